Source: an optimization exercise on an open RTL-to-GDS flow (aim: a short achievable clock period and few clock cycles). Production flows keep margins and buffers that such runs may drop. Function was checked by simulation only, so behaviour that the tests miss may differ from the original. The runs stand in the order in which they began. Some may have run side by side, so a run need not build on the results above it, and the first need not be the original design. The series may have gaps, and a smaller design here may also do less where the tests do not look. Power and IR drop assume default switching activity.

--- design.v ---
module regfile(input         clk, 
               input         we, 
               input  [4:0]  ra1, ra2, wa, 
               input  [31:0] wd, 
               output [31:0] rd1, rd2);
  reg [31:0] rf[31:0];
  always @(posedge clk)
    if (we) rf[wa] <= wd;	
  assign rd1 = (ra1 != 0) ? rf[ra1] : 0;
  assign rd2 = (ra2 != 0) ? rf[ra2] : 0;
endmodule
module alu(input      [31:0] a, b, 
           input      [3:0]  alucont, 
           output reg [31:0] result,
           output            zero);
  wire [31:0] a2, b2, sum, slt;
  assign a2 = alucont[3] ? ~a:a;
  assign b2 = alucont[2] ? ~b:b; 
  assign sum = a2 + b2 + alucont[3] + alucont[2];
  assign slt = sum[31];
  always@(*)
    case(alucont[1:0])
      2'b00: result <= a2 & b2;
      2'b01: result <= a2 | b2;
      2'b10: result <= sum;
      2'b11: result <= slt;
    endcase
  assign zero = (result == 32'b0);
endmodule
module adder(input [31:0] a, b,
             output [31:0] y);
  assign y = a + b;
endmodule
module sl2(input  [31:0] a,
           output [31:0] y);
  assign y = {a[29:0], 2'b00};
endmodule
module sign_zero_ext(input      [15:0] a,
                     input             signext,
                     output reg [31:0] y);
   always @(*)
	begin
	   if (signext)  y <= {{16{a[15]}}, a[15:0]};
	   else          y <= {16'b0, a[15:0]};
	end
endmodule
module byte_addr(	input			[31:0] 	addr_in,
						input			 			loadbyte,
						output reg 	[31:0]	addr_out);
	always @(*)
	begin		
		if(loadbyte)
			addr_out <= {addr_in[31:2], 2'b00};
		else
			addr_out <= addr_in;
	end
endmodule
module word_to_byte(input		 [31:0] a,
						  input		 [1:0]  whichbyte,
						  input				  loadbyte,
						  output reg [31:0] y);
	always @(*)
	begin
		if(loadbyte)	
			case(whichbyte[1:0])
				2'b00: y <= {24'b0, a[7:0]};
				2'b01: y <= {24'b0, a[15:8]};
				2'b10: y <= {24'b0, a[23:16]};
				2'b11: y <= {24'b0, a[31:24]};
			endcase
		else				
			y <= a[31:0];
	end
endmodule
module shift_left_16(input      [31:0] a,
		               input         		shiftl16,
                     output reg [31:0] y);
   always @(*)
	begin
	   if (shiftl16) y = {a[15:0],16'b0};
	   else          y = a[31:0];
	end
endmodule
module flopr #(parameter WIDTH = 8)
              (input                  clk, reset,
               input      [WIDTH-1:0] d, 
               output reg [WIDTH-1:0] q);
  always @(posedge clk, posedge reset)
    if (reset) q <= 0;
    else       q <= d;
endmodule
module flopenr #(parameter WIDTH = 8)
                (input                  clk, reset,
                 input                  en,
                 input      [WIDTH-1:0] d, 
                 output reg [WIDTH-1:0] q);
  always @(posedge clk, posedge reset)
    if      (reset) q <= 0;
    else if (en)    q <= d;
endmodule
module mux2 #(parameter WIDTH = 8)
             (input  [WIDTH-1:0] d0, d1, 
              input              s, 
              output [WIDTH-1:0] y);
  assign y = s ? d1 : d0; 
endmodule
module mips(input         clk, reset,
            output [31:0] pc,
            input  [31:0] instr,
            output        memwrite,
            output [31:0] memaddr,
            output [31:0] memwritedata,
            input  [31:0] memreaddata);
  wire        signext, shiftl16, memtoreg, branch;
  wire        pcsrc, zero;
  wire        alusrc, regdst, regwrite, jump;
  wire 		  loadbyte; 
  wire [3:0]  alucontrol;
  wire [31:0] aluout;
  controller c(.op         (instr[31:26]), 
			      .funct      (instr[5:0]), 
					.zero       (zero),
               .signext    (signext), 
               .shiftl16   (shiftl16), 
               .memtoreg   (memtoreg), 
					.memwrite   (memwrite), 
					.pcsrc      (pcsrc),
               .alusrc     (alusrc), 
					.regdst     (regdst), 
					.regwrite   (regwrite),
					.loadbyte   (loadbyte),
					.jump       (jump),
               .alucontrol (alucontrol));
  datapath dp( .clk        (clk), 
			      .reset      (reset), 
					.signext    (signext), 
					.shiftl16   (shiftl16), 
					.memtoreg   (memtoreg), 
					.pcsrc      (pcsrc),
               .alusrc     (alusrc), 
					.regdst     (regdst), 
					.regwrite   (regwrite),
					.loadbyte   (loadbyte),
					.jump       (jump),
               .alucontrol (alucontrol),
               .zero       (zero), 
					.pc         (pc), 
					.instr      (instr),
               .aluout     (aluout), 
					.writedata  (memwritedata), 
					.readdata   (memreaddata));
	byte_addr ba(.addr_in(aluout),
					 .loadbyte(loadbyte),
					 .addr_out(memaddr));
endmodule
module controller(input  [5:0] op, funct,
                  input        zero,
                  output       signext,
                  output       shiftl16,
                  output       memtoreg, memwrite,
                  output       pcsrc, alusrc,
                  output       regdst, regwrite,
						output		 loadbyte,
                  output       jump,
                  output [3:0] alucontrol);
  wire [2:0] aluop;
  wire       branch;
  maindec md( .op    (op), 
			     .signext   (signext), 
			     .shiftl16  (shiftl16), 
			     .memtoreg  (memtoreg), 
				  .memwrite  (memwrite), 
				  .branch    (branch),
              .alusrc    (alusrc), 
				  .regdst    (regdst), 
				  .regwrite  (regwrite),
				  .loadbyte  (loadbyte), 
				  .jump      (jump),
              .aluop     (aluop));
  aludec  ad( .funct      (funct), 
			     .aluop      (aluop), 
				  .alucontrol (alucontrol));
  assign pcsrc = branch & zero;
endmodule
module maindec(input  [5:0] op,
               output       signext,
               output       shiftl16,
               output       memtoreg, memwrite,
               output       branch, alusrc,
               output       regdst, regwrite,
					output		 loadbyte,
               output       jump,
               output [2:0] aluop);
  reg [13:0] controls;
  assign {signext, shiftl16, regwrite, regdst, 
			 alusrc, branch, memwrite,
          memtoreg, loadbyte, jump, aluop} = controls;
  always @(*)
    case(op)
      6'b000000: controls <= 13'b0011000000100;  
      6'b100011: controls <= 13'b1010100100000;  
		6'b100100: controls <= 13'b1010100110000;  
      6'b101011: controls <= 13'b1000101000000;  
      6'b000100: controls <= 13'b1000010000001;  
      6'b001000, 
      6'b001001: controls <= 13'b1010100000000;  
      6'b001101: controls <= 13'b0010100000010;  
		6'b001100: controls <= 13'b0010100000011;  
      6'b001111: controls <= 13'b0110100000000;  
      6'b000010: controls <= 13'b0000000001000;  
      default:   controls <= 13'bxxxxxxxxxxxxx;  
    endcase
endmodule
module aludec(input      [5:0] funct,
              input      [2:0] aluop,
              output reg [3:0] alucontrol);
  always @(*)
    case(aluop)
      3'b000: alucontrol <= 4'b0010;   
      3'b001: alucontrol <= 4'b0110;   
      3'b010: alucontrol <= 4'b0001;   
		3'b011: alucontrol <= 4'b0000;   
      3'b100:  
				case(funct)             
					6'b100000,
					6'b100001: alucontrol <= 4'b0010;  
					6'b100010, 
					6'b100011: alucontrol <= 4'b0110;  
					6'b100100: alucontrol <= 4'b0000;  
					6'b100101: alucontrol <= 4'b0001;  
					6'b101010: alucontrol <= 4'b0111;  
					6'b100111: alucontrol <= 4'b1100;  
					default:   alucontrol <= 4'bxxxx;  
				endcase
		default: alucontrol <= 4'bxxxx;  
    endcase
endmodule
module datapath(input         clk, reset,
                input         signext,
                input         shiftl16,
                input         memtoreg, pcsrc,
                input         alusrc, regdst,
                input         regwrite, jump,
					 input			loadbyte,
                input  [3:0]  alucontrol,
                output        zero,
                output [31:0] pc,
                input  [31:0] instr,
                output [31:0] aluout, writedata,
                input  [31:0] readdata);
  wire [4:0]  writereg;
  wire [31:0] pcnext, pcnextbr, pcplus4, pcbranch;
  wire [31:0] signimm, signimmsh, shiftedimm;
  wire [31:0] srca, srcb;
  wire [31:0] result;
  wire [31:0] memdata;
  wire        shift;
  flopr #(32) pcreg (.clk   (clk), 
			            .reset (reset), 
						   .d     (pcnext), 
						   .q     (pc));
  adder       pcadd1 (.a (pc), 
			             .b (32'b100), 
						 	 .y (pcplus4));
  sl2         immsh (.a (signimm), 
			            .y (signimmsh));
  adder       pcadd2 (.a (pcplus4), 
			             .b (signimmsh), 
							 .y (pcbranch));
  mux2 #(32)  pcbrmux(.d0  (pcplus4), 
			             .d1  (pcbranch), 
							 .s   (pcsrc), 
							 .y   (pcnextbr));
  mux2 #(32)  pcmux (.d0   (pcnextbr), 
			            .d1   ({pcplus4[31:28], instr[25:0], 2'b00}), 
                     .s    (jump), 
							.y    (pcnext));
  regfile     rf(.clk     (clk), 
			        .we      (regwrite), 
					  .ra1     (instr[25:21]),
					  .ra2     (instr[20:16]), 
					  .wa      (writereg),
                 .wd      (result), 
					  .rd1     (srca), 
					  .rd2     (writedata));
  mux2 #(5)   wrmux(.d0  (instr[20:16]), 
			           .d1  (instr[15:11]), 
						  .s   (regdst), 
						  .y   (writereg));
  mux2 #(32)  resmux(.d0 (aluout), 
			            .d1 (memdata), 
							.s  (memtoreg), 
							.y  (result));
  sign_zero_ext  sze(.a       (instr[15:0]), 
			            .signext (signext),
			            .y       (signimm[31:0]));
  word_to_byte	  wtb(.a			  (readdata),
							.loadbyte  (loadbyte),
							.whichbyte (aluout[1:0]),
							.y			  (memdata));	
  shift_left_16 sl16(.a         (signimm[31:0]), 
			            .shiftl16  (shiftl16),
			            .y         (shiftedimm[31:0]));
  mux2 #(32)  srcbmux(.d0 (writedata), 
			             .d1 (shiftedimm[31:0]), 
							 .s  (alusrc), 
							 .y  (srcb));
  alu         alu( .a       (srca), 
			          .b       (srcb), 
						 .alucont (alucontrol),
						 .result  (aluout), 
						 .zero    (zero));
endmodule
--- run.sh ---
#!/bin/bash
# synth_recipe.tcl (not shown) runs the flow's synth.tcl, then flattens the netlist and writes it again
# the make line also repeats each setting of config.mk as NAME=value (left out here)
make -C /OpenROAD-flow-scripts/flow DESIGN_CONFIG=/design/flow/config.mk WORK_HOME=/design/flow/orfs CLKGATE_MAP_FILE= SYNTH_SCRIPT=/design/flow/synth_recipe.tcl finish
--- config.mk ---
export PLATFORM = sky130hd
export DESIGN_NAME = mips
export DESIGN_NICKNAME = mips
export VERILOG_FILES = /design/flow/design.v
export SDC_FILE = /design/flow/constraint.sdc
export NUM_CORES = 4
export LEC_CHECK = 0
export CAP_MARGIN = 20
export CORE_MARGIN = 2
export CORE_UTILIZATION = 40
export SETUP_SLACK_MARGIN = 0.2
export SLEW_MARGIN = 20
--- constraint.sdc ---
create_clock -name core_clock -period 9.0 [get_ports {clk}]
set_input_delay 1.8000 -clock core_clock [delete_from_list [all_inputs] [get_ports {clk}]]
set_output_delay 1.8000 -clock core_clock [all_outputs]
set_load 0.01 [all_outputs]
==> insert_results.sql, run 1 <==
INSERT INTO impl_metrics (metric_group, metric, value, unit) VALUES
('run_status', 'run_status', 'timing/DRC/antenna clean', ''),
('cells_and_area', 'final_core_utilization', '0.494', ''),
('clock_network', 'cts-root-to-sink-buffers', '3', ''),
('setup_path', 'slowest_cell_on_crit_path', 'sky130_fd_sc_hd__clkdlybuf4s50_1', ''),
('routing', 'wl', '186000', 'um'),
('setup_path', 'cell_count_along_the_critical_path', '20', ''),
('cells_and_area', 'layout.nets', '4098', ''),
('setup_path', 'timing.critical_path.max_delay_family', 'buffers and inverters', ''),
('timing', 'slew-limit-headroom', '0.216', ''),
('setup_path', 'startpoint_of_the_most_critical_register_to_register_path', 'dp.rf.rf[7][7]', ''),
('synthesis', 'synth.distinct_cells', '81', ''),
('timing', 'final_min_period_over_clock_period', '0.969', ''),
('clock_network', 'cts_num_sinks', '1054', ''),
('pwr', 'vdd.ir_drop.worst', '0.179', 'mV'),
('setup_path', 'setup.worst_path.end_class', 'output port', ''),
('setup_path', 'rr_worst_depth', '25', ''),
('routing', 'first_pass_iters', '6', ''),
('clock_network', 'cts_inserted_buffers', '107', ''),
('pwr', 'clock_power_share', '0.266', ''),
('setup_path', 'path_class', 'input port to output port', ''),
('setup_path', 'crit_path_start', 'instr[27]', ''),
('setup_path', 'timing.critical_path.arrival', '6.92', 'ns'),
('clock_network', 'cts_root_buffer', 'sky130_fd_sc_hd__clkbuf_16', ''),
('timing', 'setup_repair_after_global_routing_missed_its_margin', 'yes', ''),
('timing', 'worst-slew-pin-transition', '1.17', 'ns'),
('floorplan', 'floorplan.core_area', '0.138', 'mm2'),
('pwr', 'power_switching_share', '0.315', ''),
('setup_path', 'critPathMaxFanout', '23', ''),
('timing', 'fmax', '115', 'MHz'),
('clock_network', 'clkLatencyLatePin', '0.76', 'ns'),
('routing', 'drt-wirelength-per-cell', '32.2', 'um'),
('clock_network', 'clk_pin_slew', '0.06', 'ns'),
('global_routing', 'antenna_found_initial', '4', ''),
('routing', 'route.vias.total', '36048', ''),
('cells_and_area', 'syn_to_final_growth', '22.2', '%'),
('setup_path', 'required', '7.20', 'ns'),
('pwr', 'power.density', '244', 'mW/mm2'),
('cells_and_area', 'layout-drive-gt1-share', '0.378', ''),
('synthesis', 'synth_area_per_inst', '16.8', 'um2'),
('pwr', 'switching_power', '5230', 'uW'),
('timing', 'setup_slack', '0.279', 'ns'),
('synthesis', 'synth_sequential_area_ratio', '0.565', ''),
('pwr', 'leakagePower', '0.0236', 'uW'),
('cells_and_area', 'final_cell_mix', '1024 x sky130_fd_sc_hd__edfxtp_1, 634 x sky130_fd_sc_hd__mux4_2, 473 x sky130_fd_sc_hd__buf_4, 178 x sky130_fd_sc_hd__nand2_1, 153 x sky130_fd_sc_hd__nor2_1', ''),
('global_routing', 'grt_pass1_vias', '35796', ''),
('floorplan', 'die_height', '377', 'um'),
('timing', 'timing.clock.skew', '0.0669', 'ns'),
('clock_network', 'h-tree-depth', '3', ''),
('synthesis', 'synthCells', '3322', ''),
('timing', 'totalNegativeSetupSlack', '0', 'ns'),
('global_routing', 'grt_use_total', '0.261', ''),
('global_routing', 'grt_start_max_net_pins', '52', ''),
('routing', 'drc_errors', '0', ''),
('timing', 'report.final.hold_viol_count', '0', ''),
('synthesis', 'syn-cell-area', '0.0557', 'mm2'),
('pwr', 'comb_power_share', '0.319', ''),
('floorplan', 'num_rows', '136', ''),
('synthesis', 'synth.top_cell.area_share', '0.552', ''),
('placement', 'routabilityCongestion', '0.939', ''),
('synthesis', 'postSynth.topFlopCell', 'sky130_fd_sc_hd__edfxtp_1', ''),
('floorplan', 'die_area', '0.142', 'mm2'),
('synthesis', 'synth_top_area_cell', 'sky130_fd_sc_hd__edfxtp_1', ''),
('clock_network', 'cts_tree', 'yes', ''),
('clock_network', 'cts_hold_buffers', '0', ''),
('timing', 'fin_crit', '8.72', 'ns'),
('timing', 'slew_viol_final', '0', ''),
('pwr', 'internal_power', '11400', 'uW'),
('routing', 'drt_iter0_drc', '4568', ''),
('setup_path', 'max_stage_delay', '0.56', 'ns'),
('flow_run', 'cap_violations', '0', ''),
('cells_and_area', 'antenna_cell_count', '0', '');
[metrics by stage]
stage / instance area (um2) / total power (uW) / std cells
final: 68100 / 16600 / 5787
after global routing: 68100 / 17200 / 5787
after CTS: 67400 / 16500 / 5768
after detailed placement: 63600 / 12100 / 5549
after global placement: 63600 / 12000 / 5548
after floorplan: 55800 / 9560 / 3323
[repair_timing]
item	in CTS	in global routing
setup endpoints to repair	16	32
buffers inserted	22	18
resized for setup	37	101
gates cloned	2	1
pin swaps	6	20
[flip-flops by register name, indices dropped and copies added (netlist names)]
| name | count |
|---|---|
| dp.rf.rf | 1024 |
| dp.pcreg.q | 30 |
[power by group through the flow]
stage	Sequential (uW)	Combinational (uW)	Clock [uW]
3_5_place_dp	7000	5080	0
3_3_place_gp	6990	5050	0
6_report	6890	5300	4430
2_1_floorplan	7010	2540	0
4_1_cts	6900	5130	4480
5_1_grt	6920	5640	4670
[worst min-delay path, cell delays in order, from the launching register on]
cell and delay, ns:
sky130_fd_sc_hd__dfrtp_1 0.36, sky130_fd_sc_hd__xor2_1 0.08, sky130_fd_sc_hd__xnor2_1 0.12
[routing by layer]
metal,global-route usage,up-vias,part of all wire
li1,-,14840,-
met1,0.358,18993,0.40
met2,0.426,1895,0.48
met3,0.0399,318,0.091
met4,0.0869,2,0.033
met5,0,-,0.000070
[layout make-up]
cell class | instances | area, um2
clock buffer | 128 | 2760
clock inverter | 67 | 688
fill | 11457 | 69800
inverter | 97 | 369
multi-input combinational | 1935 | 23700
sequential | 1054 | 31500
tap | 1794 | 2240
timing repair buffer | 712 | 6780
[Yosys cell counts, types with 45 or more instances]
cell	count
sky130_fd_sc_hd__nand2_1	182
sky130_fd_sc_hd__xor2_1	60
sky130_fd_sc_hd__o21ai_0	61
sky130_fd_sc_hd__mux4_2	634
sky130_fd_sc_hd__mux2i_1	45
sky130_fd_sc_hd__a21oi_1	148
sky130_fd_sc_hd__clkbuf_1	142
sky130_fd_sc_hd__buf_1	73
sky130_fd_sc_hd__inv_1	96
sky130_fd_sc_hd__nor2_1	185
sky130_fd_sc_hd__nor3_1	47
sky130_fd_sc_hd__ha_1	123
sky130_fd_sc_hd__edfxtp_1	1024
sky130_fd_sc_hd__xnor2_1	84
[final timing paths]
kind                                   to  slack [ns]
max                           memaddr[11]        0.28
max reg2reg                 dp.pcreg.q[6]        2.40
min                        dp.pcreg.q[31]        0.60
min reg2reg                dp.pcreg.q[31]        0.60
max in group asynchronous   dp.pcreg.q[2]        6.86
min in group asynchronous  dp.pcreg.q[27]        1.43
[logic make-up after synthesis]
| kind of cell | share of synthesized area |
|---|---|
| flops | 0.565 |
| mux | 0.267 |
| simple gates | 0.0477 |
| compound gates | 0.0453 |
| buf+inv | 0.0235 |
| xor+xnor | 0.0226 |
| fa+ha+maj | 0.0285 |
| other cells | 0.0000673 |
Testbench counts, summed over its fixed seeds: cycles 59,620.
==> run 2, diff against run 1 <==
==> design.v (replaced) <==
module regfile(input         clk,
               input         we,
               input  [4:0]  ra1, ra2, wa,
               input  [31:0] wd,
               output [31:0] rd1, rd2);
  reg [31:0] rf[31:1];
  always @(posedge clk)
    if (we && wa != 5'd0) rf[wa] <= wd;
  assign rd1 = (ra1 != 5'd0) ? rf[ra1] : 32'b0;
  assign rd2 = (ra2 != 5'd0) ? rf[ra2] : 32'b0;
endmodule
module loadsel(input      [31:0] a,
               input             lbu,
               input      [1:0]  off,
               output reg [31:0] y);
  always @(*)
    if (lbu)
      case (off)
        2'b00: y = {24'b0, a[7:0]};
        2'b01: y = {24'b0, a[15:8]};
        2'b10: y = {24'b0, a[23:16]};
        2'b11: y = {24'b0, a[31:24]};
      endcase
    else
      y = a;
endmodule
module mips(input         clk, reset,
            output [31:0] pc,
            input  [31:0] instr,
            output        memwrite,
            output [31:0] memaddr,
            output [31:0] memwritedata,
            input  [31:0] memreaddata);
  reg  [31:0] pc_r;
  wire [31:0] pcplus4 = pc_r + 32'd4;
  wire        if_j    = (instr[31:26] == 6'b000010);
  reg         d_v;
  reg  [31:0] d_ir;
  reg  [31:0] d_pc4;
  reg         e_v;           
  reg         e_we;          
  reg         e_ld;          
  reg         e_lbu;
  reg         e_sw;
  reg         e_beq;
  reg         e_sub;
  reg         e_sel_sum, e_sel_and, e_sel_or, e_sel_nor, e_sel_slt;
  reg  [4:0]  e_wr;
  reg  [31:0] e_a, e_b, e_sd;
  reg         e_fa, e_fb, e_fsd;
  reg  [31:0] e_bt;
  reg         m_we, m_ld, m_lbu, m_sw;
  reg  [4:0]  m_wr;
  reg  [31:0] m_res;
  reg  [1:0]  m_alo;
  reg  [31:0] m_sd;
  reg         w_we;
  reg  [4:0]  w_wr;
  reg  [31:0] w_res;
  wire [5:0] op    = d_ir[31:26];
  wire [5:0] funct = d_ir[5:0];
  wire [4:0] rs    = d_ir[25:21];
  wire [4:0] rt    = d_ir[20:16];
  wire [4:0] rd    = d_ir[15:11];
  wire isR    = (op == 6'b000000);
  wire isLW   = (op == 6'b100011);
  wire isLBU  = (op == 6'b100100);
  wire isSW   = (op == 6'b101011);
  wire isBEQ  = (op == 6'b000100);
  wire isADDI = (op == 6'b001000) | (op == 6'b001001);
  wire isORI  = (op == 6'b001101);
  wire isANDI = (op == 6'b001100);
  wire isLUI  = (op == 6'b001111);
  wire fAND = (funct == 6'b100100);
  wire fOR  = (funct == 6'b100101);
  wire fNOR = (funct == 6'b100111);
  wire fSLT = (funct == 6'b101010);
  wire fSUB = (funct == 6'b100010) | (funct == 6'b100011);
  wire       d_regw = isR | isLW | isLBU | isADDI | isORI | isANDI | isLUI;
  wire [4:0] d_wr   = isR ? rd : rt;
  wire       d_we   = d_v & d_regw & (d_wr != 5'd0);
  wire       d_ld   = isLW | isLBU;
  wire       use_rt = isR | isSW | isBEQ;
  wire       alusrc = ~(isR | isBEQ);
  wire [31:0] simm = {{16{d_ir[15]}}, d_ir[15:0]};
  wire [31:0] imm  = isLUI ? {d_ir[15:0], 16'b0} :
                     (isORI | isANDI) ? {16'b0, d_ir[15:0]} : simm;
  wire [31:0] rf_a, rf_b;
  regfile rf(.clk(clk), .we(w_we), .ra1(rs), .ra2(rt), .wa(w_wr),
             .wd(w_res), .rd1(rf_a), .rd2(rf_b));
  wire [31:0] m_lddata;
  loadsel ls(.a(memreaddata), .lbu(m_lbu), .off(m_res[1:0]), .y(m_lddata));
  wire [31:0] m_val = m_ld ? m_lddata : m_res;
  wire a_m = m_we & (m_wr == rs);
  wire a_w = w_we & (w_wr == rs);
  wire b_m = m_we & (m_wr == rt);
  wire b_w = w_we & (w_wr == rt);
  wire [31:0] va = a_m ? m_val : a_w ? w_res : rf_a;
  wire [31:0] vb = b_m ? m_val : b_w ? w_res : rf_b;
  wire a_e = e_we & (e_wr == rs);
  wire b_e = e_we & (e_wr == rt);
  wire taken = e_beq & (ex_a == ex_b);
  wire stall = d_v & e_ld & (a_e | (b_e & use_rt));
  wire [31:0] ex_a  = e_fa  ? m_res : e_a;
  wire [31:0] ex_b  = e_fb  ? m_res : e_b;
  wire [31:0] ex_sd = e_fsd ? m_res : e_sd;
  wire [31:0] sum = ex_a + (e_sub ? ~ex_b : ex_b) + {31'b0, e_sub};
  wire [31:0] aor = ex_a | ex_b;
  wire [31:0] res = ({32{e_sel_sum}} & sum) |
                    ({32{e_sel_and}} & (ex_a & ex_b)) |
                    ({32{e_sel_or}}  & aor) |
                    ({32{e_sel_nor}} & ~aor) |
                    {31'b0, e_sel_slt & sum[31]};
  always @(posedge clk, posedge reset)
    if (reset) begin
      pc_r <= 32'b0;
      d_v  <= 1'b0;
      e_v <= 1'b0; e_we <= 1'b0; e_ld <= 1'b0; e_sw <= 1'b0; e_beq <= 1'b0;
      e_fa <= 1'b0; e_fb <= 1'b0; e_fsd <= 1'b0;
      m_we <= 1'b0; m_ld <= 1'b0; m_sw <= 1'b0;
      w_we <= 1'b0;
    end else begin
      if (taken)       pc_r <= e_bt;
      else if (!stall) pc_r <= if_j ? {pcplus4[31:28], instr[25:0], 2'b00} : pcplus4;
      if (taken)       d_v <= 1'b0;
      else if (!stall) d_v <= 1'b1;
      if (taken | stall) begin
        e_v <= 1'b0; e_we <= 1'b0; e_ld <= 1'b0; e_sw <= 1'b0; e_beq <= 1'b0;
        e_fa <= 1'b0; e_fb <= 1'b0; e_fsd <= 1'b0;
      end else begin
        e_v   <= d_v;
        e_we  <= d_we;
        e_ld  <= d_v & d_ld;
        e_sw  <= d_v & isSW;
        e_beq <= d_v & isBEQ;
        e_fa  <= d_v & a_e;
        e_fb  <= d_v & b_e & ~alusrc;
        e_fsd <= d_v & b_e;
      end
      m_we <= e_we;
      m_ld <= e_ld;
      m_sw <= e_sw;
      w_we <= m_we;
    end
  always @(posedge clk) begin
    if (!taken & !stall) begin
      d_ir  <= instr;
      d_pc4 <= pcplus4;
    end
    e_lbu     <= isLBU;
    e_sub     <= isR & (fSUB | fSLT);
    e_sel_sum <= isR ? ~(fAND | fOR | fNOR | fSLT) : ~(isORI | isANDI);
    e_sel_and <= (isR & fAND) | isANDI;
    e_sel_or  <= (isR & fOR) | isORI;
    e_sel_nor <= isR & fNOR;
    e_sel_slt <= isR & fSLT;
    e_wr      <= d_wr;
    e_a       <= va;
    e_b       <= alusrc ? imm : vb;
    e_sd      <= vb;
    e_bt      <= d_pc4 + {simm[29:0], 2'b00};
    m_lbu <= e_lbu;
    m_wr  <= e_wr;
    m_res <= res;
    m_alo <= res[1:0] & {2{~e_lbu}};
    m_sd  <= ex_sd;
    w_wr  <= m_wr;
    w_res <= m_val;
  end
  assign pc           = pc_r;
  assign memwrite     = m_sw;
  assign memaddr      = {m_res[31:2], m_alo};
  assign memwritedata = m_sd;
endmodule
==> insert_results.sql, run 2 <==
INSERT INTO impl_metrics (metric_group, metric, value, unit) VALUES
('run_status', 'run_status', 'timing/DRC/antenna clean', ''),
('setup_path', 'startpoint_of_the_most_critical_register_to_register_path', 'e_fb', ''),
('timing', 'worst-slew-pin-transition', '1.18', 'ns'),
('timing', 'slew_viol_final', '0', ''),
('floorplan', 'floorplan.core_area', '0.162', 'mm2'),
('timing', 'final_min_period_over_clock_period', '0.496', ''),
('clock_network', 'cts_inserted_buffers', '146', ''),
('setup_path', 'critical_path.startpoint_type', 'flip-flop', ''),
('routing', 'drc_errors', '0', ''),
('synthesis', 'synthCells', '4142', ''),
('synthesis', 'synth_warn', '3', ''),
('setup_path', 'critPathMaxFanout', '51', ''),
('timing', 'setup_repair_after_global_routing_missed_its_margin', 'no', ''),
('global_routing', 'first_pass_grt_wire_length', '285000', 'um'),
('timing', 'report.final.hold_viol_count', '0', ''),
('synthesis', 'number_of_synthesized_register_bits', '1359', ''),
('synthesis', 'most_frequent_cell_after_synthesis', 'sky130_fd_sc_hd__edfxtp_1', ''),
('global_routing', 'total_grt_overflow', '0', ''),
('hold_path', 'hold_path.class', 'flip-flop to flip-flop', ''),
('synthesis', 'synth_sequential_area_ratio', '0.582', ''),
('synthesis', 'post_synth_most_frequent_cells', '1056 x sky130_fd_sc_hd__edfxtp_1, 551 x sky130_fd_sc_hd__mux4_2, 259 x sky130_fd_sc_hd__dfxtp_1', ''),
('cells_and_area', 'syn_to_final_growth', '13.8', '%'),
('clock_network', 'clkLatencyLatePin', '0.80', 'ns'),
('clock_network', 'cts-resized-gates', '0', ''),
('global_routing', 'antenna_found_initial', '2', ''),
('pwr', 'vdd.ir_drop.worst', '0.214', 'mV'),
('synthesis', 'synth-edff-count', '1056', ''),
('routing', 'route.vias.total', '39514', ''),
('cells_and_area', 'largest_register_ff_count', '992', ''),
('cells_and_area', 'final_cell_mix', '1056 x sky130_fd_sc_hd__edfxtp_1, 551 x sky130_fd_sc_hd__mux4_2, 231 x sky130_fd_sc_hd__a21oi_1, 228 x sky130_fd_sc_hd__dfxtp_1, 197 x sky130_fd_sc_hd__nor2_1', ''),
('synthesis', 'synth_top_area_cell', 'sky130_fd_sc_hd__edfxtp_1', ''),
('synthesis', 'postSynth.topFlopCell', 'sky130_fd_sc_hd__edfxtp_1', ''),
('timing', 'fin_crit', '4.46', 'ns'),
('global_routing', 'grt_use_total', '0.235', ''),
('clock_network', 'cts-root-to-sink-buffers', '3', ''),
('clock_network', 'cts_tree', 'yes', ''),
('synthesis', 'synth_area_per_inst', '15.8', 'um2'),
('clock_network', 'h-tree-depth', '4', ''),
('placement', 'post-place-ws', '4.57', 'ns'),
('cells_and_area', 'layout-drive-gt1-share', '0.239', ''),
('global_routing', 'grt_pass1_vias', '39980', ''),
('cells_and_area', 'final_common_cell', 'sky130_fd_sc_hd__edfxtp_1', ''),
('placement', 'routabilityCongestion', '0.899', ''),
('placement', 'detailed_place_hpwl', '120000', 'um'),
('pwr', 'leakagePower', '0.0252', 'uW'),
('cells_and_area', 'layout.nets', '4434', ''),
('synthesis', 'syn-cell-area', '0.0653', 'mm2'),
('synthesis', 'synth.top_cell.area_share', '0.486', ''),
('placement', 'portBuffers', '162', ''),
('pwr', 'p_seq_frac', '0.504', ''),
('pwr', 'total_power', '17500', 'uW'),
('setup_path', 'rr_worst_depth', '14', ''),
('floorplan', 'starting_density_of_the_core', '0.402', ''),
('synthesis', 'synth.area.top_cells', 'sky130_fd_sc_hd__edfxtp_1 49%, sky130_fd_sc_hd__mux4_2 19%, sky130_fd_sc_hd__dfxtp_1 7.9%', ''),
('setup_path', 'ff2ff_setup_slack', '4.54', 'ns'),
('floorplan', 'floorplan.io_pins', '163', ''),
('placement', 'place_area', '0.0695', 'mm2'),
('setup_path', 'timing.critical_path.arrival', '5.08', 'ns'),
('hold_path', 'timing.hold.worst_path_depth', '0', ''),
('timing', 'setup_slack', '4.54', 'ns'),
('clock_network', 'cts_root_buffer', 'sky130_fd_sc_hd__clkbuf_16', ''),
('pwr', 'power_switching_share', '0.284', ''),
('clock_network', 'post-cts-setup-buffer-count', '0', ''),
('cells_and_area', 'final_core_utilization', '0.457', ''),
('pwr', 'power.density', '236', 'mW/mm2'),
('floorplan', 'die_area', '0.166', 'mm2'),
('floorplan', 'die_height', '408', 'um'),
('global_routing', 'grt_start_max_net_pins', '119', ''),
('cells_and_area', 'finish.instance_area', '0.0743', 'mm2'),
('timing', 'slew-limit-headroom', '0.213', ''),
('timing', 'totalNegativeSetupSlack', '0', 'ns'),
('setup_path', 'setup.worst_path.end_class', 'flip-flop', ''),
('routing', 'drt-wirelength-per-cell', '30.2', 'um'),
('floorplan', 'num_rows', '148', ''),
('setup_path', 'regToRegEndpoint', 'm_res[28]', ''),
('timing', 'finalSetupViolCount', '0', ''),
('timing', 'timing.clock.skew', '0.0354', 'ns'),
('routing', 'drt_iter0_drc', '4270', ''),
('clock_network', 'clk_pin_slew', '0.06', 'ns'),
('routing', 'wl', '197000', 'um'),
('routing', 'first_pass_iters', '6', ''),
('flow_run', 'cap_violations', '0', ''),
('cells_and_area', 'fillCellCount', '13994', ''),
('clock_network', 'cts_num_sinks', '1359', ''),
('setup_path', 'required', '9.62', 'ns'),
('setup_path', 'crit_path_start', 'e_fb', ''),
('setup_path', 'worst_setup_path_endpoint', 'm_res[28]', ''),
('pwr', 'clock_power_share', '0.343', ''),
('pwr', 'switching_power', '4980', 'uW'),
('routing', 'ant_nets', '0', ''),
('pwr', 'comb_power_share', '0.153', ''),
('floorplan', 'die_w', '408', 'um'),
('cells_and_area', 'most_flop_heavy_register', 'rf.rf', ''),
('synthesis', 'synth.distinct_cells', '84', ''),
('pwr', 'internal_power', '12500', 'uW'),
('timing', 'fmax', '224', 'MHz'),
('synthesis', 'postSynth.asyncResetShare', '0.0324', ''),
('routing', 'vias_per_cell', '6.04', ''),
('clock_network', 'cts_hold_buffers', '0', ''),
('setup_path', 'path_class', 'flip-flop to flip-flop', '');
[run 2: cell types whose count changed in the layout (fill, tap and decap cells not counted), moves of 83 or more]
cell	previous run	this run
sky130_fd_sc_hd__a21oi_1	128	231
sky130_fd_sc_hd__buf_4	473	68
sky130_fd_sc_hd__dfxtp_1	0	228
sky130_fd_sc_hd__mux2_2	8	107
sky130_fd_sc_hd__mux2i_1	45	177
sky130_fd_sc_hd__mux4_2	634	551
sky130_fd_sc_hd__nand2_1	178	78
[run 2: how the worst min path moves through the flow]
stage	end	slack, ns	startpoint
2_1_floorplan	e_bt[0]	0.32	d_pc4[0]
3_3_place_gp	e_bt[0]	0.33	d_pc4[0]
3_5_place_dp	e_bt[0]	0.33	d_pc4[0]
4_1_cts	e_bt[0]	0.35	d_pc4[0]
5_1_grt	e_bt[0]	0.35	d_pc4[0]
6_report	e_bt[0]	0.34	d_pc4[0]
[run 2: kinds of logic after synthesis]
| kind of cell | Yosys count | synth area share |
|---|---|---|
| mux | 838 | 0.236 |
| xor+xnor | 168 | 0.0225 |
| fa+ha+maj | 126 | 0.0244 |
| simple gates | 522 | 0.0382 |
| buf+inv | 445 | 0.0265 |
| compound gates | 684 | 0.0698 |
| flops | 1359 | 0.582 |
[run 2: layout make-up]
type	count	area [um2]	area share
flip-flops and latches	1359	38100	0.513
multi-input cells	2338	25800	0.348
clock buffers	194	3990	0.0537
well taps	2175	2720	0.0367
repair buffers	239	2310	0.0311
clock inverters	74	732	0.00986
inverters	158	593	0.00799
diodes	1	2.50	0.0000337
[run 2: per-stage QoR]
stage / cells / hold slack [ns]
after global routing: 6538 / 0.354
after CTS: 6537 / 0.345
after floorplan: 4142 / 0.323
after detailed placement: 6269 / 0.333
final: 6538 / 0.342
after global placement: 6269 / 0.325
[run 2: per-layer routing]
layer	share of wire	vias up	track usage	wire length (um)
met4	0.037	2	0.0895	7230
met2	0.47	1732	0.375	93500
met5	0.000056	-	0	11
met1	0.41	20634	0.321	81700
met3	0.075	356	0.0414	14900
li1	-	16790	-	-
[run 2: power groups by stage]
stage / combinational, uW / sequential (uW) / clock (uW)
2_1_floorplan: 1710 / 8480 / 0
5_1_grt: 2890 / 8920 / 6330
6_report: 2670 / 8820 / 6000
4_1_cts: 2660 / 8810 / 6100
3_5_place_dp: 2640 / 8930 / 0
3_3_place_gp: 2630 / 8920 / 0
[run 2: worst max-delay path, stage by stage (launching register included)]
cell and delay, ns:
sky130_fd_sc_hd__dfrtp_2 0.34, sky130_fd_sc_hd__buf_4 0.64, sky130_fd_sc_hd__mux2i_1 0.39, sky130_fd_sc_hd__xnor2_1 0.11
sky130_fd_sc_hd__ha_1 0.35, sky130_fd_sc_hd__nor2b_1 0.16, sky130_fd_sc_hd__o31a_1 0.27, sky130_fd_sc_hd__or3_1 0.34
sky130_fd_sc_hd__a31o_1 0.25, sky130_fd_sc_hd__a31oi_1 0.45, sky130_fd_sc_hd__o21ai_2 0.21, sky130_fd_sc_hd__a21boi_1 0.37
sky130_fd_sc_hd__o31ai_1 0.15, sky130_fd_sc_hd__xnor2_1 0.17, sky130_fd_sc_hd__o21ai_1 0.08
Testbench counts for the RTL of run 2, summed over its fixed seeds: cycles 65,056.
==> run 3, diff against run 2 <==
--- a/design.v
+++ b/design.v
@@ -51,2 +51,4 @@
   reg  [31:0] e_bt;
+  reg         e_off0;        
+  reg         e_off1;        
   reg         m_we, m_ld, m_lbu, m_sw;
@@ -101,3 +103,6 @@
   wire b_e = e_we & (e_wr == rt);
-  wire taken = e_beq & (ex_a == ex_b);
+  wire eq     = e_beq & (ex_a == ex_b);
+  wire d_isj  = (op == 6'b000010);
+  wire taken  = eq & ~e_off0 & ~(e_off1 & ~d_isj);
+  wire squash = eq & ~e_off0;
   wire stall = d_v & e_ld & (a_e | (b_e & use_rt));
@@ -126,3 +131,3 @@
       else if (!stall) d_v <= 1'b1;
-      if (taken | stall) begin
+      if (squash | stall) begin
         e_v <= 1'b0; e_we <= 1'b0; e_ld <= 1'b0; e_sw <= 1'b0; e_beq <= 1'b0;
@@ -161,2 +166,4 @@
     e_bt      <= d_pc4 + {simm[29:0], 2'b00};
+    e_off0    <= (d_ir[15:0] == 16'd0);
+    e_off1    <= (d_ir[15:0] == 16'd1);
     m_lbu <= e_lbu;
--- a/config.mk
+++ b/config.mk
@@ -7,6 +7,7 @@
 export LEC_CHECK = 0
+export ABC_CLOCK_PERIOD_IN_PS = 2500
 export CAP_MARGIN = 20
 export CORE_MARGIN = 2
-export CORE_UTILIZATION = 40
-export SETUP_SLACK_MARGIN = 0.2
+export CORE_UTILIZATION = 55
+export SETUP_SLACK_MARGIN = 5
 export SLEW_MARGIN = 20
==> insert_results.sql, run 3 <==
INSERT INTO impl_metrics (metric_group, metric, value, unit) VALUES
('routing', 'drt-wirelength-per-cell', '33.9', 'um'),
('global_routing', 'grt_use_total', '0.334', ''),
('pwr', 'leakagePower', '0.0256', 'uW'),
('synthesis', 'number_of_synthesized_register_bits', '1361', ''),
('routing', 'ant_nets', '0', ''),
('synthesis', 'synth_sequential_area_ratio', '0.584', ''),
('synthesis', 'synth.area.top_cells', 'sky130_fd_sc_hd__edfxtp_1 49%, sky130_fd_sc_hd__mux4_2 19%, sky130_fd_sc_hd__dfxtp_1 8.0%', ''),
('synthesis', 'post_synth_most_frequent_cells', '1056 x sky130_fd_sc_hd__edfxtp_1, 552 x sky130_fd_sc_hd__mux4_2, 261 x sky130_fd_sc_hd__dfxtp_1', ''),
('hold_path', 'hold_start', 'd_pc4[0]', ''),
('floorplan', 'die_height', '348', 'um'),
('cells_and_area', 'area_of_the_multi_input_gates', '0.0259', 'mm2'),
('hold_path', 'hold_path.class', 'flip-flop to flip-flop', ''),
('synthesis', 'synth.top_cell.area_share', '0.487', ''),
('hold_path', 'timing.hold.worst_path_depth', '0', ''),
('routing', 'route.vias.total', '39965', ''),
('timing', 'timing.clock.skew', '0.0279', 'ns'),
('pwr', 'power.density', '231', 'mW/mm2'),
('synthesis', 'synth_top_area_cell', 'sky130_fd_sc_hd__edfxtp_1', ''),
('routing', 'first_pass_iters', '6', ''),
('setup_path', 'max_stage_delay', '0.70', 'ns'),
('floorplan', 'floorplan.io_pins', '163', ''),
('synthesis', 'synthCells', '4153', ''),
('clock_network', 'clkLatencyLatePin', '0.77', 'ns'),
('global_routing', 'antenna_found_initial', '4', ''),
('synthesis', 'postSynth.topFlopCell', 'sky130_fd_sc_hd__edfxtp_1', ''),
('pwr', 'total_power', '17000', 'uW'),
('timing', 'fmax', '258', 'MHz'),
('clock_network', 'cts_root_buffer', 'sky130_fd_sc_hd__clkbuf_16', ''),
('cells_and_area', 'sequential_cell_area_in_the_final_layout', '0.0381', 'mm2'),
('timing', 'finalSetupViolCount', '0', ''),
('setup_path', 'critical_path_buf_inv_count', '1', ''),
('setup_path', 'critical_path.startpoint_type', 'flip-flop', ''),
('timing', 'totalNegativeSetupSlack', '0', 'ns'),
('routing', 'wl', '202000', 'um'),
('cells_and_area', 'final_cell_mix', '1056 x sky130_fd_sc_hd__edfxtp_1, 552 x sky130_fd_sc_hd__mux4_2, 251 x sky130_fd_sc_hd__a21oi_1, 229 x sky130_fd_sc_hd__dfxtp_1, 209 x sky130_fd_sc_hd__mux2i_1', ''),
('pwr', 'switching_power', '4780', 'uW'),
('timing', 'fin_crit', '3.88', 'ns'),
('setup_path', 'required', '9.62', 'ns'),
('synthesis', 'synth_warn', '3', ''),
('synthesis', 'synth.distinct_cells', '79', ''),
('floorplan', 'starting_density_of_the_core', '0.553', ''),
('timing', 'slew_viol_final', '0', ''),
('cells_and_area', 'largest_register_ff_count', '992', ''),
('synthesis', 'synth_area_per_inst', '15.7', 'um2'),
('run_status', 'run_status', 'timing/DRC/antenna clean', ''),
('synthesis', 'synth-edff-count', '1056', ''),
('setup_path', 'ff2ff_setup_slack', '5.12', 'ns'),
('setup_path', 'timing.critical_path.mode_cell', 'sky130_fd_sc_hd__mux4_2', ''),
('clock_network', 'h-tree-depth', '4', ''),
('pwr', 'power_switching_share', '0.281', ''),
('routing', 'drt_iter0_drc', '4895', ''),
('placement', 'post-place-ws', '4.41', 'ns'),
('placement', 'portBuffers', '162', ''),
('floorplan', 'die_w', '348', 'um'),
('pwr', 'vdd.ir_drop.worst', '0.214', 'mV'),
('global_routing', 'grt_pass1_vias', '39365', ''),
('placement', 'routabilityCongestion', '0.918', ''),
('clock_network', 'cts-root-to-sink-buffers', '3', ''),
('routing', 'drc_errors', '0', ''),
('cells_and_area', 'fillCellCount', '8649', ''),
('setup_path', 'timing.critical_path.max_delay_family', 'multiplexers', ''),
('setup_path', 'rr_worst_depth', '9', ''),
('floorplan', 'die_area', '0.121', 'mm2'),
('synthesis', 'syn-cell-area', '0.0651', 'mm2'),
('synthesis', 'most_frequent_cell_after_synthesis', 'sky130_fd_sc_hd__edfxtp_1', ''),
('timing', 'final_min_period_over_clock_period', '0.431', ''),
('floorplan', 'floorplan.core_area', '0.118', 'mm2'),
('cells_and_area', 'layout-drive-gt1-share', '0.245', ''),
('global_routing', 'first_pass_grt_wire_length', '287000', 'um'),
('pwr', 'clock_power_share', '0.347', ''),
('clock_network', 'cts_num_sinks', '1361', ''),
('cells_and_area', 'final_common_cell', 'sky130_fd_sc_hd__edfxtp_1', ''),
('pwr', 'internal_power', '12200', 'uW'),
('timing', 'setup_repair_after_global_routing_missed_its_margin', 'yes', ''),
('setup_path', 'path_class', 'flip-flop to flip-flop', ''),
('global_routing', 'grt_start_max_net_pins', '124', ''),
('pwr', 'p_seq_frac', '0.511', ''),
('hold_path', 'whs_endpoint', 'e_bt[0]', ''),
('clock_network', 'cts_tree', 'yes', ''),
('global_routing', 'total_grt_overflow', '0', ''),
('setup_path', 'timing.critical_path.arrival', '4.50', 'ns'),
('floorplan', 'num_rows', '126', ''),
('setup_path', 'slowest_cell_on_crit_path', 'sky130_fd_sc_hd__dfxtp_4', ''),
('synthesis', 'postSynth.asyncResetShare', '0.0323', ''),
('pwr', 'comb_power_share', '0.142', ''),
('timing', 'setup_slack', '5.12', 'ns'),
('timing', 'slew-limit-headroom', '0.193', ''),
('setup_path', 'setup.worst_path.end_class', 'flip-flop', ''),
('cells_and_area', 'layout.nets', '4479', ''),
('setup_path', 'worstPathCellList', 'buf_12, mux4_2, mux4_2, mux2i_1, nor2_1, a211oi_2, a21oi_1, nand2_1, o21ai_0', ''),
('placement', 'detailed_place_hpwl', '120000', 'um'),
('setup_path', 'critPathMaxFanout', '109', ''),
('setup_path', 'regToRegEndpoint', 'e_b[26]', ''),
('clock_network', 'clk_pin_slew', '0.06', 'ns'),
('timing', 'worst-slew-pin-transition', '1.20', 'ns'),
('timing', 'hold_ws', '0.348', 'ns'),
('cells_and_area', 'layoutNonFillerInstCount', '5944', ''),
('flow_run', 'cap_violations', '0', ''),
('placement', 'numPlacedInstances', '5655', ''),
('cells_and_area', 'most_flop_heavy_register', 'rf.rf', ''),
('routing', 'vias_per_cell', '6.72', ''),
('clock_network', 'cts_inserted_buffers', '147', ''),
('cells_and_area', 'syn_to_final_growth', '13.3', '%'),
('timing', 'report.final.hold_viol_count', '0', '');
-- run 3: cell count changes after synthesis, sizes merged, moves of 21 or more --
cell and delta:
a211oi +24, a21o -26, inv -26, mux2 -30, mux2i +39, nand2 +69, nor2 -21, o21a -21
o21ai +32
-- run 3: stage by stage --
| stage | area (um2) | utilization |
|---|---|---|
| after global routing | 73800 | 0.627 |
| after detailed placement | 68600 | 0.583 |
| after floorplan | 65100 | - |
| after CTS | 73600 | 0.625 |
| final | 73800 | 0.627 |
| after global placement | 68600 | 0.583 |
-- run 3: final cells by class --
type | count | share of cell area
sequential | 1361 | 0.516
clock inverter | 71 | 0.00788
timing repair buffer | 268 | 0.0364
multi-input combinational | 2378 | 0.351
clock buffer | 198 | 0.0557
tap | 1536 | 0.0260
inverter | 131 | 0.00666
antenna | 1 | 0.0000339
-- run 3: power by group through the flow --
stage                     clock network, uW  registers (uW)  logic (uW)
final                                  5910            8690        2420
after CTS                              5980            8670        2390
after floorplan                           0            8400        1450
after global routing                   6230            8770        2600
after global placement                    0            8780        2350
after detailed placement                  0            8790        2350
-- run 3: cells by family (layout without fill, tap and decap cells) --
logic type      after synthesis  in the layout  share of synthesized area
buf+inv                     414            668                     0.0250
xor+xnor                    174            174                     0.0235
compound gates              642            642                     0.0625
simple gates                588            588                     0.0424
other cells                   0              1                          0
flops                      1361           1361                      0.584
fa+ha+maj                   126            126                     0.0244
mux                         848            848                      0.238
-- run 3: what timing repair did --
item,CTS,global route
gates cloned,0,1
setup buffers,7,11
hold buffers,0,0
pin swaps,1,3
endpoints found under the setup margin,161,100
endpoints found under the hold margin,0,0
gates resized for setup,29,23
-- run 3: worst max-delay path by stage --
stage | startpoint | slack (ns) | end | depth (start not counted)
global route | e_fb | 4.94 | m_res[30] | 15
CTS | d_ir[20] | 4.94 | e_b[29] | 12
floorplan | e_sub | 5.00 | m_res[0] | 17
detailed placement | e_fb | 4.41 | m_res[24] | 15
global placement | e_fb | 4.50 | m_res[30] | 16
finish | flip-flop | 5.12 | e_b[26] | 9
-- run 3: layer usage --
layer | global-route usage | part of all wire
met1 | 0.476 | 0.40
met2 | 0.524 | 0.47
met3 | 0.0589 | 0.089
met4 | 0.115 | 0.035
met5 | 0 | 0.00013
Testbench counts for the RTL of run 3, summed over its fixed seeds: cycles 63,626.
==> run 4, diff against run 3 <==
--- a/design.v
+++ b/design.v
@@ -33,5 +33,6 @@
             input  [31:0] memreaddata);
-  reg  [31:0] pc_r;
-  wire [31:0] pcplus4 = pc_r + 32'd4;
-  wire        if_j    = (instr[31:26] == 6'b000010);
+  reg  [31:0] pc_r;          
+  wire [31:0] pc4  = pc_r + 32'd4;
+  wire        if_j = (instr[31:26] == 6'b000010);
+  wire [31:0] jt   = {pc4[31:28], instr[25:0], 2'b00};
   reg         d_v;
@@ -39,3 +40,2 @@
   reg  [31:0] d_pc4;
-  reg         e_v;           
   reg         e_we;          
@@ -45,7 +45,5 @@
   reg         e_beq;
-  reg         e_sub;
-  reg         e_sel_sum, e_sel_and, e_sel_or, e_sel_nor, e_sel_slt;
+  reg         e_sel_add, e_sel_sub, e_sel_and, e_sel_or, e_sel_nor, e_sel_slt;
   reg  [4:0]  e_wr;
   reg  [31:0] e_a, e_b, e_sd;
-  reg         e_fa, e_fb, e_fsd;
   reg  [31:0] e_bt;
@@ -56,3 +54,3 @@
   reg  [31:0] m_res;
-  reg  [1:0]  m_alo;
+  reg  [31:0] m_addr;
   reg  [31:0] m_sd;
@@ -71,2 +69,3 @@
   wire isBEQ  = (op == 6'b000100);
+  wire isJ    = (op == 6'b000010);
   wire isADDI = (op == 6'b001000) | (op == 6'b001001);
@@ -87,2 +86,4 @@
   wire [31:0] simm = {{16{d_ir[15]}}, d_ir[15:0]};
+  wire        d_bz = isBEQ & (rs == rt);               
+  wire [31:0] d_bt = d_pc4 + {simm[29:0], 2'b00};
   wire [31:0] imm  = isLUI ? {d_ir[15:0], 16'b0} :
@@ -103,23 +104,23 @@
   wire b_e = e_we & (e_wr == rt);
-  wire eq     = e_beq & (ex_a == ex_b);
-  wire d_isj  = (op == 6'b000010);
-  wire taken  = eq & ~e_off0 & ~(e_off1 & ~d_isj);
+  wire [31:0] sum  = e_a + e_b;
+  wire [31:0] diff = e_a - e_b;
+  wire [31:0] aor  = e_a | e_b;
+  wire [31:0] res  = ({32{e_sel_add}} & sum) |
+                     ({32{e_sel_sub}} & diff) |
+                     ({32{e_sel_and}} & (e_a & e_b)) |
+                     ({32{e_sel_or}}  & aor) |
+                     ({32{e_sel_nor}} & ~aor) |
+                     {31'b0, e_sel_slt & diff[31]};
+  wire eq     = e_beq & (e_a == e_b);
+  wire taken  = eq & ~e_off0 & ~(e_off1 & ~isJ);
   wire squash = eq & ~e_off0;
-  wire stall = d_v & e_ld & (a_e | (b_e & use_rt));
-  wire [31:0] ex_a  = e_fa  ? m_res : e_a;
-  wire [31:0] ex_b  = e_fb  ? m_res : e_b;
-  wire [31:0] ex_sd = e_fsd ? m_res : e_sd;
-  wire [31:0] sum = ex_a + (e_sub ? ~ex_b : ex_b) + {31'b0, e_sub};
-  wire [31:0] aor = ex_a | ex_b;
-  wire [31:0] res = ({32{e_sel_sum}} & sum) |
-                    ({32{e_sel_and}} & (ex_a & ex_b)) |
-                    ({32{e_sel_or}}  & aor) |
-                    ({32{e_sel_nor}} & ~aor) |
-                    {31'b0, e_sel_slt & sum[31]};
+  wire stall  = d_v & e_ld & ~d_bz & (a_e | (b_e & use_rt));
+  wire idtake = d_v & d_bz & (d_ir[15:0] != 16'd0) & ~squash;
+  wire        jsel    = if_j & ~taken & ~idtake & ~stall;
+  wire [31:0] pc_seq  = taken ? e_bt : idtake ? d_bt : stall ? pc_r : pc4;
   always @(posedge clk, posedge reset)
     if (reset) begin
-      pc_r <= 32'b0;
-      d_v  <= 1'b0;
-      e_v <= 1'b0; e_we <= 1'b0; e_ld <= 1'b0; e_sw <= 1'b0; e_beq <= 1'b0;
-      e_fa <= 1'b0; e_fb <= 1'b0; e_fsd <= 1'b0;
+      pc_r  <= 32'b0;
+      d_v   <= 1'b0;
+      e_we <= 1'b0; e_ld <= 1'b0; e_sw <= 1'b0; e_beq <= 1'b0;
       m_we <= 1'b0; m_ld <= 1'b0; m_sw <= 1'b0;
@@ -127,11 +128,8 @@
     end else begin
-      if (taken)       pc_r <= e_bt;
-      else if (!stall) pc_r <= if_j ? {pcplus4[31:28], instr[25:0], 2'b00} : pcplus4;
-      if (taken)       d_v <= 1'b0;
-      else if (!stall) d_v <= 1'b1;
+      pc_r  <= jsel ? jt  : pc_seq;
+      if (taken | idtake) d_v <= 1'b0;
+      else if (!stall)    d_v <= 1'b1;
       if (squash | stall) begin
-        e_v <= 1'b0; e_we <= 1'b0; e_ld <= 1'b0; e_sw <= 1'b0; e_beq <= 1'b0;
-        e_fa <= 1'b0; e_fb <= 1'b0; e_fsd <= 1'b0;
+        e_we <= 1'b0; e_ld <= 1'b0; e_sw <= 1'b0; e_beq <= 1'b0;
       end else begin
-        e_v   <= d_v;
         e_we  <= d_we;
@@ -139,6 +137,3 @@
         e_sw  <= d_v & isSW;
-        e_beq <= d_v & isBEQ;
-        e_fa  <= d_v & a_e;
-        e_fb  <= d_v & b_e & ~alusrc;
-        e_fsd <= d_v & b_e;
+        e_beq <= d_v & isBEQ & ~d_bz;
       end
@@ -150,9 +145,9 @@
   always @(posedge clk) begin
-    if (!taken & !stall) begin
+    if (!stall) begin
       d_ir  <= instr;
-      d_pc4 <= pcplus4;
+      d_pc4 <= pc4;
     end
     e_lbu     <= isLBU;
-    e_sub     <= isR & (fSUB | fSLT);
-    e_sel_sum <= isR ? ~(fAND | fOR | fNOR | fSLT) : ~(isORI | isANDI);
+    e_sel_add <= isR ? (funct[5:1] == 5'b10000) : ~(isORI | isANDI);
+    e_sel_sub <= isR & fSUB;
     e_sel_and <= (isR & fAND) | isANDI;
@@ -162,13 +157,13 @@
     e_wr      <= d_wr;
-    e_a       <= va;
-    e_b       <= alusrc ? imm : vb;
-    e_sd      <= vb;
-    e_bt      <= d_pc4 + {simm[29:0], 2'b00};
+    e_a       <= a_e ? res : va;
+    e_b       <= (b_e & ~alusrc) ? res : alusrc ? imm : vb;
+    e_sd      <= b_e ? res : vb;
+    e_bt      <= d_bt;
     e_off0    <= (d_ir[15:0] == 16'd0);
     e_off1    <= (d_ir[15:0] == 16'd1);
-    m_lbu <= e_lbu;
-    m_wr  <= e_wr;
-    m_res <= res;
-    m_alo <= res[1:0] & {2{~e_lbu}};
-    m_sd  <= ex_sd;
+    m_lbu  <= e_lbu;
+    m_wr   <= e_wr;
+    m_res  <= res;
+    m_addr <= {sum[31:2], sum[1:0] & {2{~e_lbu}}};
+    m_sd   <= e_sd;
     w_wr  <= m_wr;
@@ -178,3 +173,3 @@
   assign memwrite     = m_sw;
-  assign memaddr      = {m_res[31:2], m_alo};
+  assign memaddr      = m_addr;
   assign memwritedata = m_sd;
==> flow/run.sh (new file) <==
#!/bin/bash
set -euo pipefail
bash standard.sh \
  SETUP_SLACK_MARGIN=6.5 \
  "BUFFER_PORTS_ARGS=-buffer_cell sky130_fd_sc_hd__buf_4" \
  MATCH_CELL_FOOTPRINT=0 \
  finish > make_finish.log 2>&1
==> standard.sh (new file) <==
#!/bin/bash
# synth_recipe.tcl (not shown) runs the flow's synth.tcl, then flattens the netlist and writes it again
# the make line also repeats each setting of config.mk as NAME=value (left out here)
make -C /OpenROAD-flow-scripts/flow DESIGN_CONFIG=/design/flow/config.mk WORK_HOME=/design/flow/orfs CLKGATE_MAP_FILE= SYNTH_SCRIPT=/design/flow/synth_recipe.tcl "${@:-finish}"
removed: run.sh
==> insert_results.sql, run 4 <==
INSERT INTO impl_metrics (metric_group, metric, value, unit) VALUES
('cells_and_area', 'layout.nets', '5266', ''),
('synthesis', 'synth_top_area_cell', 'sky130_fd_sc_hd__edfxtp_1', ''),
('setup_path', 'startpoint_of_the_most_critical_register_to_register_path', 'd_pc4[2]', ''),
('synthesis', 'syn-cell-area', '0.0668', 'mm2'),
('routing', 'ant_nets', '0', ''),
('synthesis', 'synth.area.top_cells', 'sky130_fd_sc_hd__edfxtp_1 47%, sky130_fd_sc_hd__mux4_2 18%, sky130_fd_sc_hd__dfxtp_1 8.7%', ''),
('clock_network', 'cts-root-to-sink-buffers', '3', ''),
('timing', 'setup_repair_after_global_routing_missed_its_margin', 'yes', ''),
('cells_and_area', 'antenna_cell_count', '0', ''),
('routing', 'route.vias.total', '47264', ''),
('synthesis', 'synth_area_per_inst', '14.9', 'um2'),
('timing', 'fmax', '294', 'MHz'),
('pwr', 'switching_power', '5640', 'uW'),
('synthesis', 'postSynth.topFlopCell', 'sky130_fd_sc_hd__edfxtp_1', ''),
('floorplan', 'num_rows', '127', ''),
('clock_network', 'cts_root_buffer', 'sky130_fd_sc_hd__clkbuf_16', ''),
('global_routing', 'met1_usage', '0.517', ''),
('clock_network', 'cts_num_sinks', '1388', ''),
('synthesis', 'postSynth.asyncResetShare', '0.0295', ''),
('placement', 'place_area', '0.0703', 'mm2'),
('clock_network', 'clk_pin_slew', '0.06', 'ns'),
('pwr', 'power.density', '226', 'mW/mm2'),
('global_routing', 'grt_start_max_net_pins', '54', ''),
('floorplan', 'floorplan.core_area', '0.120', 'mm2'),
('run_status', 'run_status', 'timing/DRC/antenna clean', ''),
('setup_path', 'critPathMaxFanout', '3', ''),
('global_routing', 'use_met2', '0.578', ''),
('timing', 'slew_viol_final', '0', ''),
('cells_and_area', 'syn_to_final_growth', '27.4', '%'),
('placement', 'numPlacedInstances', '6026', ''),
('pwr', 'internal_power', '13600', 'uW'),
('cells_and_area', 'final_common_cell', 'sky130_fd_sc_hd__edfxtp_1', ''),
('clock_network', 'h-tree-depth', '4', ''),
('cells_and_area', 'layoutNonFillerInstCount', '6799', ''),
('synthesis', 'synth-edff-count', '1056', ''),
('clock_network', 'clkLatencyLatePin', '0.81', 'ns'),
('routing', 'drc_errors', '0', ''),
('floorplan', 'die_area', '0.124', 'mm2'),
('cells_and_area', 'most_flop_heavy_register', 'rf.rf', ''),
('timing', 'finalSetupViolCount', '0', ''),
('setup_path', 'timing.critical_path.arrival', '4.10', 'ns'),
('hold_path', 'hold_path.class', 'flip-flop to flip-flop', ''),
('timing', 'report.final.hold_viol_count', '0', ''),
('routing', 'drt-wirelength-per-cell', '35.3', 'um'),
('global_routing', 'grt_use_total', '0.380', ''),
('pwr', 'total_power', '19200', 'uW'),
('floorplan', 'die_w', '353', 'um'),
('placement', 'detailed_place_hpwl', '123000', 'um'),
('pwr', 'vdd.ir_drop.worst', '0.214', 'mV'),
('routing', 'vias_per_cell', '6.95', ''),
('floorplan', 'floorplan.io_pins', '163', ''),
('setup_path', 'crit_path_start', 'd_pc4[2]', ''),
('global_routing', 'antenna_found_initial', '5', ''),
('clock_network', 'cts_inserted_buffers', '147', ''),
('synthesis', 'most_frequent_cell_after_synthesis', 'sky130_fd_sc_hd__edfxtp_1', ''),
('synthesis', 'synth.top_cell.area_share', '0.475', ''),
('setup_path', 'path_class', 'flip-flop to flip-flop', ''),
('pwr', 'comb_power_share', '0.228', ''),
('cells_and_area', 'finish.instance_area', '0.0851', 'mm2'),
('cells_and_area', 'largest_register_ff_count', '992', ''),
('setup_path', 'critical_path.startpoint_type', 'flip-flop', ''),
('global_routing', 'total_grt_overflow', '0', ''),
('clock_network', 'cts_tree', 'yes', ''),
('routing', 'first_pass_iters', '6', ''),
('timing', 'slew-limit-headroom', '0.242', ''),
('cells_and_area', 'final_cell_mix', '1056 x sky130_fd_sc_hd__edfxtp_1, 541 x sky130_fd_sc_hd__mux4_2, 358 x sky130_fd_sc_hd__buf_4, 226 x sky130_fd_sc_hd__buf_6, 212 x sky130_fd_sc_hd__nor2_1', ''),
('synthesis', 'synth.distinct_cells', '92', ''),
('timing', 'timing.clock.skew', '0.0161', 'ns'),
('routing', 'wl', '240000', 'um'),
('global_routing', 'first_pass_grt_wire_length', '335000', 'um'),
('cells_and_area', 'fillCellCount', '7843', ''),
('global_routing', 'met3_usage', '0.0847', ''),
('global_routing', 'grt_pass1_vias', '46184', ''),
('pwr', 'p_seq_frac', '0.448', ''),
('timing', 'totalNegativeSetupSlack', '0', 'ns'),
('floorplan', 'starting_density_of_the_core', '0.556', ''),
('setup_path', 'required', '9.69', 'ns'),
('synthesis', 'synthCells', '4492', ''),
('synthesis', 'number_of_synthesized_register_bits', '1388', ''),
('floorplan', 'die_height', '353', 'um'),
('clock_network', 'cts_hold_buffers', '0', ''),
('placement', 'portBuffers', '162', ''),
('cells_and_area', 'final_core_utilization', '0.708', ''),
('pwr', 'leakagePower', '0.0304', 'uW'),
('pwr', 'power_switching_share', '0.294', ''),
('cells_and_area', 'layout-drive-gt1-share', '0.427', ''),
('timing', 'worst-slew-pin-transition', '1.14', 'ns'),
('hold_path', 'hold_start', 'e_sd[31]', ''),
('pwr', 'clock_power_share', '0.324', ''),
('synthesis', 'post_synth_most_frequent_cells', '1056 x sky130_fd_sc_hd__edfxtp_1, 541 x sky130_fd_sc_hd__mux4_2, 291 x sky130_fd_sc_hd__dfxtp_1', ''),
('flow_run', 'cap_violations', '0', ''),
('placement', 'routabilityCongestion', '0.955', ''),
('synthesis', 'synth_sequential_area_ratio', '0.577', ''),
('global_routing', 'global_route.peak_usage_layer', 'met2', ''),
('synthesis', 'synth_warn', '3', ''),
('routing', 'drt_iter0_drc', '6751', ''),
('timing', 'fin_crit', '3.41', 'ns'),
('setup_path', 'setup.worst_path.end_class', 'flip-flop', ''),
('timing', 'final_min_period_over_clock_period', '0.378', '');
run 4: changes by cell type after synthesis, moves of 26 or more:
| cell | previous run | this run |
|---|---|---|
| sky130_fd_sc_hd__mux2i_1 | 216 | 134 |
| sky130_fd_sc_hd__nor2_1 | 210 | 266 |
| sky130_fd_sc_hd__dfxtp_1 | 261 | 291 |
| sky130_fd_sc_hd__buf_2 | 45 | 83 |
| sky130_fd_sc_hd__mux2_2 | 78 | 34 |
| sky130_fd_sc_hd__o21ai_1 | 2 | 61 |
| sky130_fd_sc_hd__a211oi_1 | 106 | 132 |
| sky130_fd_sc_hd__a221o_1 | 5 | 35 |
| sky130_fd_sc_hd__nand2_1 | 147 | 191 |
| sky130_fd_sc_hd__a21o_1 | 37 | 69 |
run 4: worst max-delay path, cell delays in order (launching register included):
cell	delay, ns
sky130_fd_sc_hd__edfxtp_1	0.43
sky130_fd_sc_hd__ha_4	0.20
sky130_fd_sc_hd__fa_2	0.36
sky130_fd_sc_hd__a21oi_2	0.15
sky130_fd_sc_hd__nor2b_2	0.06
sky130_fd_sc_hd__a311o_1	0.30
sky130_fd_sc_hd__a221o_1	0.36
sky130_fd_sc_hd__a21oi_4	0.23
sky130_fd_sc_hd__o22ai_4	0.12
sky130_fd_sc_hd__a311o_1	0.41
sky130_fd_sc_hd__a221o_1	0.33
sky130_fd_sc_hd__xor2_1	0.17
sky130_fd_sc_hd__o21a_1	0.17
run 4: area by class of cell:
| type | instances | area (um2) | area share |
|---|---|---|---|
| inverter | 149 | 611 | 0.00717 |
| timing repair buffer | 745 | 8610 | 0.101 |
| clock inverter | 76 | 821 | 0.00964 |
| tap | 1612 | 2020 | 0.0237 |
| multi-input combinational | 2636 | 30200 | 0.355 |
| sequential | 1388 | 38800 | 0.455 |
| timing repair inverter | 4 | 50.0 | 0.000588 |
| clock buffer | 189 | 4050 | 0.0476 |
run 4: path summary, 6_finish.rpt:
check	slack (ns)	endpoint	cells after the start
min in group asynchronous	1.18	pc_r[28]	3
max in group asynchronous	7.30	pc_r[8]	3
worst max register to register	5.59	pc_r[30]	12
worst min register to register	0.32	m_sd[31]	0
worst max-delay path	5.59	pc_r[30]	12
worst min-delay path	0.32	m_sd[31]	0
run 4: through the flow:
step / hold WS (ns) / setup WS, ns
2_1_floorplan: 0.310 / 5.74
3_3_place_gp: 0.314 / 4.51
3_5_place_dp: 0.312 / 4.47
4_1_cts: 0.324 / 5.65
5_1_grt: 0.327 / 5.51
6_report: 0.322 / 5.59
run 4: power groups by stage:
stage	combinational, uW	clock (uW)	sequential (uW)
2_1_floorplan	1880	0	8510
3_3_place_gp	2920	0	8700
3_5_place_dp	2930	0	8720
4_1_cts	3930	6260	8570
5_1_grt	4570	6510	8660
6_report	4380	6230	8600
run 4: layer usage:
| layer | wire length (um) | up-vias |
|---|---|---|
| met1 | 88200 | 24335 |
| li1 | - | 19095 |
| met5 | 163 | - |
| met2 | 110000 | 3141 |
| met3 | 26800 | 687 |
| met4 | 14700 | 6 |
run 4: cell families after synthesis:
| family | count (synthesis) | share of synthesized area |
|---|---|---|
| compound gates | 907 | 0.0905 |
| xor+xnor | 137 | 0.0180 |
| fa+ha+maj | 129 | 0.0245 |
| buf+inv | 477 | 0.0294 |
| flops | 1388 | 0.577 |
| mux | 710 | 0.208 |
| simple gates | 744 | 0.0524 |
run 4: timing repair:
item	in CTS	in global routing
pin swaps	209	140
setup buffers	344	93
gates resized for setup	820	281
cloned	64	7
setup endpoints to repair	730	1039
Testbench counts for the RTL of run 4, summed over its fixed seeds: cycles 62,901.
==> run 5, diff against run 4 <==
--- a/design.v
+++ b/design.v
@@ -34,3 +34,8 @@
   reg  [31:0] pc_r;          
-  wire [31:0] pc4  = pc_r + 32'd4;
+  reg  [31:0] pcb_r;         
+  reg         pcb_j;
+  wire [31:0] pcb4 = pcb_r + 32'd4;
+  wire [31:0] pcb8 = pcb_r + 32'd8;
+  wire [31:0] pc4  = pcb_j ? pcb4 : pcb_r;      
+  wire [31:0] pc8  = pcb_j ? pcb8 : pcb4;       
   wire        if_j = (instr[31:26] == 6'b000010);
@@ -40,2 +45,3 @@
   reg  [31:0] d_pc4;
+  reg  [13:0] d_hip, d_him;  
   reg         e_we;          
@@ -87,3 +93,6 @@
   wire        d_bz = isBEQ & (rs == rt);               
-  wire [31:0] d_bt = d_pc4 + {simm[29:0], 2'b00};
+  wire [18:0] btlo = {1'b0, d_pc4[17:0]} + {1'b0, d_ir[15:0], 2'b00};
+  wire        bneg = d_ir[15];
+  wire [13:0] bthi = (btlo[18] == bneg) ? d_pc4[31:18] : bneg ? d_him : d_hip;
+  wire [31:0] d_bt = {bthi, btlo[17:0]};
   wire [31:0] imm  = isLUI ? {d_ir[15:0], 16'b0} :
@@ -96,2 +105,4 @@
   wire [31:0] m_val = m_ld ? m_lddata : m_res;
+  wire a_e = e_we & (e_wr == rs);
+  wire b_e = e_we & (e_wr == rt);
   wire a_m = m_we & (m_wr == rs);
@@ -100,6 +111,6 @@
   wire b_w = w_we & (w_wr == rt);
-  wire [31:0] va = a_m ? m_val : a_w ? w_res : rf_a;
-  wire [31:0] vb = b_m ? m_val : b_w ? w_res : rf_b;
-  wire a_e = e_we & (e_wr == rs);
-  wire b_e = e_we & (e_wr == rt);
+  wire [31:0] va_old = a_m ? m_res : a_w ? w_res : rf_a;    
+  wire [31:0] vb_old = b_m ? m_res : b_w ? w_res : rf_b;
+  wire        a_ld   = a_m & m_ld;
+  wire        b_ld   = b_m & m_ld;
   wire [31:0] sum  = e_a + e_b;
@@ -107,5 +118,3 @@
   wire [31:0] aor  = e_a | e_b;
-  wire [31:0] res  = ({32{e_sel_add}} & sum) |
-                     ({32{e_sel_sub}} & diff) |
-                     ({32{e_sel_and}} & (e_a & e_b)) |
+  wire [31:0] lres = ({32{e_sel_and}} & (e_a & e_b)) |
                      ({32{e_sel_or}}  & aor) |
@@ -113,2 +122,19 @@
                      {31'b0, e_sel_slt & diff[31]};
+  wire [31:0] res  = ({32{e_sel_add}} & sum) | ({32{e_sel_sub}} & diff) | lres;
+  wire        sa_add = a_e & e_sel_add, sa_sub = a_e & e_sel_sub;
+  wire        sa_ld  = ~a_e & a_ld, sa_old = ~a_e & ~a_ld;
+  wire        bx_e   = b_e & ~alusrc;
+  wire        sb_add = bx_e & e_sel_add, sb_sub = bx_e & e_sel_sub;
+  wire        sb_ld  = ~alusrc & ~b_e & b_ld, sb_old = ~alusrc & ~b_e & ~b_ld;
+  wire        sd_add = b_e & e_sel_add, sd_sub = b_e & e_sel_sub;
+  wire        sd_ld  = ~b_e & b_ld, sd_old = ~b_e & ~b_ld;
+  wire [31:0] nx_a  = ({32{sa_add}} & sum) | ({32{sa_sub}} & diff) |
+                      ({32{a_e}} & lres) | ({32{sa_ld}} & m_lddata) |
+                      ({32{sa_old}} & va_old);
+  wire [31:0] nx_b  = ({32{sb_add}} & sum) | ({32{sb_sub}} & diff) |
+                      ({32{bx_e}} & lres) | ({32{sb_ld}} & m_lddata) |
+                      ({32{sb_old}} & vb_old) | ({32{alusrc}} & imm);
+  wire [31:0] nx_sd = ({32{sd_add}} & sum) | ({32{sd_sub}} & diff) |
+                      ({32{b_e}} & lres) | ({32{sd_ld}} & m_lddata) |
+                      ({32{sd_old}} & vb_old);
   wire eq     = e_beq & (e_a == e_b);
@@ -119,3 +145,4 @@
   wire        jsel    = if_j & ~taken & ~idtake & ~stall;
-  wire [31:0] pc_seq  = taken ? e_bt : idtake ? d_bt : stall ? pc_r : pc4;
+  wire        redir   = taken | idtake;
+  wire [31:0] rtgt    = taken ? e_bt : d_bt;
   always @(posedge clk, posedge reset)
@@ -123,2 +150,4 @@
       pc_r  <= 32'b0;
+      pcb_r <= 32'b0;
+      pcb_j <= 1'b1;
       d_v   <= 1'b0;
@@ -128,3 +157,5 @@
     end else begin
-      pc_r  <= jsel ? jt  : pc_seq;
+      pc_r  <= jsel ? jt : redir ? rtgt : stall ? pc_r  : pc4;
+      pcb_r <= jsel ? jt : redir ? rtgt : stall ? pcb_r : pc8;
+      pcb_j <= jsel | redir | (stall & pcb_j);
       if (taken | idtake) d_v <= 1'b0;
@@ -148,2 +179,4 @@
       d_pc4 <= pc4;
+      d_hip <= pc4[31:18] + 14'd1;
+      d_him <= pc4[31:18] - 14'd1;
     end
@@ -157,5 +190,5 @@
     e_wr      <= d_wr;
-    e_a       <= a_e ? res : va;
-    e_b       <= (b_e & ~alusrc) ? res : alusrc ? imm : vb;
-    e_sd      <= b_e ? res : vb;
+    e_a       <= nx_a;
+    e_b       <= nx_b;
+    e_sd      <= nx_sd;
     e_bt      <= d_bt;
==> insert_results.sql, run 5 <==
INSERT INTO impl_metrics (metric_group, metric, value, unit) VALUES
('pwr', 'total_power', '20900', 'uW'),
('timing', 'slew-limit-headroom', '0.182', ''),
('floorplan', 'die_w', '363', 'um'),
('clock_network', 'clkLatencyLatePin', '0.81', 'ns'),
('clock_network', 'cts_root_buffer', 'sky130_fd_sc_hd__clkbuf_16', ''),
('timing', 'setup_slack', '5.69', 'ns'),
('run_status', 'run_status', 'timing/DRC/antenna clean', ''),
('timing', 'fmax', '302', 'MHz'),
('synthesis', 'synth_area_per_inst', '14.3', 'um2'),
('timing', 'timing.clock.skew', '0.0412', 'ns'),
('pwr', 'switching_power', '6270', 'uW'),
('synthesis', 'most_frequent_cell_after_synthesis', 'sky130_fd_sc_hd__edfxtp_1', ''),
('floorplan', 'die_height', '363', 'um'),
('pwr', 'clock_power_share', '0.317', ''),
('synthesis', 'synth-edff-count', '1083', ''),
('pwr', 'power.density', '227', 'mW/mm2'),
('synthesis', 'synth_sequential_area_ratio', '0.569', ''),
('synthesis', 'post_synth_most_frequent_cells', '1083 x sky130_fd_sc_hd__edfxtp_1, 532 x sky130_fd_sc_hd__mux4_2, 291 x sky130_fd_sc_hd__dfxtp_1', ''),
('setup_path', 'critical_path.startpoint_type', 'flip-flop', ''),
('routing', 'drt-wirelength-per-cell', '34.8', 'um'),
('floorplan', 'starting_density_of_the_core', '0.555', ''),
('timing', 'setup_repair_after_global_routing_missed_its_margin', 'yes', ''),
('cells_and_area', 'most_flop_heavy_register', 'rf.rf', ''),
('timing', 'final_min_period_over_clock_period', '0.367', ''),
('setup_path', 'required', '9.68', 'ns'),
('setup_path', 'critPathMaxFanout', '8', ''),
('global_routing', 'grt_use_total', '0.390', ''),
('global_routing', 'total_grt_overflow', '0', ''),
('clock_network', 'cts-root-to-sink-buffers', '3', ''),
('pwr', 'leakagePower', '0.0329', 'uW'),
('timing', 'totalNegativeSetupSlack', '0', 'ns'),
('global_routing', 'antenna_found_initial', '7', ''),
('synthesis', 'synth.distinct_cells', '93', ''),
('global_routing', 'grt_start_max_net_pins', '75', ''),
('clock_network', 'clk_pin_slew', '0.06', 'ns'),
('routing', 'wl', '260000', 'um'),
('timing', 'fin_crit', '3.31', 'ns'),
('routing', 'route.vias.total', '52495', ''),
('placement', 'detailed_place_hpwl', '140000', 'um'),
('global_routing', 'first_pass_grt_wire_length', '363000', 'um'),
('global_routing', 'grt_pass1_vias', '50566', ''),
('cells_and_area', 'syn_to_final_growth', '30.5', '%'),
('routing', 'first_pass_iters', '8', ''),
('synthesis', 'synth_top_area_cell', 'sky130_fd_sc_hd__edfxtp_1', ''),
('pwr', 'internal_power', '14600', 'uW'),
('placement', 'routabilityCongestion', '0.973', ''),
('setup_path', 'path_class', 'flip-flop to flip-flop', ''),
('synthesis', 'postSynth.topFlopCell', 'sky130_fd_sc_hd__edfxtp_1', ''),
('clock_network', 'cts_inserted_buffers', '154', ''),
('placement', 'post-place-ws', '4.58', 'ns'),
('setup_path', 'timing.critical_path.arrival', '3.98', 'ns'),
('clock_network', 'cts_num_sinks', '1448', ''),
('cells_and_area', 'finish.instance_area', '0.0923', 'mm2'),
('synthesis', 'postSynth.asyncResetShare', '0.0511', ''),
('cells_and_area', 'layout.nets', '5885', ''),
('clock_network', 'cts_hold_buffers', '0', ''),
('clock_network', 'cts_tree', 'yes', ''),
('timing', 'slew_viol_final', '0', ''),
('floorplan', 'floorplan.core_area', '0.128', 'mm2'),
('routing', 'ant_nets', '0', ''),
('synthesis', 'synth_warn', '3', ''),
('setup_path', 'setup.worst_path.end_class', 'flip-flop', ''),
('cells_and_area', 'layout-drive-gt1-share', '0.448', ''),
('routing', 'drt_iter0_drc', '7492', ''),
('cells_and_area', 'final_common_cell', 'sky130_fd_sc_hd__edfxtp_1', ''),
('hold_path', 'hold_path.class', 'flip-flop to flip-flop', ''),
('synthesis', 'number_of_synthesized_register_bits', '1448', ''),
('floorplan', 'num_rows', '131', ''),
('floorplan', 'die_area', '0.131', 'mm2'),
('clock_network', 'h-tree-depth', '4', ''),
('pwr', 'comb_power_share', '0.250', ''),
('cells_and_area', 'largest_register_ff_count', '992', ''),
('flow_run', 'cap_violations', '0', ''),
('placement', 'portBuffers', '162', ''),
('pwr', 'power_switching_share', '0.300', ''),
('cells_and_area', 'final_cell_mix', '1083 x sky130_fd_sc_hd__edfxtp_1, 532 x sky130_fd_sc_hd__mux4_2, 489 x sky130_fd_sc_hd__buf_4, 314 x sky130_fd_sc_hd__buf_6, 200 x sky130_fd_sc_hd__clkbuf_16', ''),
('pwr', 'p_seq_frac', '0.434', ''),
('routing', 'drc_errors', '0', ''),
('synthesis', 'synthCells', '4940', ''),
('timing', 'worst-slew-pin-transition', '1.21', 'ns'),
('synthesis', 'synth.area.top_cells', 'sky130_fd_sc_hd__edfxtp_1 46%, sky130_fd_sc_hd__mux4_2 17%, sky130_fd_sc_hd__dfxtp_1 8.2%', ''),
('synthesis', 'synth.top_cell.area_share', '0.460', ''),
('routing', 'vias_per_cell', '7.01', ''),
('pwr', 'vdd.ir_drop.worst', '0.219', 'mV'),
('timing', 'report.final.hold_viol_count', '0', ''),
('placement', 'place_area', '0.0749', 'mm2'),
('timing', 'finalSetupViolCount', '0', ''),
('floorplan', 'floorplan.io_pins', '163', ''),
('synthesis', 'syn-cell-area', '0.0707', 'mm2');
-- run 5: cell types whose count changed after synthesis, moves of 26 or more --
cell                       delta
sky130_fd_sc_hd__edfxtp_1    +27
sky130_fd_sc_hd__clkbuf_1    +31
sky130_fd_sc_hd__buf_1       +27
sky130_fd_sc_hd__o211ai_1    +27
sky130_fd_sc_hd__mux2i_1     +29
sky130_fd_sc_hd__o21ai_0     +66
sky130_fd_sc_hd__dfrtp_1     +32
sky130_fd_sc_hd__o21ai_1     -53
sky130_fd_sc_hd__a22oi_1     +26
sky130_fd_sc_hd__a21oi_1     +28
sky130_fd_sc_hd__a21o_1      -27
sky130_fd_sc_hd__nor3_1      +31
sky130_fd_sc_hd__nand2_1     +43
-- run 5: routing by layer --
| metal | vias up | global-route usage | wire length (um) |
|---|---|---|---|
| met3 | 747 | 0.0767 | 28200 |
| met1 | 27016 | 0.537 | 97000 |
| met4 | 8 | 0.208 | 16700 |
| met5 | - | 0.00407 | 110 |
| met2 | 3508 | 0.592 | 118000 |
| li1 | 21216 | - | - |
-- run 5: worst max-delay path: stages (launching register included) --
cell and delay, ns:
sky130_fd_sc_hd__dfxtp_4 0.40, sky130_fd_sc_hd__inv_4 0.04, sky130_fd_sc_hd__ha_4 0.26, sky130_fd_sc_hd__buf_12 0.14, sky130_fd_sc_hd__nor4_4 0.27, sky130_fd_sc_hd__nand2_1 0.09, sky130_fd_sc_hd__or4_4 0.65, sky130_fd_sc_hd__o21ai_4 0.29
sky130_fd_sc_hd__buf_12 0.24, sky130_fd_sc_hd__nor2_4 0.06, sky130_fd_sc_hd__buf_12 0.15, sky130_fd_sc_hd__a22oi_2 0.12, sky130_fd_sc_hd__o31ai_1 0.10, sky130_fd_sc_hd__or3_1 0.32
-- run 5: logic make-up (layout without fill, tap and decap cells) --
family / Yosys count / after routing / synth area share
flip-flops: 1448 / 1448 / 0.569
AND/OR/NAND/NOR: 897 / 902 / 0.0611
buffers and inverters: 525 / 1406 / 0.0297
other: 0 / 1 / 0
adder cells (fa/ha/maj): 119 / 119 / 0.0214
XOR/XNOR: 154 / 154 / 0.0191
AO/OA/AOI/OAI: 1078 / 1081 / 0.104
multiplexers: 719 / 719 / 0.196
-- run 5: area by class of cell --
| class | instances | area (um2) |
|---|---|---|
| Multi-Input combinational cell | 2975 | 33400 |
| Timing Repair Buffer | 953 | 10400 |
| Clock inverter | 82 | 990 |
| Tap cell | 1662 | 2080 |
| Fill cell | 8089 | 35200 |
| Clock buffer | 203 | 4250 |
| Sequential cell | 1448 | 40400 |
| Inverter | 161 | 698 |
| Timing Repair inverter | 7 | 98.8 |
| Antenna cell | 1 | 2.50 |
-- run 5: power groups by stage --
stage                     combinational, uW  sequential (uW)  clock (uW)
final                                  5220             9070        6620
after detailed placement               3420             9150           0
after global placement                 3410             9130           0
after CTS                              4610             9040        6660
after floorplan                        2260             8910           0
after global routing                   5450             9140        6930
-- run 5: final timing paths --
check	startpoint	endpoint	slack, ns	cells past startpoint
max	e_a[7]	pcb_r[24]	5.69	13
min	e_sd[11]	m_sd[11]	0.32	0
max reg2reg	e_a[7]	pcb_r[24]	5.69	13
min reg2reg	e_sd[11]	m_sd[11]	0.32	0
max in group asynchronous	reset	pcb_r[11]	7.13	3
min in group asynchronous	reset	pcb_r[0]	1.24	3
-- run 5: metrics by stage --
step / utilization / cells / hold WS (ns)
CTS: 0.700 / 7293 / 0.323
finish: 0.724 / 7492 / 0.320
global route: 0.724 / 7491 / 0.329
detailed placement: 0.587 / 6503 / 0.312
floorplan: - / 4940 / 0.310
global placement: 0.587 / 6501 / 0.312
-- run 5: what timing repair did --
| item | in CTS | in global routing |
|---|---|---|
| hold endpoints to repair | 0 | 0 |
| resized for setup | 995 | 375 |
| pin swaps | 308 | 224 |
| cloned | 70 | 2 |
| endpoints found under the setup margin | 770 | 747 |
| buffers inserted | 435 | 195 |
Testbench counts for the RTL of run 5, summed over its fixed seeds: cycles 62,901.
==> run 6, diff against run 5 <==
--- a/design.v
+++ b/design.v
@@ -45,3 +45,3 @@
   reg  [31:0] d_pc4;
-  reg  [13:0] d_hip, d_him;  
+  reg  [23:0] d_pch1;        
   reg         e_we;          
@@ -54,2 +54,3 @@
   reg  [31:0] e_a, e_b, e_sd;
+  reg         e_fsd;         
   reg  [31:0] e_bt;
@@ -89,10 +90,8 @@
   wire       d_ld   = isLW | isLBU;
-  wire       use_rt = isR | isSW | isBEQ;
+  wire       use_rt = isR | isBEQ;      
   wire       alusrc = ~(isR | isBEQ);
   wire [31:0] simm = {{16{d_ir[15]}}, d_ir[15:0]};
-  wire        d_bz = isBEQ & (rs == rt);               
-  wire [18:0] btlo = {1'b0, d_pc4[17:0]} + {1'b0, d_ir[15:0], 2'b00};
-  wire        bneg = d_ir[15];
-  wire [13:0] bthi = (btlo[18] == bneg) ? d_pc4[31:18] : bneg ? d_him : d_hip;
-  wire [31:0] d_bt = {bthi, btlo[17:0]};
+  wire        d_bz = isBEQ & (rs == rt) & (d_ir[15:6] == 10'd0) & (d_ir[5:0] != 6'd0);
+  wire [8:0]  sblo = {1'b0, d_pc4[7:0]} + {1'b0, d_ir[5:0], 2'b00};
+  wire [31:0] d_sbt = {sblo[8] ? d_pch1 : d_pc4[31:8], sblo[7:0]};
   wire [31:0] imm  = isLUI ? {d_ir[15:0], 16'b0} :
@@ -128,4 +127,3 @@
   wire        sb_ld  = ~alusrc & ~b_e & b_ld, sb_old = ~alusrc & ~b_e & ~b_ld;
-  wire        sd_add = b_e & e_sel_add, sd_sub = b_e & e_sel_sub;
-  wire        sd_ld  = ~b_e & b_ld, sd_old = ~b_e & ~b_ld;
+  wire        sd_ld  = b_ld;
   wire [31:0] nx_a  = ({32{sa_add}} & sum) | ({32{sa_sub}} & diff) |
@@ -136,5 +134,3 @@
                       ({32{sb_old}} & vb_old) | ({32{alusrc}} & imm);
-  wire [31:0] nx_sd = ({32{sd_add}} & sum) | ({32{sd_sub}} & diff) |
-                      ({32{b_e}} & lres) | ({32{sd_ld}} & m_lddata) |
-                      ({32{sd_old}} & vb_old);
+  wire [31:0] nx_sd = sd_ld ? m_lddata : vb_old;    
   wire eq     = e_beq & (e_a == e_b);
@@ -143,6 +139,6 @@
   wire stall  = d_v & e_ld & ~d_bz & (a_e | (b_e & use_rt));
-  wire idtake = d_v & d_bz & (d_ir[15:0] != 16'd0) & ~squash;
+  wire idtake = d_v & d_bz & ~squash;
   wire        jsel    = if_j & ~taken & ~idtake & ~stall;
   wire        redir   = taken | idtake;
-  wire [31:0] rtgt    = taken ? e_bt : d_bt;
+  wire [31:0] rtgt    = taken ? e_bt : d_sbt;
   always @(posedge clk, posedge reset)
@@ -179,4 +175,3 @@
       d_pc4 <= pc4;
-      d_hip <= pc4[31:18] + 14'd1;
-      d_him <= pc4[31:18] - 14'd1;
+      d_pch1 <= pc4[31:8] + 24'd1;
     end
@@ -193,3 +188,4 @@
     e_sd      <= nx_sd;
-    e_bt      <= d_bt;
+    e_fsd     <= b_e;
+    e_bt      <= d_pc4 + {simm[29:0], 2'b00};
     e_off0    <= (d_ir[15:0] == 16'd0);
@@ -200,3 +196,3 @@
     m_addr <= {sum[31:2], sum[1:0] & {2{~e_lbu}}};
-    m_sd   <= e_sd;
+    m_sd   <= e_fsd ? m_val : e_sd;
     w_wr  <= m_wr;
==> insert_results.sql, run 6 <==
INSERT INTO impl_metrics (metric_group, metric, value, unit) VALUES
('synthesis', 'postSynth.topFlopCell', 'sky130_fd_sc_hd__edfxtp_1', ''),
('flow_run', 'cap_violations', '0', ''),
('routing', 'route.vias.total', '53527', ''),
('synthesis', 'synth.distinct_cells', '92', ''),
('synthesis', 'synth_xor_area_frac', '0.0195', ''),
('cells_and_area', 'final_common_cell', 'sky130_fd_sc_hd__edfxtp_1', ''),
('synthesis', 'most_frequent_cell_after_synthesis', 'sky130_fd_sc_hd__edfxtp_1', ''),
('timing', 'fin_crit', '3.77', 'ns'),
('setup_path', 'timing.critical_path.arrival', '4.45', 'ns'),
('routing', 'drt_iter0_drc', '7587', ''),
('floorplan', 'num_rows', '131', ''),
('global_routing', 'grt_use_total', '0.408', ''),
('floorplan', 'floorplan.core_area', '0.128', 'mm2'),
('timing', 'slew_viol_final', '0', ''),
('timing', 'totalNegativeSetupSlack', '0', 'ns'),
('setup_path', 'path_class', 'flip-flop to flip-flop', ''),
('routing', 'wl', '276000', 'um'),
('routing', 'drc_errors', '0', ''),
('routing', 'drt-wirelength-per-cell', '36.6', 'um'),
('timing', 'finalSetupViolCount', '0', ''),
('clock_network', 'cts_num_sinks', '1446', ''),
('pwr', 'leakagePower', '0.0335', 'uW'),
('clock_network', 'cts_hold_buffers', '0', ''),
('cells_and_area', 'final_cell_mix', '1080 x sky130_fd_sc_hd__edfxtp_1, 550 x sky130_fd_sc_hd__mux4_2, 502 x sky130_fd_sc_hd__buf_4, 268 x sky130_fd_sc_hd__nor2_1, 245 x sky130_fd_sc_hd__buf_6', ''),
('setup_path', 'setup.worst_path.end_class', 'flip-flop', ''),
('timing', 'hold_ws', '0.349', 'ns'),
('floorplan', 'starting_density_of_the_core', '0.556', ''),
('cells_and_area', 'syn_to_final_growth', '31.3', '%'),
('clock_network', 'clk_pin_slew', '0.06', 'ns'),
('routing', 'vias_per_cell', '7.11', ''),
('clock_network', 'clkLatencyLatePin', '0.81', 'ns'),
('floorplan', 'floorplan.io_pins', '163', ''),
('synthesis', 'synth_mux_area_frac', '0.207', ''),
('timing', 'timing.clock.skew', '0.0289', 'ns'),
('synthesis', 'number_of_synthesized_register_bits', '1446', ''),
('synthesis', 'syn-cell-area', '0.0710', 'mm2'),
('placement', 'place_area', '0.0750', 'mm2'),
('synthesis', 'synth.area.top_cells', 'sky130_fd_sc_hd__edfxtp_1 46%, sky130_fd_sc_hd__mux4_2 17%, sky130_fd_sc_hd__dfxtp_1 8.2%', ''),
('global_routing', 'grt_start_max_net_pins', '63', ''),
('placement', 'numPlacedInstances', '6549', ''),
('cells_and_area', 'fillCellCount', '8061', ''),
('cells_and_area', 'layout.nets', '5932', ''),
('pwr', 'vdd.ir_drop.worst', '0.197', 'mV'),
('synthesis', 'synth_warn', '3', ''),
('floorplan', 'die_area', '0.132', 'mm2'),
('global_routing', 'total_grt_overflow', '0', ''),
('clock_network', 'h-tree-depth', '4', ''),
('timing', 'worst-slew-pin-transition', '1.22', 'ns'),
('global_routing', 'antenna_found_initial', '11', ''),
('setup_path', 'critical_path.startpoint_type', 'flip-flop', ''),
('synthesis', 'synth_top_area_cell', 'sky130_fd_sc_hd__edfxtp_1', ''),
('routing', 'first_pass_iters', '9', ''),
('timing', 'slew-limit-headroom', '0.179', ''),
('floorplan', 'die_w', '363', 'um'),
('floorplan', 'die_height', '363', 'um'),
('setup_path', 'critPathMaxFanout', '8', ''),
('synthesis', 'synth_area_per_inst', '14.3', 'um2'),
('cells_and_area', 'most_flop_heavy_register', 'rf.rf', ''),
('cells_and_area', 'largest_register_ff_count', '992', ''),
('synthesis', 'synth_compound_area_frac', '0.0957', ''),
('clock_network', 'cts_tree', 'yes', ''),
('clock_network', 'cts_root_buffer', 'sky130_fd_sc_hd__clkbuf_16', ''),
('timing', 'report.final.hold_viol_count', '0', ''),
('timing', 'setup_repair_after_global_routing_missed_its_margin', 'yes', ''),
('cells_and_area', 'layout-drive-gt1-share', '0.449', ''),
('pwr', 'power.density', '221', 'mW/mm2'),
('cells_and_area', 'finish.instance_area', '0.0932', 'mm2'),
('global_routing', 'grt_pass1_vias', '50781', ''),
('cells_and_area', 'layoutNonFillerInstCount', '7531', ''),
('placement', 'detailed_place_hpwl', '145000', 'um'),
('synthesis', 'post_synth_most_frequent_cells', '1080 x sky130_fd_sc_hd__edfxtp_1, 550 x sky130_fd_sc_hd__mux4_2, 353 x sky130_fd_sc_hd__nor2_1', ''),
('synthesis', 'synth.top_cell.area_share', '0.457', ''),
('placement', 'portBuffers', '162', ''),
('run_status', 'run_status', 'timing/DRC/antenna clean', ''),
('placement', 'routabilityCongestion', '0.958', ''),
('synthesis', 'yosys.area_share.simple', '0.0612', ''),
('synthesis', 'synthCells', '4972', ''),
('timing', 'final_min_period_over_clock_period', '0.419', ''),
('clock_network', 'cts-root-to-sink-buffers', '3', ''),
('synthesis', 'synth-edff-count', '1080', ''),
('synthesis', 'synth_sequential_area_ratio', '0.565', ''),
('clock_network', 'cts_inserted_buffers', '156', ''),
('setup_path', 'required', '9.68', 'ns'),
('timing', 'fmax', '265', 'MHz'),
('hold_path', 'hold_path.class', 'flip-flop to flip-flop', ''),
('routing', 'ant_nets', '0', ''),
('synthesis', 'synth_top_family_by_area', 'multiplexers', ''),
('synthesis', 'synth_fa_ha_area_frac', '0.0234', ''),
('synthesis', 'postSynth.asyncResetShare', '0.0512', ''),
('global_routing', 'first_pass_grt_wire_length', '376000', 'um');
-- run 6: changes by cell type after synthesis, sizes merged, moves of 23 or more --
cell / change
a21oi: +36
a221oi: +26
a22o: -31
buf: -23
mux2: +27
nor2: +93
-- run 6: path summary, 6_finish.rpt --
path / start / end / slack [ns] / depth (start not counted)
setup / recovery: e_a[11] / pc_r[18] / 5.23 / 13
max in group asynchronous: reset / pcb_r[9] / 6.79 / 3
setup reg to reg: e_a[11] / pc_r[18] / 5.23 / 13
hold / removal: e_sw / m_sw / 0.35 / 0
min in group asynchronous: reset / pcb_r[21] / 0.96 / 2
hold reg to reg: e_sw / m_sw / 0.35 / 0
-- run 6: repair_timing --
| action | CTS | global route |
|---|---|---|
| endpoints found under the setup margin | 852 | 747 |
| hold endpoints to repair | 0 | 0 |
| pin swaps | 237 | 209 |
| gates cloned | 74 | 10 |
| gates resized for setup | 976 | 431 |
| setup buffers | 395 | 210 |
-- run 6: per-layer routing --
metal  track usage  wire length [um]
met1         0.551             99300
met4         0.223             18800
met2         0.607            122000
met3         0.107             35500
met5             0                51
-- run 6: metrics by stage --
stage / total power (uW) / setup slack [ns] / utilization
global route: 21100 / 5.19 / 0.729
detailed placement: 12500 / 4.28 / 0.586
finish: 20600 / 5.23 / 0.729
global placement: 12500 / 4.30 / 0.586
floorplan: 11000 / 5.59 / -
CTS: 20000 / 5.37 / 0.699
-- run 6: cell type report --
type / count / area (um2) / area share
Inverter: 177 / 706 / 0.00757
Timing Repair inverter: 2 / 22.5 / 0.000242
Tap cell: 1662 / 2080 / 0.0223
Timing Repair Buffer: 942 / 10700 / 0.114
Clock buffer: 207 / 4360 / 0.0467
Multi-Input combinational cell: 3010 / 34200 / 0.367
Clock inverter: 84 / 800 / 0.00858
Antenna cell: 1 / 2.50 / 0.0000268
Sequential cell: 1446 / 40400 / 0.433
-- run 6: kinds of logic after synthesis --
kind of cell               Yosys count
DFF                               1446
AOI/OAI and AO/OA                 1012
and+or+nand+nor                    930
muxes                              772
buffers and inverters              523
xor gates and xnor gates           158
adders and majority gates          131
-- run 6: report_power, final --
part	switching, uW	leakage, uW	total, uW	internal [uW]
Sequential	827	0.0132	9080	8260
Combinational	2730	0.0178	4980	2250
Clock	2770	0.00251	6510	3740
-- run 6: worst max-delay path: stages, from the launching register on --
cell and delay (ns):
sky130_fd_sc_hd__dfxtp_4 0.41, sky130_fd_sc_hd__inv_2 0.06, sky130_fd_sc_hd__ha_4 0.25, sky130_fd_sc_hd__or4_4 0.55, sky130_fd_sc_hd__or4_4 0.61, sky130_fd_sc_hd__nor4b_4 0.34, sky130_fd_sc_hd__clkbuf_16 0.20, sky130_fd_sc_hd__a21o_4 0.20
sky130_fd_sc_hd__nor3_4 0.06, sky130_fd_sc_hd__buf_12 0.16, sky130_fd_sc_hd__a221oi_4 0.28, sky130_fd_sc_hd__o21ai_2 0.15, sky130_fd_sc_hd__buf_4 0.16, sky130_fd_sc_hd__o22a_1 0.18
Testbench counts for the RTL of run 6, summed over its fixed seeds: cycles 62,865.
==> run 7, diff against run 6 <==
--- a/design.v
+++ b/design.v
@@ -136,9 +136,9 @@
   wire eq     = e_beq & (e_a == e_b);
-  wire taken  = eq & ~e_off0 & ~(e_off1 & ~isJ);
+  wire taken  = eq & ~e_off0 & ~(e_off1 & d_v & ~isJ & ~d_bz);
   wire squash = eq & ~e_off0;
   wire stall  = d_v & e_ld & ~d_bz & (a_e | (b_e & use_rt));
-  wire idtake = d_v & d_bz & ~squash;
-  wire        jsel    = if_j & ~taken & ~idtake & ~stall;
-  wire        redir   = taken | idtake;
-  wire [31:0] rtgt    = taken ? e_bt : d_sbt;
+  wire idtake = d_v & d_bz;    
+  wire        jsel    = if_j & ~idtake & ~stall;
+  wire [31:0] pc_id   = jsel ? jt : idtake ? d_sbt : stall ? pc_r  : pc4;
+  wire [31:0] pcb_id  = jsel ? jt : idtake ? d_sbt : stall ? pcb_r : pc8;
   always @(posedge clk, posedge reset)
@@ -153,5 +153,5 @@
     end else begin
-      pc_r  <= jsel ? jt : redir ? rtgt : stall ? pc_r  : pc4;
-      pcb_r <= jsel ? jt : redir ? rtgt : stall ? pcb_r : pc8;
-      pcb_j <= jsel | redir | (stall & pcb_j);
+      pc_r  <= taken ? e_bt : pc_id;
+      pcb_r <= taken ? e_bt : pcb_id;
+      pcb_j <= taken | jsel | idtake | (stall & pcb_j);
       if (taken | idtake) d_v <= 1'b0;
==> insert_results.sql, run 7 <==
INSERT INTO impl_metrics (metric_group, metric, value, unit) VALUES
('setup_path', 'critical_path.startpoint_type', 'flip-flop', ''),
('cells_and_area', 'layout-drive-gt1-share', '0.458', ''),
('timing', 'finalSetupViolCount', '0', ''),
('cells_and_area', 'sequential_cell_area_in_the_final_layout', '0.0403', 'mm2'),
('hold_path', 'hold_path.class', 'flip-flop to flip-flop', ''),
('timing', 'timing.clock.skew', '0.0298', 'ns'),
('cells_and_area', 'area_of_the_multi_input_gates', '0.0341', 'mm2'),
('synthesis', 'number_of_synthesized_register_bits', '1446', ''),
('placement', 'routabilityCongestion', '0.961', ''),
('routing', 'wl', '271000', 'um'),
('setup_path', 'path_class', 'flip-flop to flip-flop', ''),
('setup_path', 'worstPathCellList', 'inv_4, ha_4, o21ba_4, or4_4, and4_4, o211ai_1, buf_4, buf_6, buf_6, buf_6, nand3_4, a311oi_2, a41oi_4, buf_12, a21o_1', ''),
('floorplan', 'num_rows', '131', ''),
('synthesis', 'synth.area.top_cells', 'sky130_fd_sc_hd__edfxtp_1 46%, sky130_fd_sc_hd__mux4_2 17%, sky130_fd_sc_hd__dfxtp_1 8.2%', ''),
('setup_path', 'critPathMaxFanout', '4', ''),
('synthesis', 'synthCells', '4982', ''),
('setup_path', 'timing.critical_path.arrival', '4.01', 'ns'),
('placement', 'detailed_place_hpwl', '145000', 'um'),
('setup_path', 'timing.critical_path.mode_cell', 'sky130_fd_sc_hd__buf_6', ''),
('cells_and_area', 'final_cell_mix', '1080 x sky130_fd_sc_hd__edfxtp_1, 550 x sky130_fd_sc_hd__mux4_2, 482 x sky130_fd_sc_hd__buf_4, 287 x sky130_fd_sc_hd__buf_6, 261 x sky130_fd_sc_hd__nor2_1', ''),
('routing', 'drc_errors', '0', ''),
('synthesis', 'synth_warn', '3', ''),
('floorplan', 'die_w', '363', 'um'),
('clock_network', 'clk_pin_slew', '0.06', 'ns'),
('clock_network', 'cts_tree', 'yes', ''),
('timing', 'report.final.hold_viol_count', '0', ''),
('clock_network', 'cts_hold_buffers', '0', ''),
('synthesis', 'synth_area_per_inst', '14.3', 'um2'),
('synthesis', 'synth.distinct_cells', '92', ''),
('clock_network', 'clkLatencyLatePin', '0.81', 'ns'),
('cells_and_area', 'fillCellCount', '8027', ''),
('setup_path', 'max_stage_delay', '0.43', 'ns'),
('timing', 'hold_ws', '0.384', 'ns'),
('clock_network', 'cts_inserted_buffers', '156', ''),
('floorplan', 'floorplan.io_pins', '163', ''),
('synthesis', 'most_frequent_cell_after_synthesis', 'sky130_fd_sc_hd__edfxtp_1', ''),
('pwr', 'vdd.ir_drop.worst', '0.247', 'mV'),
('global_routing', 'grt_start_max_net_pins', '70', ''),
('synthesis', 'synth_top_area_cell', 'sky130_fd_sc_hd__edfxtp_1', ''),
('timing', 'slew_viol_final', '0', ''),
('routing', 'ant_nets', '0', ''),
('synthesis', 'post_synth_most_frequent_cells', '1080 x sky130_fd_sc_hd__edfxtp_1, 550 x sky130_fd_sc_hd__mux4_2, 342 x sky130_fd_sc_hd__nor2_1', ''),
('synthesis', 'synth.top_cell.area_share', '0.456', ''),
('placement', 'post-place-ws', '4.44', 'ns'),
('timing', 'setup_slack', '5.67', 'ns'),
('global_routing', 'grt_pass1_vias', '50398', ''),
('clock_network', 'cts-root-to-sink-buffers', '3', ''),
('synthesis', 'synth_mux_area_frac', '0.207', ''),
('run_status', 'run_status', 'timing/DRC/antenna clean', ''),
('synthesis', 'synth_compound_area_frac', '0.0932', ''),
('placement', 'portBuffers', '162', ''),
('routing', 'route.vias.total', '53516', ''),
('cells_and_area', 'syn_to_final_growth', '31.6', '%'),
('clock_network', 'cts_num_sinks', '1446', ''),
('routing', 'drt_iter0_drc', '8190', ''),
('timing', 'fin_crit', '3.33', 'ns'),
('cells_and_area', 'largest_register_ff_count', '992', ''),
('synthesis', 'synth_top_family_by_area', 'multiplexers', ''),
('floorplan', 'floorplan.core_area', '0.128', 'mm2'),
('routing', 'vias_per_cell', '7.08', ''),
('synthesis', 'postSynth.topFlopCell', 'sky130_fd_sc_hd__edfxtp_1', ''),
('timing', 'final_min_period_over_clock_period', '0.370', ''),
('floorplan', 'die_area', '0.132', 'mm2'),
('timing', 'fmax', '300', 'MHz'),
('timing', 'slew-limit-headroom', '0.205', ''),
('cells_and_area', 'final_common_cell', 'sky130_fd_sc_hd__edfxtp_1', ''),
('timing', 'totalNegativeSetupSlack', '0', 'ns'),
('synthesis', 'syn-cell-area', '0.0711', 'mm2'),
('synthesis', 'synth_xor_area_frac', '0.0195', ''),
('global_routing', 'first_pass_grt_wire_length', '370000', 'um'),
('timing', 'setup_repair_after_global_routing_missed_its_margin', 'yes', ''),
('synthesis', 'synth_fa_ha_area_frac', '0.0234', ''),
('routing', 'drt-wirelength-per-cell', '35.8', 'um'),
('pwr', 'power.density', '220', 'mW/mm2'),
('clock_network', 'cts_root_buffer', 'sky130_fd_sc_hd__clkbuf_16', ''),
('pwr', 'leakagePower', '0.0338', 'uW'),
('routing', 'first_pass_iters', '8', ''),
('clock_network', 'h-tree-depth', '4', ''),
('global_routing', 'grt_use_total', '0.398', ''),
('cells_and_area', 'layout.nets', '5954', ''),
('flow_run', 'cap_violations', '0', ''),
('global_routing', 'total_grt_overflow', '0', ''),
('floorplan', 'die_height', '363', 'um'),
('timing', 'worst-slew-pin-transition', '1.19', 'ns'),
('synthesis', 'synth_sequential_area_ratio', '0.565', ''),
('setup_path', 'slowest_cell_on_crit_path', 'sky130_fd_sc_hd__dfxtp_4', ''),
('setup_path', 'required', '9.68', 'ns'),
('setup_path', 'setup.worst_path.end_class', 'flip-flop', ''),
('cells_and_area', 'most_flop_heavy_register', 'rf.rf', ''),
('global_routing', 'antenna_found_initial', '4', ''),
('floorplan', 'starting_density_of_the_core', '0.556', ''),
('synthesis', 'synth-edff-count', '1080', ''),
('synthesis', 'yosys.area_share.simple', '0.0624', ''),
('synthesis', 'postSynth.asyncResetShare', '0.0512', '');
-- run 7: logic make-up after synthesis --
logic type,after synthesis
flops,1446
compound gates,1001
simple gates,936
mux,771
buf+inv,539
xor+xnor,158
fa+ha+maj,131
-- run 7: power by group --
| part | internal (uW) | switching, uW | leakage, uW |
|---|---|---|---|
| clock | 3780 | 2790 | 0.00252 |
| sequential | 8200 | 830 | 0.0132 |
| combinational | 2370 | 2620 | 0.0181 |
| total | 14300 | 6240 | 0.0338 |
-- run 7: worst paths after layout --
path,slack (ns),to,depth (start not counted),start
min in group asynchronous,0.92,pc_r[5],2,reset
max in group asynchronous,7.14,pcb_j,4,reset
hold reg to reg,0.38,m_wr[4],0,e_wr[4]
hold / removal,0.38,m_wr[4],0,e_wr[4]
setup reg to reg,5.67,e_a[21],15,e_a[1]
setup / recovery,5.67,e_a[21],15,e_a[1]
-- run 7: critical path: cells and delay by family, from the launching register on --
| family | cells | cell delay [ns] |
|---|---|---|
| AO/OA/AOI/OAI | 5 | 1.11 |
| AND/OR/NAND/NOR | 3 | 0.69 |
| buffers and inverters | 6 | 0.69 |
| flip-flops | 1 | 0.43 |
| adder cells (fa/ha/maj) | 1 | 0.27 |
-- run 7: repair_timing --
item	in CTS	in global routing
setup buffers	409	211
pin swaps	259	267
setup endpoints to repair	980	878
resized for setup	1023	476
gates cloned	60	23
-- run 7: layout make-up --
class / count / share of cell area
Multi-Input combinational cell: 3004 / 0.365
Antenna cell: 4 / 0.000107
Tap cell: 1662 / 0.0222
Timing Repair Buffer: 966 / 0.118
Clock inverter: 99 / 0.0108
Sequential cell: 1446 / 0.431
Inverter: 180 / 0.00761
Clock buffer: 192 / 0.0446
Timing Repair inverter: 3 / 0.000562
-- run 7: metrics by stage --
step	utilization	instances	total power, uW	instance area (um2)
after floorplan	-	4982	10900	72900
after detailed placement	0.587	6557	12300	75100
after global placement	0.587	6555	12200	75100
after global routing	0.732	7553	21100	93500
after CTS	0.699	7317	20000	89400
final	0.732	7556	20600	93500
-- run 7: metal layers --
layer | track usage | up-vias | wire [um]
met4 | 0.206 | 0 | 17500
met1 | 0.547 | 27308 | 97600
met2 | 0.608 | 4086 | 123000
li1 | - | 21292 | -
met5 | 0 | - | 0
met3 | 0.0804 | 830 | 32500
Testbench counts for the RTL of run 7, summed over its fixed seeds: cycles 62,865.
==> run 8, diff against run 7 <==
--- a/design.v
+++ b/design.v
@@ -51,3 +51,4 @@
   reg         e_beq;
-  reg         e_sel_add, e_sel_sub, e_sel_and, e_sel_or, e_sel_nor, e_sel_slt;
+  reg         e_sel_ar, e_sel_and, e_sel_or, e_sel_nor, e_sel_slt;
+  reg         e_cin;         
   reg  [4:0]  e_wr;
@@ -114,4 +115,4 @@
   wire        b_ld   = b_m & m_ld;
-  wire [31:0] sum  = e_a + e_b;
-  wire [31:0] diff = e_a - e_b;
+  wire [32:0] sum1 = {e_a, 1'b1} + {e_b, e_cin};
+  wire [31:0] sum  = sum1[32:1];
   wire [31:0] aor  = e_a | e_b;
@@ -120,16 +121,19 @@
                      ({32{e_sel_nor}} & ~aor) |
-                     {31'b0, e_sel_slt & diff[31]};
-  wire [31:0] res  = ({32{e_sel_add}} & sum) | ({32{e_sel_sub}} & diff) | lres;
-  wire        sa_add = a_e & e_sel_add, sa_sub = a_e & e_sel_sub;
+                     {31'b0, e_sel_slt & sum[31]};
+  wire [31:0] res  = ({32{e_sel_ar}} & sum) | lres;
+  wire        d_sub  = isR & (fSUB | fSLT);
+  wire [31:0] bn     = {32{d_sub}};
+  wire        sa_ar  = a_e & e_sel_ar;
   wire        sa_ld  = ~a_e & a_ld, sa_old = ~a_e & ~a_ld;
   wire        bx_e   = b_e & ~alusrc;
-  wire        sb_add = bx_e & e_sel_add, sb_sub = bx_e & e_sel_sub;
+  wire        sbp_ar = bx_e & e_sel_ar & ~d_sub, sbn_ar = bx_e & e_sel_ar & d_sub;
+  wire        sb_lg  = bx_e & ~e_sel_ar;
   wire        sb_ld  = ~alusrc & ~b_e & b_ld, sb_old = ~alusrc & ~b_e & ~b_ld;
   wire        sd_ld  = b_ld;
-  wire [31:0] nx_a  = ({32{sa_add}} & sum) | ({32{sa_sub}} & diff) |
+  wire [31:0] nx_a  = ({32{sa_ar}} & sum) |
                       ({32{a_e}} & lres) | ({32{sa_ld}} & m_lddata) |
                       ({32{sa_old}} & va_old);
-  wire [31:0] nx_b  = ({32{sb_add}} & sum) | ({32{sb_sub}} & diff) |
-                      ({32{bx_e}} & lres) | ({32{sb_ld}} & m_lddata) |
-                      ({32{sb_old}} & vb_old) | ({32{alusrc}} & imm);
+  wire [31:0] nx_b  = ({32{sbp_ar}} & sum) | ({32{sbn_ar}} & ~sum) |
+                      ({32{sb_lg}} & (lres ^ bn)) | ({32{sb_ld}} & (m_lddata ^ bn)) |
+                      ({32{sb_old}} & (vb_old ^ bn)) | ({32{alusrc}} & imm);
   wire [31:0] nx_sd = sd_ld ? m_lddata : vb_old;    
@@ -178,4 +182,4 @@
     e_lbu     <= isLBU;
-    e_sel_add <= isR ? (funct[5:1] == 5'b10000) : ~(isORI | isANDI);
-    e_sel_sub <= isR & fSUB;
+    e_sel_ar  <= isR ? (funct[5:1] == 5'b10000) | fSUB : ~(isORI | isANDI);
+    e_cin     <= d_sub;
     e_sel_and <= (isR & fAND) | isANDI;
==> insert_results.sql, run 8 <==
INSERT INTO impl_metrics (metric_group, metric, value, unit) VALUES
('run_status', 'run_status', 'timing/DRC/antenna clean', ''),
('cells_and_area', 'layout-drive-gt1-share', '0.471', ''),
('routing', 'drc_errors', '0', ''),
('floorplan', 'floorplan.io_pins', '163', ''),
('timing', 'fmax', '307', 'MHz'),
('clock_network', 'clk_pin_slew', '0.07', 'ns'),
('timing', 'setup_repair_after_global_routing_missed_its_margin', 'yes', ''),
('setup_path', 'ff2ff_setup_slack', '5.80', 'ns'),
('placement', 'post-place-ws', '4.31', 'ns'),
('setup_path', 'worst_setup_path_endpoint', 'pc[12]', ''),
('setup_path', 'critical_path_buf_inv_count', '1', ''),
('clock_network', 'h-tree-depth', '4', ''),
('cells_and_area', 'layout.nets', '6012', ''),
('setup_path', 'path_class', 'flip-flop to output port', ''),
('cells_and_area', 'largest_register_ff_count', '992', ''),
('timing', 'report.final.hold_viol_count', '0', ''),
('synthesis', 'postSynth.asyncResetShare', '0.0512', ''),
('routing', 'first_pass_iters', '7', ''),
('setup_path', 'required', '7.20', 'ns'),
('placement', 'routabilityCongestion', '0.959', ''),
('global_routing', 'grt_pass1_vias', '51880', ''),
('flow_run', 'cap_violations', '0', ''),
('clock_network', 'cts_tree', 'yes', ''),
('synthesis', 'syn-cell-area', '0.0712', 'mm2'),
('synthesis', 'post_synth_most_frequent_cells', '1080 x sky130_fd_sc_hd__edfxtp_1, 481 x sky130_fd_sc_hd__mux4_2, 370 x sky130_fd_sc_hd__nor2_1', ''),
('synthesis', 'number_of_synthesized_register_bits', '1446', ''),
('synthesis', 'synth.distinct_cells', '108', ''),
('global_routing', 'grt_start_max_net_pins', '91', ''),
('routing', 'met2RoutedLength', '131000', 'um'),
('clock_network', 'cts_inserted_buffers', '156', ''),
('cells_and_area', 'final_common_cell', 'sky130_fd_sc_hd__edfxtp_1', ''),
('pwr', 'vdd.ir_drop.worst', '0.228', 'mV'),
('setup_path', 'regToRegEndpoint', 'e_b[20]', ''),
('setup_path', 'timing.critical_path.max_delay_family', 'flip-flops', ''),
('synthesis', 'synthCells', '4997', ''),
('floorplan', 'die_area', '0.132', 'mm2'),
('floorplan', 'die_height', '364', 'um'),
('timing', 'slew-limit-headroom', '0.244', ''),
('routing', 'ant_nets', '0', ''),
('synthesis', 'postSynth.topFlopCell', 'sky130_fd_sc_hd__edfxtp_1', ''),
('synthesis', 'synth.area.top_cells', 'sky130_fd_sc_hd__edfxtp_1 46%, sky130_fd_sc_hd__mux4_2 15%, sky130_fd_sc_hd__dfxtp_1 8.2%', ''),
('pwr', 'total_power', '21000', 'uW'),
('timing', 'slew_viol_final', '0', ''),
('synthesis', 'most_frequent_cell_after_synthesis', 'sky130_fd_sc_hd__edfxtp_1', ''),
('clock_network', 'cts_num_sinks', '1446', ''),
('timing', 'final_min_period_over_clock_period', '0.362', ''),
('timing', 'finalSetupViolCount', '0', ''),
('synthesis', 'synth_sequential_area_ratio', '0.564', ''),
('floorplan', 'die_w', '364', 'um'),
('synthesis', 'synth-edff-count', '1080', ''),
('setup_path', 'cell_count_along_the_critical_path', '1', ''),
('pwr', 'switching_power', '6500', 'uW'),
('setup_path', 'slowest_cell_on_crit_path', 'sky130_fd_sc_hd__dfrtp_2', ''),
('clock_network', 'clkLatencyLatePin', '0.83', 'ns'),
('routing', 'wl', '290000', 'um'),
('hold_path', 'hold_path.class', 'flip-flop to flip-flop', ''),
('cells_and_area', 'area_of_the_multi_input_gates', '0.0350', 'mm2'),
('routing', 'detailroute.wirelength.met3', '36900', 'um'),
('global_routing', 'total_grt_overflow', '0', ''),
('cells_and_area', 'syn_to_final_growth', '34.4', '%'),
('clock_network', 'cts_root_buffer', 'sky130_fd_sc_hd__clkbuf_16', ''),
('routing', 'drt_iter0_drc', '8601', ''),
('setup_path', 'crit_path_start', 'pc_r[12]', ''),
('global_routing', 'grt_use_total', '0.424', ''),
('global_routing', 'first_pass_grt_wire_length', '391000', 'um'),
('setup_path', 'rr_worst_depth', '11', ''),
('clock_network', 'cts-root-to-sink-buffers', '3', ''),
('pwr', 'p_seq_frac', '0.436', ''),
('pwr', 'internal_power', '14500', 'uW'),
('setup_path', 'worstPathCellList', 'buf_6', ''),
('routing', 'vias_per_cell', '7.14', ''),
('synthesis', 'synth_top_area_cell', 'sky130_fd_sc_hd__edfxtp_1', ''),
('floorplan', 'starting_density_of_the_core', '0.556', ''),
('setup_path', 'timing.critical_path.arrival', '1.45', 'ns'),
('placement', 'portBuffers', '162', ''),
('cells_and_area', 'sequential_cell_area_in_the_final_layout', '0.0403', 'mm2'),
('pwr', 'power.density', '219', 'mW/mm2'),
('pwr', 'clock_power_share', '0.319', ''),
('pwr', 'power_switching_share', '0.310', ''),
('cells_and_area', 'fillCellCount', '7616', ''),
('timing', 'worst-slew-pin-transition', '1.13', 'ns'),
('routing', 'drt-wirelength-per-cell', '37.6', 'um'),
('timing', 'timing.clock.skew', '0.0416', 'ns'),
('setup_path', 'max_stage_delay', '0.47', 'ns'),
('setup_path', 'setup.worst_path.end_class', 'output port', ''),
('cells_and_area', 'final_cell_mix', '1080 x sky130_fd_sc_hd__edfxtp_1, 509 x sky130_fd_sc_hd__buf_4, 497 x sky130_fd_sc_hd__mux4_2, 288 x sky130_fd_sc_hd__nor2_1, 276 x sky130_fd_sc_hd__buf_6', ''),
('cells_and_area', 'most_flop_heavy_register', 'rf.rf', ''),
('setup_path', 'critical_path.startpoint_type', 'flip-flop', ''),
('floorplan', 'num_rows', '131', ''),
('routing', 'wirelength_met1', '101000', 'um'),
('pwr', 'comb_power_share', '0.245', ''),
('placement', 'detailed_place_hpwl', '146000', 'um'),
('setup_path', 'critPathMaxFanout', '2', ''),
('pwr', 'leakagePower', '0.0346', 'uW'),
('routing', 'topRoutingLayerUsed', 'met5', ''),
('synthesis', 'synth_area_per_inst', '14.2', 'um2'),
('timing', 'setup_slack', '5.75', 'ns'),
('clock_network', 'cts_hold_buffers', '0', ''),
('timing', 'totalNegativeSetupSlack', '0', 'ns'),
('routing', 'route.vias.total', '55061', ''),
('synthesis', 'synth_warn', '3', ''),
('floorplan', 'floorplan.core_area', '0.128', 'mm2'),
('timing', 'fin_crit', '3.25', 'ns'),
('synthesis', 'synth.top_cell.area_share', '0.456', ''),
('global_routing', 'antenna_found_initial', '12', '');
==> run 8: cell count changes in the layout (fill, tap and decap cells not counted), sizes merged, moves of 24 or more <==
cell,change
buf,+48
clkbuf,+29
inv,-26
mux2i,+38
nor2b,+24
ha,-31
mux4,-44
a21o,+51
nor2,+28
a21oi,-78
==> run 8: worst min path at each step <==
stage	startpoint	to	slack, ns	cells after the start
floorplan	e_sw	m_sw	0.33	0
global placement	e_sw	m_sw	0.35	0
detailed placement	e_sw	m_sw	0.34	0
CTS	e_sw	m_sw	0.35	0
global route	e_sw	m_sw	0.36	0
finish	e_sw	m_sw	0.35	0
==> run 8: repair_timing <==
action,4_1_cts,5_1_grt
setup buffers,466,185
cloned,112,11
resized for setup,1252,484
endpoints found under the setup margin,674,971
hold endpoints to repair,0,0
pin swaps,369,268
==> run 8: area by class of cell <==
type	count	area share
multi-input combinational	3048	0.366
inverter	152	0.00641
antenna	3	0.0000785
tap	1729	0.0226
sequential	1446	0.422
clock inverter	91	0.0116
timing repair buffer	1038	0.128
timing repair inverter	5	0.000889
clock buffer	197	0.0432
==> run 8: cells by family (layout without fill, tap and decap cells) <==
family          Yosys count  count (layout)  synth area share
flops                  1446            1446             0.564
buf+inv                 516            1483            0.0332
other cells               0               3                 0
xor+xnor                176             176            0.0217
mux                     766             766             0.199
simple gates            968             980            0.0648
compound gates         1026            1027            0.0997
fa+ha+maj                99              99            0.0176
==> run 8: through the flow <==
| stage | utilization | instances | instance area (um2) | hold WS [ns] |
|---|---|---|---|---|
| final | 0.747 | 7709 | 95700 | 0.351 |
| after global routing | 0.747 | 7707 | 95600 | 0.363 |
| after CTS | 0.717 | 7510 | 91800 | 0.352 |
| after detailed placement | 0.585 | 6644 | 74900 | 0.341 |
| after global placement | 0.585 | 6644 | 74900 | 0.347 |
| after floorplan | - | 4997 | 72600 | 0.331 |
==> run 8: power by group through the flow <==
stage	Sequential (uW)	Combinational (uW)	Clock, uW
finish	9150	5140	6690
global route	9190	5300	6950
CTS	9060	4520	6680
detailed placement	9150	3300	0
global placement	9140	3280	0
floorplan	8990	1990	0
==> run 8: layer usage <==
metal	global-route usage	vias up
met4	0.234	10
li1	-	21569
met2	0.651	4422
met3	0.104	1060
met1	0.559	28000
met5	0	-
Testbench counts for the RTL of run 8, summed over its fixed seeds: cycles 62,865.
==> run 9, diff against run 8 <==
--- a/config.mk
+++ b/config.mk
@@ -10,3 +10,3 @@
 export CORE_MARGIN = 2
-export CORE_UTILIZATION = 55
+export CORE_UTILIZATION = 70
 export SETUP_SLACK_MARGIN = 5
==> insert_results.sql, run 9 <==
INSERT INTO impl_metrics (metric_group, metric, value, unit) VALUES
('global_routing', 'grt_use_total', '0.798', ''),
('synthesis', 'synth.area.top_cells', 'sky130_fd_sc_hd__edfxtp_1 46%, sky130_fd_sc_hd__mux4_2 15%, sky130_fd_sc_hd__dfxtp_1 8.2%', ''),
('run_status', 'run_status', 'stopped before the end', ''),
('placement', 'routabilityCongestion', '1.01', ''),
('synthesis', 'number_of_synthesized_register_bits', '1446', ''),
('synthesis', 'synth_area_per_inst', '14.2', 'um2'),
('global_routing', 'grt_pass1_vias', '72691', ''),
('synthesis', 'synth.distinct_cells', '108', ''),
('synthesis', 'synth_warn', '3', ''),
('floorplan', 'die_w', '323', 'um'),
('synthesis', 'synth-edff-count', '1080', ''),
('clock_network', 'cts_inserted_buffers', '147', ''),
('clock_network', 'cts-root-to-sink-buffers', '3', ''),
('floorplan', 'floorplan.io_pins', '163', ''),
('synthesis', 'post_synth_most_frequent_cells', '1080 x sky130_fd_sc_hd__edfxtp_1, 481 x sky130_fd_sc_hd__mux4_2, 370 x sky130_fd_sc_hd__nor2_1', ''),
('floorplan', 'die_height', '323', 'um'),
('synthesis', 'synth_sequential_area_ratio', '0.564', ''),
('synthesis', 'postSynth.asyncResetShare', '0.0512', ''),
('floorplan', 'starting_density_of_the_core', '0.708', ''),
('global_routing', 'total_grt_overflow', '383', ''),
('placement', 'portBuffers', '162', ''),
('placement', 'detailed_place_hpwl', '144000', 'um'),
('synthesis', 'syn-cell-area', '0.0712', 'mm2'),
('synthesis', 'synth_top_area_cell', 'sky130_fd_sc_hd__edfxtp_1', ''),
('floorplan', 'num_rows', '116', ''),
('run_status', 'last_step_reached', 'global routing', ''),
('synthesis', 'synthCells', '4997', ''),
('clock_network', 'cts_num_sinks', '1446', ''),
('synthesis', 'postSynth.topFlopCell', 'sky130_fd_sc_hd__edfxtp_1', ''),
('global_routing', 'first_pass_grt_wire_length', '581000', 'um'),
('global_routing', 'grt_start_max_net_pins', '83', ''),
('clock_network', 'h-tree-depth', '4', ''),
('clock_network', 'cts_hold_buffers', '0', ''),
('run_status', 'first-error', '[ERROR GRT-0116] Global routing finished with congestion. Check the congestion regions in the DRC Viewer.', ''),
('synthesis', 'most_frequent_cell_after_synthesis', 'sky130_fd_sc_hd__edfxtp_1', ''),
('placement', 'post-place-ws', '4.17', 'ns'),
('clock_network', 'cts_root_buffer', 'sky130_fd_sc_hd__clkbuf_16', ''),
('synthesis', 'synth.top_cell.area_share', '0.456', '');
run 9: cell counts after synthesis:
No cell type changed its count.
run 9: how the worst max path moves through the flow:
stage                          from   endpoint  cells after the start
after floorplan           instr[30]  pcb_r[28]                      9
after global placement    flip-flop    e_b[17]                      8
after detailed placement  flip-flop    e_b[17]                      8
after CTS                  pc_r[15]     pc[15]                      1
run 9: metrics by stage:
| stage | power [uW] | std cells | utilization | area [um2] |
|---|---|---|---|---|
| floorplan | 11000 | 4997 | - | 72600 |
| global placement | 12300 | 6261 | 0.740 | 74300 |
| detailed placement | 12400 | 6261 | 0.740 | 74300 |
| CTS | 19700 | 7070 | 0.895 | 89900 |
run 9: per-layer routing:
metal  overflow  GRT usage
met3         26      0.680
met1         25      0.818
met2        187      0.930
met5          0      0.389
met4        145      0.753
run 9: repair_timing:
action / CTS
gates resized for setup: 1152
pin swaps: 289
setup buffers: 431
setup endpoints to repair: 619
gates cloned: 107
run 9: power groups by stage:
| stage | Sequential (uW) | Combinational (uW) | Clock, uW |
|---|---|---|---|
| after CTS | 9250 | 4250 | 6170 |
| after detailed placement | 9320 | 3050 | 0 |
| after global placement | 9270 | 2990 | 0 |
| after floorplan | 8990 | 1990 | 0 |
run 9: cells by family after synthesis:
logic type / share of synthesized area
DFF: 0.564
AOI/OAI and AO/OA: 0.0997
and+or+nand+nor: 0.0648
muxes: 0.199
buffers and inverters: 0.0332
xor gates and xnor gates: 0.0217
adders and majority gates: 0.0176
==> run 10, diff against run 9 <==
--- a/design.v
+++ b/design.v
@@ -45,3 +45,3 @@
   reg  [31:0] d_pc4;
-  reg  [23:0] d_pch1;        
+  reg  [24:0] d_pch1;        
   reg         e_we;          
@@ -94,5 +94,5 @@
   wire [31:0] simm = {{16{d_ir[15]}}, d_ir[15:0]};
-  wire        d_bz = isBEQ & (rs == rt) & (d_ir[15:6] == 10'd0) & (d_ir[5:0] != 6'd0);
-  wire [8:0]  sblo = {1'b0, d_pc4[7:0]} + {1'b0, d_ir[5:0], 2'b00};
-  wire [31:0] d_sbt = {sblo[8] ? d_pch1 : d_pc4[31:8], sblo[7:0]};
+  wire        d_bz = isBEQ & (rs == rt) & (d_ir[15:3] == 13'd0) & (d_ir[2:0] != 3'd0);
+  wire [5:0]  sblo = {1'b0, d_pc4[6:2]} + {3'b0, d_ir[2:0]};
+  wire [31:0] d_sbt = {sblo[5] ? d_pch1 : d_pc4[31:7], sblo[4:0], 2'b00};
   wire [31:0] imm  = isLUI ? {d_ir[15:0], 16'b0} :
@@ -179,3 +179,3 @@
       d_pc4 <= pc4;
-      d_pch1 <= pc4[31:8] + 24'd1;
+      d_pch1 <= pc4[31:7] + 25'd1;
     end
--- a/config.mk
+++ b/config.mk
@@ -10,3 +10,3 @@
 export CORE_MARGIN = 2
-export CORE_UTILIZATION = 70
+export CORE_UTILIZATION = 55
 export SETUP_SLACK_MARGIN = 5
==> insert_results.sql, run 10 <==
INSERT INTO impl_metrics (metric_group, metric, value, unit) VALUES
('cells_and_area', 'final_cell_mix', '1081 x sky130_fd_sc_hd__edfxtp_1, 512 x sky130_fd_sc_hd__mux4_2, 481 x sky130_fd_sc_hd__buf_4, 271 x sky130_fd_sc_hd__nor2_1, 261 x sky130_fd_sc_hd__buf_6', ''),
('timing', 'totalNegativeSetupSlack', '0', 'ns'),
('timing', 'timing.clock.skew', '0.0328', 'ns'),
('setup_path', 'timing.critical_path.arrival', '3.94', 'ns'),
('synthesis', 'synth-edff-count', '1081', ''),
('routing', 'vias_per_cell', '7.07', ''),
('setup_path', 'timing.critical_path.max_delay_family', 'simple AND/OR/NAND/NOR gates', ''),
('pwr', 'leakagePower', '0.0338', 'uW'),
('setup_path', 'timing.critical_path.mode_cell', 'sky130_fd_sc_hd__nand2_2', ''),
('synthesis', 'synth_area_per_inst', '14.2', 'um2'),
('setup_path', 'setup.worst_path.end_class', 'flip-flop', ''),
('timing', 'report.final.hold_viol_count', '0', ''),
('global_routing', 'global_route.peak_usage_layer', 'met2', ''),
('routing', 'ant_nets', '0', ''),
('global_routing', 'use_met2', '0.616', ''),
('setup_path', 'critPathMaxFanout', '7', ''),
('placement', 'routabilityCongestion', '0.974', ''),
('global_routing', 'first_pass_grt_wire_length', '374000', 'um'),
('synthesis', 'most_frequent_cell_after_synthesis', 'sky130_fd_sc_hd__edfxtp_1', ''),
('setup_path', 'critical_path_buf_inv_count', '3', ''),
('hold_path', 'hold_path.class', 'flip-flop to flip-flop', ''),
('routing', 'first_pass_iters', '6', ''),
('synthesis', 'synth.top_cell.area_share', '0.462', ''),
('global_routing', 'antenna_found_initial', '3', ''),
('cells_and_area', 'layout.nets', '5920', ''),
('cells_and_area', 'final_common_cell', 'sky130_fd_sc_hd__edfxtp_1', ''),
('floorplan', 'die_height', '361', 'um'),
('timing', 'slew-limit-headroom', '0.202', ''),
('timing', 'slew_viol_final', '0', ''),
('placement', 'portBuffers', '162', ''),
('synthesis', 'postSynth.topFlopCell', 'sky130_fd_sc_hd__edfxtp_1', ''),
('clock_network', 'cts_root_buffer', 'sky130_fd_sc_hd__clkbuf_16', ''),
('floorplan', 'floorplan.core_area', '0.127', 'mm2'),
('floorplan', 'die_w', '361', 'um'),
('setup_path', 'worstPathCellList', 'buf_6, nand4_4, buf_4, nor3_4, nand2_1, xor2_1, inv_1, nand2_2, or3_4, or2_4, nor2_4, nand2_2, xnor2_1', ''),
('timing', 'worst-slew-pin-transition', '1.20', 'ns'),
('cells_and_area', 'layoutNonFillerInstCount', '7546', ''),
('synthesis', 'synth_sequential_area_ratio', '0.572', ''),
('global_routing', 'total_grt_overflow', '0', ''),
('synthesis', 'syn-cell-area', '0.0703', 'mm2'),
('synthesis', 'number_of_synthesized_register_bits', '1447', ''),
('cells_and_area', 'most_flop_heavy_register', 'rf.rf', ''),
('synthesis', 'synth_compound_area_frac', '0.0941', ''),
('timing', 'final_min_period_over_clock_period', '0.379', ''),
('cells_and_area', 'largest_register_ff_count', '992', ''),
('timing', 'fmax', '293', 'MHz'),
('synthesis', 'synthCells', '4956', ''),
('global_routing', 'grt_use_total', '0.408', ''),
('synthesis', 'yosys.area_share.simple', '0.0645', ''),
('setup_path', 'path_class', 'flip-flop to flip-flop', ''),
('routing', 'drt-wirelength-per-cell', '36.7', 'um'),
('run_status', 'run_status', 'timing/DRC/antenna clean', ''),
('setup_path', 'cell_count_along_the_critical_path', '13', ''),
('setup_path', 'slowest_cell_on_crit_path', 'sky130_fd_sc_hd__nor3_4', ''),
('global_routing', 'grt_start_max_net_pins', '65', ''),
('placement', 'detailed_place_hpwl', '145000', 'um'),
('clock_network', 'clk_pin_slew', '0.06', 'ns'),
('timing', 'finalSetupViolCount', '0', ''),
('cells_and_area', 'syn_to_final_growth', '33.1', '%'),
('synthesis', 'synth.area.top_cells', 'sky130_fd_sc_hd__edfxtp_1 46%, sky130_fd_sc_hd__mux4_2 16%, sky130_fd_sc_hd__dfxtp_1 8.3%', ''),
('synthesis', 'post_synth_most_frequent_cells', '1081 x sky130_fd_sc_hd__edfxtp_1, 512 x sky130_fd_sc_hd__mux4_2, 352 x sky130_fd_sc_hd__nor2_1', ''),
('placement', 'numPlacedInstances', '6547', ''),
('hold_path', 'timing.hold.worst_path_depth', '0', ''),
('synthesis', 'postSynth.asyncResetShare', '0.0511', ''),
('routing', 'drc_errors', '0', ''),
('synthesis', 'synth_top_area_cell', 'sky130_fd_sc_hd__edfxtp_1', ''),
('timing', 'setup_repair_after_global_routing_missed_its_margin', 'yes', ''),
('floorplan', 'starting_density_of_the_core', '0.552', ''),
('synthesis', 'synth_xor_area_frac', '0.0220', ''),
('floorplan', 'num_rows', '131', ''),
('timing', 'fin_crit', '3.41', 'ns'),
('routing', 'wl', '277000', 'um'),
('flow_run', 'cap_violations', '0', ''),
('routing', 'route.vias.total', '53381', ''),
('synthesis', 'synth_warn', '3', ''),
('cells_and_area', 'layout-drive-gt1-share', '0.453', ''),
('pwr', 'total_power', '20100', 'uW'),
('global_routing', 'met1_usage', '0.555', ''),
('clock_network', 'cts_inserted_buffers', '156', ''),
('synthesis', 'synth_mux_area_frac', '0.202', ''),
('clock_network', 'cts-root-to-sink-buffers', '3', ''),
('synthesis', 'synth.distinct_cells', '92', ''),
('floorplan', 'floorplan.io_pins', '163', ''),
('clock_network', 'cts_num_sinks', '1447', ''),
('setup_path', 'required', '9.53', 'ns'),
('synthesis', 'synth_top_family_by_area', 'multiplexers', ''),
('clock_network', 'cts_tree', 'yes', ''),
('global_routing', 'grt_pass1_vias', '50192', ''),
('placement', 'place_area', '0.0743', 'mm2'),
('setup_path', 'rr_worst_depth', '13', ''),
('setup_path', 'critical_path.startpoint_type', 'flip-flop', ''),
('synthesis', 'synth_fa_ha_area_frac', '0.0178', ''),
('pwr', 'power.density', '215', 'mW/mm2'),
('clock_network', 'h-tree-depth', '4', ''),
('global_routing', 'met3_usage', '0.0987', ''),
('cells_and_area', 'finish.instance_area', '0.0935', 'mm2'),
('routing', 'drt_iter0_drc', '8600', ''),
('setup_path', 'max_stage_delay', '0.48', 'ns'),
('clock_network', 'clkLatencyLatePin', '0.80', 'ns'),
('floorplan', 'die_area', '0.131', 'mm2'),
('pwr', 'vdd.ir_drop.worst', '0.203', 'mV');
run 10: final timing paths:
kind / startpoint / endpoint / slack (ns)
max: pcb_r[4] / d_pch1[23] / 5.59
min: d_pc4[1] / e_bt[1] / 0.34
max reg2reg: pcb_r[4] / d_pch1[23] / 5.59
min reg2reg: d_pc4[1] / e_bt[1] / 0.34
max in group asynchronous: reset / m_ld / 6.67
min in group asynchronous: reset / pc_r[1] / 1.06
run 10: cell type report:
| class | instances | area (um2) |
|---|---|---|
| Sequential cell | 1447 | 40300 |
| Multi-Input combinational cell | 3023 | 33800 |
| Fill cell | 7935 | 33700 |
| Timing Repair Buffer | 972 | 11400 |
| Clock buffer | 202 | 4220 |
| Tap cell | 1662 | 2080 |
| Clock inverter | 83 | 736 |
| Inverter | 141 | 593 |
| Timing Repair inverter | 14 | 272 |
| Antenna cell | 2 | 5.00 |
run 10: metal layers:
metal | share of wire | vias up | wire length [um]
li1 | - | 21203 | -
met1 | 0.36 | 27335 | 100000
met2 | 0.45 | 3969 | 124000
met3 | 0.12 | 872 | 34200
met4 | 0.065 | 2 | 17900
met5 | 0.000040 | - | 11
run 10: cells by family (layout without fill, tap and decap cells):
kind of cell,Yosys count,in the layout
DFF,1447,1447
AOI/OAI and AO/OA,998,998
and+or+nand+nor,976,981
muxes,769,769
buffers and inverters,491,1412
xor gates and xnor gates,176,176
adders and majority gates,99,99
other,0,2
run 10: timing repair:
| item | 4_1_cts | 5_1_grt |
|---|---|---|
| buffers inserted | 392 | 215 |
| cloned | 89 | 16 |
| pin swaps | 255 | 307 |
| setup endpoints to repair | 921 | 814 |
| gates resized for setup | 1041 | 528 |
| hold buffers | 0 | 0 |
run 10: stage by stage:
stage,hold WS [ns],utilization,setup WS [ns]
floorplan,0.323,-,5.76
global placement,0.327,0.584,4.40
global route,0.360,0.735,5.54
detailed placement,0.330,0.584,4.23
CTS,0.342,0.700,5.60
finish,0.340,0.735,5.59
run 10: where the power goes:
part           internal, uW  leakage (uW)  total [uW]  switching (uW)
registers              8340        0.0132        9170             828
clock network          3550       0.00243        6340            2780
logic                  2070        0.0182        4590            2520
Testbench counts for the RTL of run 10, summed over its fixed seeds: cycles 62,865.
==> run 11, diff against run 10 <==
--- a/design.v
+++ b/design.v
@@ -45,3 +45,4 @@
   reg  [31:0] d_pc4;
-  reg  [24:0] d_pch1;        
+  reg  [23:0] d_pch1;        
+  reg  [31:0] d_ra, d_rb;    
   reg         e_we;          
@@ -64,5 +65,5 @@
   reg  [31:0] m_sd;
-  reg         w_we;
-  reg  [4:0]  w_wr;
-  reg  [31:0] w_res;
+  reg         w_we, w2_we;
+  reg  [4:0]  w_wr, w2_wr;
+  reg  [31:0] w_res, w2_res;
   wire [5:0] op    = d_ir[31:26];
@@ -94,5 +95,5 @@
   wire [31:0] simm = {{16{d_ir[15]}}, d_ir[15:0]};
-  wire        d_bz = isBEQ & (rs == rt) & (d_ir[15:3] == 13'd0) & (d_ir[2:0] != 3'd0);
-  wire [5:0]  sblo = {1'b0, d_pc4[6:2]} + {3'b0, d_ir[2:0]};
-  wire [31:0] d_sbt = {sblo[5] ? d_pch1 : d_pc4[31:7], sblo[4:0], 2'b00};
+  wire        d_bz = isBEQ & (rs == rt) & (d_ir[15:6] == 10'd0) & (d_ir[5:0] != 6'd0);
+  wire [8:0]  sblo = {1'b0, d_pc4[7:0]} + {1'b0, d_ir[5:0], 2'b00};
+  wire [31:0] d_sbt = {sblo[8] ? d_pch1 : d_pc4[31:8], sblo[7:0]};
   wire [31:0] imm  = isLUI ? {d_ir[15:0], 16'b0} :
@@ -100,4 +101,4 @@
   wire [31:0] rf_a, rf_b;
-  regfile rf(.clk(clk), .we(w_we), .ra1(rs), .ra2(rt), .wa(w_wr),
-             .wd(w_res), .rd1(rf_a), .rd2(rf_b));
+  regfile rf(.clk(clk), .we(w_we), .ra1(instr[25:21]), .ra2(instr[20:16]),
+             .wa(w_wr), .wd(w_res), .rd1(rf_a), .rd2(rf_b));
   wire [31:0] m_lddata;
@@ -111,4 +112,6 @@
   wire b_w = w_we & (w_wr == rt);
-  wire [31:0] va_old = a_m ? m_res : a_w ? w_res : rf_a;    
-  wire [31:0] vb_old = b_m ? m_res : b_w ? w_res : rf_b;
+  wire a_x = w2_we & (w2_wr == rs);
+  wire b_x = w2_we & (w2_wr == rt);
+  wire [31:0] va_old = a_m ? m_res : a_w ? w_res : a_x ? w2_res : d_ra;    
+  wire [31:0] vb_old = b_m ? m_res : b_w ? w_res : b_x ? w2_res : d_rb;
   wire        a_ld   = a_m & m_ld;
@@ -155,3 +158,3 @@
       m_we <= 1'b0; m_ld <= 1'b0; m_sw <= 1'b0;
-      w_we <= 1'b0;
+      w_we <= 1'b0; w2_we <= 1'b0;
     end else begin
@@ -173,5 +176,8 @@
       m_sw <= e_sw;
-      w_we <= m_we;
+      w_we  <= m_we;
+      w2_we <= w_we;
     end
   always @(posedge clk) begin
+    d_ra <= stall ? va_old : rf_a;
+    d_rb <= stall ? vb_old : rf_b;
     if (!stall) begin
@@ -179,3 +185,3 @@
       d_pc4 <= pc4;
-      d_pch1 <= pc4[31:7] + 25'd1;
+      d_pch1 <= pc4[31:8] + 24'd1;
     end
@@ -201,4 +207,6 @@
     m_sd   <= e_fsd ? m_val : e_sd;
-    w_wr  <= m_wr;
-    w_res <= m_val;
+    w_wr   <= m_wr;
+    w_res  <= m_val;
+    w2_wr  <= w_wr;
+    w2_res <= w_res;
   end
==> insert_results.sql, run 11 <==
INSERT INTO impl_metrics (metric_group, metric, value, unit) VALUES
('clock_network', 'cts_tree', 'yes', ''),
('setup_path', 'regToRegEndpoint', 'pcb_r[24]', ''),
('timing', 'finalSetupViolCount', '0', ''),
('synthesis', 'synth_warn', '3', ''),
('clock_network', 'h-tree-depth', '4', ''),
('cells_and_area', 'syn_to_final_growth', '36.9', '%'),
('synthesis', 'postSynth.asyncResetShare', '0.0488', ''),
('synthesis', 'synthCells', '5188', ''),
('pwr', 'leakagePower', '0.0368', 'uW'),
('floorplan', 'die_height', '371', 'um'),
('timing', 'final_min_period_over_clock_period', '0.372', ''),
('floorplan', 'floorplan.io_pins', '163', ''),
('timing', 'hold_ws', '0.354', 'ns'),
('synthesis', 'synth_area_per_inst', '14.2', 'um2'),
('timing', 'timing.clock.skew', '0.0345', 'ns'),
('global_routing', 'first_pass_grt_wire_length', '414000', 'um'),
('clock_network', 'clk_pin_slew', '0.07', 'ns'),
('global_routing', 'grt_use_total', '0.435', ''),
('setup_path', 'crit_path_start', 'd_ir[5]', ''),
('cells_and_area', 'fillCellCount', '7690', ''),
('cells_and_area', 'final_common_cell', 'sky130_fd_sc_hd__edfxtp_1', ''),
('global_routing', 'total_grt_overflow', '0', ''),
('hold_path', 'hold_path.class', 'flip-flop to flip-flop', ''),
('routing', 'drt-wirelength-per-cell', '39.1', 'um'),
('cells_and_area', 'sequential_cell_area_in_the_final_layout', '0.0421', 'mm2'),
('floorplan', 'die_w', '371', 'um'),
('flow_run', 'cap_violations', '0', ''),
('routing', 'ant_nets', '0', ''),
('timing', 'slew_viol_final', '0', ''),
('setup_path', 'rr_worst_depth', '11', ''),
('placement', 'portBuffers', '162', ''),
('synthesis', 'synth_sequential_area_ratio', '0.568', ''),
('clock_network', 'cts_root_buffer', 'sky130_fd_sc_hd__clkbuf_16', ''),
('synthesis', 'synth.top_cell.area_share', '0.439', ''),
('timing', 'slew-limit-headroom', '0.198', ''),
('placement', 'routabilityCongestion', '0.963', ''),
('synthesis', 'number_of_synthesized_register_bits', '1538', ''),
('synthesis', 'post_synth_most_frequent_cells', '1080 x sky130_fd_sc_hd__edfxtp_1, 561 x sky130_fd_sc_hd__mux4_2, 398 x sky130_fd_sc_hd__nor2_1', ''),
('cells_and_area', 'most_flop_heavy_register', 'rf.rf', ''),
('synthesis', 'syn-cell-area', '0.0739', 'mm2'),
('clock_network', 'cts_inserted_buffers', '163', ''),
('clock_network', 'cts-root-to-sink-buffers', '3', ''),
('synthesis', 'synth-edff-count', '1080', ''),
('routing', 'drc_errors', '0', ''),
('floorplan', 'die_area', '0.137', 'mm2'),
('setup_path', 'worst_setup_path_endpoint', 'pcb_r[24]', ''),
('routing', 'first_pass_iters', '9', ''),
('floorplan', 'starting_density_of_the_core', '0.554', ''),
('timing', 'setup_slack', '5.65', 'ns'),
('cells_and_area', 'layout.nets', '6297', ''),
('setup_path', 'ff2ff_setup_slack', '5.65', 'ns'),
('timing', 'totalNegativeSetupSlack', '0', 'ns'),
('timing', 'setup_repair_after_global_routing_missed_its_margin', 'yes', ''),
('cells_and_area', 'largest_register_ff_count', '992', ''),
('synthesis', 'synth.area.top_cells', 'sky130_fd_sc_hd__edfxtp_1 44%, sky130_fd_sc_hd__mux4_2 17%, sky130_fd_sc_hd__dfxtp_1 10%', ''),
('pwr', 'vdd.ir_drop.worst', '0.212', 'mV'),
('run_status', 'run_status', 'timing/DRC/antenna clean', ''),
('global_routing', 'grt_pass1_vias', '54122', ''),
('setup_path', 'startpoint_of_the_most_critical_register_to_register_path', 'd_ir[5]', ''),
('global_routing', 'grt_start_max_net_pins', '65', ''),
('placement', 'post-place-ws', '3.91', 'ns'),
('timing', 'report.final.hold_viol_count', '0', ''),
('clock_network', 'clkLatencyLatePin', '0.82', 'ns'),
('placement', 'detailed_place_hpwl', '150000', 'um'),
('synthesis', 'most_frequent_cell_after_synthesis', 'sky130_fd_sc_hd__edfxtp_1', ''),
('setup_path', 'setup.worst_path.end_class', 'flip-flop', ''),
('timing', 'fin_crit', '3.35', 'ns'),
('setup_path', 'required', '9.73', 'ns'),
('global_routing', 'antenna_found_initial', '17', ''),
('pwr', 'power.density', '220', 'mW/mm2'),
('setup_path', 'path_class', 'flip-flop to flip-flop', ''),
('setup_path', 'timing.critical_path.arrival', '4.08', 'ns'),
('synthesis', 'synth.distinct_cells', '90', ''),
('setup_path', 'critical_path.startpoint_type', 'flip-flop', ''),
('timing', 'worst-slew-pin-transition', '1.20', 'ns'),
('floorplan', 'num_rows', '134', ''),
('routing', 'route.vias.total', '58638', ''),
('routing', 'wl', '315000', 'um'),
('synthesis', 'postSynth.topFlopCell', 'sky130_fd_sc_hd__edfxtp_1', ''),
('cells_and_area', 'final_cell_mix', '1080 x sky130_fd_sc_hd__edfxtp_1, 561 x sky130_fd_sc_hd__mux4_2, 554 x sky130_fd_sc_hd__buf_4, 306 x sky130_fd_sc_hd__nor2_1, 291 x sky130_fd_sc_hd__buf_6', ''),
('cells_and_area', 'layout-drive-gt1-share', '0.486', ''),
('clock_network', 'cts_num_sinks', '1538', ''),
('floorplan', 'floorplan.core_area', '0.133', 'mm2'),
('routing', 'vias_per_cell', '7.29', ''),
('routing', 'drt_iter0_drc', '9907', ''),
('cells_and_area', 'area_of_the_multi_input_gates', '0.0367', 'mm2'),
('synthesis', 'synth_top_area_cell', 'sky130_fd_sc_hd__edfxtp_1', ''),
('setup_path', 'critPathMaxFanout', '3', ''),
('timing', 'fmax', '298', 'MHz');
run 11: changes by cell type in the layout (fill, tap and decap cells not counted), moves of 24 or more:
| cell | delta |
|---|---|
| sky130_fd_sc_hd__inv_1 | -26 |
| sky130_fd_sc_hd__mux2i_4 | +28 |
| sky130_fd_sc_hd__dfxtp_1 | +90 |
| sky130_fd_sc_hd__mux4_2 | +49 |
| sky130_fd_sc_hd__buf_6 | +30 |
| sky130_fd_sc_hd__o22ai_2 | +33 |
| sky130_fd_sc_hd__a21oi_2 | +48 |
| sky130_fd_sc_hd__mux2_4 | +39 |
| sky130_fd_sc_hd__nor2_1 | +35 |
| sky130_fd_sc_hd__a211oi_1 | -25 |
| sky130_fd_sc_hd__nand2_1 | -58 |
| sky130_fd_sc_hd__clkbuf_16 | +45 |
| sky130_fd_sc_hd__a221oi_4 | -24 |
| sky130_fd_sc_hd__buf_4 | +73 |
run 11: worst min path at each step:
stage          depth (start not counted)       end  slack, ns  startpoint
3_5_place_dp                           0      m_sw       0.34        e_sw
5_1_grt                                0      m_sw       0.37        e_sw
4_1_cts                                0      m_sw       0.35        e_sw
2_1_floorplan                          0  w2_wr[2]       0.33     w_wr[2]
6_report                               0      m_sw       0.35        e_sw
3_3_place_gp                           0      m_sw       0.34        e_sw
run 11: cells by family after synthesis:
family	share of synthesized area
AOI/OAI and AO/OA	0.0922
xor gates and xnor gates	0.0199
adders and majority gates	0.0170
buffers and inverters	0.0258
DFF	0.568
muxes	0.215
and+or+nand+nor	0.0615
run 11: critical path: stages (launching register included):
cell and delay, ns:
sky130_fd_sc_hd__edfxtp_1 0.45, sky130_fd_sc_hd__or4_4 0.60, sky130_fd_sc_hd__o311ai_4 0.27, sky130_fd_sc_hd__buf_4 0.18, sky130_fd_sc_hd__nor4_4 0.05, sky130_fd_sc_hd__buf_4 0.17, sky130_fd_sc_hd__o21a_4 0.26, sky130_fd_sc_hd__nor2_4 0.20
sky130_fd_sc_hd__and2_4 0.24, sky130_fd_sc_hd__nand2_4 0.10, sky130_fd_sc_hd__or4b_1 0.59, sky130_fd_sc_hd__nand3_1 0.17
run 11: what timing repair did:
item | in CTS | in global routing
setup endpoints to repair | 888 | 635
pin swaps | 319 | 280
buffers inserted | 514 | 209
gates resized for setup | 1305 | 527
gates cloned | 137 | 12
hold buffers | 0 | 0
run 11: cell type report:
| class | count | share of cell area |
|---|---|---|
| timing repair inverter | 6 | 0.000903 |
| inverter | 114 | 0.00444 |
| multi-input combinational | 3165 | 0.363 |
| tap | 1768 | 0.0219 |
| timing repair buffer | 1144 | 0.138 |
| antenna | 10 | 0.000247 |
| clock inverter | 89 | 0.00880 |
| sequential | 1538 | 0.417 |
| clock buffer | 214 | 0.0463 |
run 11: where the power goes:
| part | switching (uW) | internal [uW] | leakage (uW) | total, uW |
|---|---|---|---|---|
| Sequential | 1050 | 8910 | 0.0140 | 9960 |
| Clock | 3020 | 4010 | 0.00275 | 7030 |
| Combinational | 2840 | 2430 | 0.0201 | 5270 |
run 11: routing by layer:
layer	share of wire	GRT usage	vias up
met5	0.00037	0	-
met4	0.085	0.262	18
met3	0.15	0.143	1442
met2	0.43	0.637	5084
met1	0.34	0.568	29628
li1	-	-	22466
run 11: metrics by stage:
step / std cells / instance area, um2 / utilization / power, uW
floorplan: 5188 / 75800 / - / 11700
global placement: 6860 / 78000 / 0.585 / 13200
detailed placement: 6863 / 78100 / 0.585 / 13200
CTS: 7817 / 96600 / 0.724 / 21400
global route: 8041 / 101000 / 0.758 / 22700
finish: 8048 / 101000 / 0.758 / 22300
Testbench counts for the RTL of run 11, summed over its fixed seeds: cycles 62,865.
==> run 12, diff against run 11 <==
--- a/design.v
+++ b/design.v
@@ -40,2 +40,3 @@
   wire [31:0] pc8  = pcb_j ? pcb8 : pcb4;       
+  wire [31:0] pc0  = pcb_j ? pcb_r : pcb_r - 32'd4;   
   wire        if_j = (instr[31:26] == 6'b000010);
@@ -45,3 +46,2 @@
   reg  [31:0] d_pc4;
-  reg  [23:0] d_pch1;        
   reg  [31:0] d_ra, d_rb;    
@@ -97,2 +97,3 @@
   wire [8:0]  sblo = {1'b0, d_pc4[7:0]} + {1'b0, d_ir[5:0], 2'b00};
+  wire [23:0] d_pch1 = d_pc4[31:8] + 24'd1;
   wire [31:0] d_sbt = {sblo[8] ? d_pch1 : d_pc4[31:8], sblo[7:0]};
@@ -148,3 +149,3 @@
   wire        jsel    = if_j & ~idtake & ~stall;
-  wire [31:0] pc_id   = jsel ? jt : idtake ? d_sbt : stall ? pc_r  : pc4;
+  wire [31:0] pc_id   = jsel ? jt : idtake ? d_sbt : stall ? pc0   : pc4;
   wire [31:0] pcb_id  = jsel ? jt : idtake ? d_sbt : stall ? pcb_r : pc8;
@@ -185,3 +186,2 @@
       d_pc4 <= pc4;
-      d_pch1 <= pc4[31:8] + 24'd1;
     end
==> insert_results.sql, run 12 <==
INSERT INTO impl_metrics (metric_group, metric, value, unit) VALUES
('routing', 'first_pass_iters', '12', ''),
('timing', 'worst-slew-pin-transition', '1.16', 'ns'),
('floorplan', 'num_rows', '134', ''),
('hold_path', 'hold_path.class', 'flip-flop to flip-flop', ''),
('routing', 'ant_nets', '0', ''),
('synthesis', 'number_of_synthesized_register_bits', '1514', ''),
('setup_path', 'critPathMaxFanout', '8', ''),
('pwr', 'power.density', '219', 'mW/mm2'),
('synthesis', 'most_frequent_cell_after_synthesis', 'sky130_fd_sc_hd__edfxtp_1', ''),
('routing', 'drt-wirelength-per-cell', '38.7', 'um'),
('hold_path', 'hold_start', 'e_sw', ''),
('setup_path', 'slowest_cell_on_crit_path', 'sky130_fd_sc_hd__edfxtp_1', ''),
('pwr', 'total_power', '21600', 'uW'),
('synthesis', 'syn-cell-area', '0.0735', 'mm2'),
('global_routing', 'grt_pass1_vias', '53238', ''),
('timing', 'setup_slack', '5.82', 'ns'),
('floorplan', 'floorplan.io_pins', '163', ''),
('timing', 'report.final.hold_viol_count', '0', ''),
('timing', 'fmax', '315', 'MHz'),
('global_routing', 'first_pass_grt_wire_length', '410000', 'um'),
('setup_path', 'setup.worst_path.end_class', 'flip-flop', ''),
('synthesis', 'postSynth.asyncResetShare', '0.0495', ''),
('timing', 'timing.clock.skew', '0.0284', 'ns'),
('cells_and_area', 'largest_register_ff_count', '992', ''),
('routing', 'drc_errors', '0', ''),
('clock_network', 'cts_tree', 'yes', ''),
('floorplan', 'starting_density_of_the_core', '0.552', ''),
('hold_path', 'whs_endpoint', 'm_sw', ''),
('setup_path', 'startpoint_of_the_most_critical_register_to_register_path', 'd_ir[15]', ''),
('routing', 'drt_iter0_drc', '9755', ''),
('timing', 'fin_crit', '3.18', 'ns'),
('cells_and_area', 'layout.nets', '6152', ''),
('floorplan', 'die_area', '0.137', 'mm2'),
('cells_and_area', 'final_common_cell', 'sky130_fd_sc_hd__edfxtp_1', ''),
('routing', 'wl', '306000', 'um'),
('clock_network', 'clkLatencyLatePin', '0.83', 'ns'),
('routing', 'vias_per_cell', '7.22', ''),
('cells_and_area', 'most_flop_heavy_register', 'rf.rf', ''),
('synthesis', 'synth.top_cell.area_share', '0.431', ''),
('global_routing', 'antenna_found_initial', '10', ''),
('cells_and_area', 'syn_to_final_growth', '34.2', '%'),
('clock_network', 'h-tree-depth', '4', ''),
('synthesis', 'synth.area.top_cells', 'sky130_fd_sc_hd__edfxtp_1 43%, sky130_fd_sc_hd__mux4_2 17%, sky130_fd_sc_hd__dfxtp_1 10%', ''),
('timing', 'finalSetupViolCount', '0', ''),
('setup_path', 'path_class', 'flip-flop to flip-flop', ''),
('global_routing', 'grt_use_total', '0.434', ''),
('cells_and_area', 'final_cell_mix', '1056 x sky130_fd_sc_hd__edfxtp_1, 570 x sky130_fd_sc_hd__mux4_2, 409 x sky130_fd_sc_hd__buf_4, 327 x sky130_fd_sc_hd__nor2_1, 292 x sky130_fd_sc_hd__dfxtp_1', ''),
('placement', 'portBuffers', '162', ''),
('flow_run', 'cap_violations', '0', ''),
('timing', 'slew_viol_final', '0', ''),
('setup_path', 'timing.critical_path.max_delay_family', 'simple AND/OR/NAND/NOR gates', ''),
('clock_network', 'cts_root_buffer', 'sky130_fd_sc_hd__clkbuf_16', ''),
('clock_network', 'cts_inserted_buffers', '160', ''),
('timing', 'final_min_period_over_clock_period', '0.353', ''),
('synthesis', 'synth_area_per_inst', '14.1', 'um2'),
('clock_network', 'cts_hold_buffers', '0', ''),
('setup_path', 'required', '9.66', 'ns'),
('placement', 'detailed_place_hpwl', '147000', 'um'),
('timing', 'hold_ws', '0.350', 'ns'),
('floorplan', 'floorplan.core_area', '0.133', 'mm2'),
('floorplan', 'die_height', '370', 'um'),
('setup_path', 'critical_path_buf_inv_count', '6', ''),
('synthesis', 'synthCells', '5223', ''),
('setup_path', 'timing.critical_path.mode_cell', 'sky130_fd_sc_hd__buf_12', ''),
('setup_path', 'worstPathCellList', 'buf_12, or4_4, nor4_4, and4_1, and2_4, buf_12, buf_8, buf_6, a21oi_4, buf_12, buf_4, nand2_8, nor3b_1, o21ai_1, o311ai_1', ''),
('synthesis', 'postSynth.topFlopCell', 'sky130_fd_sc_hd__edfxtp_1', ''),
('synthesis', 'post_synth_most_frequent_cells', '1056 x sky130_fd_sc_hd__edfxtp_1, 570 x sky130_fd_sc_hd__mux4_2, 421 x sky130_fd_sc_hd__nor2_1', ''),
('setup_path', 'regToRegEndpoint', 'pcb_r[3]', ''),
('synthesis', 'synth_sequential_area_ratio', '0.561', ''),
('synthesis', 'synth_warn', '3', ''),
('setup_path', 'timing.critical_path.arrival', '3.84', 'ns'),
('setup_path', 'ff2ff_setup_slack', '5.82', 'ns'),
('clock_network', 'cts_num_sinks', '1514', ''),
('timing', 'totalNegativeSetupSlack', '0', 'ns'),
('pwr', 'vdd.ir_drop.worst', '0.190', 'mV'),
('setup_path', 'max_stage_delay', '0.43', 'ns'),
('timing', 'setup_repair_after_global_routing_missed_its_margin', 'yes', ''),
('global_routing', 'total_grt_overflow', '0', ''),
('placement', 'routabilityCongestion', '0.942', ''),
('synthesis', 'synth_top_area_cell', 'sky130_fd_sc_hd__edfxtp_1', ''),
('synthesis', 'synth-edff-count', '1056', ''),
('setup_path', 'critical_path.startpoint_type', 'flip-flop', ''),
('cells_and_area', 'layout-drive-gt1-share', '0.461', ''),
('clock_network', 'cts-root-to-sink-buffers', '3', ''),
('hold_path', 'timing.hold.worst_path_depth', '0', ''),
('synthesis', 'synth.distinct_cells', '88', ''),
('floorplan', 'die_w', '370', 'um'),
('global_routing', 'grt_start_max_net_pins', '67', ''),
('routing', 'route.vias.total', '56970', ''),
('placement', 'post-place-ws', '3.38', 'ns'),
('run_status', 'run_status', 'timing/DRC/antenna clean', ''),
('pwr', 'leakagePower', '0.0357', 'uW'),
('timing', 'slew-limit-headroom', '0.226', ''),
('setup_path', 'rr_worst_depth', '15', ''),
('clock_network', 'clk_pin_slew', '0.06', 'ns');
-- run 12: changes by cell type after synthesis, moves of 19 or more --
| cell | change |
|---|---|
| sky130_fd_sc_hd__mux2i_1 | -19 |
| sky130_fd_sc_hd__nand2_1 | +33 |
| sky130_fd_sc_hd__buf_2 | +23 |
| sky130_fd_sc_hd__xor2_1 | +22 |
| sky130_fd_sc_hd__buf_1 | -21 |
| sky130_fd_sc_hd__nor2_1 | +23 |
| sky130_fd_sc_hd__edfxtp_1 | -24 |
-- run 12: kinds of logic after synthesis --
kind of cell,count (synthesis),synth area share
muxes,861,0.216
xor gates and xnor gates,194,0.0232
buffers and inverters,502,0.0266
adders and majority gates,102,0.0176
and+or+nand+nor,1017,0.0645
DFF,1514,0.561
AOI/OAI and AO/OA,1033,0.0914
-- run 12: routing by layer --
layer	part of all wire	global-route usage	vias to the layer above
met2	0.44	0.638	4832
met3	0.14	0.135	1197
li1	-	-	22181
met4	0.075	0.257	16
met1	0.35	0.570	28744
met5	0.00057	0.000712	-
-- run 12: worst max-delay path by stage --
stage	start	end	slack, ns	cells past startpoint
after floorplan	instr[16]	d_rb[7]	5.50	7
after global placement	instr[16]	d_rb[15]	3.42	7
after detailed placement	instr[16]	d_rb[15]	3.38	7
after CTS	pc_r[14]	pc[14]	5.85	1
after global routing	d_ir[15]	pcb_r[3]	5.79	14
final	d_ir[15]	pcb_r[3]	5.82	15
-- run 12: what timing repair did --
action,4_1_cts,5_1_grt
endpoints found under the setup margin,816,770
gates resized for setup,1108,582
gates cloned,149,14
setup buffers,389,158
pin swaps,240,268
endpoints found under the hold margin,0,0
-- run 12: power by group --
part / leakage, uW / switching, uW / internal, uW
Clock: 0.00265 / 2920 / 3920
Sequential: 0.0137 / 1080 / 8730
Combinational: 0.0193 / 2630 / 2270
-- run 12: per-stage QoR --
stage,util,cell area [um2],instances
3_5_place_dp,0.583,77700,6880
5_1_grt,0.741,98700,7889
3_3_place_gp,0.583,77700,6880
2_1_floorplan,-,75400,5223
4_1_cts,0.708,94300,7716
6_report,0.741,98700,7892
-- run 12: area by class of cell --
type                            instances  area, um2
Multi-Input combinational cell       3214      36500
Sequential cell                      1514      41400
Antenna cell                            4       10.0
Timing Repair inverter                 12        228
Inverter                              109        445
Fill cell                            8191      34500
Tap cell                             1768       2210
Clock buffer                          230       4620
Clock inverter                         68        807
Timing Repair Buffer                  973      12500
Testbench counts for the RTL of run 12, summed over its fixed seeds: cycles 62,865.
==> run 13, diff against run 12 <==
--- a/design.v
+++ b/design.v
@@ -47,2 +47,4 @@
   reg  [31:0] d_ra, d_rb;    
+  reg         fa_e, fa_m, fa_w, fa_x, fb_e, fb_m, fb_w, fb_x;
+  reg         d_bzr;
   reg         e_we;          
@@ -95,3 +97,3 @@
   wire [31:0] simm = {{16{d_ir[15]}}, d_ir[15:0]};
-  wire        d_bz = isBEQ & (rs == rt) & (d_ir[15:6] == 10'd0) & (d_ir[5:0] != 6'd0);
+  wire        d_bz = d_bzr;
   wire [8:0]  sblo = {1'b0, d_pc4[7:0]} + {1'b0, d_ir[5:0], 2'b00};
@@ -107,10 +109,4 @@
   wire [31:0] m_val = m_ld ? m_lddata : m_res;
-  wire a_e = e_we & (e_wr == rs);
-  wire b_e = e_we & (e_wr == rt);
-  wire a_m = m_we & (m_wr == rs);
-  wire a_w = w_we & (w_wr == rs);
-  wire b_m = m_we & (m_wr == rt);
-  wire b_w = w_we & (w_wr == rt);
-  wire a_x = w2_we & (w2_wr == rs);
-  wire b_x = w2_we & (w2_wr == rt);
+  wire a_e = fa_e, a_m = fa_m, a_w = fa_w, a_x = fa_x;
+  wire b_e = fb_e, b_m = fb_m, b_w = fb_w, b_x = fb_x;
   wire [31:0] va_old = a_m ? m_res : a_w ? w_res : a_x ? w2_res : d_ra;    
@@ -151,2 +147,7 @@
   wire [31:0] pcb_id  = jsel ? jt : idtake ? d_sbt : stall ? pcb_r : pc8;
+  wire [4:0] irs  = instr[25:21];
+  wire [4:0] irt  = instr[20:16];
+  wire       dgo  = d_we & ~squash;
+  wire       n_bz = (instr[31:26] == 6'b000100) & (irs == irt) &
+                    (instr[15:6] == 10'd0) & (instr[5:0] != 6'd0);
   always @(posedge clk, posedge reset)
@@ -183,2 +184,16 @@
     d_rb <= stall ? vb_old : rf_b;
+    if (stall) begin
+      fa_e <= 1'b0; fa_m <= fa_e; fa_w <= fa_m; fa_x <= fa_w;
+      fb_e <= 1'b0; fb_m <= fb_e; fb_w <= fb_m; fb_x <= fb_w;
+    end else begin
+      fa_e <= dgo  & (d_wr == irs);
+      fa_m <= e_we & (e_wr == irs);
+      fa_w <= m_we & (m_wr == irs);
+      fa_x <= w_we & (w_wr == irs);
+      fb_e <= dgo  & (d_wr == irt);
+      fb_m <= e_we & (e_wr == irt);
+      fb_w <= m_we & (m_wr == irt);
+      fb_x <= w_we & (w_wr == irt);
+      d_bzr <= n_bz;
+    end
     if (!stall) begin
==> insert_results.sql, run 13 <==
INSERT INTO impl_metrics (metric_group, metric, value, unit) VALUES
('routing', 'ant_nets', '0', ''),
('synthesis', 'number_of_synthesized_register_bits', '1512', ''),
('timing', 'timing.clock.skew', '0.0262', 'ns'),
('setup_path', 'timing.critical_path.max_delay_family', 'flip-flops', ''),
('synthesis', 'synth_xor_area_frac', '0.0287', ''),
('routing', 'drt_iter0_drc', '7960', ''),
('routing', 'route.vias.total', '54172', ''),
('floorplan', 'die_w', '368', 'um'),
('clock_network', 'cts_tree', 'yes', ''),
('clock_network', 'clk_pin_slew', '0.06', 'ns'),
('cells_and_area', 'layout.nets', '6051', ''),
('synthesis', 'synth_top_area_cell', 'sky130_fd_sc_hd__edfxtp_1', ''),
('run_status', 'run_status', 'timing/DRC/antenna clean', ''),
('synthesis', 'post_synth_most_frequent_cells', '1052 x sky130_fd_sc_hd__edfxtp_1, 518 x sky130_fd_sc_hd__mux4_2, 414 x sky130_fd_sc_hd__nor2_1', ''),
('placement', 'post-place-ws', '4.01', 'ns'),
('floorplan', 'starting_density_of_the_core', '0.554', ''),
('global_routing', 'grt_start_max_net_pins', '64', ''),
('synthesis', 'synth.top_cell.area_share', '0.434', ''),
('synthesis', 'synth_sequential_area_ratio', '0.565', ''),
('synthesis', 'most_frequent_cell_after_synthesis', 'sky130_fd_sc_hd__edfxtp_1', ''),
('timing', 'worst-slew-pin-transition', '1.15', 'ns'),
('global_routing', 'total_grt_overflow', '0', ''),
('cells_and_area', 'largest_register_ff_count', '992', ''),
('setup_path', 'startpoint_of_the_most_critical_register_to_register_path', 'e_a[12]', ''),
('setup_path', 'path_class', 'flip-flop to output port', ''),
('synthesis', 'synth_warn', '3', ''),
('setup_path', 'max_stage_delay', '0.41', 'ns'),
('timing', 'slew-limit-headroom', '0.231', ''),
('routing', 'drc_errors', '0', ''),
('global_routing', 'met1_usage', '0.548', ''),
('hold_path', 'whs_endpoint', 'm_sw', ''),
('timing', 'slew_viol_final', '0', ''),
('pwr', 'leakagePower', '0.0338', 'uW'),
('clock_network', 'h-tree-depth', '4', ''),
('floorplan', 'die_height', '368', 'um'),
('hold_path', 'timing.hold.worst_path_depth', '0', ''),
('flow_run', 'cap_violations', '0', ''),
('setup_path', 'regToRegEndpoint', 'e_a[29]', ''),
('pwr', 'power.density', '229', 'mW/mm2'),
('timing', 'setup_repair_after_global_routing_missed_its_margin', 'yes', ''),
('cells_and_area', 'most_flop_heavy_register', 'rf.rf', ''),
('cells_and_area', 'final_cell_mix', '1052 x sky130_fd_sc_hd__edfxtp_1, 518 x sky130_fd_sc_hd__mux4_2, 356 x sky130_fd_sc_hd__nor2_1, 354 x sky130_fd_sc_hd__buf_4, 288 x sky130_fd_sc_hd__a21oi_1', ''),
('global_routing', 'use_met2', '0.625', ''),
('floorplan', 'floorplan.core_area', '0.131', 'mm2'),
('synthesis', 'synth_mux_area_frac', '0.201', ''),
('clock_network', 'clkLatencyLatePin', '0.82', 'ns'),
('clock_network', 'cts_inserted_buffers', '163', ''),
('global_routing', 'global_route.peak_usage_layer', 'met2', ''),
('setup_path', 'slowest_cell_on_crit_path', 'sky130_fd_sc_hd__dfrtp_1', ''),
('setup_path', 'worstPathCellList', 'buf_6', ''),
('setup_path', 'required', '7.20', 'ns'),
('setup_path', 'critical_path.startpoint_type', 'flip-flop', ''),
('timing', 'fmax', '319', 'MHz'),
('synthesis', 'postSynth.asyncResetShare', '0.0489', ''),
('setup_path', 'rr_worst_depth', '13', ''),
('cells_and_area', 'final_core_utilization', '0.714', ''),
('placement', 'portBuffers', '162', ''),
('synthesis', 'synth_top_family_by_area', 'multiplexers', ''),
('synthesis', 'synth.distinct_cells', '81', ''),
('timing', 'finalSetupViolCount', '0', ''),
('timing', 'hold_ws', '0.350', 'ns'),
('routing', 'wl', '281000', 'um'),
('pwr', 'vdd.ir_drop.worst', '0.229', 'mV'),
('global_routing', 'met3_usage', '0.0924', ''),
('setup_path', 'setup.worst_path.end_class', 'output port', ''),
('timing', 'setup_slack', '5.86', 'ns'),
('clock_network', 'cts-root-to-sink-buffers', '3', ''),
('hold_path', 'hold_path.class', 'flip-flop to flip-flop', ''),
('floorplan', 'num_rows', '133', ''),
('timing', 'final_min_period_over_clock_period', '0.349', ''),
('global_routing', 'first_pass_grt_wire_length', '386000', 'um'),
('synthesis', 'synth_fa_ha_area_frac', '0.0177', ''),
('timing', 'fin_crit', '3.14', 'ns'),
('clock_network', 'cts_num_sinks', '1512', ''),
('timing', 'totalNegativeSetupSlack', '0', 'ns'),
('cells_and_area', 'final_common_cell', 'sky130_fd_sc_hd__edfxtp_1', ''),
('setup_path', 'timing.critical_path.arrival', '1.34', 'ns'),
('placement', 'routabilityCongestion', '0.922', ''),
('timing', 'report.final.hold_viol_count', '0', ''),
('synthesis', 'synth.area.top_cells', 'sky130_fd_sc_hd__edfxtp_1 43%, sky130_fd_sc_hd__mux4_2 16%, sky130_fd_sc_hd__dfxtp_1 11%', ''),
('routing', 'drt-wirelength-per-cell', '36.1', 'um'),
('cells_and_area', 'syn_to_final_growth', '28.8', '%'),
('setup_path', 'critPathMaxFanout', '1', ''),
('synthesis', 'synth_compound_area_frac', '0.0960', ''),
('setup_path', 'critical_path_buf_inv_count', '1', ''),
('synthesis', 'synthCells', '5304', ''),
('clock_network', 'cts_hold_buffers', '0', ''),
('hold_path', 'hold_start', 'e_sw', ''),
('floorplan', 'floorplan.io_pins', '163', ''),
('global_routing', 'grt_pass1_vias', '50790', ''),
('synthesis', 'synth-edff-count', '1052', ''),
('placement', 'detailed_place_hpwl', '147000', 'um'),
('global_routing', 'grt_use_total', '0.405', ''),
('synthesis', 'synth_area_per_inst', '13.7', 'um2'),
('floorplan', 'die_area', '0.135', 'mm2'),
('routing', 'first_pass_iters', '8', ''),
('synthesis', 'postSynth.topFlopCell', 'sky130_fd_sc_hd__edfxtp_1', ''),
('synthesis', 'yosys.area_share.simple', '0.0640', ''),
('clock_network', 'cts_root_buffer', 'sky130_fd_sc_hd__clkbuf_16', ''),
('routing', 'vias_per_cell', '6.96', ''),
('cells_and_area', 'layout-drive-gt1-share', '0.389', ''),
('synthesis', 'syn-cell-area', '0.0728', 'mm2'),
('global_routing', 'antenna_found_initial', '10', ''),
('setup_path', 'ff2ff_setup_slack', '5.91', 'ns');
run 13: logic make-up (layout without fill, tap and decap cells):
kind of cell | after synthesis | count (layout)
AOI/OAI and AO/OA | 1118 | 1119
xor gates and xnor gates | 239 | 239
adders and majority gates | 102 | 102
buffers and inverters | 514 | 1232
DFF | 1512 | 1512
muxes | 804 | 804
other | 0 | 2
and+or+nand+nor | 1015 | 1016
run 13: repair_timing:
action,4_1_cts,5_1_grt
setup endpoints to repair,939,631
setup buffers,290,128
cloned,116,11
resized for setup,871,348
pin swaps,217,230
run 13: worst max-delay path by stage:
| stage | start | end | cells past startpoint |
|---|---|---|---|
| after global routing | d_ir[0] | pcb_r[31] | 14 |
| after global placement | instr[21] | d_ra[2] | 6 |
| final | pc_r[31] | pc[31] | 1 |
| after detailed placement | instr[21] | d_ra[6] | 6 |
| after floorplan | instr[16] | d_rb[31] | 8 |
| after CTS | pc_r[31] | pc[31] | 1 |
run 13: stage by stage:
stage	power (uW)	std cells	instance area, um2
5_1_grt	22100	7779	93800
3_5_place_dp	13200	6928	76900
4_1_cts	20900	7640	91000
3_3_place_gp	13100	6928	76900
2_1_floorplan	11600	5304	74700
6_report	21500	7781	93800
run 13: area by class of cell:
type                       count  area [um2]
clock inverter                72         901
timing repair inverter         7         118
sequential                  1512       41300
antenna                        2        5.00
timing repair buffer         817       10300
clock buffer                 234        4650
multi-input combinational   3280       33900
fill                        8549       37700
inverter                     102         444
tap                         1755        2200
run 13: routing by layer:
metal / routed length, um / up-vias
met5: 43 / -
li1: - / 21869
met3: 33700 / 902
met4: 17100 / 8
met1: 103000 / 27507
met2: 127000 / 3886
run 13: report_power, final:
group          internal, uW  total [uW]  switching (uW)
clock                  4030        6950            2920
combinational          2230        4910            2680
sequential             8710        9610             908
Testbench counts for the RTL of run 13, summed over its fixed seeds: cycles 62,865.
==> run 14, diff against run 13 <==
--- a/flow/run.sh
+++ b/flow/run.sh
@@ -3,3 +3,3 @@
 bash standard.sh \
-  SETUP_SLACK_MARGIN=6.5 \
+  SETUP_SLACK_MARGIN=6.0 \
   "BUFFER_PORTS_ARGS=-buffer_cell sky130_fd_sc_hd__buf_4" \
==> insert_results.sql, run 14 <==
INSERT INTO impl_metrics (metric_group, metric, value, unit) VALUES
('run_status', 'run_status', 'timing/DRC/antenna clean', ''),
('setup_path', 'setup.worst_path.end_class', 'output port', ''),
('routing', 'wl', '259000', 'um'),
('hold_path', 'hold_start', 'e_sw', ''),
('synthesis', 'post_synth_most_frequent_cells', '1052 x sky130_fd_sc_hd__edfxtp_1, 518 x sky130_fd_sc_hd__mux4_2, 414 x sky130_fd_sc_hd__nor2_1', ''),
('setup_path', 'worstPathCellList', 'buf_6', ''),
('routing', 'route.vias.total', '51315', ''),
('clock_network', 'cts_root_buffer', 'sky130_fd_sc_hd__clkbuf_16', ''),
('setup_path', 'critical_path.startpoint_type', 'flip-flop', ''),
('cells_and_area', 'most_flop_heavy_register', 'rf.rf', ''),
('hold_path', 'hold_path.class', 'flip-flop to flip-flop', ''),
('global_routing', 'grt_pass1_vias', '48322', ''),
('routing', 'drt-wirelength-per-cell', '34.7', 'um'),
('timing', 'fin_crit', '3.15', 'ns'),
('synthesis', 'synth.top_cell.area_share', '0.434', ''),
('pwr', 'switching_power', '6060', 'uW'),
('routing', 'vias_per_cell', '6.87', ''),
('routing', 'drc_errors', '0', ''),
('synthesis', 'synth_compound_area_frac', '0.0960', ''),
('synthesis', 'most_frequent_cell_after_synthesis', 'sky130_fd_sc_hd__edfxtp_1', ''),
('synthesis', 'synth_mux_area_frac', '0.201', ''),
('clock_network', 'cts-root-to-sink-buffers', '3', ''),
('synthesis', 'yosys.area_share.simple', '0.0640', ''),
('synthesis', 'syn-cell-area', '0.0728', 'mm2'),
('pwr', 'power.density', '234', 'mW/mm2'),
('synthesis', 'synth.area.top_cells', 'sky130_fd_sc_hd__edfxtp_1 43%, sky130_fd_sc_hd__mux4_2 16%, sky130_fd_sc_hd__dfxtp_1 11%', ''),
('synthesis', 'synth-edff-count', '1052', ''),
('global_routing', 'first_pass_grt_wire_length', '359000', 'um'),
('timing', 'fmax', '317', 'MHz'),
('setup_path', 'slowest_cell_on_crit_path', 'sky130_fd_sc_hd__dfrtp_1', ''),
('pwr', 'clock_power_share', '0.329', ''),
('timing', 'worst-slew-pin-transition', '1.14', 'ns'),
('pwr', 'leakagePower', '0.0305', 'uW'),
('timing', 'slew-limit-headroom', '0.239', ''),
('clock_network', 'cts_hold_buffers', '0', ''),
('synthesis', 'synth_area_per_inst', '13.7', 'um2'),
('setup_path', 'critical_path_buf_inv_count', '1', ''),
('timing', 'slew_viol_final', '0', ''),
('routing', 'first_pass_iters', '5', ''),
('placement', 'detailed_place_hpwl', '146000', 'um'),
('synthesis', 'synth_fa_ha_area_frac', '0.0177', ''),
('cells_and_area', 'layout.nets', '5741', ''),
('timing', 'totalNegativeSetupSlack', '0', 'ns'),
('floorplan', 'floorplan.core_area', '0.131', 'mm2'),
('cells_and_area', 'largest_register_ff_count', '992', ''),
('setup_path', 'required', '7.20', 'ns'),
('floorplan', 'floorplan.io_pins', '163', ''),
('pwr', 'comb_power_share', '0.201', ''),
('synthesis', 'synth_xor_area_frac', '0.0287', ''),
('placement', 'numPlacedInstances', '6925', ''),
('routing', 'drt_iter0_drc', '7596', ''),
('pwr', 'vdd.ir_drop.worst', '0.192', 'mV'),
('global_routing', 'antenna_found_initial', '13', ''),
('timing', 'setup_repair_after_global_routing_missed_its_margin', 'yes', ''),
('synthesis', 'synthCells', '5304', ''),
('cells_and_area', 'final_common_cell', 'sky130_fd_sc_hd__edfxtp_1', ''),
('global_routing', 'total_grt_overflow', '0', ''),
('clock_network', 'cts_inserted_buffers', '162', ''),
('routing', 'ant_nets', '0', ''),
('clock_network', 'cts_num_sinks', '1512', ''),
('timing', 'report.final.hold_viol_count', '0', ''),
('cells_and_area', 'final_cell_mix', '1052 x sky130_fd_sc_hd__edfxtp_1, 518 x sky130_fd_sc_hd__mux4_2, 370 x sky130_fd_sc_hd__nor2_1, 321 x sky130_fd_sc_hd__a21oi_1, 292 x sky130_fd_sc_hd__dfxtp_1', ''),
('timing', 'timing.clock.skew', '0.0265', 'ns'),
('timing', 'final_min_period_over_clock_period', '0.350', ''),
('setup_path', 'timing.critical_path.max_delay_family', 'flip-flops', ''),
('floorplan', 'die_w', '368', 'um'),
('synthesis', 'synth_top_area_cell', 'sky130_fd_sc_hd__edfxtp_1', ''),
('setup_path', 'startpoint_of_the_most_critical_register_to_register_path', 'e_a[0]', ''),
('floorplan', 'die_height', '368', 'um'),
('setup_path', 'max_stage_delay', '0.42', 'ns'),
('synthesis', 'number_of_synthesized_register_bits', '1512', ''),
('setup_path', 'crit_path_start', 'pc_r[18]', ''),
('pwr', 'p_seq_frac', '0.469', ''),
('global_routing', 'grt_start_max_net_pins', '76', ''),
('timing', 'finalSetupViolCount', '0', ''),
('synthesis', 'synth.distinct_cells', '81', ''),
('clock_network', 'cts_tree', 'yes', ''),
('placement', 'portBuffers', '162', ''),
('clock_network', 'h-tree-depth', '4', ''),
('clock_network', 'clk_pin_slew', '0.06', 'ns'),
('flow_run', 'cap_violations', '0', ''),
('pwr', 'internal_power', '14300', 'uW'),
('cells_and_area', 'layoutNonFillerInstCount', '7470', ''),
('cells_and_area', 'layout-drive-gt1-share', '0.304', ''),
('placement', 'routabilityCongestion', '0.929', ''),
('setup_path', 'critPathMaxFanout', '1', ''),
('floorplan', 'starting_density_of_the_core', '0.554', ''),
('clock_network', 'clkLatencyLatePin', '0.81', 'ns'),
('synthesis', 'postSynth.topFlopCell', 'sky130_fd_sc_hd__edfxtp_1', ''),
('pwr', 'power_switching_share', '0.298', ''),
('synthesis', 'synth_top_family_by_area', 'multiplexers', ''),
('setup_path', 'timing.critical_path.arrival', '1.35', 'ns'),
('setup_path', 'path_class', 'flip-flop to output port', ''),
('timing', 'hold_ws', '0.350', 'ns'),
('cells_and_area', 'syn_to_final_growth', '19.1', '%'),
('synthesis', 'synth_sequential_area_ratio', '0.565', ''),
('floorplan', 'die_area', '0.135', 'mm2'),
('synthesis', 'synth_warn', '3', ''),
('floorplan', 'num_rows', '133', ''),
('global_routing', 'grt_use_total', '0.374', ''),
('synthesis', 'postSynth.asyncResetShare', '0.0489', '');
## run 14: per-layer routing
layer | global-route usage | up-vias | wire length, um
met5 | 0 | - | 66
met4 | 0.161 | 10 | 13600
li1 | - | 21243 | -
met3 | 0.0829 | 680 | 28400
met1 | 0.506 | 26036 | 97500
met2 | 0.585 | 3346 | 120000
## run 14: area by class of cell
type | count | area (um2)
Clock buffer | 229 | 4570
Clock inverter | 74 | 708
Multi-Input combinational cell | 3281 | 31400
Timing Repair Buffer | 511 | 6010
Antenna cell | 3 | 7.51
Tap cell | 1755 | 2200
Fill cell | 9379 | 44700
Timing Repair inverter | 3 | 33.8
Inverter | 102 | 455
Sequential cell | 1512 | 41300
## run 14: cells by family after synthesis
kind of cell | Yosys count
AND/OR/NAND/NOR | 1015
multiplexers | 804
flip-flops | 1512
adder cells (fa/ha/maj) | 102
XOR/XNOR | 239
AO/OA/AOI/OAI | 1118
buffers and inverters | 514
## run 14: final timing paths
| path | to | slack [ns] | cells past startpoint |
|---|---|---|---|
| worst min register to register | m_sw | 0.35 | 0 |
| max in group asynchronous | pcb_r[16] | 6.71 | 3 |
| worst min-delay path | m_sw | 0.35 | 0 |
| min in group asynchronous | pcb_r[4] | 1.16 | 2 |
| worst max-delay path | pc[18] | 5.85 | 1 |
| worst max register to register | e_a[29] | 5.88 | 13 |
## run 14: stage by stage
stage / setup slack [ns] / util / power (uW) / instance area, um2
CTS: 5.81 / 0.647 / 20100 / 85000
floorplan: 5.35 / - / 11500 / 73800
finish: 5.85 / 0.660 / 20300 / 86700
global placement: 3.98 / 0.579 / 13000 / 76100
detailed placement: 3.97 / 0.579 / 13000 / 76100
global route: 5.80 / 0.660 / 21000 / 86700
## run 14: timing repair
item | CTS | global route
pin swaps | 52 | 82
endpoints found under the setup margin | 399 | 286
gates resized for setup | 416 | 167
setup buffers | 104 | 74
cloned | 45 | 16
## run 14: power groups by stage
stage | Clock [uW] | Sequential [uW] | Combinational (uW)
6_report | 6690 | 9540 | 4090
5_1_grt | 7020 | 9610 | 4340
4_1_cts | 6740 | 9490 | 3840
3_5_place_dp | 0 | 9590 | 3430
3_3_place_gp | 0 | 9570 | 3410
2_1_floorplan | 0 | 9420 | 2070
==> run 15, diff against run 14 <==
--- a/design.v
+++ b/design.v
@@ -49,2 +49,3 @@
   reg         d_bzr;
+  reg         d_bz0r;        
   reg         e_we;          
@@ -140,6 +141,11 @@
   wire eq     = e_beq & (e_a == e_b);
-  wire taken  = eq & ~e_off0 & ~(e_off1 & d_v & ~isJ & ~d_bz);
+  wire taken  = eq & ~e_off0 & ~(e_off1 & d_v & ~isJ & ~d_bz & ~zres);
   wire squash = eq & ~e_off0;
   wire stall  = d_v & e_ld & ~d_bz & (a_e | (b_e & use_rt));
-  wire idtake = d_v & d_bz;    
+  wire [31:0] zx   = e_a ^ e_b;
+  wire [31:0] zo   = e_a | e_b;
+  wire        zero = &({zx[31:1], zx[0]} ~^ {zo[30:0], e_cin});
+  wire        zres = d_v & d_bz0r & a_e & e_sel_ar & ~e_ld;
+  wire        ztake = zres & zero;
+  wire idtake = d_v & d_bz | ztake;    
   wire        jsel    = if_j & ~idtake & ~stall;
@@ -150,4 +156,6 @@
   wire       dgo  = d_we & ~squash;
-  wire       n_bz = (instr[31:26] == 6'b000100) & (irs == irt) &
+  wire       n_bs = (instr[31:26] == 6'b000100) &
                     (instr[15:6] == 10'd0) & (instr[5:0] != 6'd0);
+  wire       n_bz = n_bs & (irs == irt);
+  wire       n_bz0 = n_bs & (irt == 5'd0) & (irs != 5'd0);
   always @(posedge clk, posedge reset)
@@ -165,3 +173,3 @@
       pcb_j <= taken | jsel | idtake | (stall & pcb_j);
-      if (taken | idtake) d_v <= 1'b0;
+      if (taken | idtake) d_v <= 1'b0;    
       else if (!stall)    d_v <= 1'b1;
@@ -173,3 +181,3 @@
         e_sw  <= d_v & isSW;
-        e_beq <= d_v & isBEQ & ~d_bz;
+        e_beq <= d_v & isBEQ & ~d_bz & ~zres;
       end
@@ -197,2 +205,3 @@
       d_bzr <= n_bz;
+      d_bz0r <= n_bz0;
     end
--- a/flow/run.sh
+++ b/flow/run.sh
@@ -3,3 +3,3 @@
 bash standard.sh \
-  SETUP_SLACK_MARGIN=6.0 \
+  SETUP_SLACK_MARGIN=6.5 \
   "BUFFER_PORTS_ARGS=-buffer_cell sky130_fd_sc_hd__buf_4" \
==> insert_results.sql, run 15 <==
INSERT INTO impl_metrics (metric_group, metric, value, unit) VALUES
('timing', 'slew_viol_final', '0', ''),
('global_routing', 'grt_use_total', '0.432', ''),
('synthesis', 'most_frequent_cell_after_synthesis', 'sky130_fd_sc_hd__edfxtp_1', ''),
('synthesis', 'synth.area.top_cells', 'sky130_fd_sc_hd__edfxtp_1 43%, sky130_fd_sc_hd__mux4_2 13%, sky130_fd_sc_hd__dfxtp_1 10%', ''),
('timing', 'report.final.hold_viol_count', '0', ''),
('pwr', 'internal_power', '14500', 'uW'),
('timing', 'fin_crit', '3.34', 'ns'),
('timing', 'slew-limit-headroom', '0.199', ''),
('clock_network', 'clkLatencyLatePin', '0.83', 'ns'),
('global_routing', 'total_grt_overflow', '0', ''),
('floorplan', 'floorplan.core_area', '0.133', 'mm2'),
('pwr', 'p_seq_frac', '0.458', ''),
('timing', 'timing.clock.skew', '0.0482', 'ns'),
('floorplan', 'starting_density_of_the_core', '0.553', ''),
('synthesis', 'synthCells', '5601', ''),
('clock_network', 'cts_inserted_buffers', '161', ''),
('clock_network', 'cts_hold_buffers', '0', ''),
('routing', 'vias_per_cell', '7.07', ''),
('floorplan', 'num_rows', '134', ''),
('setup_path', 'critPathMaxFanout', '7', ''),
('setup_path', 'path_class', 'input port to flip-flop', ''),
('pwr', 'total_power', '21000', 'uW'),
('clock_network', 'cts_tree', 'yes', ''),
('placement', 'detailed_place_hpwl', '156000', 'um'),
('floorplan', 'die_height', '370', 'um'),
('cells_and_area', 'layout.nets', '6364', ''),
('routing', 'first_pass_iters', '8', ''),
('routing', 'met2RoutedLength', '132000', 'um'),
('placement', 'numPlacedInstances', '7233', ''),
('routing', 'drc_errors', '0', ''),
('timing', 'totalNegativeSetupSlack', '0', 'ns'),
('synthesis', 'synth-edff-count', '1053', ''),
('floorplan', 'die_w', '370', 'um'),
('routing', 'wl', '302000', 'um'),
('routing', 'drt-wirelength-per-cell', '37.3', 'um'),
('synthesis', 'synth_top_area_cell', 'sky130_fd_sc_hd__edfxtp_1', ''),
('setup_path', 'required', '9.68', 'ns'),
('synthesis', 'post_synth_most_frequent_cells', '1053 x sky130_fd_sc_hd__edfxtp_1, 424 x sky130_fd_sc_hd__mux4_2, 418 x sky130_fd_sc_hd__nor2_1', ''),
('cells_and_area', 'layoutNonFillerInstCount', '8101', ''),
('routing', 'ant_nets', '0', ''),
('timing', 'fmax', '300', 'MHz'),
('run_status', 'run_status', 'timing/DRC/antenna clean', ''),
('floorplan', 'die_area', '0.137', 'mm2'),
('synthesis', 'syn-cell-area', '0.0737', 'mm2'),
('synthesis', 'synth_warn', '3', ''),
('routing', 'drt_iter0_drc', '8687', ''),
('synthesis', 'synth.top_cell.area_share', '0.429', ''),
('global_routing', 'first_pass_grt_wire_length', '412000', 'um'),
('routing', 'route.vias.total', '57280', ''),
('clock_network', 'cts_root_buffer', 'sky130_fd_sc_hd__clkbuf_16', ''),
('setup_path', 'timing.critical_path.arrival', '4.01', 'ns'),
('flow_run', 'cap_violations', '0', ''),
('cells_and_area', 'layout-drive-gt1-share', '0.368', ''),
('setup_path', 'critical_path.startpoint_type', 'input port', ''),
('pwr', 'comb_power_share', '0.229', ''),
('pwr', 'leakagePower', '0.0347', 'uW'),
('clock_network', 'cts_num_sinks', '1513', ''),
('synthesis', 'postSynth.asyncResetShare', '0.0489', ''),
('setup_path', 'setup.worst_path.end_class', 'flip-flop', ''),
('global_routing', 'antenna_found_initial', '9', ''),
('routing', 'detailroute.wirelength.met3', '38000', 'um'),
('cells_and_area', 'final_common_cell', 'sky130_fd_sc_hd__edfxtp_1', ''),
('setup_path', 'timing.critical_path.max_delay_family', 'simple AND/OR/NAND/NOR gates', ''),
('clock_network', 'clk_pin_slew', '0.06', 'ns'),
('pwr', 'power_switching_share', '0.308', ''),
('synthesis', 'synth_sequential_area_ratio', '0.559', ''),
('timing', 'hold_ws', '0.357', 'ns'),
('setup_path', 'worstPathCellList', 'buf_6, or4_4, nor3b_4, o21ai_4, buf_4, buf_12, nor2_4, nor2_4, buf_6, o21ai_4, a21oi_1, o32a_2', ''),
('pwr', 'power.density', '221', 'mW/mm2'),
('setup_path', 'critical_path_buf_inv_count', '4', ''),
('timing', 'finalSetupViolCount', '0', ''),
('global_routing', 'grt_start_max_net_pins', '75', ''),
('pwr', 'vdd.ir_drop.worst', '0.195', 'mV'),
('global_routing', 'grt_pass1_vias', '53131', ''),
('pwr', 'clock_power_share', '0.314', ''),
('synthesis', 'synth.distinct_cells', '91', ''),
('cells_and_area', 'largest_register_ff_count', '992', ''),
('synthesis', 'synth_area_per_inst', '13.2', 'um2'),
('placement', 'portBuffers', '162', ''),
('synthesis', 'number_of_synthesized_register_bits', '1513', ''),
('setup_path', 'slowest_cell_on_crit_path', 'sky130_fd_sc_hd__or4_4', ''),
('clock_network', 'cts-root-to-sink-buffers', '3', ''),
('timing', 'worst-slew-pin-transition', '1.20', 'ns'),
('placement', 'routabilityCongestion', '0.960', ''),
('cells_and_area', 'most_flop_heavy_register', 'rf.rf', ''),
('cells_and_area', 'syn_to_final_growth', '28.6', '%'),
('hold_path', 'hold_path.class', 'flip-flop to flip-flop', ''),
('timing', 'final_min_period_over_clock_period', '0.371', ''),
('timing', 'setup_repair_after_global_routing_missed_its_margin', 'yes', ''),
('routing', 'topRoutingLayerUsed', 'met5', ''),
('synthesis', 'postSynth.topFlopCell', 'sky130_fd_sc_hd__edfxtp_1', ''),
('pwr', 'switching_power', '6460', 'uW'),
('setup_path', 'max_stage_delay', '0.59', 'ns'),
('floorplan', 'floorplan.io_pins', '163', ''),
('routing', 'wirelength_met1', '107000', 'um'),
('clock_network', 'h-tree-depth', '4', ''),
('cells_and_area', 'final_cell_mix', '1053 x sky130_fd_sc_hd__edfxtp_1, 424 x sky130_fd_sc_hd__mux4_2, 384 x sky130_fd_sc_hd__buf_4, 360 x sky130_fd_sc_hd__nor2_1, 336 x sky130_fd_sc_hd__mux2i_1', '');
run 15: changes by cell type in the layout (fill, tap and decap cells not counted), moves of 49 or more:
cell,delta
sky130_fd_sc_hd__mux2_2,-64
sky130_fd_sc_hd__buf_12,+49
sky130_fd_sc_hd__a21oi_1,-63
sky130_fd_sc_hd__mux2i_1,+133
sky130_fd_sc_hd__mux2_4,+62
sky130_fd_sc_hd__buf_4,+105
sky130_fd_sc_hd__buf_6,+116
sky130_fd_sc_hd__mux4_2,-94
run 15: cells by family after synthesis:
family | after synthesis | share of synthesized area
flops | 1513 | 0.559
compound gates | 1224 | 0.106
simple gates | 1120 | 0.0698
mux | 853 | 0.189
buf+inv | 538 | 0.0294
xor+xnor | 250 | 0.0297
fa+ha+maj | 103 | 0.0176
run 15: worst paths after layout:
check	from	to	slack, ns	depth (start not counted)
min in group asynchronous	reset	pcb_r[28]	1.27	3
max reg2reg	e_b[13]	pcb_r[14]	5.74	13
min	e_sw	m_sw	0.36	0
min reg2reg	e_sw	m_sw	0.36	0
max in group asynchronous	reset	pcb_r[15]	7.16	3
max	instr[26]	pcb_r[14]	5.66	12
run 15: area by class of cell:
class	instances	area, um2
diodes	7	17.5
clock buffers	227	4550
clock inverters	66	582
fillers	8906	38500
inverters	117	485
multi-input cells	3551	34900
flip-flops and latches	1513	41400
well taps	1768	2210
repair buffers	851	10700
repair inverters	1	11.3
run 15: worst reg2reg max path: cells and delay by family, from the launching register on:
kind                       cells  cell delay [ns]
buffers and inverters          5             0.62
AOI/OAI and AO/OA              3             0.96
DFF                            1             0.33
adders and majority gates      1             0.46
and+or+nand+nor                3             0.57
xor gates and xnor gates       1             0.19
run 15: through the flow:
stage / util / setup slack [ns] / cell area, um2
5_1_grt: 0.711 / 5.64 / 94800
3_3_place_gp: 0.583 / 3.92 / 77700
2_1_floorplan: - / 5.28 / 75800
3_5_place_dp: 0.583 / 3.88 / 77700
4_1_cts: 0.691 / 5.79 / 92100
6_report: 0.711 / 5.66 / 94800
run 15: repair_timing:
action / 4_1_cts / 5_1_grt
pin swaps: 212 / 223
gates resized for setup: 990 / 300
setup endpoints to repair: 903 / 587
gates cloned: 115 / 7
setup buffers: 289 / 157
run 15: per-layer routing:
layer,vias up,track usage
met3,1088,0.103
met1,28741,0.572
li1,22936,-
met5,-,0
met4,8,0.275
met2,4507,0.644
run 15: power groups by stage:
| stage | logic [uW] | clock network [uW] | registers [uW] |
|---|---|---|---|
| floorplan | 2110 | 0 | 9390 |
| global placement | 3370 | 0 | 9640 |
| detailed placement | 3370 | 0 | 9650 |
| CTS | 4280 | 6590 | 9540 |
| global route | 4980 | 6880 | 9670 |
| finish | 4800 | 6590 | 9610 |
Testbench counts for the RTL of run 15, summed over its fixed seeds: cycles 62,109.
==> run 16, diff against run 15 <==
--- a/design.v
+++ b/design.v
@@ -149,3 +149,3 @@
   wire        ztake = zres & zero;
-  wire idtake = d_v & d_bz | ztake;    
+  wire idtake = d_v & d_bz;    
   wire        jsel    = if_j & ~idtake & ~stall;
@@ -170,6 +170,6 @@
     end else begin
-      pc_r  <= taken ? e_bt : pc_id;
-      pcb_r <= taken ? e_bt : pcb_id;
-      pcb_j <= taken | jsel | idtake | (stall & pcb_j);
-      if (taken | idtake) d_v <= 1'b0;    
+      pc_r  <= taken ? e_bt : ztake ? d_sbt : pc_id;
+      pcb_r <= taken ? e_bt : ztake ? d_sbt : pcb_id;
+      pcb_j <= taken | ztake | jsel | idtake | (stall & pcb_j);
+      if (taken | ztake | idtake) d_v <= 1'b0;
       else if (!stall)    d_v <= 1'b1;
==> insert_results.sql, run 16 <==
INSERT INTO impl_metrics (metric_group, metric, value, unit) VALUES
('placement', 'numPlacedInstances', '7071', ''),
('clock_network', 'cts_tree', 'yes', ''),
('routing', 'ant_nets', '0', ''),
('timing', 'timing.clock.skew', '0.0401', 'ns'),
('pwr', 'internal_power', '14900', 'uW'),
('clock_network', 'cts_num_sinks', '1513', ''),
('clock_network', 'cts_inserted_buffers', '163', ''),
('setup_path', 'critical_path.startpoint_type', 'input port', ''),
('routing', 'route.vias.total', '55138', ''),
('clock_network', 'clkLatencyLatePin', '0.82', 'ns'),
('routing', 'vias_per_cell', '7.02', ''),
('synthesis', 'postSynth.asyncResetShare', '0.0489', ''),
('pwr', 'total_power', '21400', 'uW'),
('floorplan', 'die_w', '371', 'um'),
('routing', 'drt-wirelength-per-cell', '36.3', 'um'),
('global_routing', 'antenna_found_initial', '10', ''),
('synthesis', 'synth_sequential_area_ratio', '0.557', ''),
('flow_run', 'cap_violations', '0', ''),
('pwr', 'power.density', '227', 'mW/mm2'),
('global_routing', 'total_grt_overflow', '0', ''),
('setup_path', 'timing.critical_path.arrival', '3.96', 'ns'),
('clock_network', 'cts-root-to-sink-buffers', '3', ''),
('cells_and_area', 'layoutNonFillerInstCount', '7856', ''),
('timing', 'slew-limit-headroom', '0.246', ''),
('timing', 'worst-slew-pin-transition', '1.13', 'ns'),
('synthesis', 'synth_area_per_inst', '13.6', 'um2'),
('routing', 'first_pass_iters', '6', ''),
('synthesis', 'synth.area.top_cells', 'sky130_fd_sc_hd__edfxtp_1 43%, sky130_fd_sc_hd__mux4_2 16%, sky130_fd_sc_hd__dfxtp_1 10%', ''),
('synthesis', 'syn-cell-area', '0.0740', 'mm2'),
('cells_and_area', 'layout-drive-gt1-share', '0.380', ''),
('placement', 'routabilityCongestion', '0.956', ''),
('timing', 'final_min_period_over_clock_period', '0.367', ''),
('cells_and_area', 'final_common_cell', 'sky130_fd_sc_hd__edfxtp_1', ''),
('global_routing', 'grt_start_max_net_pins', '88', ''),
('pwr', 'switching_power', '6540', 'uW'),
('cells_and_area', 'layout.nets', '6114', ''),
('pwr', 'p_seq_frac', '0.445', ''),
('timing', 'finalSetupViolCount', '0', ''),
('floorplan', 'num_rows', '134', ''),
('clock_network', 'cts_hold_buffers', '0', ''),
('pwr', 'vdd.ir_drop.worst', '0.168', 'mV'),
('setup_path', 'critPathMaxFanout', '3', ''),
('pwr', 'power_switching_share', '0.305', ''),
('cells_and_area', 'finish.instance_area', '0.0942', 'mm2'),
('synthesis', 'synthCells', '5444', ''),
('placement', 'detailed_place_hpwl', '149000', 'um'),
('hold_path', 'hold_path.class', 'flip-flop to flip-flop', ''),
('placement', 'portBuffers', '162', ''),
('floorplan', 'die_area', '0.138', 'mm2'),
('global_routing', 'grt_use_total', '0.410', ''),
('run_status', 'run_status', 'timing/DRC/antenna clean', ''),
('synthesis', 'postSynth.topFlopCell', 'sky130_fd_sc_hd__edfxtp_1', ''),
('synthesis', 'number_of_synthesized_register_bits', '1513', ''),
('clock_network', 'h-tree-depth', '4', ''),
('cells_and_area', 'fillCellCount', '8868', ''),
('routing', 'wl', '285000', 'um'),
('synthesis', 'synth-edff-count', '1053', ''),
('placement', 'place_area', '0.0779', 'mm2'),
('setup_path', 'setup.worst_path.end_class', 'flip-flop', ''),
('cells_and_area', 'syn_to_final_growth', '27.3', '%'),
('pwr', 'clock_power_share', '0.319', ''),
('floorplan', 'floorplan.core_area', '0.133', 'mm2'),
('timing', 'fmax', '303', 'MHz'),
('timing', 'slew_viol_final', '0', ''),
('routing', 'drc_errors', '0', ''),
('pwr', 'comb_power_share', '0.235', ''),
('clock_network', 'clk_pin_slew', '0.06', 'ns'),
('global_routing', 'first_pass_grt_wire_length', '395000', 'um'),
('setup_path', 'required', '9.66', 'ns'),
('timing', 'report.final.hold_viol_count', '0', ''),
('setup_path', 'path_class', 'input port to flip-flop', ''),
('timing', 'fin_crit', '3.30', 'ns'),
('synthesis', 'synth_top_area_cell', 'sky130_fd_sc_hd__edfxtp_1', ''),
('cells_and_area', 'final_cell_mix', '1053 x sky130_fd_sc_hd__edfxtp_1, 533 x sky130_fd_sc_hd__mux4_2, 394 x sky130_fd_sc_hd__nor2_1, 322 x sky130_fd_sc_hd__buf_4, 314 x sky130_fd_sc_hd__a21oi_1', ''),
('floorplan', 'starting_density_of_the_core', '0.555', ''),
('synthesis', 'synth.top_cell.area_share', '0.427', ''),
('cells_and_area', 'largest_register_ff_count', '992', ''),
('synthesis', 'synth_warn', '3', ''),
('timing', 'totalNegativeSetupSlack', '0', 'ns'),
('synthesis', 'post_synth_most_frequent_cells', '1053 x sky130_fd_sc_hd__edfxtp_1, 533 x sky130_fd_sc_hd__mux4_2, 447 x sky130_fd_sc_hd__nor2_1', ''),
('clock_network', 'cts_root_buffer', 'sky130_fd_sc_hd__clkbuf_16', ''),
('timing', 'hold_ws', '0.351', 'ns'),
('timing', 'setup_repair_after_global_routing_missed_its_margin', 'yes', ''),
('pwr', 'leakagePower', '0.0338', 'uW'),
('synthesis', 'synth.distinct_cells', '100', ''),
('cells_and_area', 'most_flop_heavy_register', 'rf.rf', ''),
('floorplan', 'floorplan.io_pins', '163', ''),
('routing', 'drt_iter0_drc', '8658', ''),
('global_routing', 'grt_pass1_vias', '52084', ''),
('floorplan', 'die_height', '371', 'um'),
('synthesis', 'most_frequent_cell_after_synthesis', 'sky130_fd_sc_hd__edfxtp_1', '');
[run 16: cell count changes after synthesis, sizes merged, moves of 29 or more]
cell    delta
nor2      +32
a211oi    -29
mux4     +109
a22oi     -38
nand3     -45
a21oi     +38
mux2i    -137
[run 16: per-layer routing]
metal / part of all wire / vias up / track usage
met5: 0.00025 / - / 0
li1: - / 22167 / -
met2: 0.45 / 3947 / 0.621
met3: 0.12 / 855 / 0.0974
met4: 0.062 / 12 / 0.204
met1: 0.37 / 28157 / 0.557
[run 16: repair_timing]
action	CTS	global route
gates resized for setup	939	314
setup endpoints to repair	645	504
cloned	111	5
setup buffers	225	137
pin swaps	253	187
[run 16: layout make-up]
class	count	area, um2	area share
Inverter	114	470	0.00499
Multi-Input combinational cell	3399	35200	0.374
Sequential cell	1513	41400	0.439
Clock inverter	77	818	0.00868
Clock buffer	227	4590	0.0487
Tap cell	1768	2210	0.0235
Antenna cell	3	7.51	0.0000797
Timing Repair Buffer	755	9550	0.101
[run 16: cell families after synthesis]
logic type	synth area share
flops	0.557
simple gates	0.0708
compound gates	0.0925
mux	0.202
buf+inv	0.0285
xor+xnor	0.0318
fa+ha+maj	0.0174
[run 16: path summary, 6_finish.rpt]
kind,from,end,slack (ns),cells after the start
max,instr[30],pcb_r[29],5.70,13
min,e_sw,m_sw,0.35,0
max reg2reg,d_ir[1],e_bt[31],5.73,13
min reg2reg,e_sw,m_sw,0.35,0
max in group asynchronous,reset,pcb_r[2],7.18,3
min in group asynchronous,reset,pc_r[8],1.24,3
[run 16: critical path: stages]
cell,delay [ns]
sky130_fd_sc_hd__buf_6,0.09
sky130_fd_sc_hd__or4_4,0.55
sky130_fd_sc_hd__nor3b_4,0.26
sky130_fd_sc_hd__buf_4,0.16
sky130_fd_sc_hd__o21ai_4,0.06
sky130_fd_sc_hd__buf_12,0.14
sky130_fd_sc_hd__buf_8,0.13
sky130_fd_sc_hd__a21oi_4,0.14
sky130_fd_sc_hd__a21oi_2,0.06
sky130_fd_sc_hd__a22oi_2,0.17
sky130_fd_sc_hd__a311oi_2,0.12
sky130_fd_sc_hd__a21oi_1,0.18
sky130_fd_sc_hd__a21oi_1,0.08
[run 16: through the flow]
stage	worst slack, ns	utilization
final	5.70	0.706
after global routing	5.61	0.706
after CTS	5.72	0.686
after detailed placement	3.69	0.584
after global placement	3.66	0.584
after floorplan	5.31	-
[run 16: power by group through the flow]
stage,Combinational (uW),Sequential (uW),Clock [uW]
detailed placement,3620,9570,0
finish,5040,9530,6840
global route,5270,9590,7150
floorplan,2240,9430,0
global placement,3610,9560,0
CTS,4520,9480,6850
Testbench counts for the RTL of run 16, summed over its fixed seeds: cycles 62,109.
==> run 17, diff against run 16 <==
--- a/design.v
+++ b/design.v
@@ -49,3 +49,2 @@
   reg         d_bzr;
-  reg         d_bz0r;        
   reg         e_we;          
@@ -141,10 +140,5 @@
   wire eq     = e_beq & (e_a == e_b);
-  wire taken  = eq & ~e_off0 & ~(e_off1 & d_v & ~isJ & ~d_bz & ~zres);
+  wire taken  = eq & ~e_off0 & ~(e_off1 & d_v & ~isJ & ~d_bz);
   wire squash = eq & ~e_off0;
   wire stall  = d_v & e_ld & ~d_bz & (a_e | (b_e & use_rt));
-  wire [31:0] zx   = e_a ^ e_b;
-  wire [31:0] zo   = e_a | e_b;
-  wire        zero = &({zx[31:1], zx[0]} ~^ {zo[30:0], e_cin});
-  wire        zres = d_v & d_bz0r & a_e & e_sel_ar & ~e_ld;
-  wire        ztake = zres & zero;
   wire idtake = d_v & d_bz;    
@@ -156,6 +150,4 @@
   wire       dgo  = d_we & ~squash;
-  wire       n_bs = (instr[31:26] == 6'b000100) &
+  wire       n_bz = (instr[31:26] == 6'b000100) & (irs == irt) &
                     (instr[15:6] == 10'd0) & (instr[5:0] != 6'd0);
-  wire       n_bz = n_bs & (irs == irt);
-  wire       n_bz0 = n_bs & (irt == 5'd0) & (irs != 5'd0);
   always @(posedge clk, posedge reset)
@@ -170,6 +162,6 @@
     end else begin
-      pc_r  <= taken ? e_bt : ztake ? d_sbt : pc_id;
-      pcb_r <= taken ? e_bt : ztake ? d_sbt : pcb_id;
-      pcb_j <= taken | ztake | jsel | idtake | (stall & pcb_j);
-      if (taken | ztake | idtake) d_v <= 1'b0;
+      pc_r  <= taken ? e_bt : pc_id;
+      pcb_r <= taken ? e_bt : pcb_id;
+      pcb_j <= taken | jsel | idtake | (stall & pcb_j);
+      if (taken | idtake) d_v <= 1'b0;
       else if (!stall)    d_v <= 1'b1;
@@ -181,3 +173,3 @@
         e_sw  <= d_v & isSW;
-        e_beq <= d_v & isBEQ & ~d_bz & ~zres;
+        e_beq <= d_v & isBEQ & ~d_bz;
       end
@@ -205,3 +197,2 @@
       d_bzr <= n_bz;
-      d_bz0r <= n_bz0;
     end
--- a/config.mk
+++ b/config.mk
@@ -10,3 +10,3 @@
 export CORE_MARGIN = 2
-export CORE_UTILIZATION = 55
+export CORE_UTILIZATION = 60
 export SETUP_SLACK_MARGIN = 5
==> insert_results.sql, run 17 <==
INSERT INTO impl_metrics (metric_group, metric, value, unit) VALUES
('routing', 'first_pass_iters', '9', ''),
('timing', 'worst-slew-pin-transition', '1.33', 'ns'),
('hold_path', 'timing.hold.worst_path_depth', '0', ''),
('placement', 'detailed_place_hpwl', '144000', 'um'),
('timing', 'fmax', '318', 'MHz'),
('synthesis', 'synth.distinct_cells', '81', ''),
('synthesis', 'number_of_synthesized_register_bits', '1512', ''),
('setup_path', 'worstPathCellList', 'buf_6', ''),
('global_routing', 'total_grt_overflow', '0', ''),
('clock_network', 'cts_hold_buffers', '0', ''),
('cells_and_area', 'finish.instance_area', '0.0924', 'mm2'),
('timing', 'fin_crit', '3.15', 'ns'),
('floorplan', 'starting_density_of_the_core', '0.606', ''),
('clock_network', 'cts-root-to-sink-buffers', '3', ''),
('setup_path', 'max_stage_delay', '0.42', 'ns'),
('cells_and_area', 'fillCellCount', '7024', ''),
('placement', 'routabilityCongestion', '0.946', ''),
('setup_path', 'setup.worst_path.end_class', 'output port', ''),
('pwr', 'vdd.ir_drop.worst', '0.252', 'mV'),
('pwr', 'power.density', '226', 'mW/mm2'),
('setup_path', 'timing.critical_path.max_delay_family', 'flip-flops', ''),
('floorplan', 'floorplan.core_area', '0.120', 'mm2'),
('cells_and_area', 'layout-drive-gt1-share', '0.386', ''),
('setup_path', 'required', '7.20', 'ns'),
('floorplan', 'die_area', '0.124', 'mm2'),
('pwr', 'leakagePower', '0.0332', 'uW'),
('cells_and_area', 'most_flop_heavy_register', 'rf.rf', ''),
('synthesis', 'synth_area_per_inst', '13.7', 'um2'),
('routing', 'wl', '284000', 'um'),
('hold_path', 'hold_path.class', 'flip-flop to flip-flop', ''),
('floorplan', 'floorplan.io_pins', '163', ''),
('global_routing', 'antenna_found_initial', '14', ''),
('synthesis', 'synth_top_area_cell', 'sky130_fd_sc_hd__edfxtp_1', ''),
('routing', 'drt-wirelength-per-cell', '37.4', 'um'),
('routing', 'vias_per_cell', '7.33', ''),
('synthesis', 'synth-edff-count', '1052', ''),
('clock_network', 'clkLatencyLatePin', '0.82', 'ns'),
('global_routing', 'grt_use_total', '0.441', ''),
('setup_path', 'cell_count_along_the_critical_path', '1', ''),
('setup_path', 'path_class', 'flip-flop to output port', ''),
('setup_path', 'critPathMaxFanout', '1', ''),
('floorplan', 'die_height', '352', 'um'),
('timing', 'slew-limit-headroom', '0.101', ''),
('cells_and_area', 'largest_register_ff_count', '992', ''),
('placement', 'portBuffers', '162', ''),
('cells_and_area', 'layout.nets', '6002', ''),
('setup_path', 'critical_path_buf_inv_count', '1', ''),
('timing', 'finalSetupViolCount', '0', ''),
('synthesis', 'postSynth.topFlopCell', 'sky130_fd_sc_hd__edfxtp_1', ''),
('setup_path', 'rr_worst_depth', '14', ''),
('placement', 'place_area', '0.0767', 'mm2'),
('clock_network', 'cts_root_buffer', 'sky130_fd_sc_hd__clkbuf_16', ''),
('timing', 'setup_slack', '5.85', 'ns'),
('setup_path', 'critical_path.startpoint_type', 'flip-flop', ''),
('synthesis', 'synth_sequential_area_ratio', '0.565', ''),
('timing', 'timing.clock.skew', '0.0412', 'ns'),
('setup_path', 'slowest_cell_on_crit_path', 'sky130_fd_sc_hd__dfrtp_1', ''),
('routing', 'route.vias.total', '55609', ''),
('cells_and_area', 'final_cell_mix', '1052 x sky130_fd_sc_hd__edfxtp_1, 518 x sky130_fd_sc_hd__mux4_2, 358 x sky130_fd_sc_hd__nor2_1, 348 x sky130_fd_sc_hd__buf_4, 282 x sky130_fd_sc_hd__dfxtp_1', ''),
('timing', 'setup_repair_after_global_routing_missed_its_margin', 'yes', ''),
('pwr', 'total_power', '20900', 'uW'),
('synthesis', 'synthCells', '5304', ''),
('routing', 'drt_iter0_drc', '9533', ''),
('cells_and_area', 'final_common_cell', 'sky130_fd_sc_hd__edfxtp_1', ''),
('flow_run', 'cap_violations', '0', ''),
('synthesis', 'post_synth_most_frequent_cells', '1052 x sky130_fd_sc_hd__edfxtp_1, 518 x sky130_fd_sc_hd__mux4_2, 414 x sky130_fd_sc_hd__nor2_1', ''),
('clock_network', 'cts_inserted_buffers', '158', ''),
('synthesis', 'postSynth.asyncResetShare', '0.0489', ''),
('synthesis', 'syn-cell-area', '0.0728', 'mm2'),
('timing', 'totalNegativeSetupSlack', '0', 'ns'),
('clock_network', 'cts_num_sinks', '1512', ''),
('routing', 'ant_nets', '0', ''),
('floorplan', 'die_w', '352', 'um'),
('global_routing', 'grt_pass1_vias', '52108', ''),
('timing', 'slew_viol_final', '0', ''),
('synthesis', 'synth.area.top_cells', 'sky130_fd_sc_hd__edfxtp_1 43%, sky130_fd_sc_hd__mux4_2 16%, sky130_fd_sc_hd__dfxtp_1 11%', ''),
('global_routing', 'grt_start_max_net_pins', '66', ''),
('clock_network', 'h-tree-depth', '4', ''),
('placement', 'post-place-ws', '4.13', 'ns'),
('timing', 'final_min_period_over_clock_period', '0.350', ''),
('run_status', 'run_status', 'timing/DRC/antenna clean', ''),
('floorplan', 'num_rows', '127', ''),
('timing', 'report.final.hold_viol_count', '0', ''),
('global_routing', 'first_pass_grt_wire_length', '386000', 'um'),
('cells_and_area', 'syn_to_final_growth', '26.9', '%'),
('routing', 'drc_errors', '0', ''),
('synthesis', 'synth_warn', '3', ''),
('synthesis', 'most_frequent_cell_after_synthesis', 'sky130_fd_sc_hd__edfxtp_1', ''),
('synthesis', 'synth.top_cell.area_share', '0.434', ''),
('setup_path', 'timing.critical_path.arrival', '1.35', 'ns'),
('clock_network', 'clk_pin_slew', '0.06', 'ns'),
('clock_network', 'cts_tree', 'yes', '');
run 17: cell count changes after synthesis, sizes merged, moves of 15 or more:
| cell | delta |
|---|---|
| o22ai | -56 |
| o211ai | +55 |
| a22oi | +36 |
| nor2 | -36 |
| a21oi | -24 |
| xor2 | -22 |
| nand3 | -21 |
| o21ai | +21 |
| buf | -15 |
| mux4 | -15 |
run 17: through the flow:
step	utilization	hold slack [ns]	std cells
2_1_floorplan	-	0.331	5304
3_3_place_gp	0.638	0.335	6776
3_5_place_dp	0.638	0.346	6777
4_1_cts	0.748	0.359	7457
5_1_grt	0.769	0.364	7581
6_report	0.769	0.361	7582
run 17: worst paths after layout:
check	start	end	slack [ns]
setup / recovery	pc_r[31]	pc[31]	5.85
hold / removal	e_sw	m_sw	0.36
setup reg to reg	d_ir[26]	pc_r[19]	5.91
hold reg to reg	e_sw	m_sw	0.36
max in group asynchronous	reset	pcb_r[18]	6.66
min in group asynchronous	reset	pc_r[1]	1.14
run 17: layout make-up:
cell class / count / area, um2 / area share
Antenna cell: 2 / 5.00 / 0.0000542
Inverter: 102 / 440 / 0.00477
Multi-Input combinational cell: 3278 / 33800 / 0.366
Sequential cell: 1512 / 41300 / 0.447
Tap cell: 1612 / 2020 / 0.0218
Timing Repair inverter: 8 / 175 / 0.00190
Timing Repair Buffer: 774 / 9550 / 0.103
Clock buffer: 224 / 4440 / 0.0480
Clock inverter: 70 / 621 / 0.00672
run 17: cell families after synthesis:
family	share of synthesized area
adders and majority gates	0.0177
muxes	0.201
DFF	0.565
xor gates and xnor gates	0.0287
buffers and inverters	0.0273
and+or+nand+nor	0.0640
AOI/OAI and AO/OA	0.0960
run 17: per-layer routing:
| metal | global-route usage | wire, um |
|---|---|---|
| met5 | 0.00115 | 115 |
| met1 | 0.585 | 97000 |
| met3 | 0.140 | 42500 |
| met4 | 0.243 | 20100 |
| met2 | 0.650 | 124000 |
run 17: where the power goes:
group          internal (uW)  leakage [uW]  switching, uW
combinational           2130        0.0170           2650
clock                   3650       0.00249           2840
sequential              8710        0.0137            928
total                  14500        0.0332           6420
run 17: timing repair:
item                                    in CTS  in global routing
buffers inserted                           281                109
pin swaps                                  237                219
resized for setup                          848                325
endpoints found under the setup margin     947                467
cloned                                     105                 13
Testbench counts for the RTL of run 17, summed over its fixed seeds: cycles 62,865.
==> run 18, diff against run 17 <==
--- a/design.v
+++ b/design.v
@@ -49,2 +49,3 @@
   reg         d_bzr;
+  reg         d_bz0r;        
   reg         e_we;          
@@ -140,9 +141,22 @@
   wire eq     = e_beq & (e_a == e_b);
-  wire taken  = eq & ~e_off0 & ~(e_off1 & d_v & ~isJ & ~d_bz);
+  wire taken  = eq & ~e_off0 & ~(e_off1 & d_v & ~isJ & ~d_bz & ~zres);
   wire squash = eq & ~e_off0;
   wire stall  = d_v & e_ld & ~d_bz & (a_e | (b_e & use_rt));
+  wire [31:0] zx   = e_a ^ e_b;
+  wire [31:0] zo   = e_a | e_b;
+  wire        zero = &({zx[31:1], zx[0]} ~^ {zo[30:0], e_cin});
+  wire        zres = d_v & d_bz0r & a_e & e_sel_ar & ~e_ld;
+  wire        ztake = zres & zero;
   wire idtake = d_v & d_bz;    
   wire        jsel    = if_j & ~idtake & ~stall;
-  wire [31:0] pc_id   = jsel ? jt : idtake ? d_sbt : stall ? pc0   : pc4;
-  wire [31:0] pcb_id  = jsel ? jt : idtake ? d_sbt : stall ? pcb_r : pc8;
+  wire        pass    = ~taken & ~ztake;
+  wire        s_z     = ~taken & ztake;
+  wire        s_j     = pass & jsel;
+  wire        s_b     = pass & idtake;
+  wire        s_h     = pass & stall;
+  wire        s_s     = pass & ~jsel & ~idtake & ~stall;
+  wire [31:0] pc_nx   = ({32{taken}} & e_bt) | ({32{s_z | s_b}} & d_sbt) |
+                        ({32{s_j}} & jt) | ({32{s_h}} & pc0) | ({32{s_s}} & pc4);
+  wire [31:0] pcb_nx  = ({32{taken}} & e_bt) | ({32{s_z | s_b}} & d_sbt) |
+                        ({32{s_j}} & jt) | ({32{s_h}} & pcb_r) | ({32{s_s}} & pc8);
   wire [4:0] irs  = instr[25:21];
@@ -150,4 +164,6 @@
   wire       dgo  = d_we & ~squash;
-  wire       n_bz = (instr[31:26] == 6'b000100) & (irs == irt) &
+  wire       n_bs = (instr[31:26] == 6'b000100) &
                     (instr[15:6] == 10'd0) & (instr[5:0] != 6'd0);
+  wire       n_bz = n_bs & (irs == irt);
+  wire       n_bz0 = n_bs & (irt == 5'd0) & (irs != 5'd0);
   always @(posedge clk, posedge reset)
@@ -162,6 +178,6 @@
     end else begin
-      pc_r  <= taken ? e_bt : pc_id;
-      pcb_r <= taken ? e_bt : pcb_id;
-      pcb_j <= taken | jsel | idtake | (stall & pcb_j);
-      if (taken | idtake) d_v <= 1'b0;
+      pc_r  <= pc_nx;
+      pcb_r <= pcb_nx;
+      pcb_j <= taken | ztake | jsel | idtake | (stall & pcb_j);
+      if (taken | ztake | idtake) d_v <= 1'b0;
       else if (!stall)    d_v <= 1'b1;
@@ -173,3 +189,3 @@
         e_sw  <= d_v & isSW;
-        e_beq <= d_v & isBEQ & ~d_bz;
+        e_beq <= d_v & isBEQ & ~d_bz & ~zres;
       end
@@ -197,2 +213,3 @@
       d_bzr <= n_bz;
+      d_bz0r <= n_bz0;
     end
--- a/config.mk
+++ b/config.mk
@@ -10,3 +10,3 @@
 export CORE_MARGIN = 2
-export CORE_UTILIZATION = 60
+export CORE_UTILIZATION = 55
 export SETUP_SLACK_MARGIN = 5
==> insert_results.sql, run 18 <==
INSERT INTO impl_metrics (metric_group, metric, value, unit) VALUES
('synthesis', 'postSynth.asyncResetShare', '0.0477', ''),
('synthesis', 'post_synth_most_frequent_cells', '1053 x sky130_fd_sc_hd__edfxtp_1, 506 x sky130_fd_sc_hd__mux4_2, 396 x sky130_fd_sc_hd__nor2_1', ''),
('setup_path', 'critical_path.startpoint_type', 'flip-flop', ''),
('synthesis', 'synth_sequential_area_ratio', '0.563', ''),
('clock_network', 'cts_num_sinks', '1511', ''),
('cells_and_area', 'most_flop_heavy_register', 'rf.rf', ''),
('cells_and_area', 'final_common_cell', 'sky130_fd_sc_hd__edfxtp_1', ''),
('setup_path', 'critical_path_buf_inv_count', '2', ''),
('hold_path', 'hold_path.class', 'flip-flop to flip-flop', ''),
('setup_path', 'crit_path_start', 'e_a[13]', ''),
('pwr', 'vdd.ir_drop.worst', '0.183', 'mV'),
('setup_path', 'required', '9.65', 'ns'),
('floorplan', 'floorplan.io_pins', '163', ''),
('setup_path', 'regToRegEndpoint', 'pcb_r[15]', ''),
('clock_network', 'clkLatencyLatePin', '0.82', 'ns'),
('floorplan', 'die_height', '369', 'um'),
('synthesis', 'synth_warn', '3', ''),
('cells_and_area', 'largest_register_ff_count', '992', ''),
('hold_path', 'whs_endpoint', 'm_lbu', ''),
('timing', 'timing.clock.skew', '0.0242', 'ns'),
('global_routing', 'grt_use_total', '0.407', ''),
('synthesis', 'synth-edff-count', '1053', ''),
('setup_path', 'critPathMaxFanout', '9', ''),
('pwr', 'power.density', '223', 'mW/mm2'),
('timing', 'setup_repair_after_global_routing_missed_its_margin', 'yes', ''),
('synthesis', 'synth.distinct_cells', '78', ''),
('synthesis', 'number_of_synthesized_register_bits', '1511', ''),
('routing', 'drt_iter0_drc', '8456', ''),
('setup_path', 'path_class', 'flip-flop to flip-flop', ''),
('synthesis', 'most_frequent_cell_after_synthesis', 'sky130_fd_sc_hd__edfxtp_1', ''),
('timing', 'slew-limit-headroom', '0.229', ''),
('global_routing', 'global_route.peak_usage_layer', 'met2', ''),
('cells_and_area', 'final_cell_mix', '1053 x sky130_fd_sc_hd__edfxtp_1, 506 x sky130_fd_sc_hd__mux4_2, 337 x sky130_fd_sc_hd__buf_4, 327 x sky130_fd_sc_hd__nor2_1, 275 x sky130_fd_sc_hd__dfxtp_1', ''),
('setup_path', 'ff2ff_setup_slack', '5.80', 'ns'),
('routing', 'wl', '285000', 'um'),
('floorplan', 'die_area', '0.136', 'mm2'),
('timing', 'worst-slew-pin-transition', '1.16', 'ns'),
('global_routing', 'total_grt_overflow', '0', ''),
('placement', 'detailed_place_hpwl', '151000', 'um'),
('timing', 'fmax', '312', 'MHz'),
('pwr', 'leakagePower', '0.0339', 'uW'),
('setup_path', 'max_stage_delay', '0.47', 'ns'),
('placement', 'numPlacedInstances', '6907', ''),
('placement', 'routabilityCongestion', '0.969', ''),
('floorplan', 'die_w', '369', 'um'),
('global_routing', 'use_met2', '0.619', ''),
('cells_and_area', 'layout.nets', '5999', ''),
('clock_network', 'cts_hold_buffers', '0', ''),
('floorplan', 'num_rows', '133', ''),
('clock_network', 'clk_pin_slew', '0.06', 'ns'),
('cells_and_area', 'layoutNonFillerInstCount', '7731', ''),
('flow_run', 'cap_violations', '0', ''),
('clock_network', 'cts_tree', 'yes', ''),
('clock_network', 'cts-root-to-sink-buffers', '3', ''),
('synthesis', 'synthCells', '5282', ''),
('synthesis', 'synth.top_cell.area_share', '0.432', ''),
('timing', 'report.final.hold_viol_count', '0', ''),
('global_routing', 'grt_start_max_net_pins', '66', ''),
('cells_and_area', 'layout-drive-gt1-share', '0.389', ''),
('synthesis', 'postSynth.topFlopCell', 'sky130_fd_sc_hd__edfxtp_1', ''),
('clock_network', 'cts_inserted_buffers', '161', ''),
('clock_network', 'h-tree-depth', '4', ''),
('placement', 'portBuffers', '162', ''),
('setup_path', 'slowest_cell_on_crit_path', 'sky130_fd_sc_hd__nand4_1', ''),
('global_routing', 'met1_usage', '0.551', ''),
('floorplan', 'starting_density_of_the_core', '0.555', ''),
('global_routing', 'first_pass_grt_wire_length', '390000', 'um'),
('synthesis', 'synth_top_area_cell', 'sky130_fd_sc_hd__edfxtp_1', ''),
('hold_path', 'timing.hold.worst_path_depth', '0', ''),
('timing', 'totalNegativeSetupSlack', '0', 'ns'),
('run_status', 'run_status', 'failed layout checks', ''),
('routing', 'route.vias.total', '54605', ''),
('routing', 'drc_errors', '0', ''),
('timing', 'fin_crit', '3.20', 'ns'),
('timing', 'final_min_period_over_clock_period', '0.356', ''),
('timing', 'slew_viol_final', '0', ''),
('routing', 'vias_per_cell', '7.06', ''),
('run_status', 'layout.failed_checks', 'antenna violations', ''),
('routing', 'ant_nets', '1', ''),
('setup_path', 'timing.critical_path.arrival', '3.85', 'ns'),
('setup_path', 'timing.critical_path.max_delay_family', 'simple AND/OR/NAND/NOR gates', ''),
('clock_network', 'cts_root_buffer', 'sky130_fd_sc_hd__clkbuf_16', ''),
('routing', 'first_pass_iters', '8', ''),
('cells_and_area', 'syn_to_final_growth', '28.6', '%'),
('global_routing', 'met3_usage', '0.0971', ''),
('synthesis', 'synth_area_per_inst', '13.8', 'um2'),
('setup_path', 'setup.worst_path.end_class', 'flip-flop', ''),
('synthesis', 'synth.area.top_cells', 'sky130_fd_sc_hd__edfxtp_1 43%, sky130_fd_sc_hd__mux4_2 16%, sky130_fd_sc_hd__dfxtp_1 11%', ''),
('setup_path', 'worstPathCellList', 'inv_1, ha_4, xor2_1, nand4_1, nor4_4, a31oi_4, nor2b_4, buf_12, a221oi_4, o211ai_1', ''),
('hold_path', 'hold_start', 'e_lbu', ''),
('global_routing', 'grt_pass1_vias', '51300', ''),
('cells_and_area', 'final_core_utilization', '0.714', ''),
('timing', 'finalSetupViolCount', '0', ''),
('global_routing', 'antenna_found_initial', '12', ''),
('setup_path', 'rr_worst_depth', '10', ''),
('floorplan', 'floorplan.core_area', '0.132', 'mm2'),
('setup_path', 'startpoint_of_the_most_critical_register_to_register_path', 'e_a[13]', ''),
('synthesis', 'syn-cell-area', '0.0731', 'mm2'),
('routing', 'drt-wirelength-per-cell', '36.9', 'um'),
('pwr', 'total_power', '21000', 'uW');
[run 18: cell types whose count changed after synthesis, moves of 13 or more]
cell,previous run,this run
sky130_fd_sc_hd__a221o_1,34,53
sky130_fd_sc_hd__a221oi_1,31,66
sky130_fd_sc_hd__inv_1,97,116
sky130_fd_sc_hd__xnor2_1,138,116
sky130_fd_sc_hd__a211oi_1,87,100
sky130_fd_sc_hd__o21ai_0,256,183
sky130_fd_sc_hd__a22oi_1,66,43
sky130_fd_sc_hd__mux2i_1,206,290
sky130_fd_sc_hd__a21oi_1,364,302
sky130_fd_sc_hd__xor2_1,101,114
sky130_fd_sc_hd__nor2_1,414,396
sky130_fd_sc_hd__a21o_1,62,78
sky130_fd_sc_hd__o22ai_1,28,49
[run 18: worst max path at each step]
stage	to	slack [ns]	cells past startpoint
2_1_floorplan	d_rb[11]	5.59	6
3_3_place_gp	d_rb[22]	3.70	6
3_5_place_dp	d_rb[22]	3.73	6
4_1_cts	pc[18]	5.79	1
5_1_grt	pc[18]	5.80	1
6_report	pcb_r[15]	5.80	10
[run 18: report_power, final]
part	internal, uW	switching [uW]
Combinational	2100	2510
Sequential	8670	946
Clock	3890	2910
[run 18: per-layer routing]
| metal | vias to the layer above | share of wire |
|---|---|---|
| li1 | 21871 | - |
| met1 | 27682 | 0.36 |
| met2 | 4127 | 0.45 |
| met3 | 913 | 0.12 |
| met4 | 12 | 0.064 |
| met5 | - | 0.00027 |
[run 18: metrics by stage]
stage	cell area, um2	hold slack [ns]	worst slack [ns]
after detailed placement	77200	0.351	3.73
after global placement	77200	0.332	3.70
after global routing	94100	0.372	5.80
after CTS	91300	0.347	5.79
after floorplan	75100	0.331	5.59
final	94100	0.353	5.80
[run 18: area by class of cell]
class	instances	area [um2]
fillers	8471	37700
inverters	118	488
clock inverters	80	882
repair inverters	2	25.0
diodes	8	20.0
well taps	1755	2200
clock buffers	219	4480
flip-flops and latches	1511	41300
repair buffers	776	9800
multi-input cells	3262	34900
[run 18: logic make-up after synthesis]
| family | Yosys count | synth area share |
|---|---|---|
| DFF | 1511 | 0.563 |
| adders and majority gates | 101 | 0.0175 |
| and+or+nand+nor | 993 | 0.0627 |
| AOI/OAI and AO/OA | 1061 | 0.0960 |
| muxes | 865 | 0.206 |
| buffers and inverters | 521 | 0.0276 |
| xor gates and xnor gates | 230 | 0.0275 |
[run 18: timing repair]
action | CTS | global route
gates resized for setup | 956 | 320
pin swaps | 196 | 183
endpoints found under the hold margin | 0 | 0
endpoints found under the setup margin | 995 | 563
gates cloned | 115 | 13
setup buffers | 257 | 132
Testbench counts for the RTL of run 18, summed over its fixed seeds: cycles 62,109.
==> run 19, diff against run 18 <==
--- a/config.mk
+++ b/config.mk
@@ -10,3 +10,3 @@
 export CORE_MARGIN = 2
-export CORE_UTILIZATION = 55
+export CORE_UTILIZATION = 60
 export SETUP_SLACK_MARGIN = 5
==> insert_results.sql, run 19 <==
INSERT INTO impl_metrics (metric_group, metric, value, unit) VALUES
('floorplan', 'num_rows', '128', ''),
('hold_path', 'timing.hold.worst_path_depth', '0', ''),
('setup_path', 'rr_worst_depth', '11', ''),
('synthesis', 'synth_area_per_inst', '13.8', 'um2'),
('routing', 'drt_iter0_drc', '9240', ''),
('cells_and_area', 'final_common_cell', 'sky130_fd_sc_hd__edfxtp_1', ''),
('synthesis', 'most_frequent_cell_after_synthesis', 'sky130_fd_sc_hd__edfxtp_1', ''),
('cells_and_area', 'final_cell_mix', '1053 x sky130_fd_sc_hd__edfxtp_1, 506 x sky130_fd_sc_hd__mux4_2, 349 x sky130_fd_sc_hd__buf_4, 324 x sky130_fd_sc_hd__nor2_1, 268 x sky130_fd_sc_hd__dfxtp_1', ''),
('routing', 'route.vias.total', '55619', ''),
('hold_path', 'hold_start', 'e_sw', ''),
('placement', 'routabilityCongestion', '0.968', ''),
('global_routing', 'grt_pass1_vias', '52344', ''),
('floorplan', 'floorplan.core_area', '0.121', 'mm2'),
('flow_run', 'cap_violations', '0', ''),
('routing', 'drc_errors', '0', ''),
('timing', 'final_min_period_over_clock_period', '0.360', ''),
('synthesis', 'postSynth.topFlopCell', 'sky130_fd_sc_hd__edfxtp_1', ''),
('setup_path', 'slowest_cell_on_crit_path', 'sky130_fd_sc_hd__o211ai_1', ''),
('cells_and_area', 'finish.instance_area', '0.0940', 'mm2'),
('pwr', 'switching_power', '6250', 'uW'),
('hold_path', 'whs_endpoint', 'm_sw', ''),
('placement', 'portBuffers', '162', ''),
('cells_and_area', 'largest_register_ff_count', '992', ''),
('clock_network', 'cts_hold_buffers', '0', ''),
('global_routing', 'first_pass_grt_wire_length', '388000', 'um'),
('cells_and_area', 'layout.nets', '5998', ''),
('setup_path', 'ff2ff_setup_slack', '5.83', 'ns'),
('global_routing', 'antenna_found_initial', '14', ''),
('floorplan', 'floorplan.io_pins', '163', ''),
('pwr', 'internal_power', '14700', 'uW'),
('floorplan', 'die_w', '353', 'um'),
('timing', 'fmax', '309', 'MHz'),
('floorplan', 'die_height', '353', 'um'),
('synthesis', 'syn-cell-area', '0.0731', 'mm2'),
('synthesis', 'synthCells', '5282', ''),
('pwr', 'comb_power_share', '0.219', ''),
('global_routing', 'use_met2', '0.652', ''),
('clock_network', 'clk_pin_slew', '0.06', 'ns'),
('timing', 'finalSetupViolCount', '0', ''),
('clock_network', 'cts_num_sinks', '1511', ''),
('global_routing', 'grt_use_total', '0.440', ''),
('pwr', 'vdd.ir_drop.worst', '0.230', 'mV'),
('clock_network', 'cts_tree', 'yes', ''),
('global_routing', 'total_grt_overflow', '0', ''),
('setup_path', 'crit_path_start', 'instr[16]', ''),
('pwr', 'p_seq_frac', '0.460', ''),
('cells_and_area', 'most_flop_heavy_register', 'rf.rf', ''),
('timing', 'worst-slew-pin-transition', '1.23', 'ns'),
('clock_network', 'cts-root-to-sink-buffers', '3', ''),
('setup_path', 'max_stage_delay', '0.64', 'ns'),
('synthesis', 'post_synth_most_frequent_cells', '1053 x sky130_fd_sc_hd__edfxtp_1, 506 x sky130_fd_sc_hd__mux4_2, 396 x sky130_fd_sc_hd__nor2_1', ''),
('setup_path', 'setup.worst_path.end_class', 'flip-flop', ''),
('setup_path', 'required', '9.63', 'ns'),
('timing', 'slew-limit-headroom', '0.181', ''),
('global_routing', 'met1_usage', '0.575', ''),
('setup_path', 'path_class', 'input port to flip-flop', ''),
('pwr', 'power.density', '223', 'mW/mm2'),
('global_routing', 'global_route.peak_usage_layer', 'met2', ''),
('placement', 'place_area', '0.0770', 'mm2'),
('synthesis', 'synth-edff-count', '1053', ''),
('synthesis', 'synth_warn', '3', ''),
('cells_and_area', 'syn_to_final_growth', '28.4', '%'),
('global_routing', 'grt_start_max_net_pins', '68', ''),
('setup_path', 'critical_path.startpoint_type', 'input port', ''),
('routing', 'drt-wirelength-per-cell', '37.4', 'um'),
('synthesis', 'synth.distinct_cells', '78', ''),
('global_routing', 'met3_usage', '0.132', ''),
('pwr', 'leakagePower', '0.0339', 'uW'),
('placement', 'detailed_place_hpwl', '146000', 'um'),
('cells_and_area', 'layout-drive-gt1-share', '0.393', ''),
('run_status', 'run_status', 'timing/DRC/antenna clean', ''),
('synthesis', 'synth.area.top_cells', 'sky130_fd_sc_hd__edfxtp_1 43%, sky130_fd_sc_hd__mux4_2 16%, sky130_fd_sc_hd__dfxtp_1 11%', ''),
('pwr', 'power_switching_share', '0.299', ''),
('pwr', 'clock_power_share', '0.320', ''),
('floorplan', 'die_area', '0.125', 'mm2'),
('hold_path', 'hold_path.class', 'flip-flop to flip-flop', ''),
('synthesis', 'synth_sequential_area_ratio', '0.563', ''),
('setup_path', 'timing.critical_path.arrival', '3.87', 'ns'),
('synthesis', 'postSynth.asyncResetShare', '0.0477', ''),
('setup_path', 'timing.critical_path.max_delay_family', 'multiplexers', ''),
('routing', 'wl', '284000', 'um'),
('setup_path', 'worstPathCellList', 'buf_16, buf_16, mux4_2, mux4_2, o211ai_1, o21ai_1', ''),
('routing', 'vias_per_cell', '7.33', ''),
('routing', 'ant_nets', '0', ''),
('routing', 'first_pass_iters', '6', ''),
('timing', 'slew_viol_final', '0', ''),
('floorplan', 'starting_density_of_the_core', '0.603', ''),
('timing', 'totalNegativeSetupSlack', '0', 'ns'),
('timing', 'fin_crit', '3.24', 'ns'),
('setup_path', 'regToRegEndpoint', 'pcb_r[21]', ''),
('synthesis', 'synth_top_area_cell', 'sky130_fd_sc_hd__edfxtp_1', ''),
('synthesis', 'number_of_synthesized_register_bits', '1511', ''),
('timing', 'setup_repair_after_global_routing_missed_its_margin', 'yes', ''),
('synthesis', 'synth.top_cell.area_share', '0.432', ''),
('timing', 'timing.clock.skew', '0.0509', 'ns'),
('clock_network', 'clkLatencyLatePin', '0.83', 'ns'),
('clock_network', 'h-tree-depth', '4', ''),
('clock_network', 'cts_inserted_buffers', '156', ''),
('setup_path', 'critPathMaxFanout', '6', ''),
('setup_path', 'critical_path_buf_inv_count', '2', ''),
('setup_path', 'startpoint_of_the_most_critical_register_to_register_path', 'd_ir[30]', ''),
('clock_network', 'cts_root_buffer', 'sky130_fd_sc_hd__clkbuf_16', ''),
('timing', 'report.final.hold_viol_count', '0', '');
run 19: routing by layer:
metal | up-vias | wire (um)
met3 | 1211 | 39900
li1 | 21858 | -
met1 | 27671 | 96600
met5 | - | 96
met2 | 4865 | 125000
met4 | 14 | 22400
run 19: logic make-up after synthesis:
kind of cell / Yosys count / share of synthesized area
AND/OR/NAND/NOR: 993 / 0.0627
buffers and inverters: 521 / 0.0276
adder cells (fa/ha/maj): 101 / 0.0175
flip-flops: 1511 / 0.563
XOR/XNOR: 230 / 0.0275
multiplexers: 865 / 0.206
AO/OA/AOI/OAI: 1061 / 0.0960
run 19: area by class of cell:
class                   instances  area (um2)
repair buffers                780        9750
repair inverters                2        17.5
clock inverters                67         797
fillers                      7024       27400
flip-flops and latches       1511       41300
inverters                     118         472
multi-input cells            3262       35100
well taps                    1625        2030
clock buffers                 219        4420
diodes                          7        17.5
run 19: timing repair:
| action | 4_1_cts | 5_1_grt |
|---|---|---|
| resized for setup | 923 | 388 |
| buffers inserted | 266 | 126 |
| gates cloned | 117 | 16 |
| endpoints found under the setup margin | 791 | 549 |
| pin swaps | 216 | 198 |
run 19: worst max path at each step:
| stage | endpoint | slack [ns] | cells after the start |
|---|---|---|---|
| finish | d_rb[11] | 5.76 | 6 |
| global placement | d_rb[9] | 3.68 | 7 |
| global route | d_rb[11] | 5.78 | 6 |
| floorplan | d_rb[11] | 5.59 | 6 |
| detailed placement | d_rb[15] | 3.71 | 7 |
| CTS | pc[5] | 5.85 | 1 |
run 19: power by group through the flow:
stage / logic [uW] / registers (uW) / clock network (uW)
after floorplan: 2030 / 9370 / 0
after global placement: 3180 / 9600 / 0
after detailed placement: 3210 / 9620 / 0
after CTS: 4060 / 9540 / 6710
after global routing: 4750 / 9680 / 6980
final: 4580 / 9630 / 6700
run 19: per-stage QoR:
step / hold slack [ns] / util / cells / setup WS (ns) / total power [uW]
6_report: 0.352 / 0.774 / 7591 / 5.76 / 20900
3_5_place_dp: 0.339 / 0.634 / 6772 / 3.71 / 12800
4_1_cts: 0.354 / 0.749 / 7441 / 5.85 / 20300
5_1_grt: 0.352 / 0.774 / 7585 / 5.78 / 21400
2_1_floorplan: 0.331 / - / 5282 / 5.59 / 11400
3_3_place_gp: 0.333 / 0.634 / 6772 / 3.68 / 12800

-- static timing again, ports no longer ideal --
Ports are ideal in the flow. The routed layouts listed here were re-timed in OpenROAD. Step 1: set_driving_cell puts a clkbuf_16 on clk and a buf_2 on each other input, an assumption about the parent block. Step 2 moves the port delays by t, midway between the first and last clock arrival at a register: inputs arrive t later, outputs are due t later. That takes back most of the time a late clock gives input paths. a / b / c = ideal / step 1 / step 2; a / b = the first two.
run | t (ns) | setup WS [ns] | worst data-port slew with drivers (ns)
run 1 | 0.807 | 0.279 / 0.221 / 0.221 | 0.08
run 2 | 0.857 | 4.537 / 4.537 / 4.537 | 0.09
run 3 | 0.836 | 5.121 / 5.121 / 4.578 | 0.05
run 4 | 0.879 | 5.594 / 5.594 / 5.223 | 0.05
run 5 | 0.869 | 5.693 / 5.693 / 4.995 | 0.05
run 6 | 0.878 | 5.230 / 5.230 / 5.159 | 0.07
run 7 | 0.877 | 5.668 / 5.668 / 5.343 | 0.04
run 8 | 0.893 | 5.746 / 5.664 / 5.172 | 0.05
run 10 | 0.866 | 5.585 / 5.585 / 5.295 | 0.05
run 11 | 0.877 | 5.649 / 5.454 / 4.578 | 0.61
run 12 | 0.901 | 5.821 / 5.430 / 4.529 | 0.80
run 13 | 0.891 | 5.861 / 5.559 / 4.668 | 0.55
run 14 | 0.879 | 5.849 / 5.593 / 4.714 | 0.49
run 15 | 0.889 | 5.665 / 5.715 / 4.826 | 0.51
run 16 | 0.883 | 5.696 / 5.590 / 4.706 | 0.46
run 17 | 0.875 | 5.851 / 5.575 / 4.699 | 0.48
run 18 | 0.891 | 5.795 / 5.499 / 4.608 | 0.43
run 19 | 0.895 | 5.760 / 5.559 / 4.665 | 0.45
The setup slack of run 12, which loses most, moves by -0.391 ns with the drivers and by -1.292 ns with both steps.
